Context: an optimization exercise on an open-source flow, tuned for small area. The choices shown serve that exercise and are no tape-out recipe.
In this exercise RTL edits were held to simulation tests only and were not proved equivalent to the original.
Order is by start time. A run may have started before the one above it ended, and the first run may already hold edits.
Some runs may be left out. An edit can pass the tests and still lose a function that they never use.

==> design.v <==
`timescale 1ns / 1ps
module spi_master_byte
#(
  parameter DIV_INIT = 16'd250   
)
(
  input  wire        clk,
  input  wire        rst,
  input  wire [15:0] clk_div,      
  input  wire        start,        
  input  wire [7:0]  mosi_byte,
  output reg  [7:0]  miso_byte,
  output reg         busy,
  output reg         done,         
  output reg         sck,
  output reg         mosi,
  input  wire        miso
);
  reg [15:0] div_cnt;
  reg [2:0]  bit_cnt;
  reg        sck_en;          
  reg [7:0]  shifter_tx;
  reg [7:0]  shifter_rx;
  always @(posedge clk) begin
    if (rst) begin
      sck        <= 1'b0;    
      mosi       <= 1'b1;    
      busy       <= 1'b0;
      done       <= 1'b0;
      div_cnt    <= 16'd0;
      bit_cnt    <= 3'd0;
      sck_en     <= 1'b0;
      shifter_tx <= 8'hFF;
      shifter_rx <= 8'h00;
      miso_byte  <= 8'h00;
    end else begin
      done <= 1'b0;
      if (start && !busy) begin
        busy       <= 1'b1;
        sck_en     <= 1'b1;
        bit_cnt    <= 3'd7;
        shifter_tx <= mosi_byte;
        shifter_rx <= 8'h00;
        mosi       <= mosi_byte[7];   
        sck        <= 1'b0;           
        div_cnt    <= clk_div;
      end
      if (busy && sck_en) begin
        if (div_cnt == 16'd0) begin
          div_cnt <= clk_div;
          sck     <= ~sck;
          if (~sck) begin
            shifter_rx <= {shifter_rx[6:0], miso};
            if (bit_cnt == 3'd0) begin
            end
          end else begin
            if (bit_cnt != 3'd0) begin
              bit_cnt    <= bit_cnt - 3'd1;
              shifter_tx <= {shifter_tx[6:0], 1'b1};
              mosi       <= shifter_tx[6];  
            end else begin
              busy      <= 1'b0;
              sck_en    <= 1'b0;
              sck       <= 1'b0;   
              mosi      <= 1'b1;
              miso_byte <= shifter_rx;    
              done      <= 1'b1;
            end
          end
        end else begin
          div_cnt <= div_cnt - 16'd1;
        end
      end
    end
  end
endmodule
`timescale 1ns / 1ps
module sd_spi_init
#(
  parameter DUMMY_BYTES   = 10,       
  parameter INIT_DIV      = 16'd250,  
  parameter TMO_LONG      = 24'd255,  
  parameter TMO_SHORT     = 24'd127   
)
(
  input  wire        clk,
  input  wire        rst,
  output wire [15:0] spi_div,
  output reg         spi_start,
  output reg  [7:0]  spi_mosi,
  input  wire        spi_busy,
  input  wire        spi_done,
  input  wire [7:0]  spi_miso,
  output reg         sd_cs_n,
  output reg         ready,
  output reg         is_sdhc,
  output reg         error
);
  assign spi_div = INIT_DIV;
  localparam CMD0  = 8'h40;  
  localparam CMD8  = 8'h48;  
  localparam CMD55 = 8'h77;  
  localparam ACMD41= 8'h69;  
  localparam CMD58 = 8'h7A;  
  localparam CMD16 = 8'h50;  
  reg [23:0] timeout;
  reg [7:0]  byte_cnt;
  reg [7:0]  r1;
  reg [31:0] r_long;
  localparam S_RST         = 0,
             S_DUMMY_CS1   = 1,
             S_DUMMY_SEND  = 2,
             S_CMD0_SEND   = 3,
             S_CMD0_R1     = 4,
             S_CMD8_SEND   = 5,
             S_CMD8_R1     = 6,
             S_CMD8_READ   = 7,
             S_ACMD_LOOP   = 8,
             S_CMD55_SEND  = 9,
             S_CMD55_R1    = 10,
             S_ACMD41_SEND = 11,
             S_ACMD41_R1   = 12,
             S_CMD58_SEND  = 13,
             S_CMD58_R1    = 14,
             S_CMD58_READ  = 15,
             S_CMD16_SEND  = 16,
             S_CMD16_R1    = 17,
             S_DONE        = 18,
             S_ERR         = 19;
  reg [4:0] state, next;
  task send_byte;
  begin
    if (!spi_busy && !spi_done) begin
      spi_start <= 1'b1;
    end
  end
  endtask
  always @(posedge clk) begin
    if (rst) begin
      state     <= S_RST;
      sd_cs_n   <= 1'b1;
      spi_start <= 1'b0;
      spi_mosi  <= 8'hFF;
      ready     <= 1'b0;
      is_sdhc   <= 1'b0;
      error     <= 1'b0;
      timeout   <= 24'd0;
      byte_cnt  <= 8'd0;
      r1        <= 8'hFF;
      r_long    <= 32'h0;
    end else begin
      spi_start <= 1'b0;  
      case (state)
        S_RST: begin
          sd_cs_n  <= 1'b1;
          ready    <= 1'b0;
          is_sdhc  <= 1'b0;
          error    <= 1'b0;
          timeout  <= 24'd0;
          byte_cnt <= 8'd0;
          state    <= S_DUMMY_CS1;
        end
        S_DUMMY_CS1: begin
          sd_cs_n  <= 1'b1;
          if (byte_cnt < DUMMY_BYTES) begin
            spi_mosi <= 8'hFF;
            send_byte();
            if (spi_done) byte_cnt <= byte_cnt + 8'd1;
          end else begin
            byte_cnt <= 8'd0;
            state    <= S_CMD0_SEND;
          end
        end
        S_CMD0_SEND: begin
          sd_cs_n  <= 1'b0;
          if (!spi_busy && !spi_done) begin
            case (byte_cnt)
              8'd0: begin spi_mosi<=CMD0;  send_byte(); byte_cnt<=1; end
              8'd1: begin spi_mosi<=8'h00; send_byte(); byte_cnt<=2; end
              8'd2: begin spi_mosi<=8'h00; send_byte(); byte_cnt<=3; end
              8'd3: begin spi_mosi<=8'h00; send_byte(); byte_cnt<=4; end
              8'd4: begin spi_mosi<=8'h00; send_byte(); byte_cnt<=5; end
              8'd5: begin spi_mosi<=8'h95; send_byte(); byte_cnt<=6; end
              default: begin byte_cnt<=0; state<=S_CMD0_R1; timeout<=TMO_LONG; end
            endcase
          end
        end
        S_CMD0_R1: begin
          if (timeout==0) begin error<=1'b1; state<=S_ERR; end
          else begin
            if (!spi_busy && !spi_done) begin spi_mosi<=8'hFF; send_byte(); timeout<=timeout-1; end
            if (spi_done) begin
              r1 <= spi_miso;
              if (spi_miso==8'h01) begin state<=S_CMD8_SEND; end
              else if (spi_miso!=8'hFF) begin error<=1'b1; state<=S_ERR; end
            end
          end
        end
        S_CMD8_SEND: begin
          if (!spi_busy && !spi_done) begin
            case (byte_cnt)
              8'd0: begin spi_mosi<=CMD8;          send_byte(); byte_cnt<=1; end
              8'd1: begin spi_mosi<=8'h00;         send_byte(); byte_cnt<=2; end
              8'd2: begin spi_mosi<=8'h00;         send_byte(); byte_cnt<=3; end
              8'd3: begin spi_mosi<=8'h01;         send_byte(); byte_cnt<=4; end
              8'd4: begin spi_mosi<=8'hAA;         send_byte(); byte_cnt<=5; end
              8'd5: begin spi_mosi<=8'h87;         send_byte(); byte_cnt<=6; end
              default: begin byte_cnt<=0; state<=S_CMD8_R1; timeout<=TMO_LONG; end
            endcase
          end
        end
        S_CMD8_R1: begin
          if (timeout==0) begin error<=1'b1; state<=S_ERR; end
          else begin
            if (!spi_busy && !spi_done) begin spi_mosi<=8'hFF; send_byte(); timeout<=timeout-1; end
            if (spi_done) begin
              r1 <= spi_miso;
              if (spi_miso==8'h01 || spi_miso==8'h05) begin  
                byte_cnt<=0; state<=S_CMD8_READ;
              end else if (spi_miso!=8'hFF) begin error<=1'b1; state<=S_ERR; end
            end
          end
        end
        S_CMD8_READ: begin
          if (byte_cnt<4) begin
            if (!spi_busy && !spi_done) begin spi_mosi<=8'hFF; send_byte(); end
            if (spi_done) begin
              r_long <= {r_long[23:0], spi_miso};
              byte_cnt <= byte_cnt + 1;
            end
          end else begin
            byte_cnt <= 0;
            state    <= S_ACMD_LOOP;
          end
        end
        S_ACMD_LOOP: begin
          state <= S_CMD55_SEND;
        end
        S_CMD55_SEND: begin
          if (!spi_busy && !spi_done) begin
            case (byte_cnt)
              8'd0: begin spi_mosi<=CMD55; send_byte(); byte_cnt<=1; end
              8'd1: begin spi_mosi<=8'h00; send_byte(); byte_cnt<=2; end
              8'd2: begin spi_mosi<=8'h00; send_byte(); byte_cnt<=3; end
              8'd3: begin spi_mosi<=8'h00; send_byte(); byte_cnt<=4; end
              8'd4: begin spi_mosi<=8'h00; send_byte(); byte_cnt<=5; end
              8'd5: begin spi_mosi<=8'h65; send_byte(); byte_cnt<=6; end  
              default: begin byte_cnt<=0; state<=S_CMD55_R1; timeout<=TMO_SHORT; end
            endcase
          end
        end
        S_CMD55_R1: begin
          if (timeout==0) begin error<=1'b1; state<=S_ERR; end
          else begin
            if (!spi_busy && !spi_done) begin spi_mosi<=8'hFF; send_byte(); timeout<=timeout-1; end
            if (spi_done) begin
              r1 <= spi_miso;
              if (spi_miso!=8'hFF) begin state<=S_ACMD41_SEND; byte_cnt<=0; end
            end
          end
        end
        S_ACMD41_SEND: begin
          if (!spi_busy && !spi_done) begin
            case (byte_cnt)
              8'd0: begin spi_mosi<=ACMD41; send_byte(); byte_cnt<=1; end
              8'd1: begin spi_mosi<=8'h40;  send_byte(); byte_cnt<=2; end
              8'd2: begin spi_mosi<=8'h00;  send_byte(); byte_cnt<=3; end
              8'd3: begin spi_mosi<=8'h00;  send_byte(); byte_cnt<=4; end
              8'd4: begin spi_mosi<=8'h00;  send_byte(); byte_cnt<=5; end
              8'd5: begin spi_mosi<=8'h77;  send_byte(); byte_cnt<=6; end  
              default: begin byte_cnt<=0; state<=S_ACMD41_R1; timeout<=TMO_LONG; end
            endcase
          end
        end
        S_ACMD41_R1: begin
          if (timeout==0) begin error<=1'b1; state<=S_ERR; end
          else begin
            if (!spi_busy && !spi_done) begin spi_mosi<=8'hFF; send_byte(); timeout<=timeout-1; end
            if (spi_done) begin
              r1 <= spi_miso;
              if (spi_miso==8'h00) begin state<=S_CMD58_SEND; byte_cnt<=0; end
              else if (spi_miso!=8'hFF) begin state<=S_ACMD_LOOP; end  
            end
          end
        end
        S_CMD58_SEND: begin
          if (!spi_busy && !spi_done) begin
            case (byte_cnt)
              8'd0: begin spi_mosi<=CMD58; send_byte(); byte_cnt<=1; end
              8'd1: begin spi_mosi<=8'h00; send_byte(); byte_cnt<=2; end
              8'd2: begin spi_mosi<=8'h00; send_byte(); byte_cnt<=3; end
              8'd3: begin spi_mosi<=8'h00; send_byte(); byte_cnt<=4; end
              8'd4: begin spi_mosi<=8'h00; send_byte(); byte_cnt<=5; end
              8'd5: begin spi_mosi<=8'hFD; send_byte(); byte_cnt<=6; end  
              default: begin byte_cnt<=0; state<=S_CMD58_R1; timeout<=TMO_SHORT; end
            endcase
          end
        end
        S_CMD58_R1: begin
          if (timeout==0) begin error<=1'b1; state<=S_ERR; end
          else begin
            if (!spi_busy && !spi_done) begin spi_mosi<=8'hFF; send_byte(); timeout<=timeout-1; end
            if (spi_done) begin
              r1 <= spi_miso;
              if (spi_miso==8'h00) begin byte_cnt<=0; r_long<=32'h0; state<=S_CMD58_READ; end
              else if (spi_miso!=8'hFF) begin error<=1'b1; state<=S_ERR; end
            end
          end
        end
        S_CMD58_READ: begin
          if (byte_cnt<4) begin
            if (!spi_busy && !spi_done) begin spi_mosi<=8'hFF; send_byte(); end
            if (spi_done) begin
              r_long <= {r_long[23:0], spi_miso};
              byte_cnt <= byte_cnt + 1;
            end
          end else begin
            is_sdhc <= r_long[30];
            if (!r_long[30]) state <= S_CMD16_SEND;  
            else             state <= S_DONE;
            byte_cnt <= 0;
          end
        end
        S_CMD16_SEND: begin
          if (!spi_busy && !spi_done) begin
            case (byte_cnt)
              8'd0: begin spi_mosi<=CMD16; send_byte(); byte_cnt<=1; end
              8'd1: begin spi_mosi<=8'h00; send_byte(); byte_cnt<=2; end
              8'd2: begin spi_mosi<=8'h00; send_byte(); byte_cnt<=3; end
              8'd3: begin spi_mosi<=8'h02; send_byte(); byte_cnt<=4; end
              8'd4: begin spi_mosi<=8'h00; send_byte(); byte_cnt<=5; end
              8'd5: begin spi_mosi<=8'h15; send_byte(); byte_cnt<=6; end  
              default: begin byte_cnt<=0; state<=S_CMD16_R1; timeout<=TMO_SHORT; end
            endcase
          end
        end
        S_CMD16_R1: begin
          if (timeout==0) begin error<=1'b1; state<=S_ERR; end
          else begin
            if (!spi_busy && !spi_done) begin spi_mosi<=8'hFF; send_byte(); timeout<=timeout-1; end
            if (spi_done) begin
              if (spi_miso==8'h00) state<=S_DONE;
              else if (spi_miso!=8'hFF) begin error<=1'b1; state<=S_ERR; end
            end
          end
        end
        S_DONE: begin
          sd_cs_n <= 1'b1;  
          ready   <= 1'b1;
        end
        S_ERR: begin
          sd_cs_n <= 1'b1;
          ready   <= 1'b0;
        end
        default: state <= S_ERR;
      endcase
    end
  end
endmodule
`timescale 1ns / 1ps
module sd_block_reader
#(
  parameter DATA_DIV    = 16'd4,      
  parameter WAIT_BYTES  = 24'd800000  
)
(
  input  wire        clk,
  input  wire        rst,
  output wire [15:0] spi_div,
  output reg         spi_start,
  output reg  [7:0]  spi_mosi,
  input  wire        spi_busy,
  input  wire        spi_done,
  input  wire [7:0]  spi_miso,
  output reg         sd_cs_n,
  input  wire        start,        
  input  wire        multi,        
  input  wire [31:0] lba_start,
  input  wire [31:0] blocks,       
  input  wire        stop_multi,   
  output reg         data_valid,
  output reg  [7:0]  data_byte,
  output reg         block_done,   
  output reg         all_done,     
  output reg         error
);
  assign spi_div = DATA_DIV;
  localparam CMD17 = 8'h51;
  localparam CMD18 = 8'h52;
  localparam CMD12 = 8'h4C;
  reg [23:0] waitcnt;
  reg [8:0]  bcnt;         
  reg [31:0] cur_lba;
  reg [31:0] blocks_left;
  reg [7:0]  r1;
  reg [7:0]  token;
  localparam R_IDLE       = 0,
             R_CMD_SEND   = 1,
             R_CMD_R1     = 2,
             R_WAIT_TOK   = 3,
             R_STREAM     = 4,
             R_DROP_CRC   = 5,
             R_BLK_DONE   = 6,
             R_NEXT_BLK   = 7,
             R_SEND_STOP  = 8,
             R_STOP_R1    = 9,
             R_DONE       = 10,
             R_ERR        = 11;
  reg [3:0] state;
  reg [2:0] ph;  
  task start_byte;
  begin
    if (!spi_busy && !spi_done) spi_start <= 1'b1;
  end
  endtask
  always @(posedge clk) begin
    if (rst) begin
      sd_cs_n     <= 1'b1;
      spi_start   <= 1'b0;
      spi_mosi    <= 8'hFF;
      data_valid  <= 1'b0;
      data_byte   <= 8'h00;
      block_done  <= 1'b0;
      all_done    <= 1'b0;
      error       <= 1'b0;
      state       <= R_IDLE;
      waitcnt     <= 24'd0;
      bcnt        <= 9'd0;
      cur_lba     <= 32'd0;
      blocks_left <= 32'd0;
      r1          <= 8'hFF;
      token       <= 8'hFF;
      ph          <= 3'd0;
    end else begin
      spi_start  <= 1'b0;
      data_valid <= 1'b0;
      block_done <= 1'b0;
      all_done   <= 1'b0;
      case (state)
        R_IDLE: begin
          sd_cs_n     <= 1'b1;
          if (start) begin
            sd_cs_n     <= 1'b0;
            cur_lba     <= lba_start;
            blocks_left <= blocks;
            ph          <= 3'd0;
            state       <= R_CMD_SEND;
            error       <= 1'b0;
          end
        end
        R_CMD_SEND: begin
          if (!spi_busy && !spi_done) begin
            case (ph)
              3'd0: begin spi_mosi <= multi ? CMD18 : CMD17; start_byte(); ph<=3'd1; end
              3'd1: begin spi_mosi <= cur_lba[31:24];         start_byte(); ph<=3'd2; end
              3'd2: begin spi_mosi <= cur_lba[23:16];         start_byte(); ph<=3'd3; end
              3'd3: begin spi_mosi <= cur_lba[15:8];          start_byte(); ph<=3'd4; end
              3'd4: begin spi_mosi <= cur_lba[7:0];           start_byte(); ph<=3'd5; end
              3'd5: begin spi_mosi <= 8'hFF;                  start_byte(); ph<=3'd6; end  
              default: begin ph<=3'd0; waitcnt<=WAIT_BYTES; state<=R_CMD_R1; end
            endcase
          end
        end
        R_CMD_R1: begin
          if (waitcnt==0) begin error<=1'b1; state<=R_ERR; end
          else if (!spi_busy && !spi_done) begin spi_mosi<=8'hFF; start_byte(); waitcnt<=waitcnt-1; end
          if (spi_done) begin
            r1 <= spi_miso;
            if (spi_miso==8'h00) begin bcnt<=9'd0; state<=R_WAIT_TOK; waitcnt<=WAIT_BYTES; end
            else if (spi_miso!=8'hFF) begin error<=1'b1; state<=R_ERR; end
          end
        end
        R_WAIT_TOK: begin
          if (waitcnt==0) begin error<=1'b1; state<=R_ERR; end
          else if (!spi_busy && !spi_done) begin spi_mosi<=8'hFF; start_byte(); waitcnt<=waitcnt-1; end
          if (spi_done) begin
            token <= spi_miso;
            if (spi_miso==8'hFE) begin state<=R_STREAM; bcnt<=9'd0; end
          end
        end
        R_STREAM: begin
          if (!spi_busy && !spi_done) begin spi_mosi<=8'hFF; start_byte(); end
          if (spi_done) begin
            data_byte  <= spi_miso;
            data_valid <= 1'b1;
            bcnt       <= bcnt + 1;
            if (bcnt == 9'd511) state<=R_DROP_CRC;
          end
        end
        R_DROP_CRC: begin
          if (!spi_busy && !spi_done) begin spi_mosi<=8'hFF; start_byte(); end
          if (spi_done) begin
            if (ph==0) begin ph<=1; end
            else begin ph<=0; state<=R_BLK_DONE; end
          end
        end
        R_BLK_DONE: begin
          block_done <= 1'b1;
          if (!multi) begin
            sd_cs_n  <= 1'b1;  
            all_done <= 1'b1;
            state    <= R_DONE;
          end else begin
            if (stop_multi || (blocks_left==32'd1)) begin
              state <= R_SEND_STOP;
              ph    <= 0;
            end else begin
              cur_lba     <= cur_lba + 32'd1;
              if (blocks_left!=0) blocks_left <= blocks_left - 32'd1;
              state <= R_NEXT_BLK;
            end
          end
        end
        R_NEXT_BLK: begin
          waitcnt <= WAIT_BYTES;
          state   <= R_WAIT_TOK;
        end
        R_SEND_STOP: begin
          if (!spi_busy && !spi_done) begin
            case (ph)
              3'd0: begin spi_mosi<=CMD12; start_byte(); ph<=1; end
              3'd1: begin spi_mosi<=8'h00; start_byte(); ph<=2; end
              3'd2: begin spi_mosi<=8'h00; start_byte(); ph<=3; end
              3'd3: begin spi_mosi<=8'h00; start_byte(); ph<=4; end
              3'd4: begin spi_mosi<=8'h00; start_byte(); ph<=5; end
              3'd5: begin spi_mosi<=8'hFD; start_byte(); ph<=6; end
              default: begin ph<=0; waitcnt<=WAIT_BYTES; state<=R_STOP_R1; end
            endcase
          end
        end
        R_STOP_R1: begin
          if (waitcnt==0) begin error<=1'b1; state<=R_ERR; end
          else if (!spi_busy && !spi_done) begin spi_mosi<=8'hFF; start_byte(); waitcnt<=waitcnt-1; end
          if (spi_done) begin
            if (spi_miso!=8'hFF) begin
              sd_cs_n  <= 1'b1;
              all_done <= 1'b1;
              state    <= R_DONE;
            end
          end
        end
        R_DONE: begin
        end
        R_ERR: begin
          sd_cs_n <= 1'b1;
        end
        default: state <= R_ERR;
      endcase
    end
  end
endmodule
`timescale 1ns / 1ps
module sd_frame_reader_top
#(
  parameter SYSCLK_HZ      = 100_000_000,
  parameter INIT_DIV       = 16'd250,   
  parameter DATA_DIV       = 16'd2,     
  parameter LBA_START      = 32'd2048,  
  parameter BLOCKS_TO_READ = 32'd600    
)
(
  input  wire        clk,
  input  wire        rst,
  output wire        sd_sck,
  output wire        sd_mosi,
  input  wire        sd_miso,
  output wire        sd_cs_n,
  output reg  [31:0] waddr,
  output reg  [7:0]  wdata,
  output reg         we,
  output reg         frame_done,
  output wire        init_ready,
  output wire        init_is_sdhc,
  output wire        any_error
);
  wire [15:0] spi_div_sel;
  wire        spi_start;
  wire [7:0]  spi_mosi_b;
  wire        spi_busy;
  wire        spi_done;
  wire [7:0]  spi_miso_b;
  wire        sck_net, mosi_net;
  wire        cs_from_init, cs_from_rd;
  wire [15:0] div_from_init, div_from_rd;
  wire        start_from_init, start_from_rd;
  wire [7:0]  mosi_from_init,  mosi_from_rd;
reg         use_init;
wire        spi_start_sel;
wire [7:0]  spi_mosi_sel;
wire        spi_busy_own = spi_busy | spi_start_sel;
assign spi_div_sel  = use_init ? div_from_init   : div_from_rd;
assign spi_start_sel= use_init ? start_from_init : start_from_rd;
assign spi_mosi_sel = use_init ? mosi_from_init  : mosi_from_rd;
assign sd_cs_n      = use_init ? cs_from_init    : cs_from_rd;
spi_master_byte spi0 (
  .clk       (clk),
  .rst       (rst),
  .clk_div   (spi_div_sel),    
  .start     (spi_start_sel),  
  .mosi_byte (spi_mosi_sel),   
  .miso_byte (spi_miso_b),
  .busy      (spi_busy),
  .done      (spi_done),
  .sck       (sck_net),
  .mosi      (mosi_net),
  .miso      (sd_miso)
);
assign sd_sck  = sck_net;
assign sd_mosi = mosi_net;
  wire init_ready_w;
  wire init_is_sdhc_w;
  wire init_err;
  sd_spi_init #(
    .DUMMY_BYTES (10),
    .INIT_DIV    (INIT_DIV)
  ) init0 (
    .clk        (clk),
    .rst        (rst),
    .spi_div    (div_from_init),
    .spi_start  (start_from_init),
    .spi_mosi   (mosi_from_init),
    .spi_busy   (spi_busy_own),
    .spi_done   (spi_done),
    .spi_miso   (spi_miso_b),
    .sd_cs_n    (cs_from_init),
    .ready      (init_ready_w),
    .is_sdhc    (init_is_sdhc_w),
    .error      (init_err)
  );
  assign init_ready   = init_ready_w;
  assign init_is_sdhc = init_is_sdhc_w;
  reg         rd_start;
  reg         rd_multi;
  reg  [31:0] rd_lba;
  reg  [31:0] rd_blocks;
  reg         rd_stop;
  wire [15:0] div_from_rd_w;
  assign div_from_rd = div_from_rd_w;
  wire rd_data_valid;
  wire [7:0] rd_data_byte;
  wire rd_block_done, rd_all_done, rd_err;
  sd_block_reader #(
    .DATA_DIV   (DATA_DIV),
    .WAIT_BYTES (24'd20_000)  
  ) reader0 (
    .clk        (clk),
    .rst        (rst),
    .spi_div    (div_from_rd_w),
    .spi_start  (start_from_rd),
    .spi_mosi   (mosi_from_rd),
    .spi_busy   (spi_busy_own),
    .spi_done   (spi_done),
    .spi_miso   (spi_miso_b),
    .sd_cs_n    (cs_from_rd),
    .start      (rd_start),
    .multi      (rd_multi),
    .lba_start  (rd_lba),
    .blocks     (rd_blocks),
    .stop_multi (rd_stop),
    .data_valid (rd_data_valid),
    .data_byte  (rd_data_byte),
    .block_done (rd_block_done),
    .all_done   (rd_all_done),
    .error      (rd_err)
  );
  localparam T_INIT    = 0,
             T_WAIT    = 1,
             T_READ    = 2,
             T_FINISH  = 3;
  reg [1:0] tstate;
  assign any_error = init_err | rd_err;
  always @(posedge clk) begin
    if (rst) begin
      use_init    <= 1'b1;
      waddr       <= 32'd0;
      wdata       <= 8'd0;
      we          <= 1'b0;
      frame_done  <= 1'b0;
      rd_start    <= 1'b0;
      rd_multi    <= 1'b0;
      rd_lba      <= 32'd0;
      rd_blocks   <= 32'd0;
      rd_stop     <= 1'b0;
      tstate      <= T_INIT;
    end else begin
      we         <= 1'b0;
      frame_done <= 1'b0;
      rd_start   <= 1'b0;
      rd_stop    <= 1'b0;
      case (tstate)
        T_INIT: begin
          use_init <= 1'b1;
          if (init_ready_w) begin
            tstate <= T_WAIT;
          end
        end
        T_WAIT: begin
          use_init <= 1'b0;
          if (init_is_sdhc_w)
            rd_lba <= LBA_START;
          else
            rd_lba <= LBA_START << 9;
          rd_blocks <= BLOCKS_TO_READ;
          rd_multi  <= 1'b1;  
          rd_start  <= 1'b1;
          tstate    <= T_READ;
        end
        T_READ: begin
          if (rd_data_valid) begin
            wdata <= rd_data_byte;
            we    <= 1'b1;
            waddr <= waddr + 32'd1;
          end
          if (rd_block_done && (rd_blocks==32'd1)) begin
            rd_stop   <= 1'b1;    
          end
          if (rd_block_done && rd_blocks!=0) begin
            rd_blocks <= rd_blocks - 32'd1;
          end
          if (rd_all_done) begin
            frame_done <= 1'b1;
            tstate     <= T_FINISH;
          end
        end
        T_FINISH: begin
        end
        default: tstate <= T_INIT;
      endcase
    end
  end
endmodule
==> run.sh <==
#!/bin/bash
# synth_recipe.tcl (not shown) runs the flow's synth.tcl, then flattens the netlist and writes it again
# the make line also repeats each setting of config.mk as NAME=value (left out here)
make -C /OpenROAD-flow-scripts/flow DESIGN_CONFIG=/design/flow/config.mk WORK_HOME=/design/flow/orfs CLKGATE_MAP_FILE= SYNTH_SCRIPT=/design/flow/synth_recipe.tcl finish
==> config.mk <==
export PLATFORM = sky130hd
export DESIGN_NAME = sd_frame_reader_top
export DESIGN_NICKNAME = sd_frame_reader_top
export VERILOG_FILES = /design/flow/design.v
export SDC_FILE = /design/flow/constraint.sdc
export NUM_CORES = 4
export LEC_CHECK = 0
export CAP_MARGIN = 20
export CORE_MARGIN = 2
export CORE_UTILIZATION = 40
export SLEW_MARGIN = 20
==> constraint.sdc <==
create_clock -name core_clock -period 10.0 [get_ports {clk}]
set_input_delay 2.0000 -clock core_clock [delete_from_list [all_inputs] [get_ports {clk}]]
set_output_delay 2.0000 -clock core_clock [all_outputs]
set_load 0.01 [all_outputs]
==> results of run 1 <==
==> metrics by stage <==
stage / std cells / cell area, sq um / hold WS (ns) / worst slack [ns] / util
floorplan: 2243 / 17500 / 0.432 / 6.78 / -
global placement: 2753 / 18400 / 0.443 / 6.05 / 0.426
detailed placement: 2753 / 18400 / 0.450 / 6.02 / 0.426
CTS: 2819 / 19700 / 0.460 / 5.67 / 0.455
global route: 2819 / 19700 / 0.476 / 5.62 / 0.456
finish: 2819 / 19700 / 0.456 / 5.71 / 0.456
==> registers in the layout (all words and copies together), names as in the netlist, 3 cells and up <==
signal               flops
rd_blocks               32
reader0.blocks_left     32
reader0.cur_lba         32
waddr                   32
init0.timeout           24
reader0.waitcnt         24
spi0.div_cnt            16
reader0.bcnt             9
init0.byte_cnt           8
init0.spi_mosi           8
reader0.data_byte        8
reader0.spi_mosi         8
spi0.miso_byte           8
spi0.shifter_rx          8
wdata                    8
spi0.shifter_tx          7
init0.state              5
init0.r_long             4
reader0.state            4
reader0.ph               3
spi0.bit_cnt             3
==> area by class of cell <==
| type | count | area [sq um] |
|---|---|---|
| clock buffer | 49 | 1010 |
| fill | 4372 | 23500 |
| inverter | 56 | 210 |
| multi-input combinational | 1730 | 10600 |
| sequential | 309 | 6190 |
| tap | 585 | 732 |
| timing repair buffer | 73 | 674 |
| clock inverter | 17 | 245 |
==> layout by cell type, fill, tap and decap left out, drive strengths merged, types with 41 or more instances in the layout <==
cell	count
a21oi	221
clkbuf	49
clkdlybuf4s50	49
dfxtp	309
inv	55
mux2i	43
nand2	198
nand3	80
nand4	41
nor2	233
nor3	75
o21ai	115
o31ai	52
or3	52
or4	58
==> worst max-delay path by stage <==
| stage | startpoint | endpoint | slack (ns) | cells after the start |
|---|---|---|---|---|
| final | use_init$_SDFFE_PP1P_ | sd_cs_n | 5.71 | 2 |
| after global routing | use_init$_SDFFE_PP1P_ | sd_cs_n | 5.62 | 2 |
| after floorplan | use_init$_SDFFE_PP1P_ | sd_cs_n | 6.78 | 3 |
| after CTS | use_init$_SDFFE_PP1P_ | sd_cs_n | 5.67 | 2 |
| after global placement | rst | reader0.waitcnt[1]$_SDFFE_PP0P_ | 6.05 | 5 |
| after detailed placement | rst | reader0.waitcnt[1]$_SDFFE_PP0P_ | 6.02 | 5 |
==> cell families after synthesis <==
family,count (synthesis),share of synthesized area
flops,309,0.352
mux,54,0.0318
xor+xnor,44,0.0220
simple gates,939,0.280
buf+inv,204,0.0459
compound gates,669,0.251
fa+ha+maj,24,0.0171
==> routing by layer <==
layer | global-route usage | routed length, um
met2 | 0.354 | 23100
met4 | 0.0812 | 1500
met5 | 0 | 0
met1 | 0.303 | 23500
met3 | 0.0343 | 2610
==> synth_stat cells (15+ instances only) <==
master                     count
sky130_fd_sc_hd__nand3_1      80
sky130_fd_sc_hd__a21o_1       17
sky130_fd_sc_hd__and3_1       24
sky130_fd_sc_hd__a21oi_1     221
sky130_fd_sc_hd__o21ai_0     110
sky130_fd_sc_hd__nor4_1       33
sky130_fd_sc_hd__nand2_1     198
sky130_fd_sc_hd__a31oi_1      31
sky130_fd_sc_hd__dfxtp_1     309
sky130_fd_sc_hd__or4_1        57
sky130_fd_sc_hd__nand3b_1     15
sky130_fd_sc_hd__mux2i_1      43
sky130_fd_sc_hd__o211ai_1     16
sky130_fd_sc_hd__inv_1        51
sky130_fd_sc_hd__or2_2        17
sky130_fd_sc_hd__nand4_1      41
sky130_fd_sc_hd__a311oi_1     20
sky130_fd_sc_hd__xnor2_1      16
sky130_fd_sc_hd__a211oi_1     36
sky130_fd_sc_hd__ha_1         24
sky130_fd_sc_hd__or3_1        51
sky130_fd_sc_hd__nor2_1      233
sky130_fd_sc_hd__o31ai_1      52
sky130_fd_sc_hd__clkbuf_1    124
sky130_fd_sc_hd__nor3_1       73
sky130_fd_sc_hd__nor2b_1      17
sky130_fd_sc_hd__xor2_1       28
sky130_fd_sc_hd__nand2b_1     30
sky130_fd_sc_hd__o22ai_1      15
==> worst min-delay path, stage by stage, from the launching register on <==
cell	delay (ns)
sky130_fd_sc_hd__dfxtp_1	0.31
sky130_fd_sc_hd__nand2_1	0.05
sky130_fd_sc_hd__a21oi_1	0.05
==> flow_summary.html, run 1 <==
<table>
<tr><th>Metric</th><th>Value</th></tr>
<tr><th colspan="2">Logic synthesis</th></tr>
<tr><td>Post-Syn Area per Cell</td><td>7.82 sq um</td></tr>
<tr><td>Number of warnings issued by yosys</td><td>4</td></tr>
<tr><td>EDFF count, synth</td><td>0</td></tr>
<tr><td>Number of distinct library cell variants in the gate-level netlist after synthesis</td><td>99</td></tr>
<tr><td>Synth area leaders</td><td>sky130_fd_sc_hd__dfxtp_1 (35%), sky130_fd_sc_hd__a21oi_1 (6.3%), sky130_fd_sc_hd__nor2_1 (5.0%)</td></tr>
<tr><td>Netlist area before placement</td><td>0.0175 sq mm</td></tr>
<tr><td>Share of Yosys cell area claimed by the top area cell type</td><td>0.352</td></tr>
<tr><td>Post-synthesis cell type with the largest combined area</td><td>sky130_fd_sc_hd__dfxtp_1</td></tr>
<tr><td>Proportion of synthesized chip area in sequential cells</td><td>0.352</td></tr>
<tr><td>Cells after Synth</td><td>2243</td></tr>
<tr><td>Synthesized flop and latch total</td><td>309</td></tr>
<tr><td>Most used DFF post-synth</td><td>sky130_fd_sc_hd__dfxtp_1</td></tr>
<tr><td>Post-synthesis async set-or-reset flop share</td><td>0</td></tr>
<tr><th colspan="2">Route</th></tr>
<tr><td>Routed wirelength normalized by instance count</td><td>18.0 um</td></tr>
<tr><td>Ratio of routed vias to standard cells</td><td>6.03</td></tr>
<tr><td>Post-route antenna net violation count</td><td>0</td></tr>
<tr><td>Number of design-rule violations left by the first detailed-router iteration</td><td>1361</td></tr>
<tr><td>Length of the first detailed-routing pass in iterations</td><td>6</td></tr>
<tr><td>Wire length after detailed routing</td><td>50800 um</td></tr>
<tr><td>Number of remaining DRC errors</td><td>0</td></tr>
<tr><td>Detailed-route via count</td><td>16993</td></tr>
<tr><th colspan="2">Floorplan</th></tr>
<tr><td>Die height</td><td>roughly 210 um</td></tr>
<tr><td>Number of I/O pins</td><td>51</td></tr>
<tr><td>Effective utilization at floorplan</td><td>0.407</td></tr>
<tr><td>Core Box Area</td><td>about 0.043 sq mm</td></tr>
<tr><td>Row Count</td><td>76</td></tr>
<tr><td>Die span in x</td><td>roughly 210 um</td></tr>
<tr><td>Die ar.</td><td>0.0456 sq mm</td></tr>
<tr><th colspan="2">Worst setup path</th></tr>
<tr><td>Buffer and inverter count on the worst path</td><td>1</td></tr>
<tr><td>Start of the worst register-to-register path</td><td>reader0.state[2]$_SDFFE_PP0P_</td></tr>
<tr><td>Category of the worst setup path launch point</td><td>register</td></tr>
<tr><td>Peak per-stage delay on the critical path</td><td>between 0.8 and 0.9 ns</td></tr>
<tr><td>Slowest cell on crit path</td><td>sky130_fd_sc_hd__dfxtp_1</td></tr>
<tr><td>CP top delay family</td><td>flip-flops</td></tr>
<tr><td>Minimum setup slack among reg-to-reg paths</td><td>around 6.1 ns</td></tr>
<tr><td>Critical path data required time</td><td>approximately 8.0 ns</td></tr>
<tr><td>Terminus of the critical flop-to-flop path</td><td>reader0.blocks_left[12]$_SDFFE_PP0P_</td></tr>
<tr><td>Critical path cell sequence</td><td>mux2_2 -&gt; clkdlybuf4s50_1</td></tr>
<tr><td>Category of the critical setup timing path</td><td>reg2out</td></tr>
<tr><td>Kind of end point of the critical path</td><td>output pin</td></tr>
<tr><td>Arrival time of data at the critical path endpoint</td><td>around 2.3 ns</td></tr>
<tr><td>Worst Reg-to-Reg Cells</td><td>7</td></tr>
<tr><td>Largest driver fanout on the critical path</td><td>13</td></tr>
<tr><th colspan="2">Layout</th></tr>
<tr><td>Share of post-route cells with drive strength above 1</td><td>0.0676</td></tr>
<tr><td>Nets@finish</td><td>2234</td></tr>
<tr><td>Area Growth Syn to Fin</td><td>12.1%</td></tr>
<tr><td>Count of antenna diodes in the layout</td><td>0</td></tr>
<tr><th colspan="2">CTS</th></tr>
<tr><td>Post-CTS sizing</td><td>0</td></tr>
<tr><td>Hold bufs inserted after CTS</td><td>0</td></tr>
<tr><td>Number of clock sinks</td><td>309</td></tr>
<tr><td>Clk pin slew, worst setup/hold paths</td><td>0.06 ns</td></tr>
<tr><td>H-tree lvl count</td><td>2</td></tr>
<tr><td>Deepest clock path buffer count</td><td>3</td></tr>
<tr><td>Clock latency on the worst-skew pair</td><td>0.56 ns</td></tr>
<tr><td>Post-CTS setup repair buffer count</td><td>0</td></tr>
<tr><td>Total CTS buffers</td><td>37</td></tr>
<tr><td>Clock tree root driver cell</td><td>sky130_fd_sc_hd__clkbuf_16</td></tr>
<tr><td>Clock tree from TritonCTS</td><td>built</td></tr>
<tr><th colspan="2">Global route</th></tr>
<tr><td>Gr usage total</td><td>0.222</td></tr>
<tr><td>Overflow left after global routing</td><td>0</td></tr>
<tr><td>Number of global-route vias before repair</td><td>15820</td></tr>
<tr><td>Maximum number of pins on one net before global-route repair</td><td>slightly below 100</td></tr>
<tr><td>Wire length of the first global-routing pass</td><td>83400 um</td></tr>
<tr><td>Number of antenna violations at the first check in global routing</td><td>0</td></tr>
<tr><th colspan="2">Placement</th></tr>
<tr><td>Final RePlAce weighted congestion</td><td>0.916</td></tr>
<tr><td>Number of port buffers</td><td>50</td></tr>
<tr><td>Detailed Place HPWL</td><td>34500 um</td></tr>
<tr><th colspan="2">Hold path</th></tr>
<tr><td>Hold Path Stages</td><td>2</td></tr>
<tr><td>Start point of the worst min-delay path</td><td>reader0.data_byte[3]$_SDFFE_PP0P_</td></tr>
<tr><td>Hold crit path type</td><td>reg2reg</td></tr>
<tr><td>Hold EP</td><td>wdata[3]$_SDFFE_PP0P_</td></tr>
<tr><th colspan="2">Timing</th></tr>
<tr><td>Total Negative Setup Slacks</td><td>0 ns</td></tr>
<tr><td>Setup repair after global routing missed its margin</td><td>false</td></tr>
<tr><td>Final number of setup-violating endpoints</td><td>0</td></tr>
<tr><td>Worst slew margin relative to its limit</td><td>0.290</td></tr>
<tr><td>Fraction of the cycle the final worst path needs</td><td>0.429</td></tr>
<tr><td>Minimum clock period after layout</td><td>4.29 ns</td></tr>
<tr><td>Final count of hold timing violations</td><td>0</td></tr>
<tr><td>Slew at the pin closest to its max-slew limit</td><td>1.06 ns</td></tr>
<tr><td>Maximum frequency from static timing analysis</td><td>0.233 GHz</td></tr>
<tr><td>Number of max-slew violations in the final report</td><td>0</td></tr>
<tr><td>Post-Route Skew</td><td>~0.010 ns</td></tr>
<tr><th colspan="2">Outcome</th></tr>
<tr><td>Run status</td><td>finished clean</td></tr>
<tr><th colspan="2">Job</th></tr>
<tr><td>Max Cap Viol</td><td>0</td></tr>
</table>
Power of run 1 is not shown: the default activity estimate is doubtful for this run.
==> run 2: changes to the inputs <==
==> design.v (replaced) <==
`timescale 1ns / 1ps
module sd_frame_reader_top
#(
  parameter SYSCLK_HZ      = 100_000_000,
  parameter INIT_DIV       = 16'd250,
  parameter DATA_DIV       = 16'd2,
  parameter LBA_START      = 32'd2048,
  parameter BLOCKS_TO_READ = 32'd600
)
(
  input  wire        clk,
  input  wire        rst,
  output wire        sd_sck,
  output wire        sd_mosi,
  input  wire        sd_miso,
  output wire        sd_cs_n,
  output wire [31:0] waddr,
  output reg  [7:0]  wdata,
  output reg         we,
  output reg         frame_done,
  output wire        init_ready,
  output wire        init_is_sdhc,
  output wire        any_error
);
  localparam S_RST      = 5'd0,
             S_DUMMY    = 5'd1,
             S_CMD0_S   = 5'd2,
             S_CMD0_R   = 5'd3,
             S_CMD8_S   = 5'd4,
             S_CMD8_R   = 5'd5,
             S_CMD8_RD  = 5'd6,
             S_LOOP     = 5'd7,
             S_CMD55_S  = 5'd8,
             S_CMD55_R  = 5'd9,
             S_ACMD41_S = 5'd10,
             S_ACMD41_R = 5'd11,
             S_CMD58_S  = 5'd12,
             S_CMD58_R  = 5'd13,
             S_CMD58_RD = 5'd14,
             S_CMD16_S  = 5'd15,
             S_CMD16_R  = 5'd16,
             S_DONE     = 5'd17,
             S_RCMD_S   = 5'd18,
             S_RCMD_R   = 5'd19,
             S_WTOK     = 5'd20,
             S_STREAM   = 5'd21,
             S_DROP     = 5'd22,
             S_BLK      = 5'd23,
             S_NEXT     = 5'd24,
             S_STOP_S   = 5'd25,
             S_STOP_R   = 5'd26,
             S_FIN1     = 5'd27,
             S_FIN      = 5'd28,
             S_ERR      = 5'd29;
  reg [4:0]  state;
  reg [14:0] cnt;       
  reg        start, busy, done, sck;
  reg [2:0]  bitc;
  reg [7:0]  divc;
  reg [7:0]  rx;
  reg        cs_n, ready, sdhc, ccs, dv;
  reg [18:0] addr;
  wire idle = !busy && !start && !done;
  reg [7:0] tx;
  always @* begin
    tx = 8'hFF;
    case (state)
      S_CMD0_S:   case (cnt[2:0]) 3'd1: tx = 8'h40; 3'd6: tx = 8'h95; default: tx = 8'h00; endcase
      S_CMD8_S:   case (cnt[2:0]) 3'd1: tx = 8'h48; 3'd4: tx = 8'h01; 3'd5: tx = 8'hAA; 3'd6: tx = 8'h87; default: tx = 8'h00; endcase
      S_CMD55_S:  case (cnt[2:0]) 3'd1: tx = 8'h77; 3'd6: tx = 8'h65; default: tx = 8'h00; endcase
      S_ACMD41_S: case (cnt[2:0]) 3'd1: tx = 8'h69; 3'd2: tx = 8'h40; 3'd6: tx = 8'h77; default: tx = 8'h00; endcase
      S_CMD58_S:  case (cnt[2:0]) 3'd1: tx = 8'h7A; 3'd6: tx = 8'hFD; default: tx = 8'h00; endcase
      S_CMD16_S:  case (cnt[2:0]) 3'd1: tx = 8'h50; 3'd4: tx = 8'h02; 3'd6: tx = 8'h15; default: tx = 8'h00; endcase
      S_RCMD_S:   case (cnt[2:0]) 3'd1: tx = 8'h52; 3'd3: tx = sdhc ? 8'h00 : 8'h10; 3'd4: tx = sdhc ? 8'h08 : 8'h00; 3'd6: tx = 8'hFF; default: tx = 8'h00; endcase
      S_STOP_S:   case (cnt[2:0]) 3'd1: tx = 8'h4C; 3'd6: tx = 8'hFD; default: tx = 8'h00; endcase
      default:    tx = 8'hFF;
    endcase
  end
  assign sd_sck       = sck;
  assign sd_mosi      = busy ? tx[bitc] : 1'b1;
  assign sd_cs_n      = cs_n;
  assign waddr        = {13'd0, addr};
  assign init_ready   = ready;
  assign init_is_sdhc = sdhc;
  assign any_error    = (state == S_ERR);
  always @(posedge clk) begin
    if (rst) begin
      busy <= 1'b0;
      done <= 1'b0;
      sck  <= 1'b0;
      bitc <= 3'd0;
      divc <= 8'd0;
      rx   <= 8'd0;
    end else begin
      done <= 1'b0;
      if (start) begin
        busy <= 1'b1;
        bitc <= 3'd7;
        divc <= ready ? DATA_DIV[7:0] : INIT_DIV[7:0];
      end
      if (busy) begin
        if (divc == 8'd0) begin
          divc <= ready ? DATA_DIV[7:0] : INIT_DIV[7:0];
          sck  <= ~sck;
          if (!sck) rx <= {rx[6:0], sd_miso};
          else if (bitc != 3'd0) bitc <= bitc - 3'd1;
          else begin busy <= 1'b0; done <= 1'b1; end
        end else begin
          divc <= divc - 8'd1;
        end
      end
    end
  end
  reg [4:0] nstate;
  reg       issue, inc;
  always @* begin
    nstate = state;
    issue  = 1'b0;
    inc    = 1'b0;
    case (state)
      S_RST: nstate = S_DUMMY;
      S_DUMMY: begin
        if (!(cnt[3] & cnt[1])) begin issue = idle; inc = done; end
        else nstate = S_CMD0_S;
      end
      S_CMD0_S, S_CMD8_S, S_CMD55_S, S_ACMD41_S, S_CMD58_S, S_CMD16_S,
      S_RCMD_S, S_STOP_S: begin
        if (idle) begin
          if (!(cnt[2] & cnt[1])) begin issue = 1'b1; inc = 1'b1; end
          else case (state)
            S_CMD0_S:   nstate = S_CMD0_R;
            S_CMD8_S:   nstate = S_CMD8_R;
            S_CMD55_S:  nstate = S_CMD55_R;
            S_ACMD41_S: nstate = S_ACMD41_R;
            S_CMD58_S:  nstate = S_CMD58_R;
            S_CMD16_S:  nstate = S_CMD16_R;
            S_RCMD_S:   nstate = S_RCMD_R;
            default:    nstate = S_STOP_R;
          endcase
        end
      end
      S_CMD0_R, S_CMD8_R, S_ACMD41_R: begin
        if (&cnt[7:0]) nstate = S_ERR;
        else begin
          issue = idle; inc = idle;
          if (done) begin
            case (state)
              S_CMD0_R:
                if (rx == 8'h01) nstate = S_CMD8_S;
                else if (rx != 8'hFF) nstate = S_ERR;
              S_CMD8_R:
                if (rx == 8'h01 || rx == 8'h05) nstate = S_CMD8_RD;
                else if (rx != 8'hFF) nstate = S_ERR;
              default:
                if (rx == 8'h00) nstate = S_CMD58_S;
                else if (rx != 8'hFF) nstate = S_LOOP;
            endcase
          end
        end
      end
      S_CMD55_R, S_CMD58_R, S_CMD16_R: begin
        if (&cnt[6:0]) nstate = S_ERR;
        else begin
          issue = idle; inc = idle;
          if (done) begin
            case (state)
              S_CMD55_R:
                if (rx != 8'hFF) nstate = S_ACMD41_S;
              S_CMD58_R:
                if (rx == 8'h00) nstate = S_CMD58_RD;
                else if (rx != 8'hFF) nstate = S_ERR;
              default:
                if (rx == 8'h00) nstate = S_DONE;
                else if (rx != 8'hFF) nstate = S_ERR;
            endcase
          end
        end
      end
      S_CMD8_RD, S_CMD58_RD: begin
        if (!cnt[2]) begin issue = idle; inc = done; end
        else if (state == S_CMD8_RD) nstate = S_LOOP;
        else nstate = ccs ? S_DONE : S_CMD16_S;
      end
      S_LOOP: nstate = S_CMD55_S;
      S_DONE: begin
        inc = 1'b1;
        if (cnt[1] & cnt[0]) nstate = S_RCMD_S;
      end
      S_RCMD_R, S_WTOK, S_STOP_R: begin
        if (cnt[14] & cnt[11] & cnt[10] & cnt[9] & cnt[5]) nstate = S_ERR;
        else begin
          issue = idle; inc = idle;
        end
        if (done) begin
          case (state)
            S_RCMD_R:
              if (rx == 8'h00) nstate = S_WTOK;
              else if (rx != 8'hFF) nstate = S_ERR;
            S_WTOK:
              if (rx == 8'hFE) nstate = S_STREAM;
            default:
              if (rx != 8'hFF) nstate = S_FIN1;
          endcase
        end
      end
      S_STREAM: begin
        issue = idle;
        if (done && (&addr[8:0])) nstate = S_DROP;
      end
      S_DROP: begin
        issue = idle; inc = done;
        if (done && cnt[0]) nstate = S_BLK;
      end
      S_BLK:  nstate = (addr[18] & addr[15] & addr[13] & addr[12]) ? S_STOP_S : S_NEXT;
      S_NEXT: nstate = S_WTOK;
      S_STOP_S: ;
      S_FIN1: nstate = S_FIN;
      S_FIN:  ;
      default: nstate = S_ERR;
    endcase
  end
  always @(posedge clk) begin
    if (rst) begin
      state      <= S_RST;
      cnt        <= 15'd0;
      start      <= 1'b0;
      cs_n       <= 1'b1;
      ready      <= 1'b0;
      sdhc       <= 1'b0;
      ccs        <= 1'b0;
      dv         <= 1'b0;
      we         <= 1'b0;
      wdata      <= 8'd0;
      addr       <= 19'd0;
      frame_done <= 1'b0;
    end else begin
      state <= nstate;
      start <= issue;
      if (nstate != state) cnt <= 15'd0;
      else if (inc)        cnt <= cnt + 15'd1;
      case (state)
        S_CMD0_S: cs_n <= 1'b0;
        S_DONE:   cs_n <= cnt[1] & cnt[0] ? 1'b0 : 1'b1;
        S_ERR:    cs_n <= 1'b1;
        default: ;
      endcase
      if (nstate == S_FIN1) cs_n <= 1'b1;
      if (state == S_DONE) ready <= 1'b1;
      if (state == S_CMD58_RD && done && cnt[2:0] == 3'd0) ccs <= rx[6];
      if (state == S_CMD58_RD && cnt[2]) sdhc <= ccs;
      dv <= (state == S_STREAM) && done;
      we <= dv;
      if (dv) begin
        wdata <= rx;
        addr  <= addr + 19'd1;
      end
      frame_done <= (state == S_FIN1);
    end
  end
endmodule
--- a/config.mk
+++ b/config.mk
@@ -7,2 +7,3 @@
 export LEC_CHECK = 0
+export ABC_AREA = 1
 export CAP_MARGIN = 20
==> run 2 against run 1 <==
Against the previous run:
- sequential share of layout area is 6.1 points lower
- setup slack worse by 0.94 ns
- synthesized area is 70% lower
- clock skew is 0.0020 ns lower
- die area is 69% lower
- highest routed layer unchanged
- final cell count is 63% lower
- global-route usage is 0.30 points lower
- core utilization is 0.68 points higher
- cell area is 69% lower
- synthesized cell count is 63% lower
- maximum frequency is 18% lower
==> flow_summary.html, run 2 <==
<table>
<tr><th>Metric</th><th>Value</th></tr>
<tr><th colspan="2">Outcome</th></tr>
<tr><td>Run status</td><td>finished clean</td></tr>
<tr><th colspan="2">Floorplan</th></tr>
<tr><td>Die ar.</td><td>0.0143 sq mm (-69%)</td></tr>
<tr><td>Effective utilization at floorplan</td><td>0.407 (about the same)</td></tr>
<tr><td>Number of I/O pins</td><td>51 (unchanged)</td></tr>
<tr><td>Core Box Area</td><td>0.0131 sq mm (-70%)</td></tr>
<tr><td>Die height</td><td>120 um (-44%)</td></tr>
<tr><td>Die span in x</td><td>120 um (-44%)</td></tr>
<tr><td>Row Count</td><td>42 (-45%)</td></tr>
<tr><th colspan="2">Timing</th></tr>
<tr><td>Worst path setup slack after routing</td><td>4.77 ns (-0.939 ns)</td></tr>
<tr><td>Number of max-slew violations in the final report</td><td>0 (unchanged)</td></tr>
<tr><td>Total Negative Setup Slacks</td><td>0 ns (unchanged)</td></tr>
<tr><td>Setup repair after global routing missed its margin</td><td>false</td></tr>
<tr><td>Final count of hold timing violations</td><td>0 (unchanged)</td></tr>
<tr><td>Maximum frequency from static timing analysis</td><td>0.191 GHz (-18%)</td></tr>
<tr><td>Fraction of the cycle the final worst path needs</td><td>0.523 (+0.0939)</td></tr>
<tr><td>Worst slew margin relative to its limit</td><td>0.387 (+0.0967)</td></tr>
<tr><td>Post-Route Skew</td><td>0.00833 ns (-0.00196 ns)</td></tr>
<tr><td>Slew at the pin closest to its max-slew limit</td><td>0.918 ns (-0.142 ns)</td></tr>
<tr><td>Final number of setup-violating endpoints</td><td>0 (unchanged)</td></tr>
<tr><td>Minimum clock period after layout</td><td>5.23 ns (+0.939 ns)</td></tr>
<tr><th colspan="2">Route</th></tr>
<tr><td>Wire length after detailed routing</td><td>15100 um (-70%)</td></tr>
<tr><td>Ratio of routed vias to standard cells</td><td>5.20 (-14%)</td></tr>
<tr><td>Post-route antenna net violation count</td><td>0 (unchanged)</td></tr>
<tr><td>Detailed-route via count</td><td>5458 (-68%)</td></tr>
<tr><td>Number of remaining DRC errors</td><td>0 (unchanged)</td></tr>
<tr><td>Number of design-rule violations left by the first detailed-router iteration</td><td>345 (-75%)</td></tr>
<tr><td>Length of the first detailed-routing pass in iterations</td><td>5 (-1)</td></tr>
<tr><td>Routed wirelength normalized by instance count</td><td>14.4 um (-20%)</td></tr>
<tr><th colspan="2">Job</th></tr>
<tr><td>Max Cap Viol</td><td>0 (unchanged)</td></tr>
<tr><th colspan="2">Layout</th></tr>
<tr><td>Count of antenna diodes in the layout</td><td>0 (unchanged)</td></tr>
<tr><td>Share of post-route cells with drive strength above 1</td><td>0.0825 (+0.0149)</td></tr>
<tr><td>Leading cell types in the layout, fill and taps excluded</td><td>sky130_fd_sc_hd__nand2_1 (171), sky130_fd_sc_hd__nor2_1 (113), sky130_fd_sc_hd__inv_1 (87)</td></tr>
<tr><td>Area Growth Syn to Fin</td><td>13.8%</td></tr>
<tr><td>Nets@finish</td><td>881 (-61%)</td></tr>
<tr><td>Max reg flops</td><td>19</td></tr>
<tr><td>Register with the most flip-flops</td><td>addr</td></tr>
<tr><td>Leading cell type in the layout, fill and taps excluded</td><td>sky130_fd_sc_hd__nand2_1</td></tr>
<tr><td>Largest registers</td><td>addr (19), cnt (15)</td></tr>
<tr><th colspan="2">CTS</th></tr>
<tr><td>Clock tree from TritonCTS</td><td>built</td></tr>
<tr><td>Hold bufs inserted after CTS</td><td>0 (unchanged)</td></tr>
<tr><td>Deepest clock path buffer count</td><td>2 (-1)</td></tr>
<tr><td>Clock tree root driver cell</td><td>sky130_fd_sc_hd__clkbuf_16</td></tr>
<tr><td>H-tree lvl count</td><td>3 (+1)</td></tr>
<tr><td>Total CTS buffers</td><td>9 (-76%)</td></tr>
<tr><td>Number of clock sinks</td><td>77 (-75%)</td></tr>
<tr><td>Clk pin slew, worst setup/hold paths</td><td>0.06 ns (about the same)</td></tr>
<tr><td>Post-CTS setup repair buffer count</td><td>0 (unchanged)</td></tr>
<tr><td>Post-CTS sizing</td><td>0 (unchanged)</td></tr>
<tr><td>Clock latency on the worst-skew pair</td><td>0.35 ns (-0.21 ns)</td></tr>
<tr><th colspan="2">Worst setup path</th></tr>
<tr><td>Category of the worst setup path launch point</td><td>register</td></tr>
<tr><td>Critical path data required time</td><td>8.00 ns (about the same)</td></tr>
<tr><td>Buffer and inverter count on the worst path</td><td>3 (+2)</td></tr>
<tr><td>Peak per-stage delay on the critical path</td><td>0.61 ns (-0.20 ns)</td></tr>
<tr><td>Most numerous cell on the critical path</td><td>sky130_fd_sc_hd__nand2_1</td></tr>
<tr><td>Kind of end point of the critical path</td><td>output pin</td></tr>
<tr><td>Arrival time of data at the critical path endpoint</td><td>3.23 ns (+0.94 ns)</td></tr>
<tr><td>Slowest cell on crit path</td><td>sky130_fd_sc_hd__dfxtp_1</td></tr>
<tr><td>Critical path cell sequence</td><td>inv_2 -&gt; nor2_4 -&gt; nand2_1 -&gt; nor2_1 -&gt; inv_1 -&gt; o21ai_0 -&gt; nor2_1 -&gt; nand3_1 -&gt; o2bb2ai_1 -&gt; and2_0 -&gt; o21ai_0 -&gt; nand2_1 -&gt; nand2_1 -&gt; clkdlybuf4s50_1</td></tr>
<tr><td>CP top delay family</td><td>simple AND/OR/NAND/NOR gates</td></tr>
<tr><td>Largest driver fanout on the critical path</td><td>9 (-4)</td></tr>
<tr><td>Category of the critical setup timing path</td><td>reg2out</td></tr>
<tr><th colspan="2">Logic synthesis</th></tr>
<tr><td>Proportion of synthesized chip area in sequential cells</td><td>0.289 (-0.0639)</td></tr>
<tr><td>Most frequent cells after synthesis</td><td>sky130_fd_sc_hd__nand2_1 (171), sky130_fd_sc_hd__nor2_1 (113), sky130_fd_sc_hd__inv_1 (87), sky130_fd_sc_hd__dfxtp_1 (77), sky130_fd_sc_hd__nand3_1 (75)</td></tr>
<tr><td>Number of distinct library cell variants in the gate-level netlist after synthesis</td><td>46 (-54%)</td></tr>
<tr><td>Post-Syn Area per Cell</td><td>6.36 sq um (-19%)</td></tr>
<tr><td>Cell with the most instances after synthesis</td><td>sky130_fd_sc_hd__nand2_1</td></tr>
<tr><td>Synth area leaders</td><td>sky130_fd_sc_hd__dfxtp_1 (29%), sky130_fd_sc_hd__nand2_1 (12%), sky130_fd_sc_hd__nor2_1 (7.9%)</td></tr>
<tr><td>Number of warnings issued by yosys</td><td>1 (-3)</td></tr>
<tr><td>Post-synthesis async set-or-reset flop share</td><td>0 (unchanged)</td></tr>
<tr><td>Post-synthesis cell type with the largest combined area</td><td>sky130_fd_sc_hd__dfxtp_1</td></tr>
<tr><td>Synthesized flop and latch total</td><td>77 (-75%)</td></tr>
<tr><td>Share of Yosys cell area claimed by the top area cell type</td><td>0.289 (-0.0639)</td></tr>
<tr><td>EDFF count, synth</td><td>0 (unchanged)</td></tr>
<tr><td>Netlist area before placement</td><td>0.00534 sq mm (-70%)</td></tr>
<tr><td>Most used DFF post-synth</td><td>sky130_fd_sc_hd__dfxtp_1</td></tr>
<tr><td>Cells after Synth</td><td>840 (-63%)</td></tr>
<tr><th colspan="2">Hold path</th></tr>
<tr><td>Hold crit path type</td><td>reg2reg</td></tr>
<tr><th colspan="2">Global route</th></tr>
<tr><td>Number of antenna violations at the first check in global routing</td><td>0 (unchanged)</td></tr>
<tr><td>Wire length of the first global-routing pass</td><td>25100 um (-70%)</td></tr>
<tr><td>Overflow left after global routing</td><td>0 (unchanged)</td></tr>
<tr><td>Number of global-route vias before repair</td><td>5111 (-68%)</td></tr>
<tr><td>Gr usage total</td><td>0.219 (-0.00296)</td></tr>
<tr><td>Maximum number of pins on one net before global-route repair</td><td>34 (-65%)</td></tr>
<tr><th colspan="2">Placement</th></tr>
<tr><td>Final RePlAce weighted congestion</td><td>0.948 (+3.6%)</td></tr>
<tr><td>Number of port buffers</td><td>37 (-26%)</td></tr>
<tr><td>Detailed Place HPWL</td><td>11300 um (-67%)</td></tr>
<tr><td>Placement Setup Slack</td><td>5.15 ns (-0.870 ns)</td></tr>
</table>
==> run 2: kinds of logic after synthesis <==
group           Yosys count  synth area share
simple gates            453             0.388
compound gates          145             0.149
buf+inv                 130             0.110
flops                    77             0.289
xor+xnor                 17            0.0279
fa+ha+maj                10            0.0234
mux                       7            0.0131
other cells               1          0.000702
==> run 2: worst min-delay path, cell delays in order, from the launching register on <==
cell	delay (ns)
sky130_fd_sc_hd__dfxtp_1	0.31
sky130_fd_sc_hd__inv_1	0.07
sky130_fd_sc_hd__a221oi_1	0.07
==> run 2: through the flow <==
step / hold WS, ns / instances / cell area [sq um] / utilization
after floorplan: 0.463 / 852 / 5390 / -
after global placement: 0.487 / 1033 / 5770 / 0.439
after detailed placement: 0.492 / 1033 / 5770 / 0.439
after CTS: 0.501 / 1049 / 6080 / 0.462
after global routing: 0.527 / 1049 / 6080 / 0.462
final: 0.498 / 1049 / 6080 / 0.462
==> run 2: cell type report <==
class | instances | area [sq um]
clock buffers | 11 | 233
clock inverters | 5 | 75.1
fillers | 1398 | 7060
inverters | 95 | 357
multi-input cells | 645 | 3260
flip-flops and latches | 77 | 1540
well taps | 176 | 220
repair buffers | 40 | 393
==> run 2: path summary, 6_finish.rpt <==
path / from / end / slack, ns / cells past startpoint
worst min-delay path: divc[1]$_SDFFE_PP0N_ / divc[1]$_SDFFE_PP0N_ / 0.50 / 2
worst max-delay path: state[1]$_SDFF_PP0_ / sd_mosi / 4.77 / 14
worst max register to register: state[3]$_SDFF_PP0_ / cnt[1]$_SDFFE_PP0P_ / 7.03 / 16
worst min register to register: divc[1]$_SDFFE_PP0N_ / divc[1]$_SDFFE_PP0N_ / 0.50 / 2
==> run 2: per-layer routing <==
layer	GRT usage	vias up	wire [um]	share of wire
li1	-	2800	-	-
met5	0	-	0	0
met3	0.0442	43	807	0.053
met4	0.106	0	622	0.041
met2	0.354	199	6760	0.45
met1	0.278	2416	6930	0.46
Power of run 2 is not shown: the default activity estimate is doubtful for this run.
==> run 3: changes to the inputs <==
==> design.v (replaced) <==
`timescale 1ns / 1ps
module sd_frame_reader_top
(
  input  wire        clk,
  input  wire        rst,
  output wire        sd_sck,
  output wire        sd_mosi,
  input  wire        sd_miso,
  output wire        sd_cs_n,
  output wire [31:0] waddr,
  output reg  [7:0]  wdata,
  output wire        we,
  output wire        frame_done,
  output wire        init_ready,
  output wire        init_is_sdhc,
  output wire        any_error
);
  localparam [4:0]
    S_RST      = 5'd0,
    S_DUMMY    = 5'd1,
    S_CMD0_S   = 5'd2,
    S_CMD0_R   = 5'd3,
    S_CMD8_S   = 5'd4,
    S_CMD8_R   = 5'd5,
    S_CMD8_RD  = 5'd6,
    S_LOOP     = 5'd7,
    S_CMD55_S  = 5'd8,
    S_CMD55_R  = 5'd9,
    S_ACMD41_S = 5'd10,
    S_ACMD41_R = 5'd11,
    S_CMD58_S  = 5'd12,
    S_CMD58_R  = 5'd13,
    S_CMD58_RD = 5'd14,
    S_CMD16_S  = 5'd15,
    S_CMD16_R  = 5'd16,
    S_DONE     = 5'd17,
    S_RCMD_S   = 5'd18,
    S_RCMD_R   = 5'd19,
    S_WTOK     = 5'd20,
    S_STRF     = 5'd21,
    S_STREAM   = 5'd22,
    S_DROP     = 5'd23,
    S_BLK      = 5'd24,
    S_NEXT     = 5'd25,
    S_STOP_S   = 5'd26,
    S_STOP_R   = 5'd27,
    S_FIN1     = 5'd28,
    S_FIN2     = 5'd29,
    S_FIN      = 5'd30,
    S_ERR      = 5'd31;
  reg [4:0]  state;
  reg [16:0] R;
  wire [3:0] idx = R[11:8];
  reg        start, busy, done, sck;
  reg [2:0]  bitc;
  reg [7:0]  rx;
  reg        cs_n, ready, sdhc, ccs;
  reg [18:0] addr;
  wire idle = !busy && !start && !done;
  wire st_send = (state == S_CMD0_S) | (state == S_CMD8_S) | (state == S_CMD55_S) |
                 (state == S_ACMD41_S) | (state == S_CMD58_S) | (state == S_CMD16_S) |
                 (state == S_RCMD_S) | (state == S_STOP_S);
  wire st_long  = (state == S_CMD0_R) | (state == S_CMD8_R) | (state == S_ACMD41_R);
  wire st_short = (state == S_CMD55_R) | (state == S_CMD58_R) | (state == S_CMD16_R);
  wire st_wait  = (state == S_RCMD_R) | (state == S_WTOK) | (state == S_STOP_R);
  wire st_poll  = st_long | st_short | st_wait;
  wire st_read  = (state == S_CMD8_RD) | (state == S_CMD58_RD);
  wire lim = st_long  ? &R[15:8] :
             st_short ? &R[14:8] :
             (R[16] & R[13] & R[12] & R[11] & R[7]);    
  wire rx_ff = &rx;
  wire rx_00 = ~|rx;
  wire rx_01 = (rx == 8'h01);
  wire dv = idle  && ((state == S_STREAM) || (state == S_DROP && idx[0] == 1'b0));
  assign we = start && ((state == S_STREAM) || (state == S_DROP && idx[0] == 1'b0));
  reg [7:0] tx;
  always @* begin
    case (state)
      S_CMD0_S:   case (idx[2:0]) 3'd1: tx = 8'h40; 3'd6: tx = 8'h95; default: tx = 8'h00; endcase
      S_CMD8_S:   case (idx[2:0]) 3'd1: tx = 8'h48; 3'd4: tx = 8'h01; 3'd5: tx = 8'hAA; 3'd6: tx = 8'h87; default: tx = 8'h00; endcase
      S_CMD55_S:  case (idx[2:0]) 3'd1: tx = 8'h77; 3'd6: tx = 8'h65; default: tx = 8'h00; endcase
      S_ACMD41_S: case (idx[2:0]) 3'd1: tx = 8'h69; 3'd2: tx = 8'h40; 3'd6: tx = 8'h77; default: tx = 8'h00; endcase
      S_CMD58_S:  case (idx[2:0]) 3'd1: tx = 8'h7A; 3'd6: tx = 8'hFD; default: tx = 8'h00; endcase
      S_CMD16_S:  case (idx[2:0]) 3'd1: tx = 8'h50; 3'd4: tx = 8'h02; 3'd6: tx = 8'h15; default: tx = 8'h00; endcase
      S_RCMD_S:   case (idx[2:0]) 3'd1: tx = 8'h52; 3'd3: tx = sdhc ? 8'h00 : 8'h10; 3'd4: tx = sdhc ? 8'h08 : 8'h00; 3'd6: tx = 8'hFF; default: tx = 8'h00; endcase
      S_STOP_S:   case (idx[2:0]) 3'd1: tx = 8'h4C; 3'd6: tx = 8'hFD; default: tx = 8'h00; endcase
      default:    tx = 8'hFF;
    endcase
  end
  assign sd_sck       = sck;
  assign sd_mosi      = busy ? tx[bitc] : 1'b1;
  assign sd_cs_n      = cs_n;
  assign waddr        = {13'd0, addr};
  assign init_ready   = ready;
  assign init_is_sdhc = sdhc;
  assign any_error    = (state == S_ERR);
  assign frame_done   = (state == S_FIN2);
  wire tc = ready ? R[1] : (&R[7:3] & R[1]);
  always @(posedge clk) begin
    if (start) bitc <= 3'd7;
    else if (busy && tc && sck) bitc <= bitc - 3'd1;
    if (busy && tc && !sck) rx <= {rx[6:0], sd_miso};
    if (state == S_CMD58_RD && done && idx[2:0] == 3'd0) ccs <= rx[6];
  end
  always @(posedge clk) begin
    if (rst) begin
      busy <= 1'b0;
      done <= 1'b0;
      sck  <= 1'b0;
    end else begin
      done <= 1'b0;
      if (start) busy <= 1'b1;
      if (busy && tc) begin
        sck <= ~sck;
        if (sck && bitc == 3'd0) begin busy <= 1'b0; done <= 1'b1; end
      end
    end
  end
  reg [4:0] nstate;
  reg       issue, iinc, iclr, pclr, gox;
  always @* begin
    nstate = state;
    gox    = 1'b0;
    issue  = 1'b0;
    iinc   = 1'b0;
    iclr   = 1'b0;
    pclr   = 1'b0;
    if (st_send) begin
      if (idle) begin
        if (!(idx[2] & idx[1])) begin issue = 1'b1; iinc = 1'b1; end
        else begin
          iclr = 1'b1;
          case (state)
            S_CMD0_S:   begin gox = 1'b1; nstate = S_CMD0_R; end
            S_CMD8_S:   begin gox = 1'b1; nstate = S_CMD8_R; end
            S_CMD55_S:  begin gox = 1'b1; nstate = S_CMD55_R; end
            S_ACMD41_S: begin gox = 1'b1; nstate = S_ACMD41_R; end
            S_CMD58_S:  begin gox = 1'b1; nstate = S_CMD58_R; end
            S_CMD16_S:  begin gox = 1'b1; nstate = S_CMD16_R; end
            S_RCMD_S:   begin gox = 1'b1; nstate = S_RCMD_R; end
            default:    begin gox = 1'b1; nstate = S_STOP_R; end
          endcase
        end
      end
    end
    if (st_long | st_short) begin
      if (lim) begin gox = 1'b1; nstate = S_ERR; end
      else begin
        issue = idle;
        if (done) begin
          case (state)
            S_CMD0_R:
              if (rx_01) begin gox = 1'b1; nstate = S_CMD8_S; end
              else if (!rx_ff) begin gox = 1'b1; nstate = S_ERR; end
            S_CMD8_R:
              if (rx_01 || rx == 8'h05) begin gox = 1'b1; nstate = S_CMD8_RD; end
              else if (!rx_ff) begin gox = 1'b1; nstate = S_ERR; end
            S_ACMD41_R:
              if (rx_00) begin gox = 1'b1; nstate = S_CMD58_S; end
              else if (!rx_ff) begin gox = 1'b1; nstate = S_LOOP; end
            S_CMD55_R:
              if (!rx_ff) begin gox = 1'b1; nstate = S_ACMD41_S; end
            S_CMD58_R:
              if (rx_00) begin gox = 1'b1; nstate = S_CMD58_RD; end
              else if (!rx_ff) begin gox = 1'b1; nstate = S_ERR; end
            default:
              if (rx_00) begin gox = 1'b1; nstate = S_DONE; end
              else if (!rx_ff) begin gox = 1'b1; nstate = S_ERR; end
          endcase
        end
      end
    end
    if (st_wait) begin
      if (lim) begin gox = 1'b1; nstate = S_ERR; end
      else issue = idle;
      if (done) begin
        case (state)
          S_RCMD_R:
            if (rx_00) begin begin gox = 1'b1; nstate = S_WTOK; end pclr = 1'b1; end
            else if (!rx_ff) begin gox = 1'b1; nstate = S_ERR; end
          S_WTOK:
            if (rx == 8'hFE) begin gox = 1'b1; nstate = S_STRF; end
          default:
            if (!rx_ff) begin gox = 1'b1; nstate = S_FIN1; end
        endcase
      end
    end
    if (st_read) begin
      if (!idx[2]) begin issue = idle; iinc = done; end
      else begin
        iclr = 1'b1;
        if (state == S_CMD8_RD) begin gox = 1'b1; nstate = S_LOOP; end
        else begin gox = 1'b1; nstate = ccs ? S_DONE : S_CMD16_S; end
      end
    end
    case (state)
      S_RST: begin gox = 1'b1; nstate = S_DUMMY; end
      S_DUMMY: begin
        if (!(idx[3] & idx[1])) begin issue = idle; iinc = done; end
        else begin iclr = 1'b1; begin gox = 1'b1; nstate = S_CMD0_S; end end
      end
      S_LOOP: begin gox = 1'b1; nstate = S_CMD55_S; end
      S_DONE: begin
        iinc = 1'b1;
        if (idx[1] & idx[0]) begin iclr = 1'b1; begin gox = 1'b1; nstate = S_RCMD_S; end end
      end
      S_STRF: begin
        issue = idle;
        if (done) begin gox = 1'b1; nstate = S_STREAM; end
      end
      S_STREAM: begin
        issue = idle;
        if (done && (&addr[8:0])) begin gox = 1'b1; nstate = S_DROP; end
      end
      S_DROP: begin
        issue = idle; iinc = done;
        if (done && idx[0]) begin iclr = 1'b1; begin gox = 1'b1; nstate = S_BLK; end end
      end
      S_BLK:  begin gox = 1'b1; nstate = (addr[18] & addr[15] & addr[13] & addr[12]) ? S_STOP_S : S_NEXT; end
      S_NEXT: begin gox = 1'b1; nstate = S_WTOK; end
      S_FIN1: begin gox = 1'b1; nstate = S_FIN2; end
      S_FIN2: begin gox = 1'b1; nstate = S_FIN; end
      default: ;
    endcase
  end
  wire        go    = gox | pclr;
  wire        pstep = issue & st_poll;
  wire        c0    = busy & !tc;
  wire        c2    = ready & pstep;
  wire        c8    = (!ready & pstep) | iinc;
  wire [1:0]  s0    = R[1:0] + {1'b0, c0};
  wire        k2    = (c0 & R[1] & R[0]) | c2;
  wire [5:0]  s2    = R[7:2] + {5'd0, k2};
  wire        k8    = (k2 & (&R[7:2])) | c8;
  wire [8:0]  s8    = R[16:8] + {8'd0, k8};
  wire        dclr  = start | (busy & tc);
  always @(posedge clk) begin
    if (rst || go) R <= 17'd0;
    else if (dclr) R <= {s8, ready ? s2 : 6'd0, 2'd0};
    else R <= {s8, s2, s0};
  end
  always @(posedge clk) begin
    if (rst) begin
      state      <= S_RST;
      start      <= 1'b0;
      cs_n       <= 1'b1;
      ready      <= 1'b0;
      sdhc       <= 1'b0;
      wdata      <= 8'd0;
      addr       <= 19'd0;
    end else begin
      state <= nstate;
      start <= issue;
      if (state == S_CMD0_S) cs_n <= 1'b0;
      if (state == S_DONE) cs_n <= idx[1] & idx[0] ? 1'b0 : 1'b1;
      if (state == S_ERR || nstate == S_FIN1) cs_n <= 1'b1;
      if (state == S_DONE) ready <= 1'b1;
      if (state == S_CMD58_RD && idx[2]) sdhc <= ccs;
      if (dv) begin
        wdata <= rx;
        addr  <= addr + 19'd1;
      end
    end
  end
endmodule
==> run 3 against run 2 <==
Against the previous run:
- via count shrank 11%
- die area shrank 13%
- flip-flop and latch count shrank 9
- synthesized area shrank 14%
- hold slack lost 0.0071 ns
- critical path depth shrank 2
- maximum frequency grew 3.8%
==> flow_summary.html, run 3 <==
<table>
<tr><th>Metric</th><th>Value</th></tr>
<tr><th colspan="2">Outcome</th></tr>
<tr><td>Run status</td><td>finished clean</td></tr>
<tr><th colspan="2">Global route</th></tr>
<tr><td>Number of antenna violations at the first check in global routing</td><td>0 (unchanged)</td></tr>
<tr><td>Maximum number of pins on one net before global-route repair</td><td>24 (-29%)</td></tr>
<tr><td>Number of global-route vias before repair</td><td>4590 (-10%)</td></tr>
<tr><td>Gr usage total</td><td>0.225 (+0.00641)</td></tr>
<tr><td>Overflow left after global routing</td><td>0 (unchanged)</td></tr>
<tr><td>Wire length of the first global-routing pass</td><td>22600 um (-10%)</td></tr>
<tr><th colspan="2">Layout</th></tr>
<tr><td>Multi-input gate area</td><td>0.00264 sq mm (-19%)</td></tr>
<tr><td>Register with the most flip-flops</td><td>addr</td></tr>
<tr><td>Area Growth Syn to Fin</td><td>15.4%</td></tr>
<tr><td>Share of post-route cells with drive strength above 1</td><td>0.0474 (-0.0351)</td></tr>
<tr><td>Count of antenna diodes in the layout</td><td>0 (unchanged)</td></tr>
<tr><td>Reg area</td><td>0.00145 sq mm (-5.8%)</td></tr>
<tr><td>Count of fill cells added during filler insertion</td><td>1220 (-13%)</td></tr>
<tr><td>Largest registers</td><td>addr (19), R (17)</td></tr>
<tr><td>Max reg flops</td><td>19 (unchanged)</td></tr>
<tr><td>Leading cell types in the layout, fill and taps excluded</td><td>sky130_fd_sc_hd__nand2_1 (169), sky130_fd_sc_hd__nor2_1 (128), sky130_fd_sc_hd__inv_1 (102)</td></tr>
<tr><td>Leading cell type in the layout, fill and taps excluded</td><td>sky130_fd_sc_hd__nand2_1</td></tr>
<tr><td>Nets@finish</td><td>788 (-11%)</td></tr>
<tr><th colspan="2">Floorplan</th></tr>
<tr><td>Die span in x</td><td>111 um (-6.8%)</td></tr>
<tr><td>Row Count</td><td>39 (-7.1%)</td></tr>
<tr><td>Effective utilization at floorplan</td><td>0.408 (+0.00147)</td></tr>
<tr><td>Core Box Area</td><td>0.0113 sq mm (-14%)</td></tr>
<tr><td>Number of I/O pins</td><td>51 (unchanged)</td></tr>
<tr><td>Die ar.</td><td>0.0124 sq mm (-13%)</td></tr>
<tr><td>Die height</td><td>111 um (-6.8%)</td></tr>
<tr><th colspan="2">Logic synthesis</th></tr>
<tr><td>Share of Yosys cell area claimed by the top area cell type</td><td>0.256 (-0.0329)</td></tr>
<tr><td>Netlist area before placement</td><td>0.00462 sq mm (-14%)</td></tr>
<tr><td>Number of distinct library cell variants in the gate-level netlist after synthesis</td><td>46 (unchanged)</td></tr>
<tr><td>Post-synthesis cell type with the largest combined area</td><td>sky130_fd_sc_hd__dfxtp_1</td></tr>
<tr><td>Cells after Synth</td><td>742 (-12%)</td></tr>
<tr><td>Most frequent cells after synthesis</td><td>sky130_fd_sc_hd__nand2_1 (169), sky130_fd_sc_hd__nor2_1 (128), sky130_fd_sc_hd__inv_1 (102), sky130_fd_sc_hd__dfxtp_1 (59), sky130_fd_sc_hd__nand3_1 (50)</td></tr>
<tr><td>Synth area leaders</td><td>sky130_fd_sc_hd__dfxtp_1 (26%), sky130_fd_sc_hd__nand2_1 (14%), sky130_fd_sc_hd__nor2_1 (10%)</td></tr>
<tr><td>EDFF count, synth</td><td>9 (+9)</td></tr>
<tr><td>Post-Syn Area per Cell</td><td>6.23 sq um (-2.1%)</td></tr>
<tr><td>Cell with the most instances after synthesis</td><td>sky130_fd_sc_hd__nand2_1</td></tr>
<tr><td>Post-synthesis async set-or-reset flop share</td><td>0 (unchanged)</td></tr>
<tr><td>Most used DFF post-synth</td><td>sky130_fd_sc_hd__dfxtp_1</td></tr>
<tr><td>Synthesized flop and latch total</td><td>68 (-12%)</td></tr>
<tr><td>Proportion of synthesized chip area in sequential cells</td><td>0.314 (+0.0256)</td></tr>
<tr><td>Number of warnings issued by yosys</td><td>1 (unchanged)</td></tr>
<tr><th colspan="2">Timing</th></tr>
<tr><td>Worst slew margin relative to its limit</td><td>0.475 (+0.0879)</td></tr>
<tr><td>Maximum frequency from static timing analysis</td><td>0.198 GHz (+3.8%)</td></tr>
<tr><td>Setup repair after global routing missed its margin</td><td>false</td></tr>
<tr><td>Number of max-slew violations in the final report</td><td>0 (unchanged)</td></tr>
<tr><td>Total Negative Setup Slacks</td><td>0 ns (unchanged)</td></tr>
<tr><td>Minimum clock period after layout</td><td>5.04 ns (-0.190 ns)</td></tr>
<tr><td>Post-Route Skew</td><td>0.00668 ns (-0.00164 ns)</td></tr>
<tr><td>Slew at the pin closest to its max-slew limit</td><td>0.784 ns (-0.134 ns)</td></tr>
<tr><td>Final number of setup-violating endpoints</td><td>0 (unchanged)</td></tr>
<tr><td>Final count of hold timing violations</td><td>0 (unchanged)</td></tr>
<tr><td>Fraction of the cycle the final worst path needs</td><td>0.504 (-0.0190)</td></tr>
<tr><th colspan="2">Route</th></tr>
<tr><td>Wire length after detailed routing</td><td>13800 um (-8.7%)</td></tr>
<tr><td>Number of remaining DRC errors</td><td>0 (unchanged)</td></tr>
<tr><td>Length of the first detailed-routing pass in iterations</td><td>5 (unchanged)</td></tr>
<tr><td>Post-route antenna net violation count</td><td>0 (unchanged)</td></tr>
<tr><td>Ratio of routed vias to standard cells</td><td>5.23 (+0.53%)</td></tr>
<tr><td>Detailed-route via count</td><td>4833 (-11%)</td></tr>
<tr><td>Number of design-rule violations left by the first detailed-router iteration</td><td>465 (+35%)</td></tr>
<tr><td>Routed wirelength normalized by instance count</td><td>14.9 um (+3.6%)</td></tr>
<tr><th colspan="2">Worst setup path</th></tr>
<tr><td>Category of the worst setup path launch point</td><td>register</td></tr>
<tr><td>Start of the worst register-to-register path</td><td>state[4]$_SDFF_PP0_</td></tr>
<tr><td>Arrival time of data at the critical path endpoint</td><td>3.04 ns (-0.19 ns)</td></tr>
<tr><td>Most numerous cell on the critical path</td><td>sky130_fd_sc_hd__nor2_1</td></tr>
<tr><td>Category of the critical setup timing path</td><td>reg2out</td></tr>
<tr><td>Largest driver fanout on the critical path</td><td>8 (-1)</td></tr>
<tr><td>Kind of end point of the critical path</td><td>output pin</td></tr>
<tr><td>Slowest cell on crit path</td><td>sky130_fd_sc_hd__clkdlybuf4s50_1</td></tr>
<tr><td>Peak per-stage delay on the critical path</td><td>0.52 ns (-0.09 ns)</td></tr>
<tr><td>Minimum setup slack among reg-to-reg paths</td><td>6.41 ns (-0.62 ns)</td></tr>
<tr><td>Critical path cell sequence</td><td>nor2_1 -&gt; nand2_1 -&gt; nor2_1 -&gt; inv_1 -&gt; nor2_1 -&gt; nor2_1 -&gt; nand2_1 -&gt; nor2_1 -&gt; o311ai_0 -&gt; o21ai_0 -&gt; nand2_1 -&gt; clkdlybuf4s50_1</td></tr>
<tr><td>Critical path data required time</td><td>8.00 ns (about the same)</td></tr>
<tr><td>Crit path launch</td><td>state[3]$_SDFF_PP0_</td></tr>
<tr><th colspan="2">CTS</th></tr>
<tr><td>Clock tree root driver cell</td><td>sky130_fd_sc_hd__clkbuf_16</td></tr>
<tr><td>Deepest clock path buffer count</td><td>2 (unchanged)</td></tr>
<tr><td>H-tree lvl count</td><td>3 (unchanged)</td></tr>
<tr><td>Post-CTS setup repair buffer count</td><td>0 (unchanged)</td></tr>
<tr><td>Clock tree from TritonCTS</td><td>built</td></tr>
<tr><td>Clock latency on the worst-skew pair</td><td>0.34 ns (about the same)</td></tr>
<tr><td>Hold bufs inserted after CTS</td><td>0 (unchanged)</td></tr>
<tr><td>Clk pin slew, worst setup/hold paths</td><td>0.06 ns (about the same)</td></tr>
<tr><td>Number of clock sinks</td><td>68 (-12%)</td></tr>
<tr><td>Total CTS buffers</td><td>9 (unchanged)</td></tr>
<tr><td>Post-CTS sizing</td><td>0 (unchanged)</td></tr>
<tr><th colspan="2">Placement</th></tr>
<tr><td>Final RePlAce weighted congestion</td><td>0.945 (-0.31%)</td></tr>
<tr><td>Number of port buffers</td><td>37 (unchanged)</td></tr>
<tr><td>Detailed Place HPWL</td><td>10900 um (-3.2%)</td></tr>
<tr><th colspan="2">Hold path</th></tr>
<tr><td>Hold crit path type</td><td>reg2reg</td></tr>
<tr><td>Start point of the worst min-delay path</td><td>cs_n$_SDFFE_PP1P_</td></tr>
<tr><th colspan="2">Job</th></tr>
<tr><td>Max Cap Viol</td><td>0 (unchanged)</td></tr>
</table>
[run 3: cell count changes after synthesis, sizes merged, moves of 9 or more]
cell / before / now
inv: 95 / 108
dfxtp: 77 / 59
nand2: 182 / 171
edfxtp: 0 / 9
o21ai: 56 / 42
a21oi: 63 / 45
nand3: 80 / 53
[run 3: path summary, 6_finish.rpt]
path	end	depth (start not counted)
setup / recovery	sd_mosi	12
hold / removal	cs_n$_SDFFE_PP1P_	2
setup reg to reg	R[16]$_SDFF_PP0_	18
hold reg to reg	cs_n$_SDFFE_PP1P_	2
[run 3: worst max-delay path: cells and delay by family (launching register included)]
kind	cells	cell delay, ns
flops	1	0.38
simple gates	8	1.26
compound gates	2	0.44
buf+inv	2	0.62
[run 3: area by class of cell]
cell class,instances,area share
Multi-Input combinational cell,551,0.496
Sequential cell,68,0.272
Inverter,109,0.0767
Timing Repair Buffer,37,0.0695
Clock buffer,13,0.0488
Tap cell,143,0.0336
Clock inverter,3,0.00375
[run 3: per-stage QoR]
| stage | worst slack, ns | instances | cell area (sq um) | utilization | hold slack (ns) |
|---|---|---|---|---|---|
| finish | 4.96 | 924 | 5330 | 0.471 | 0.491 |
| global placement | 5.32 | 908 | 5050 | 0.446 | 0.469 |
| detailed placement | 5.37 | 908 | 5050 | 0.446 | 0.469 |
| global route | 4.68 | 924 | 5330 | 0.471 | 0.526 |
| CTS | 4.99 | 924 | 5330 | 0.471 | 0.494 |
| floorplan | 6.05 | 754 | 4660 | - | 0.457 |
[run 3: cells by family after synthesis]
group           share of synthesized area
simple gates                        0.379
buf+inv                             0.124
compound gates                      0.145
flops                               0.314
fa+ha+maj                          0.0244
xor+xnor                           0.0133
other cells                      0.000812
[run 3: routing by layer]
metal | GRT usage | share of wire
met3 | 0.0452 | 0.062
met5 | 0 | 0
met4 | 0.0963 | 0.030
met2 | 0.346 | 0.43
met1 | 0.309 | 0.48
Power of run 3 is not shown: the default activity estimate is doubtful for this run.
==> run 4: changes to the inputs <==
==> flow/run.sh (new file) <==
#!/bin/bash
# Own layout flow: the standard synthesis, then an area re-mapping of the
# combinational logic (registers untouched), then the standard layout.
set -euo pipefail
W=$(pwd)
R=$W/orfs/results/$FLOW_PLATFORM/sd_frame_reader_top/base
YOSYS=$FLOW_HOME/../tools/install/yosys/bin/yosys
[[ -x $YOSYS ]] || YOSYS=yosys

bash standard.sh synth > $W/log_synth.txt 2>&1
cp $R/1_2_yosys.v $W/std_synth.v

export REMAP_LIB=$FLOW_HOME/platforms/$FLOW_PLATFORM/lib/sky130_fd_sc_hd__tt_025C_1v80.lib
export REMAP_TOP=$FLOW_TOP
export REMAP_IN=$W/std_synth.v
export REMAP_OUT=$W/remap.v
export REMAP_ABC_TIME=60
export REMAP_DONT_USE="$(cat $W/flow/dont_use.txt)"
$YOSYS -c $W/flow/remap.tcl > $W/log_remap.txt 2>&1

cp $W/remap.v $R/1_2_yosys.v
rm -f $R/1_synth.odb $R/1_synth.sdc
bash standard.sh > $W/log_layout.txt 2>&1
==> flow/dont_use.txt (new file) <==
sky130_fd_sc_hd__probe_p_8 sky130_fd_sc_hd__probec_p_8 sky130_fd_sc_hd__lpflow_bleeder_1 sky130_fd_sc_hd__lpflow_clkbufkapwr_1 sky130_fd_sc_hd__lpflow_clkbufkapwr_16 sky130_fd_sc_hd__lpflow_clkbufkapwr_2 sky130_fd_sc_hd__lpflow_clkbufkapwr_4 sky130_fd_sc_hd__lpflow_clkbufkapwr_8 sky130_fd_sc_hd__lpflow_clkinvkapwr_1 sky130_fd_sc_hd__lpflow_clkinvkapwr_16 sky130_fd_sc_hd__lpflow_clkinvkapwr_2 sky130_fd_sc_hd__lpflow_clkinvkapwr_4 sky130_fd_sc_hd__lpflow_clkinvkapwr_8 sky130_fd_sc_hd__lpflow_decapkapwr_12 sky130_fd_sc_hd__lpflow_decapkapwr_3 sky130_fd_sc_hd__lpflow_decapkapwr_4 sky130_fd_sc_hd__lpflow_decapkapwr_6 sky130_fd_sc_hd__lpflow_decapkapwr_8 sky130_fd_sc_hd__lpflow_inputiso0n_1 sky130_fd_sc_hd__lpflow_inputiso0p_1 sky130_fd_sc_hd__lpflow_inputiso1n_1 sky130_fd_sc_hd__lpflow_inputiso1p_1 sky130_fd_sc_hd__lpflow_inputisolatch_1 sky130_fd_sc_hd__lpflow_isobufsrc_1 sky130_fd_sc_hd__lpflow_isobufsrc_16 sky130_fd_sc_hd__lpflow_isobufsrc_2 sky130_fd_sc_hd__lpflow_isobufsrc_4 sky130_fd_sc_hd__lpflow_isobufsrc_8 sky130_fd_sc_hd__lpflow_isobufsrckapwr_16 sky130_fd_sc_hd__lpflow_lsbuf_lh_hl_isowell_tap_1 sky130_fd_sc_hd__lpflow_lsbuf_lh_hl_isowell_tap_2 sky130_fd_sc_hd__lpflow_lsbuf_lh_hl_isowell_tap_4 sky130_fd_sc_hd__lpflow_lsbuf_lh_isowell_4 sky130_fd_sc_hd__lpflow_lsbuf_lh_isowell_tap_1 sky130_fd_sc_hd__lpflow_lsbuf_lh_isowell_tap_2 sky130_fd_sc_hd__lpflow_lsbuf_lh_isowell_tap_4
==> flow/remap.tcl (new file) <==
# Area re-mapping of the standard synthesis netlist's combinational logic.
# Every register instance keeps its name and cell type; only the logic
# between registers and ports is re-synthesised (ABC, area oriented).
yosys -import
set lib      $::env(REMAP_LIB)
set top      $::env(REMAP_TOP)
set abc_time $::env(REMAP_ABC_TIME)
set du {}
foreach c $::env(REMAP_DONT_USE) { lappend du -dont_use $c }

read_liberty -ignore_miss_func $lib
read_verilog $::env(REMAP_IN)
hierarchy -top $top
# sequential cells stay instances
setattr -mod -set keep_hierarchy 1 sky130_fd_sc_hd__*df* sky130_fd_sc_hd__*dl*
flatten
opt_clean -purge
select -module $top
tee -o $::env(REMAP_OUT).pre_stat.txt stat
abc -liberty $lib {*}$du -script "+strash;&get,-n;&deepsyn,-T,$abc_time;&put;dch,-f;amap;topo"
opt_clean -purge
splitnets
opt_clean -purge
hilomap -singleton -hicell sky130_fd_sc_hd__conb_1 HI -locell sky130_fd_sc_hd__conb_1 LO
insbuf -buf sky130_fd_sc_hd__buf_4 A X
opt_clean -purge
select -clear
select $top
write_verilog -noattr -nohex -nodec -selected $::env(REMAP_OUT)
==> standard.sh (new file) <==
#!/bin/bash
# synth_recipe.tcl (not shown) runs the flow's synth.tcl, then flattens the netlist and writes it again
# the make line also repeats each setting of config.mk as NAME=value (left out here)
make -C /OpenROAD-flow-scripts/flow DESIGN_CONFIG=/design/flow/config.mk WORK_HOME=/design/flow/orfs CLKGATE_MAP_FILE= SYNTH_SCRIPT=/design/flow/synth_recipe.tcl "${@:-finish}"
removed: run.sh
==> run 4 against run 3 <==
Against the previous run:
- register-to-register slack lost 1.2 ns
- first-iteration DRC count fell by 33%
- final cell count decreased by 35%
- maximum frequency down 12%
- die area down 23%
- critical path depth unchanged
- non-clock buffer count increased by 1
- core utilization shrank 0.85 points
- clock skew grew 0.0023 ns
==> flow_summary.html, run 4 <==
<table>
<tr><th>Metric</th><th>Value</th></tr>
<tr><th colspan="2">Floorplan</th></tr>
<tr><td>Core Box Area</td><td>0.00859 sq mm (-24%)</td></tr>
<tr><td>Effective utilization at floorplan</td><td>0.408 (about the same)</td></tr>
<tr><td>Die span in x</td><td>97.6 um (-12%)</td></tr>
<tr><td>Number of I/O pins</td><td>51 (unchanged)</td></tr>
<tr><td>Die height</td><td>97.6 um (-12%)</td></tr>
<tr><td>Die ar.</td><td>0.00953 sq mm (-23%)</td></tr>
<tr><td>Row Count</td><td>34 (-13%)</td></tr>
<tr><th colspan="2">Global route</th></tr>
<tr><td>Number of global-route vias before repair</td><td>3074 (-33%)</td></tr>
<tr><td>Wire length of the first global-routing pass</td><td>15200 um (-32%)</td></tr>
<tr><td>Maximum number of pins on one net before global-route repair</td><td>34 (+42%)</td></tr>
<tr><td>Number of antenna violations at the first check in global routing</td><td>0 (unchanged)</td></tr>
<tr><td>Overflow left after global routing</td><td>0 (unchanged)</td></tr>
<tr><td>Gr usage total</td><td>0.198 (-0.0271)</td></tr>
<tr><th colspan="2">Worst setup path</th></tr>
<tr><td>Kind of end point of the critical path</td><td>output pin</td></tr>
<tr><td>CP top delay family</td><td>compound AO/OA/AOI/OAI gates</td></tr>
<tr><td>Minimum setup slack among reg-to-reg paths</td><td>5.20 ns (-1.21 ns)</td></tr>
<tr><td>Worst Reg-to-Reg Cells</td><td>21 (+3)</td></tr>
<tr><td>Terminus of the critical flop-to-flop path</td><td>addr[18]$_SDFFE_PP0P_</td></tr>
<tr><td>Slowest cell on crit path</td><td>sky130_fd_sc_hd__dfxtp_1</td></tr>
<tr><td>Category of the worst setup path launch point</td><td>register</td></tr>
<tr><td>Critical path data required time</td><td>8.00 ns (about the same)</td></tr>
<tr><td>Critical path cell sequence</td><td>clkinv_1 -&gt; nand2_1 -&gt; nor3_1 -&gt; a221o_1 -&gt; o21ai_0 -&gt; nor2_1 -&gt; a221oi_1 -&gt; a31oi_1 -&gt; o21ai_0 -&gt; a31oi_1 -&gt; or3_1 -&gt; clkdlybuf4s50_1</td></tr>
<tr><td>Category of the critical setup timing path</td><td>reg2out</td></tr>
<tr><td>Start of the worst register-to-register path</td><td>state[2]$_SDFF_PP0_</td></tr>
<tr><td>Buffer and inverter count on the worst path</td><td>2 (unchanged)</td></tr>
<tr><td>Arrival time of data at the critical path endpoint</td><td>3.71 ns (+0.67 ns)</td></tr>
<tr><td>Peak per-stage delay on the critical path</td><td>0.60 ns (+0.08 ns)</td></tr>
<tr><td>Largest driver fanout on the critical path</td><td>12 (+4)</td></tr>
<tr><th colspan="2">Timing</th></tr>
<tr><td>Post-Route Skew</td><td>0.00900 ns (+0.00232 ns)</td></tr>
<tr><td>Number of max-slew violations in the final report</td><td>0 (unchanged)</td></tr>
<tr><td>Slew at the pin closest to its max-slew limit</td><td>0.816 ns (+0.0314 ns)</td></tr>
<tr><td>Setup repair after global routing missed its margin</td><td>false</td></tr>
<tr><td>Fraction of the cycle the final worst path needs</td><td>0.571 (+0.0673)</td></tr>
<tr><td>Tightest hold margin</td><td>0.452 ns (-0.0393 ns)</td></tr>
<tr><td>Worst path setup slack after routing</td><td>4.29 ns (-0.673 ns)</td></tr>
<tr><td>Worst slew margin relative to its limit</td><td>0.448 (-0.0266)</td></tr>
<tr><td>Final number of setup-violating endpoints</td><td>0 (unchanged)</td></tr>
<tr><td>Final count of hold timing violations</td><td>0 (unchanged)</td></tr>
<tr><td>Minimum clock period after layout</td><td>5.71 ns (+0.673 ns)</td></tr>
<tr><td>Maximum frequency from static timing analysis</td><td>0.175 GHz (-12%)</td></tr>
<tr><td>Total Negative Setup Slacks</td><td>0 ns (unchanged)</td></tr>
<tr><th colspan="2">Layout</th></tr>
<tr><td>Count of antenna diodes in the layout</td><td>0 (unchanged)</td></tr>
<tr><td>Largest registers</td><td>addr (19), R (17)</td></tr>
<tr><td>Finished Core Util</td><td>0.463 (-0.00846)</td></tr>
<tr><td>Share of post-route cells with drive strength above 1</td><td>0.0304 (-0.0169)</td></tr>
<tr><td>Register with the most flip-flops</td><td>addr</td></tr>
<tr><td>Nets@finish</td><td>491 (-38%)</td></tr>
<tr><td>Leading cell type in the layout, fill and taps excluded</td><td>sky130_fd_sc_hd__nor2_1</td></tr>
<tr><td>Area Growth Syn to Fin</td><td>13.4%</td></tr>
<tr><td>Leading cell types in the layout, fill and taps excluded</td><td>sky130_fd_sc_hd__nor2_1 (94), sky130_fd_sc_hd__dfxtp_1 (59), sky130_fd_sc_hd__nor3_1 (54)</td></tr>
<tr><td>Max reg flops</td><td>19 (unchanged)</td></tr>
<tr><td>Count of fill cells added during filler insertion</td><td>893 (-27%)</td></tr>
<tr><th colspan="2">Logic synthesis</th></tr>
<tr><td>Cells after Synth</td><td>467 (-37%)</td></tr>
<tr><td>Netlist area before placement</td><td>0.00350 sq mm (-24%)</td></tr>
<tr><td>Number of warnings issued by yosys</td><td>1 (unchanged)</td></tr>
<tr><td>Post-Syn Area per Cell</td><td>7.50 sq um (+21%)</td></tr>
<tr><th colspan="2">Placement</th></tr>
<tr><td>Placement Setup Slack</td><td>4.82 ns (-0.557 ns)</td></tr>
<tr><td>Final RePlAce weighted congestion</td><td>0.983 (+4.0%)</td></tr>
<tr><td>Detailed Place HPWL</td><td>6840 um (-37%)</td></tr>
<tr><td>Number of port buffers</td><td>37 (unchanged)</td></tr>
<tr><th colspan="2">Hold path</th></tr>
<tr><td>Hold crit path type</td><td>reg2reg</td></tr>
<tr><td>Hold Path Stages</td><td>2 (unchanged)</td></tr>
<tr><td>Start point of the worst min-delay path</td><td>wdata[4]$_SDFFE_PP0P_</td></tr>
<tr><td>Hold EP</td><td>wdata[4]$_SDFFE_PP0P_</td></tr>
<tr><th colspan="2">CTS</th></tr>
<tr><td>Hold bufs inserted after CTS</td><td>0 (unchanged)</td></tr>
<tr><td>Deepest clock path buffer count</td><td>2 (unchanged)</td></tr>
<tr><td>Post-CTS sizing</td><td>0 (unchanged)</td></tr>
<tr><td>Clock tree from TritonCTS</td><td>built</td></tr>
<tr><td>H-tree lvl count</td><td>3 (unchanged)</td></tr>
<tr><td>Clk pin slew, worst setup/hold paths</td><td>0.07 ns (about the same)</td></tr>
<tr><td>Number of clock sinks</td><td>68 (unchanged)</td></tr>
<tr><td>Clock tree root driver cell</td><td>sky130_fd_sc_hd__clkbuf_8</td></tr>
<tr><td>Post-CTS setup repair buffer count</td><td>0 (unchanged)</td></tr>
<tr><td>Clock latency on the worst-skew pair</td><td>0.35 ns (about the same)</td></tr>
<tr><td>Total CTS buffers</td><td>9 (unchanged)</td></tr>
<tr><th colspan="2">Route</th></tr>
<tr><td>Post-route antenna net violation count</td><td>0 (unchanged)</td></tr>
<tr><td>Met1 WL</td><td>4160 um (-37%)</td></tr>
<tr><td>Wire length on met3</td><td>692 um (-19%)</td></tr>
<tr><td>Number of remaining DRC errors</td><td>0 (unchanged)</td></tr>
<tr><td>Detailed-route via count</td><td>3304 (-32%)</td></tr>
<tr><td>Length of the first detailed-routing pass in iterations</td><td>6 (+1)</td></tr>
<tr><td>Number of design-rule violations left by the first detailed-router iteration</td><td>310 (-33%)</td></tr>
<tr><td>Routed wirelength normalized by instance count</td><td>15.3 um (+2.3%)</td></tr>
<tr><td>Ratio of routed vias to standard cells</td><td>5.50 (+5.1%)</td></tr>
<tr><td>Wire length after detailed routing</td><td>9180 um (-33%)</td></tr>
<tr><td>Top sig layer</td><td>met4</td></tr>
<tr><td>Met2 wirelength from detailed routing</td><td>4030 um (-33%)</td></tr>
<tr><th colspan="2">Job</th></tr>
<tr><td>Max Cap Viol</td><td>0 (unchanged)</td></tr>
<tr><th colspan="2">Outcome</th></tr>
<tr><td>Run status</td><td>finished clean</td></tr>
</table>
## run 4: worst max path at each step
stage,start,end,slack [ns],cells past startpoint
floorplan,state[3]$_SDFF_PP0_,sd_mosi,5.68,11
global placement,state[3]$_SDFF_PP0_,sd_mosi,4.96,12
detailed placement,state[3]$_SDFF_PP0_,sd_mosi,4.82,12
CTS,state[3]$_SDFF_PP0_,sd_mosi,4.36,12
global route,state[3]$_SDFF_PP0_,sd_mosi,4.06,12
finish,state[3]$_SDFF_PP0_,sd_mosi,4.29,12
## run 4: per-layer routing
metal,track usage,vias to the layer above
met3,0.0518,26
met4,0.0951,0
met1,0.261,1502
met2,0.302,157
li1,-,1619
met5,0,-
## run 4: area by class of cell
| class | instances | area, sq um | area share |
|---|---|---|---|
| Clock buffer | 13 | 170 | 0.0428 |
| Clock inverter | 3 | 42.5 | 0.0107 |
| Inverter | 52 | 195 | 0.0491 |
| Multi-Input combinational cell | 319 | 1600 | 0.403 |
| Sequential cell | 68 | 1450 | 0.365 |
| Tap cell | 108 | 135 | 0.0340 |
| Timing Repair Buffer | 38 | 378 | 0.0951 |
## run 4: metrics by stage
step                      cell area [sq um]  cells
after floorplan                        3550    479
after global placement                 3760    585
after detailed placement               3760    585
after CTS                              3980    601
after global routing                   3980    601
final                                  3980    601
## run 4: tightest hold or removal path, cell delays in order (launching register included)
cell and delay, ns:
sky130_fd_sc_hd__dfxtp_1 0.32, sky130_fd_sc_hd__nand2_1 0.04, sky130_fd_sc_hd__o21ai_0 0.05
Power of run 4 is not shown: the default activity estimate is doubtful for this run.
==> run 5: changes to the inputs <==
==> design.v (replaced) <==
`timescale 1ns / 1ps
module sd_frame_reader_top
(
  input  wire        clk,
  input  wire        rst,
  output wire        sd_sck,
  output wire        sd_mosi,
  input  wire        sd_miso,
  output wire        sd_cs_n,
  output wire [31:0] waddr,
  output reg  [7:0]  wdata,
  output wire        we,
  output wire        frame_done,
  output wire        init_ready,
  output wire        init_is_sdhc,
  output wire        any_error
);
  localparam [4:0]
    S_RST      = 5'd0,
    S_DUMMY    = 5'd1,
    S_CMD0_S   = 5'd2,
    S_CMD0_R   = 5'd3,
    S_CMD8_S   = 5'd4,
    S_CMD8_R   = 5'd5,
    S_CMD8_RD  = 5'd6,
    S_LOOP     = 5'd7,
    S_CMD55_S  = 5'd8,
    S_CMD55_R  = 5'd9,
    S_ACMD41_S = 5'd10,
    S_ACMD41_R = 5'd11,
    S_CMD58_S  = 5'd12,
    S_CMD58_R  = 5'd13,
    S_CMD58_RD = 5'd14,
    S_CMD16_S  = 5'd15,
    S_CMD16_R  = 5'd16,
    S_ERR_I    = 5'd17,
    S_DONE     = 5'd18,
    S_RCMD_S   = 5'd19,
    S_RCMD_R   = 5'd20,
    S_WTOK     = 5'd21,
    S_STRF     = 5'd22,
    S_STREAM   = 5'd23,
    S_DROP     = 5'd24,
    S_BLK      = 5'd25,
    S_NEXT     = 5'd26,
    S_STOP_S   = 5'd27,
    S_STOP_R   = 5'd28,
    S_FIN      = 5'd29,
    S_ERR_R    = 5'd30;
  reg [4:0]  state;
  reg [16:0] R;
  wire [3:0] idx = R[11:8];
  reg [1:0]  ph;
  reg        sck;
  reg [2:0]  bitc;
  reg [7:0]  rx;
  reg        sdhc;
  reg [18:0] addr;
  wire idle  = (ph == 2'd0);
  wire start = (ph == 2'd1);
  wire busy  = (ph == 2'd2);
  wire done  = (ph == 2'd3);
  wire rd    = (state > S_DONE);           
  wire st_send  = (state == S_CMD0_S) | (state == S_CMD8_S) | (state == S_CMD55_S) |
                  (state == S_ACMD41_S) | (state == S_CMD58_S) | (state == S_CMD16_S) |
                  (state == S_RCMD_S) | (state == S_STOP_S);
  wire st_long  = (state == S_CMD0_R) | (state == S_CMD8_R) | (state == S_ACMD41_R);
  wire st_short = (state == S_CMD55_R) | (state == S_CMD58_R) | (state == S_CMD16_R);
  wire st_wait  = (state == S_RCMD_R) | (state == S_WTOK) | (state == S_STOP_R);
  wire st_poll  = st_long | st_short | st_wait;
  wire st_read  = (state == S_CMD8_RD) | (state == S_CMD58_RD);
  wire st_err   = (state == S_ERR_I) | (state == S_ERR_R);
  wire lim = st_long  ? &R[15:8] :
             st_short ? &R[14:8] :
             (R[16] & R[13] & R[12] & R[11] & R[7]);    
  wire rx_ff = &rx;
  wire rx_00 = ~|rx;
  wire rx_01 = (rx == 8'h01);
  wire wr_st = (state == S_STREAM) || (state == S_DROP && idx[0] == 1'b0);
  wire dv = idle && wr_st;
  assign we = start && wr_st;
  reg [7:0] tx;
  always @* begin
    case (state)
      S_CMD0_S:   case (idx[2:0]) 3'd1: tx = 8'h40; 3'd6: tx = 8'h95; default: tx = 8'h00; endcase
      S_CMD8_S:   case (idx[2:0]) 3'd1: tx = 8'h48; 3'd4: tx = 8'h01; 3'd5: tx = 8'hAA; 3'd6: tx = 8'h87; default: tx = 8'h00; endcase
      S_CMD55_S:  case (idx[2:0]) 3'd1: tx = 8'h77; 3'd6: tx = 8'h65; default: tx = 8'h00; endcase
      S_ACMD41_S: case (idx[2:0]) 3'd1: tx = 8'h69; 3'd2: tx = 8'h40; 3'd6: tx = 8'h77; default: tx = 8'h00; endcase
      S_CMD58_S:  case (idx[2:0]) 3'd1: tx = 8'h7A; 3'd6: tx = 8'hFD; default: tx = 8'h00; endcase
      S_CMD16_S:  case (idx[2:0]) 3'd1: tx = 8'h50; 3'd4: tx = 8'h02; 3'd6: tx = 8'h15; default: tx = 8'h00; endcase
      S_RCMD_S:   case (idx[2:0]) 3'd1: tx = 8'h52; 3'd3: tx = sdhc ? 8'h00 : 8'h10; 3'd4: tx = sdhc ? 8'h08 : 8'h00; 3'd6: tx = 8'hFF; default: tx = 8'h00; endcase
      S_STOP_S:   case (idx[2:0]) 3'd1: tx = 8'h4C; 3'd6: tx = 8'hFD; default: tx = 8'h00; endcase
      default:    tx = 8'hFF;
    endcase
  end
  assign sd_sck       = sck;
  assign sd_mosi      = busy ? tx[bitc] : 1'b1;
  assign sd_cs_n      = (state == S_RST) | (state == S_DUMMY) |
                        ((state == S_CMD0_S) & (idx[2:0] == 3'd0)) |
                        ((state == S_DONE) & (idx[1:0] != 2'd0)) |
                        (state == S_FIN) | (st_err & idx[0]);
  assign waddr        = {13'd0, addr};
  assign init_ready   = rd | ((state == S_DONE) & (idx[1:0] != 2'd0));
  assign init_is_sdhc = sdhc;
  assign any_error    = st_err;
  assign frame_done   = (state == S_FIN) & (idx[1:0] == 2'd1);
  wire tc  = rd ? R[1] : (&R[7:3] & R[1]);
  wire fin = busy && tc && sck && bitc == 3'd0;
  always @(posedge clk) begin
    if (start) bitc <= 3'd7;
    else if (busy && tc && sck) bitc <= bitc - 3'd1;
    if (busy && tc && !sck) rx <= {rx[6:0], sd_miso};
  end
  reg [4:0] nstate;
  reg       issue, iinc, go;
  always @* begin
    nstate = state;
    go     = 1'b0;
    issue  = 1'b0;
    iinc   = 1'b0;
    if (st_send) begin
      if (idle) begin
        if (!(idx[2] & idx[1])) begin issue = 1'b1; iinc = 1'b1; end
        else begin
          go = 1'b1;
          case (state)
            S_CMD0_S:   nstate = S_CMD0_R;
            S_CMD8_S:   nstate = S_CMD8_R;
            S_CMD55_S:  nstate = S_CMD55_R;
            S_ACMD41_S: nstate = S_ACMD41_R;
            S_CMD58_S:  nstate = S_CMD58_R;
            S_CMD16_S:  nstate = S_CMD16_R;
            S_RCMD_S:   nstate = S_RCMD_R;
            default:    nstate = S_STOP_R;
          endcase
        end
      end
    end
    if (st_long | st_short) begin
      if (lim) begin go = 1'b1; nstate = S_ERR_I; end
      else begin
        issue = idle;
        if (done) begin
          case (state)
            S_CMD0_R:
              if (rx_01) begin go = 1'b1; nstate = S_CMD8_S; end
              else if (!rx_ff) begin go = 1'b1; nstate = S_ERR_I; end
            S_CMD8_R:
              if (rx_01 || rx == 8'h05) begin go = 1'b1; nstate = S_CMD8_RD; end
              else if (!rx_ff) begin go = 1'b1; nstate = S_ERR_I; end
            S_ACMD41_R:
              if (rx_00) begin go = 1'b1; nstate = S_CMD58_S; end
              else if (!rx_ff) begin go = 1'b1; nstate = S_LOOP; end
            S_CMD55_R:
              if (!rx_ff) begin go = 1'b1; nstate = S_ACMD41_S; end
            S_CMD58_R:
              if (rx_00) begin go = 1'b1; nstate = S_CMD58_RD; end
              else if (!rx_ff) begin go = 1'b1; nstate = S_ERR_I; end
            default:
              if (rx_00) begin go = 1'b1; nstate = S_DONE; end
              else if (!rx_ff) begin go = 1'b1; nstate = S_ERR_I; end
          endcase
        end
      end
    end
    if (st_wait) begin
      if (lim) begin go = 1'b1; nstate = S_ERR_R; end
      else issue = idle;
      if (done) begin
        case (state)
          S_RCMD_R:
            if (rx_00) begin go = 1'b1; nstate = S_WTOK; end
            else if (!rx_ff) begin go = 1'b1; nstate = S_ERR_R; end
          S_WTOK:
            if (rx == 8'hFE) begin go = 1'b1; nstate = S_STRF; end
          default:
            if (!rx_ff) begin go = 1'b1; nstate = S_FIN; end
        endcase
      end
    end
    if (st_read) begin
      if (!idx[2]) begin issue = idle; iinc = done; end
      else begin
        go = 1'b1;
        if (state == S_CMD8_RD) nstate = S_LOOP;
        else nstate = R[12] ? S_DONE : S_CMD16_S;
      end
    end
    if (st_err) iinc = !idx[0];
    case (state)
      S_RST: begin go = 1'b1; nstate = S_DUMMY; end
      S_DUMMY: begin
        if (!(idx[3] & idx[1])) begin issue = idle; iinc = done; end
        else begin go = 1'b1; nstate = S_CMD0_S; end
      end
      S_LOOP: begin go = 1'b1; nstate = S_CMD55_S; end
      S_DONE: begin
        iinc = 1'b1;
        if (idx[1] & idx[0]) begin go = 1'b1; nstate = S_RCMD_S; end
      end
      S_STRF: begin
        issue = idle;
        if (done) begin go = 1'b1; nstate = S_STREAM; end
      end
      S_STREAM: begin
        issue = idle;
        if (done && (&addr[8:0])) begin go = 1'b1; nstate = S_DROP; end
      end
      S_DROP: begin
        issue = idle; iinc = done;
        if (done && idx[0]) begin go = 1'b1; nstate = S_BLK; end
      end
      S_BLK:  begin go = 1'b1; nstate = (addr[18] & addr[15] & addr[13] & addr[12]) ? S_STOP_S : S_NEXT; end
      S_NEXT: begin go = 1'b1; nstate = S_WTOK; end
      S_FIN:  iinc = !idx[1];
      default: ;
    endcase
  end
  wire        pstep = issue & st_poll;
  wire        c0    = busy & !tc;
  wire        c2    = rd & pstep;
  wire        c8    = (!rd & pstep) | iinc;
  wire [1:0]  s0    = R[1:0] + {1'b0, c0};
  wire        k2    = (c0 & R[1] & R[0]) | c2;
  wire [5:0]  s2    = R[7:2] + {5'd0, k2};
  wire        k8    = (k2 & (&R[7:2])) | c8;
  wire [8:0]  s8    = R[16:8] + {8'd0, k8};
  wire        dclr  = start | (busy & tc);
  wire        ccs_ld = (state == S_CMD58_RD) & done & (idx[2:0] == 3'd0);
  always @(posedge clk) begin
    if (go) R <= 17'd0;
    else begin
      if (dclr) R <= {s8, rd ? s2 : 6'd0, 2'd0};
      else      R <= {s8, s2, s0};
      if (ccs_ld) R[12] <= rx[6];
    end
  end
  always @(posedge clk) begin
    if (rst) begin
      state <= S_RST;
      ph    <= 2'd0;
      sck   <= 1'b0;
      sdhc  <= 1'b0;
      wdata <= 8'd0;
      addr  <= 19'd0;
    end else begin
      state <= nstate;
      case (ph)
        2'd0:    ph <= issue ? 2'd1 : 2'd0;
        2'd1:    ph <= 2'd2;
        2'd2:    ph <= fin ? 2'd3 : 2'd2;
        default: ph <= 2'd0;
      endcase
      if (busy && tc) sck <= ~sck;
      if (state == S_CMD58_RD && idx[2]) sdhc <= R[12];
      if (dv) begin
        wdata <= rx;
        addr  <= addr + 19'd1;
      end
    end
  end
endmodule
--- a/flow/run.sh
+++ b/flow/run.sh
@@ -8,2 +8,5 @@
 [[ -x $YOSYS ]] || YOSYS=yosys
+
+export BUFFER_PORTS_ARGS="-buffer_cell sky130_fd_sc_hd__buf_1"
+export CTS_ARGS="-sink_clustering_enable -repair_clock_nets -dont_use_dummy_load -buf_list sky130_fd_sc_hd__clkbuf_8"
 
--- a/config.mk
+++ b/config.mk
@@ -10,3 +10,4 @@
 export CORE_MARGIN = 2
-export CORE_UTILIZATION = 40
+export CORE_UTILIZATION = 60
+export PLACE_DENSITY = 0.7
 export SLEW_MARGIN = 20
==> run 5 against run 4 <==
Against the previous run:
- synthesized area is 1.1% lower
- global-route usage is 10 points higher
- flip-flop and latch count is 4 lower
- wire length is 0.13% higher
- maximum frequency is 17% higher
- highest routed layer unchanged
- critical path depth is 4 lower
- first-iteration DRC count is 29% higher
==> flow_summary.html, run 5 <==
<table>
<tr><th>Metric</th><th>Value</th></tr>
<tr><th colspan="2">Global route</th></tr>
<tr><td>Gr usage total</td><td>0.298 (+0.100)</td></tr>
<tr><td>Number of global-route vias before repair</td><td>2970 (-3.4%)</td></tr>
<tr><td>Number of antenna violations at the first check in global routing</td><td>0 (unchanged)</td></tr>
<tr><td>Wire length of the first global-routing pass</td><td>14500 um (-4.7%)</td></tr>
<tr><td>Maximum number of pins on one net before global-route repair</td><td>29 (-15%)</td></tr>
<tr><td>Overflow left after global routing</td><td>0 (unchanged)</td></tr>
<tr><th colspan="2">Job</th></tr>
<tr><td>Max Cap Viol</td><td>0 (unchanged)</td></tr>
<tr><th colspan="2">CTS</th></tr>
<tr><td>H-tree lvl count</td><td>3 (unchanged)</td></tr>
<tr><td>Clk pin slew, worst setup/hold paths</td><td>0.05 ns (-0.02 ns)</td></tr>
<tr><td>Hold bufs inserted after CTS</td><td>0 (unchanged)</td></tr>
<tr><td>Post-CTS setup repair buffer count</td><td>0 (unchanged)</td></tr>
<tr><td>Number of clock sinks</td><td>64 (-5.9%)</td></tr>
<tr><td>Total CTS buffers</td><td>9 (unchanged)</td></tr>
<tr><td>Deepest clock path buffer count</td><td>2 (unchanged)</td></tr>
<tr><td>Clock tree from TritonCTS</td><td>built</td></tr>
<tr><td>Post-CTS sizing</td><td>0 (unchanged)</td></tr>
<tr><td>Clock tree root driver cell</td><td>sky130_fd_sc_hd__clkbuf_8</td></tr>
<tr><td>Clock latency on the worst-skew pair</td><td>0.34 ns (about the same)</td></tr>
<tr><th colspan="2">Layout</th></tr>
<tr><td>Count of antenna diodes in the layout</td><td>0 (unchanged)</td></tr>
<tr><td>Share of post-route cells with drive strength above 1</td><td>0.0229 (-0.00756)</td></tr>
<tr><td>Leading cell type in the layout, fill and taps excluded</td><td>sky130_fd_sc_hd__nor2_1</td></tr>
<tr><td>Reg area</td><td>0.00136 sq mm (-6.2%)</td></tr>
<tr><td>Multi-input gate area</td><td>0.00166 sq mm (+3.7%)</td></tr>
<tr><td>Leading cell types in the layout, fill and taps excluded</td><td>sky130_fd_sc_hd__nor2_1 (103), sky130_fd_sc_hd__dfxtp_1 (56), sky130_fd_sc_hd__clkinv_1 (50)</td></tr>
<tr><td>Register with the most flip-flops</td><td>addr</td></tr>
<tr><td>Count of fill cells added during filler insertion</td><td>520 (-42%)</td></tr>
<tr><td>Area Growth Syn to Fin</td><td>3.25%</td></tr>
<tr><td>Largest registers</td><td>addr (19), R (17)</td></tr>
<tr><td>Nets@finish</td><td>486 (-1.0%)</td></tr>
<tr><td>Max reg flops</td><td>19 (unchanged)</td></tr>
<tr><th colspan="2">Timing</th></tr>
<tr><td>Final number of setup-violating endpoints</td><td>0 (unchanged)</td></tr>
<tr><td>Number of max-slew violations in the final report</td><td>0 (unchanged)</td></tr>
<tr><td>Tightest hold margin</td><td>0.464 ns (+0.0128 ns)</td></tr>
<tr><td>Worst slew margin relative to its limit</td><td>0.447 (-0.00106)</td></tr>
<tr><td>Total Negative Setup Slacks</td><td>0 ns (unchanged)</td></tr>
<tr><td>Fraction of the cycle the final worst path needs</td><td>0.488 (-0.0831)</td></tr>
<tr><td>Final count of hold timing violations</td><td>0 (unchanged)</td></tr>
<tr><td>Slew at the pin closest to its max-slew limit</td><td>0.826 ns (+0.0100 ns)</td></tr>
<tr><td>Minimum clock period after layout</td><td>4.88 ns (-0.831 ns)</td></tr>
<tr><td>Post-Route Skew</td><td>0.0138 ns (+0.00483 ns)</td></tr>
<tr><td>Setup repair after global routing missed its margin</td><td>false</td></tr>
<tr><td>Maximum frequency from static timing analysis</td><td>0.205 GHz (+17%)</td></tr>
<tr><th colspan="2">Outcome</th></tr>
<tr><td>Run status</td><td>finished clean</td></tr>
<tr><th colspan="2">Route</th></tr>
<tr><td>Routed wirelength normalized by instance count</td><td>16.6 um (+8.8%)</td></tr>
<tr><td>Met1 WL</td><td>3970 um (-4.5%)</td></tr>
<tr><td>Wire length on met3</td><td>733 um (+5.9%)</td></tr>
<tr><td>Detailed-route via count</td><td>3370 (+2.0%)</td></tr>
<tr><td>Met2 wirelength from detailed routing</td><td>4120 um (+2.3%)</td></tr>
<tr><td>Ratio of routed vias to standard cells</td><td>6.09 (+11%)</td></tr>
<tr><td>Number of remaining DRC errors</td><td>0 (unchanged)</td></tr>
<tr><td>Number of design-rule violations left by the first detailed-router iteration</td><td>401 (+29%)</td></tr>
<tr><td>Wire length after detailed routing</td><td>9190 um (+0.13%)</td></tr>
<tr><td>Top sig layer</td><td>met4</td></tr>
<tr><td>Post-route antenna net violation count</td><td>0 (unchanged)</td></tr>
<tr><td>Length of the first detailed-routing pass in iterations</td><td>10 (+4)</td></tr>
<tr><th colspan="2">Worst setup path</th></tr>
<tr><td>Category of the worst setup path launch point</td><td>register</td></tr>
<tr><td>Arrival time of data at the critical path endpoint</td><td>2.88 ns (-0.83 ns)</td></tr>
<tr><td>Critical path cell sequence</td><td>clkinv_1 -&gt; o21ai_0 -&gt; a21oi_1 -&gt; a2111oi_0 -&gt; o22ai_1 -&gt; nand3b_1 -&gt; nand4b_1 -&gt; buf_1</td></tr>
<tr><td>Worst Reg-to-Reg Cells</td><td>15 (-29%)</td></tr>
<tr><td>Category of the critical setup timing path</td><td>reg2out</td></tr>
<tr><td>Worst setup path end</td><td>sd_mosi</td></tr>
<tr><td>Largest driver fanout on the critical path</td><td>14 (+2)</td></tr>
<tr><td>Crit path launch</td><td>state[2]$_SDFF_PP0_</td></tr>
<tr><td>Peak per-stage delay on the critical path</td><td>0.61 ns (about the same)</td></tr>
<tr><td>Start of the worst register-to-register path</td><td>state[2]$_SDFF_PP0_</td></tr>
<tr><td>Critical path data required time</td><td>8.00 ns (about the same)</td></tr>
<tr><td>Minimum setup slack among reg-to-reg paths</td><td>5.70 ns (+0.50 ns)</td></tr>
<tr><td>Terminus of the critical flop-to-flop path</td><td>addr[18]$_SDFFE_PP0P_</td></tr>
<tr><td>Slowest cell on crit path</td><td>sky130_fd_sc_hd__a2111oi_0</td></tr>
<tr><td>Kind of end point of the critical path</td><td>output pin</td></tr>
<tr><th colspan="2">Floorplan</th></tr>
<tr><td>Die ar.</td><td>0.00640 sq mm (-33%)</td></tr>
<tr><td>Row Count</td><td>27 (-21%)</td></tr>
<tr><td>Die height</td><td>80 um (-18%)</td></tr>
<tr><td>Number of I/O pins</td><td>51 (unchanged)</td></tr>
<tr><td>Die span in x</td><td>80 um (-18%)</td></tr>
<tr><td>Core Box Area</td><td>0.00554 sq mm (-36%)</td></tr>
<tr><td>Effective utilization at floorplan</td><td>0.626 (+0.218)</td></tr>
<tr><th colspan="2">Placement</th></tr>
<tr><td>Detailed Place HPWL</td><td>6880 um (+0.60%)</td></tr>
<tr><td>Final RePlAce weighted congestion</td><td>1.00 (+2.1%)</td></tr>
<tr><td>Number of port buffers</td><td>37 (unchanged)</td></tr>
<tr><th colspan="2">Logic synthesis</th></tr>
<tr><td>Cells after Synth</td><td>461 (-1.3%)</td></tr>
<tr><td>Number of warnings issued by yosys</td><td>1 (unchanged)</td></tr>
<tr><td>Netlist area before placement</td><td>0.00347 sq mm (-1.1%)</td></tr>
<tr><td>Post-Syn Area per Cell</td><td>7.52 sq um (+0.18%)</td></tr>
<tr><th colspan="2">Hold path</th></tr>
<tr><td>Hold crit path type</td><td>reg2reg</td></tr>
</table>
-- run 5: area by class of cell --
type / count / share of cell area
clock buffers: 9 / 0.0346
well taps: 72 / 0.0252
multi-input cells: 319 / 0.464
flip-flops and latches: 64 / 0.380
repair buffers: 39 / 0.0430
inverters: 50 / 0.0524
-- run 5: how the worst min path moves through the flow --
stage	end	startpoint	slack, ns	cells after the start
finish	R[6]$_SDFF_PP0_	R[6]$_SDFF_PP0_	0.46	2
global route	R[3]$_SDFF_PP0_	R[3]$_SDFF_PP0_	0.49	2
CTS	R[6]$_SDFF_PP0_	R[6]$_SDFF_PP0_	0.47	2
detailed placement	R[6]$_SDFF_PP0_	R[6]$_SDFF_PP0_	0.46	2
global placement	R[6]$_SDFF_PP0_	R[6]$_SDFF_PP0_	0.46	2
floorplan	R[16]$_SDFF_PP0_	R[16]$_SDFF_PP0_	0.44	2
-- run 5: through the flow --
stage          std cells  cell area [sq um]   util  setup WS (ns)
2_1_floorplan        473               3510      -           6.24
3_3_place_gp         544               3450  0.624           5.66
3_5_place_dp         544               3450  0.624           5.65
4_1_cts              553               3580  0.646           5.28
5_1_grt              553               3580  0.646           4.99
6_report             553               3580  0.646           5.12
-- run 5: worst max-delay path: cells and delay by family, from the launching register on --
| family | cells | cell delay [ns] |
|---|---|---|
| AOI/OAI and AO/OA | 4 | 1.25 |
| DFF | 1 | 0.49 |
| buffers and inverters | 2 | 0.59 |
| and+or+nand+nor | 2 | 0.22 |
-- run 5: metal layers --
metal | track usage | vias to the layer above
li1 | - | 1622
met1 | 0.394 | 1505
met2 | 0.469 | 195
met3 | 0.0464 | 48
met4 | 0.154 | 0
met5 | 0 | -
Power of run 5 is not shown: the default activity estimate is doubtful for this run.
==> run 6: changes to the inputs <==
--- a/flow/run.sh
+++ b/flow/run.sh
@@ -10,3 +10,2 @@
 export BUFFER_PORTS_ARGS="-buffer_cell sky130_fd_sc_hd__buf_1"
-export CTS_ARGS="-sink_clustering_enable -repair_clock_nets -dont_use_dummy_load -buf_list sky130_fd_sc_hd__clkbuf_8"
 
--- a/config.mk
+++ b/config.mk
@@ -10,4 +10,3 @@
 export CORE_MARGIN = 2
-export CORE_UTILIZATION = 60
-export PLACE_DENSITY = 0.7
+export CORE_UTILIZATION = 40
 export SLEW_MARGIN = 20
==> run 6 against run 5 <==
Against the previous run:
- via count decreased by 1.6%
- wire length rose by 3.2%
- synthesized cell count is the same
- clock-buffer cell count is the same
- clock skew grew 0.0020 ns
==> flow_summary.html, run 6 <==
<table>
<tr><th>Metric</th><th>Value</th></tr>
<tr><th colspan="2">CTS</th></tr>
<tr><td>Clock tree from TritonCTS</td><td>built</td></tr>
<tr><td>Clock tree root driver cell</td><td>sky130_fd_sc_hd__clkbuf_8</td></tr>
<tr><td>Clock latency on the worst-skew pair</td><td>0.35 ns (about the same)</td></tr>
<tr><td>H-tree lvl count</td><td>3 (unchanged)</td></tr>
<tr><td>Total CTS buffers</td><td>9 (unchanged)</td></tr>
<tr><td>Post-CTS setup repair buffer count</td><td>0 (unchanged)</td></tr>
<tr><td>Hold bufs inserted after CTS</td><td>0 (unchanged)</td></tr>
<tr><td>Clk pin slew, worst setup/hold paths</td><td>0.09 ns (+0.04 ns)</td></tr>
<tr><td>Post-CTS sizing</td><td>0 (unchanged)</td></tr>
<tr><td>Number of clock sinks</td><td>64 (unchanged)</td></tr>
<tr><td>Deepest clock path buffer count</td><td>2 (unchanged)</td></tr>
<tr><th colspan="2">Timing</th></tr>
<tr><td>Number of max-slew violations in the final report</td><td>0 (unchanged)</td></tr>
<tr><td>Final number of setup-violating endpoints</td><td>0 (unchanged)</td></tr>
<tr><td>Setup repair after global routing missed its margin</td><td>false</td></tr>
<tr><td>Worst slew margin relative to its limit</td><td>0.425 (-0.0220)</td></tr>
<tr><td>Final count of hold timing violations</td><td>0 (unchanged)</td></tr>
<tr><td>Post-Route Skew</td><td>0.0158 ns (+0.00200 ns)</td></tr>
<tr><td>Slew at the pin closest to its max-slew limit</td><td>0.859 ns (+0.0329 ns)</td></tr>
<tr><td>Maximum frequency from static timing analysis</td><td>0.207 GHz (+0.93%)</td></tr>
<tr><td>Fraction of the cycle the final worst path needs</td><td>0.484 (-0.00450)</td></tr>
<tr><td>Minimum clock period after layout</td><td>4.84 ns (-0.0450 ns)</td></tr>
<tr><td>Worst path setup slack after routing</td><td>5.16 ns (+0.0450 ns)</td></tr>
<tr><td>Total Negative Setup Slacks</td><td>0 ns (unchanged)</td></tr>
<tr><th colspan="2">Route</th></tr>
<tr><td>Met1 WL</td><td>4330 um (+8.9%)</td></tr>
<tr><td>Post-route antenna net violation count</td><td>0 (unchanged)</td></tr>
<tr><td>Length of the first detailed-routing pass in iterations</td><td>5 (-5)</td></tr>
<tr><td>Met2 wirelength from detailed routing</td><td>4390 um (+6.4%)</td></tr>
<tr><td>Number of remaining DRC errors</td><td>0 (unchanged)</td></tr>
<tr><td>Routed wirelength normalized by instance count</td><td>16.0 um (-3.8%)</td></tr>
<tr><td>Wire length on met3</td><td>599 um (-18%)</td></tr>
<tr><td>Number of design-rule violations left by the first detailed-router iteration</td><td>211 (-47%)</td></tr>
<tr><td>Ratio of routed vias to standard cells</td><td>5.59 (-8.2%)</td></tr>
<tr><td>Top sig layer</td><td>met4</td></tr>
<tr><td>Wire length after detailed routing</td><td>9490 um (+3.2%)</td></tr>
<tr><td>Detailed-route via count</td><td>3316 (-1.6%)</td></tr>
<tr><th colspan="2">Job</th></tr>
<tr><td>Max Cap Viol</td><td>0 (unchanged)</td></tr>
<tr><th colspan="2">Floorplan</th></tr>
<tr><td>Die height</td><td>97.1 um (+21%)</td></tr>
<tr><td>Core Box Area</td><td>0.00830 sq mm (+50%)</td></tr>
<tr><td>Die ar.</td><td>0.00943 sq mm (+47%)</td></tr>
<tr><td>Number of I/O pins</td><td>51 (unchanged)</td></tr>
<tr><td>Effective utilization at floorplan</td><td>0.418 (-0.208)</td></tr>
<tr><td>Die span in x</td><td>97.1 um (+21%)</td></tr>
<tr><td>Row Count</td><td>33 (+22%)</td></tr>
<tr><th colspan="2">Global route</th></tr>
<tr><td>Gr usage total</td><td>0.199 (-0.0988)</td></tr>
<tr><td>Maximum number of pins on one net before global-route repair</td><td>29 (unchanged)</td></tr>
<tr><td>Overflow left after global routing</td><td>0 (unchanged)</td></tr>
<tr><td>Wire length of the first global-routing pass</td><td>15100 um (+4.1%)</td></tr>
<tr><td>Number of antenna violations at the first check in global routing</td><td>0 (unchanged)</td></tr>
<tr><td>Number of global-route vias before repair</td><td>2961 (-0.30%)</td></tr>
<tr><th colspan="2">Placement</th></tr>
<tr><td>Detailed Place HPWL</td><td>7190 um (+4.5%)</td></tr>
<tr><td>Number of port buffers</td><td>37 (unchanged)</td></tr>
<tr><td>Placement Setup Slack</td><td>5.62 ns (-0.0328 ns)</td></tr>
<tr><td>Final RePlAce weighted congestion</td><td>0.925 (-7.9%)</td></tr>
<tr><th colspan="2">Worst setup path</th></tr>
<tr><td>Worst Reg-to-Reg Cells</td><td>15 (unchanged)</td></tr>
<tr><td>Worst setup path end</td><td>sd_mosi</td></tr>
<tr><td>Crit path launch</td><td>state[2]$_SDFF_PP0_</td></tr>
<tr><td>Minimum setup slack among reg-to-reg paths</td><td>5.70 ns (about the same)</td></tr>
<tr><td>Category of the worst setup path launch point</td><td>register</td></tr>
<tr><td>Kind of end point of the critical path</td><td>output pin</td></tr>
<tr><td>Arrival time of data at the critical path endpoint</td><td>2.84 ns (-0.04 ns)</td></tr>
<tr><td>Largest driver fanout on the critical path</td><td>14 (unchanged)</td></tr>
<tr><td>Critical path data required time</td><td>8.00 ns (about the same)</td></tr>
<tr><td>Terminus of the critical flop-to-flop path</td><td>addr[18]$_SDFFE_PP0P_</td></tr>
<tr><td>Start of the worst register-to-register path</td><td>state[2]$_SDFF_PP0_</td></tr>
<tr><td>Category of the critical setup timing path</td><td>reg2out</td></tr>
<tr><th colspan="2">Layout</th></tr>
<tr><td>Leading cell types in the layout, fill and taps excluded</td><td>sky130_fd_sc_hd__nor2_1 (103), sky130_fd_sc_hd__dfxtp_1 (56), sky130_fd_sc_hd__clkinv_1 (50)</td></tr>
<tr><td>Largest registers</td><td>addr (19), R (17)</td></tr>
<tr><td>Max reg flops</td><td>19 (unchanged)</td></tr>
<tr><td>Leading cell type in the layout, fill and taps excluded</td><td>sky130_fd_sc_hd__nor2_1</td></tr>
<tr><td>Area Growth Syn to Fin</td><td>6.07%</td></tr>
<tr><td>Register with the most flip-flops</td><td>addr</td></tr>
<tr><td>Nets@finish</td><td>486 (unchanged)</td></tr>
<tr><td>Share of post-route cells with drive strength above 1</td><td>0.0369 (+0.0140)</td></tr>
<tr><td>Count of antenna diodes in the layout</td><td>0 (unchanged)</td></tr>
<tr><th colspan="2">Outcome</th></tr>
<tr><td>Run status</td><td>finished clean</td></tr>
<tr><th colspan="2">Hold path</th></tr>
<tr><td>Hold crit path type</td><td>reg2reg</td></tr>
<tr><th colspan="2">Logic synthesis</th></tr>
<tr><td>Post-Syn Area per Cell</td><td>7.52 sq um (unchanged)</td></tr>
<tr><td>Cells after Synth</td><td>461 (unchanged)</td></tr>
<tr><td>Number of warnings issued by yosys</td><td>1 (unchanged)</td></tr>
<tr><td>Netlist area before placement</td><td>0.00347 sq mm (unchanged)</td></tr>
</table>
==> run 6: metrics by stage <==
step           hold WS (ns)  std cells  area [sq um]   util
5_1_grt               0.494        593          3680  0.443
3_5_place_dp          0.463        577          3500  0.421
3_3_place_gp          0.460        577          3500  0.421
2_1_floorplan         0.441        473          3510      -
6_report              0.473        593          3680  0.443
4_1_cts               0.476        593          3680  0.443
==> run 6: worst min path at each step <==
stage                          start                to  depth (start not counted)
floorplan           R[16]$_SDFF_PP0_  R[16]$_SDFF_PP0_                          2
global placement     R[3]$_SDFF_PP0_   R[3]$_SDFF_PP0_                          2
detailed placement  R[15]$_SDFF_PP0_  R[15]$_SDFF_PP0_                          2
CTS                 R[15]$_SDFF_PP0_  R[15]$_SDFF_PP0_                          2
global route         R[6]$_SDFF_PP0_   R[6]$_SDFF_PP0_                          2
finish               R[3]$_SDFF_PP0_   R[3]$_SDFF_PP0_                          2
==> run 6: critical path: stages (launching register included) <==
cell and delay (ns):
sky130_fd_sc_hd__dfxtp_1 0.51, sky130_fd_sc_hd__clkinv_1 0.44, sky130_fd_sc_hd__nor2_1 0.33, sky130_fd_sc_hd__clkinv_1 0.18, sky130_fd_sc_hd__o21ai_0 0.19, sky130_fd_sc_hd__nor2_1 0.09, sky130_fd_sc_hd__a221oi_1 0.39, sky130_fd_sc_hd__nand4b_1 0.18
sky130_fd_sc_hd__buf_1 0.17
==> run 6: cell type report <==
cell class / count / area, sq um
clock buffers: 9 / 124
clock inverters: 7 / 56.3
fillers: 859 / 4620
inverters: 50 / 188
multi-input cells: 319 / 1660
flip-flops and latches: 64 / 1360
well taps: 105 / 131
repair buffers: 39 / 154
==> run 6: metal layers <==
layer / vias up / GRT usage
met3: 17 / 0.0410
met1: 1556 / 0.273
met2: 110 / 0.317
li1: 1633 / -
met4: 0 / 0.0618
met5: - / 0
Power of run 6 is not shown: the default activity estimate is doubtful for this run.
==> run 7: changes to the inputs <==
--- a/flow/run.sh
+++ b/flow/run.sh
@@ -10,2 +10,3 @@
 export BUFFER_PORTS_ARGS="-buffer_cell sky130_fd_sc_hd__buf_1"
+export CTS_ARGS="-sink_clustering_enable -repair_clock_nets -dont_use_dummy_load -buf_list sky130_fd_sc_hd__clkbuf_16 -sink_clustering_size 64 -sink_clustering_max_diameter 300"
 
--- a/config.mk
+++ b/config.mk
@@ -10,3 +10,4 @@
 export CORE_MARGIN = 2
-export CORE_UTILIZATION = 40
+export CORE_UTILIZATION = 60
+export PLACE_DENSITY = 0.7
 export SLEW_MARGIN = 20
==> run 7 against run 6 <==
Against the previous run:
- first-iteration DRC count is 120% higher
- synthesized area stayed put
- global-route usage is 10 points higher
- maximum frequency is 0.45% lower
- via count is 1.1% higher
- register-to-register slack worse by 0.04 ns
- highest routed layer unchanged
- non-clock buffer count stayed put
- cell area is 0.10% higher
==> flow_summary.html, run 7 <==
<table>
<tr><th>Metric</th><th>Value</th></tr>
<tr><th colspan="2">Worst setup path</th></tr>
<tr><td>Largest driver fanout on the critical path</td><td>10 (-4)</td></tr>
<tr><td>Kind of end point of the critical path</td><td>output pin</td></tr>
<tr><td>Category of the worst setup path launch point</td><td>register</td></tr>
<tr><td>Critical path data required time</td><td>8.00 ns (about the same)</td></tr>
<tr><td>Category of the critical setup timing path</td><td>reg2out</td></tr>
<tr><td>Arrival time of data at the critical path endpoint</td><td>2.86 ns (+0.02 ns)</td></tr>
<tr><th colspan="2">Route</th></tr>
<tr><td>Length of the first detailed-routing pass in iterations</td><td>7 (+2)</td></tr>
<tr><td>Number of design-rule violations left by the first detailed-router iteration</td><td>468 (+120%)</td></tr>
<tr><td>Post-route antenna net violation count</td><td>0 (unchanged)</td></tr>
<tr><td>Number of remaining DRC errors</td><td>0 (unchanged)</td></tr>
<tr><td>Ratio of routed vias to standard cells</td><td>6.06 (+8.4%)</td></tr>
<tr><td>Wire length after detailed routing</td><td>9240 um (-2.6%)</td></tr>
<tr><td>Detailed-route via count</td><td>3351 (+1.1%)</td></tr>
<tr><td>Routed wirelength normalized by instance count</td><td>16.7 um (+4.5%)</td></tr>
<tr><th colspan="2">Floorplan</th></tr>
<tr><td>Effective utilization at floorplan</td><td>0.626 (+0.208)</td></tr>
<tr><td>Die height</td><td>80 um (-18%)</td></tr>
<tr><td>Row Count</td><td>27 (-18%)</td></tr>
<tr><td>Die span in x</td><td>80 um (-18%)</td></tr>
<tr><td>Number of I/O pins</td><td>51 (unchanged)</td></tr>
<tr><td>Die ar.</td><td>0.00640 sq mm (-32%)</td></tr>
<tr><td>Core Box Area</td><td>0.00554 sq mm (-33%)</td></tr>
<tr><th colspan="2">Timing</th></tr>
<tr><td>Tightest hold margin</td><td>0.463 ns (-0.0103 ns)</td></tr>
<tr><td>Number of max-slew violations in the final report</td><td>0 (unchanged)</td></tr>
<tr><td>Worst path setup slack after routing</td><td>5.14 ns (-0.0217 ns)</td></tr>
<tr><td>Maximum frequency from static timing analysis</td><td>0.206 GHz (-0.45%)</td></tr>
<tr><td>Final count of hold timing violations</td><td>0 (unchanged)</td></tr>
<tr><td>Final number of setup-violating endpoints</td><td>0 (unchanged)</td></tr>
<tr><td>Post-Route Skew</td><td>0.0106 ns (-0.00521 ns)</td></tr>
<tr><td>Minimum clock period after layout</td><td>4.86 ns (+0.0217 ns)</td></tr>
<tr><td>Total Negative Setup Slacks</td><td>0 ns (unchanged)</td></tr>
<tr><td>Fraction of the cycle the final worst path needs</td><td>0.486 (+0.00217)</td></tr>
<tr><td>Worst slew margin relative to its limit</td><td>0.449 (+0.0237)</td></tr>
<tr><td>Setup repair after global routing missed its margin</td><td>false</td></tr>
<tr><td>Slew at the pin closest to its max-slew limit</td><td>0.823 ns (-0.0354 ns)</td></tr>
<tr><th colspan="2">CTS</th></tr>
<tr><td>Deepest clock path buffer count</td><td>2 (unchanged)</td></tr>
<tr><td>Number of clock sinks</td><td>64 (unchanged)</td></tr>
<tr><td>Clock tree root driver cell</td><td>sky130_fd_sc_hd__clkbuf_16</td></tr>
<tr><td>Clock tree from TritonCTS</td><td>built</td></tr>
<tr><td>H-tree lvl count</td><td>3 (unchanged)</td></tr>
<tr><td>Post-CTS setup repair buffer count</td><td>0 (unchanged)</td></tr>
<tr><td>Hold bufs inserted after CTS</td><td>0 (unchanged)</td></tr>
<tr><td>Clk pin slew, worst setup/hold paths</td><td>0.04 ns (-0.05 ns)</td></tr>
<tr><td>Clock latency on the worst-skew pair</td><td>0.32 ns (-0.03 ns)</td></tr>
<tr><td>Post-CTS sizing</td><td>0 (unchanged)</td></tr>
<tr><td>Total CTS buffers</td><td>9 (unchanged)</td></tr>
<tr><th colspan="2">Global route</th></tr>
<tr><td>Maximum number of pins on one net before global-route repair</td><td>29 (unchanged)</td></tr>
<tr><td>Number of global-route vias before repair</td><td>2982 (+0.71%)</td></tr>
<tr><td>Number of antenna violations at the first check in global routing</td><td>0 (unchanged)</td></tr>
<tr><td>Wire length of the first global-routing pass</td><td>14600 um (-3.5%)</td></tr>
<tr><td>Overflow left after global routing</td><td>0 (unchanged)</td></tr>
<tr><td>Gr usage total</td><td>0.299 (+0.100)</td></tr>
<tr><th colspan="2">Layout</th></tr>
<tr><td>Area Growth Syn to Fin</td><td>6.17%</td></tr>
<tr><td>Leading cell type in the layout, fill and taps excluded</td><td>sky130_fd_sc_hd__nor2_1</td></tr>
<tr><td>Number of standard cells in the final layout excluding fillers</td><td>553 (-6.7%)</td></tr>
<tr><td>Count of fill cells added during filler insertion</td><td>501 (-42%)</td></tr>
<tr><td>Nets@finish</td><td>486 (unchanged)</td></tr>
<tr><td>Leading cell types in the layout, fill and taps excluded</td><td>sky130_fd_sc_hd__nor2_1 (103), sky130_fd_sc_hd__dfxtp_1 (56), sky130_fd_sc_hd__clkinv_1 (50)</td></tr>
<tr><td>Multi-input gate area</td><td>0.00166 sq mm (unchanged)</td></tr>
<tr><td>Largest registers</td><td>addr (19), R (17)</td></tr>
<tr><td>Reg area</td><td>0.00136 sq mm (unchanged)</td></tr>
<tr><td>Share of post-route cells with drive strength above 1</td><td>0.0229 (-0.0140)</td></tr>
<tr><td>Count of antenna diodes in the layout</td><td>0 (unchanged)</td></tr>
<tr><td>Max reg flops</td><td>19 (unchanged)</td></tr>
<tr><td>Register with the most flip-flops</td><td>addr</td></tr>
<tr><th colspan="2">Placement</th></tr>
<tr><td>Placement Setup Slack</td><td>5.65 ns (+0.0328 ns)</td></tr>
<tr><td>Number of port buffers</td><td>37 (unchanged)</td></tr>
<tr><td>Final RePlAce weighted congestion</td><td>1.00 (+8.6%)</td></tr>
<tr><td>Detailed Place HPWL</td><td>6880 um (-4.3%)</td></tr>
<tr><td>Number of cells after detailed placement</td><td>544 (-5.7%)</td></tr>
<tr><th colspan="2">Hold path</th></tr>
<tr><td>Hold crit path type</td><td>reg2reg</td></tr>
<tr><th colspan="2">Outcome</th></tr>
<tr><td>Run status</td><td>finished clean</td></tr>
<tr><th colspan="2">Job</th></tr>
<tr><td>Max Cap Viol</td><td>0 (unchanged)</td></tr>
<tr><th colspan="2">Logic synthesis</th></tr>
<tr><td>Post-Syn Area per Cell</td><td>7.52 sq um (unchanged)</td></tr>
<tr><td>Number of warnings issued by yosys</td><td>1 (unchanged)</td></tr>
<tr><td>Cells after Synth</td><td>461 (unchanged)</td></tr>
<tr><td>Netlist area before placement</td><td>0.00347 sq mm (unchanged)</td></tr>
</table>
[run 7: stage by stage]
stage	cell area, sq um	utilization
5_1_grt	3680	0.664
4_1_cts	3680	0.664
6_report	3680	0.664
3_3_place_gp	3450	0.624
2_1_floorplan	3510	-
3_5_place_dp	3450	0.624
[run 7: path summary, 6_finish.rpt]
check,from,endpoint,slack [ns],cells past startpoint
max,state[3]$_SDFF_PP0_,sd_mosi,5.14,8
min,R[6]$_SDFF_PP0_,R[6]$_SDFF_PP0_,0.46,2
max reg2reg,state[2]$_SDFF_PP0_,addr[18]$_SDFFE_PP0P_,5.66,15
min reg2reg,R[6]$_SDFF_PP0_,R[6]$_SDFF_PP0_,0.46,2
[run 7: worst max-delay path: stages (launching register included)]
cell and delay, ns:
sky130_fd_sc_hd__dfxtp_1 0.53, sky130_fd_sc_hd__clkinv_1 0.30, sky130_fd_sc_hd__nor2_1 0.37, sky130_fd_sc_hd__a21oi_1 0.17
sky130_fd_sc_hd__a2111oi_0 0.62, sky130_fd_sc_hd__o22ai_1 0.16, sky130_fd_sc_hd__nand3b_1 0.11, sky130_fd_sc_hd__nand4b_1 0.11
sky130_fd_sc_hd__buf_1 0.16
[run 7: layout make-up]
cell class                 count  share of cell area
sequential                    64               0.370
inverter                      50              0.0510
timing repair buffer          39              0.0418
tap                           72              0.0245
clock buffer                   9              0.0612
multi-input combinational    319               0.452
[run 7: per-layer routing]
layer / track usage / vias up / routed length [um]
met5: 0 / - / 0
met4: 0.154 / 0 / 403
li1: - / 1619 / -
met3: 0.0475 / 50 / 754
met2: 0.473 / 193 / 4130
met1: 0.394 / 1489 / 3960
Power of run 7 is not shown: the default activity estimate is doubtful for this run.
==> run 8: changes to the inputs <==
--- a/flow/run.sh
+++ b/flow/run.sh
@@ -10,3 +10,3 @@
 export BUFFER_PORTS_ARGS="-buffer_cell sky130_fd_sc_hd__buf_1"
-export CTS_ARGS="-sink_clustering_enable -repair_clock_nets -dont_use_dummy_load -buf_list sky130_fd_sc_hd__clkbuf_16 -sink_clustering_size 64 -sink_clustering_max_diameter 300"
+export CTS_ARGS="-sink_clustering_enable -repair_clock_nets -dont_use_dummy_load -buf_list sky130_fd_sc_hd__clkbuf_8 -sink_clustering_size 32 -sink_clustering_max_diameter 300"
 
==> run 8 against run 7 <==
Against the previous run:
- global-route usage is 0.12 points lower
- final cell count is the same
- hold slack better by 0.0012 ns
- clock-buffer cell count did not move
- flip-flop and latch count unchanged
- sequential share of layout area increased by 1.0 points
- cell area is 2.8% lower
- critical path depth unchanged
- critical path type unchanged
- largest cell class unchanged
==> flow_summary.html, run 8 <==
<table>
<tr><th>Metric</th><th>Value</th></tr>
<tr><th colspan="2">Floorplan</th></tr>
<tr><td>Die height</td><td>80 um (unchanged)</td></tr>
<tr><td>Effective utilization at floorplan</td><td>0.626 (unchanged)</td></tr>
<tr><td>Die span in x</td><td>80 um (unchanged)</td></tr>
<tr><td>Core Box Area</td><td>0.00554 sq mm (unchanged)</td></tr>
<tr><td>Number of I/O pins</td><td>51 (unchanged)</td></tr>
<tr><td>Row Count</td><td>27 (unchanged)</td></tr>
<tr><td>Die ar.</td><td>0.00640 sq mm (unchanged)</td></tr>
<tr><th colspan="2">Route</th></tr>
<tr><td>Routed wirelength normalized by instance count</td><td>16.6 um (-0.53%)</td></tr>
<tr><td>Wire length on met3</td><td>733 um (-2.8%)</td></tr>
<tr><td>Ratio of routed vias to standard cells</td><td>6.09 (+0.57%)</td></tr>
<tr><td>Number of remaining DRC errors</td><td>0 (unchanged)</td></tr>
<tr><td>Number of design-rule violations left by the first detailed-router iteration</td><td>401 (-14%)</td></tr>
<tr><td>Wire length after detailed routing</td><td>9190 um (-0.53%)</td></tr>
<tr><td>Length of the first detailed-routing pass in iterations</td><td>10 (+3)</td></tr>
<tr><td>Detailed-route via count</td><td>3370 (+0.57%)</td></tr>
<tr><td>Top sig layer</td><td>met4</td></tr>
<tr><td>Met1 WL</td><td>3970 um (+0.40%)</td></tr>
<tr><td>Post-route antenna net violation count</td><td>0 (unchanged)</td></tr>
<tr><td>Met2 wirelength from detailed routing</td><td>4120 um (about the same)</td></tr>
<tr><th colspan="2">Global route</th></tr>
<tr><td>Gr usage total</td><td>0.298 (-0.00119)</td></tr>
<tr><td>Number of global-route vias before repair</td><td>2970 (-0.40%)</td></tr>
<tr><td>Wire length of the first global-routing pass</td><td>14500 um (-0.47%)</td></tr>
<tr><td>Number of antenna violations at the first check in global routing</td><td>0 (unchanged)</td></tr>
<tr><td>Overflow left after global routing</td><td>0 (unchanged)</td></tr>
<tr><td>Maximum number of pins on one net before global-route repair</td><td>29 (unchanged)</td></tr>
<tr><th colspan="2">CTS</th></tr>
<tr><td>Post-CTS sizing</td><td>0 (unchanged)</td></tr>
<tr><td>Clock tree root driver cell</td><td>sky130_fd_sc_hd__clkbuf_8</td></tr>
<tr><td>Hold bufs inserted after CTS</td><td>0 (unchanged)</td></tr>
<tr><td>Total CTS buffers</td><td>9 (unchanged)</td></tr>
<tr><td>Number of clock sinks</td><td>64 (unchanged)</td></tr>
<tr><td>Deepest clock path buffer count</td><td>2 (unchanged)</td></tr>
<tr><td>H-tree lvl count</td><td>3 (unchanged)</td></tr>
<tr><td>Clock latency on the worst-skew pair</td><td>0.34 ns (+0.02 ns)</td></tr>
<tr><td>Clock tree from TritonCTS</td><td>built</td></tr>
<tr><td>Clk pin slew, worst setup/hold paths</td><td>0.05 ns (about the same)</td></tr>
<tr><td>Post-CTS setup repair buffer count</td><td>0 (unchanged)</td></tr>
<tr><th colspan="2">Outcome</th></tr>
<tr><td>Run status</td><td>finished clean</td></tr>
<tr><th colspan="2">Timing</th></tr>
<tr><td>Final number of setup-violating endpoints</td><td>0 (unchanged)</td></tr>
<tr><td>Worst slew margin relative to its limit</td><td>0.447 (-0.00169)</td></tr>
<tr><td>Fraction of the cycle the final worst path needs</td><td>0.488 (+0.00232)</td></tr>
<tr><td>Tightest hold margin</td><td>0.464 ns (+0.00122 ns)</td></tr>
<tr><td>Maximum frequency from static timing analysis</td><td>0.205 GHz (-0.48%)</td></tr>
<tr><td>Setup repair after global routing missed its margin</td><td>false</td></tr>
<tr><td>Slew at the pin closest to its max-slew limit</td><td>0.826 ns (+0.00253 ns)</td></tr>
<tr><td>Minimum clock period after layout</td><td>4.88 ns (+0.0232 ns)</td></tr>
<tr><td>Post-Route Skew</td><td>0.0138 ns (+0.00321 ns)</td></tr>
<tr><td>Total Negative Setup Slacks</td><td>0 ns (unchanged)</td></tr>
<tr><td>Final count of hold timing violations</td><td>0 (unchanged)</td></tr>
<tr><td>Number of max-slew violations in the final report</td><td>0 (unchanged)</td></tr>
<tr><th colspan="2">Layout</th></tr>
<tr><td>Leading cell types in the layout, fill and taps excluded</td><td>sky130_fd_sc_hd__nor2_1 (103), sky130_fd_sc_hd__dfxtp_1 (56), sky130_fd_sc_hd__clkinv_1 (50)</td></tr>
<tr><td>Post-route cell area</td><td>0.00358 sq mm (-2.8%)</td></tr>
<tr><td>Leading cell type in the layout, fill and taps excluded</td><td>sky130_fd_sc_hd__nor2_1</td></tr>
<tr><td>Nets@finish</td><td>486 (unchanged)</td></tr>
<tr><td>Number of standard cells in the final layout excluding fillers</td><td>553 (unchanged)</td></tr>
<tr><td>Share of post-route cells with drive strength above 1</td><td>0.0229 (unchanged)</td></tr>
<tr><td>Area Growth Syn to Fin</td><td>3.25%</td></tr>
<tr><td>Register with the most flip-flops</td><td>addr</td></tr>
<tr><td>Count of fill cells added during filler insertion</td><td>520 (+3.8%)</td></tr>
<tr><td>Count of antenna diodes in the layout</td><td>0 (unchanged)</td></tr>
<tr><td>Largest registers</td><td>addr (19), R (17)</td></tr>
<tr><td>Max reg flops</td><td>19 (unchanged)</td></tr>
<tr><th colspan="2">Placement</th></tr>
<tr><td>Number of port buffers</td><td>37 (unchanged)</td></tr>
<tr><td>Placed standard-cell area</td><td>0.00345 sq mm (unchanged)</td></tr>
<tr><td>Number of cells after detailed placement</td><td>544 (unchanged)</td></tr>
<tr><td>Detailed Place HPWL</td><td>6880 um (unchanged)</td></tr>
<tr><td>Final RePlAce weighted congestion</td><td>1.00 (unchanged)</td></tr>
<tr><th colspan="2">Worst setup path</th></tr>
<tr><td>Largest driver fanout on the critical path</td><td>14 (+4)</td></tr>
<tr><td>Critical path data required time</td><td>8.00 ns (about the same)</td></tr>
<tr><td>Kind of end point of the critical path</td><td>output pin</td></tr>
<tr><td>Category of the worst setup path launch point</td><td>register</td></tr>
<tr><td>Category of the critical setup timing path</td><td>reg2out</td></tr>
<tr><td>Arrival time of data at the critical path endpoint</td><td>2.88 ns (+0.02 ns)</td></tr>
<tr><th colspan="2">Logic synthesis</th></tr>
<tr><td>Number of warnings issued by yosys</td><td>1 (unchanged)</td></tr>
<tr><td>Netlist area before placement</td><td>0.00347 sq mm (unchanged)</td></tr>
<tr><td>Post-Syn Area per Cell</td><td>7.52 sq um (unchanged)</td></tr>
<tr><td>Cells after Synth</td><td>461 (unchanged)</td></tr>
<tr><th colspan="2">Job</th></tr>
<tr><td>Max Cap Viol</td><td>0 (unchanged)</td></tr>
<tr><th colspan="2">Hold path</th></tr>
<tr><td>Hold crit path type</td><td>reg2reg</td></tr>
</table>
[run 8: cell types whose count changed in the layout (fill, tap and decap cells not counted)]
cell | before | now
sky130_fd_sc_hd__clkbuf_16 | 9 | 0
sky130_fd_sc_hd__clkbuf_8 | 0 | 9
[run 8: cell type report]
type / count / area (sq um) / area share
Sequential cell: 64 / 1360 / 0.380
Multi-Input combinational cell: 319 / 1660 / 0.464
Tap cell: 72 / 90.1 / 0.0252
Timing Repair Buffer: 39 / 154 / 0.0430
Clock buffer: 9 / 124 / 0.0346
Inverter: 50 / 188 / 0.0524
[run 8: final timing paths]
path | start | endpoint | slack [ns] | depth (start not counted)
max | state[2]$_SDFF_PP0_ | sd_mosi | 5.12 | 8
min | R[6]$_SDFF_PP0_ | R[6]$_SDFF_PP0_ | 0.46 | 2
max reg2reg | state[2]$_SDFF_PP0_ | addr[18]$_SDFFE_PP0P_ | 5.70 | 15
min reg2reg | R[6]$_SDFF_PP0_ | R[6]$_SDFF_PP0_ | 0.46 | 2
[run 8: metrics by stage]
step	setup WS [ns]	utilization
finish	5.12	0.646
global route	4.99	0.646
global placement	5.66	0.624
detailed placement	5.65	0.624
floorplan	6.24	-
CTS	5.28	0.646
[run 8: per-layer routing]
| metal | vias up | GRT usage |
|---|---|---|
| li1 | 1622 | - |
| met1 | 1505 | 0.394 |
| met2 | 195 | 0.469 |
| met3 | 48 | 0.0464 |
| met4 | 0 | 0.154 |
| met5 | - | 0 |
[run 8: critical path, stage by stage, from the launching register on]
cell	delay (ns)
sky130_fd_sc_hd__dfxtp_1	0.49
sky130_fd_sc_hd__clkinv_1	0.43
sky130_fd_sc_hd__o21ai_0	0.37
sky130_fd_sc_hd__a21oi_1	0.11
sky130_fd_sc_hd__a2111oi_0	0.61
sky130_fd_sc_hd__o22ai_1	0.16
sky130_fd_sc_hd__nand3b_1	0.11
sky130_fd_sc_hd__nand4b_1	0.11
sky130_fd_sc_hd__buf_1	0.16
Power of run 8 is not shown: the default activity estimate is doubtful for this run.
==> run 9: changes to the inputs <==
--- a/flow/run.sh
+++ b/flow/run.sh
@@ -10,3 +10,3 @@
 export BUFFER_PORTS_ARGS="-buffer_cell sky130_fd_sc_hd__buf_1"
-export CTS_ARGS="-sink_clustering_enable -repair_clock_nets -dont_use_dummy_load -buf_list sky130_fd_sc_hd__clkbuf_8 -sink_clustering_size 32 -sink_clustering_max_diameter 300"
+export CTS_ARGS="-sink_clustering_enable -repair_clock_nets -dont_use_dummy_load -buf_list sky130_fd_sc_hd__clkbuf_4"
 
==> run 9 against run 8 <==
Against the previous run:
- register-to-register slack worse by 0.03 ns
- cell area fell by 1.6%
- wire length is 0.99% lower
- core utilization decreased by 1.0 points
- die area is the same
- non-clock buffer count unchanged
- flip-flop and latch count unchanged
- hold slack better by 0.0038 ns
- first-iteration DRC count fell by 8.2%
- critical path depth unchanged
- setup slack got worse by 0.0044 ns
==> flow_summary.html, run 9 <==
<table>
<tr><th>Metric</th><th>Value</th></tr>
<tr><th colspan="2">Layout</th></tr>
<tr><td>Register with the most flip-flops</td><td>addr</td></tr>
<tr><td>Leading cell types in the layout, fill and taps excluded</td><td>sky130_fd_sc_hd__nor2_1 (103), sky130_fd_sc_hd__dfxtp_1 (56), sky130_fd_sc_hd__clkinv_1 (50)</td></tr>
<tr><td>Share of post-route cells with drive strength above 1</td><td>0.0229 (unchanged)</td></tr>
<tr><td>Largest registers</td><td>addr (19), R (17)</td></tr>
<tr><td>Count of antenna diodes in the layout</td><td>0 (unchanged)</td></tr>
<tr><td>Leading cell type in the layout, fill and taps excluded</td><td>sky130_fd_sc_hd__nor2_1</td></tr>
<tr><td>Area Growth Syn to Fin</td><td>1.62%</td></tr>
<tr><td>Nets@finish</td><td>486 (unchanged)</td></tr>
<tr><td>Max reg flops</td><td>19 (unchanged)</td></tr>
<tr><th colspan="2">CTS</th></tr>
<tr><td>Hold bufs inserted after CTS</td><td>0 (unchanged)</td></tr>
<tr><td>Number of clock sinks</td><td>64 (unchanged)</td></tr>
<tr><td>Clk pin slew, worst setup/hold paths</td><td>0.09 ns (+0.04 ns)</td></tr>
<tr><td>Clock tree from TritonCTS</td><td>built</td></tr>
<tr><td>Total CTS buffers</td><td>9 (unchanged)</td></tr>
<tr><td>Clock tree root driver cell</td><td>sky130_fd_sc_hd__clkbuf_4</td></tr>
<tr><td>Clock latency on the worst-skew pair</td><td>0.41 ns (+0.07 ns)</td></tr>
<tr><td>Post-CTS sizing</td><td>0 (unchanged)</td></tr>
<tr><td>Deepest clock path buffer count</td><td>2 (unchanged)</td></tr>
<tr><td>Post-CTS setup repair buffer count</td><td>0 (unchanged)</td></tr>
<tr><td>H-tree lvl count</td><td>3 (unchanged)</td></tr>
<tr><th colspan="2">Global route</th></tr>
<tr><td>Overflow left after global routing</td><td>0 (unchanged)</td></tr>
<tr><td>Most crowded layer after global routing</td><td>met2</td></tr>
<tr><td>Wire length of the first global-routing pass</td><td>14500 um (-0.14%)</td></tr>
<tr><td>Gr usage total</td><td>0.298 (about the same)</td></tr>
<tr><td>Maximum number of pins on one net before global-route repair</td><td>29 (unchanged)</td></tr>
<tr><td>Number of global-route vias before repair</td><td>2962 (-0.27%)</td></tr>
<tr><td>Number of antenna violations at the first check in global routing</td><td>0 (unchanged)</td></tr>
<tr><td>GR Util met1</td><td>0.394 (unchanged)</td></tr>
<tr><td>M2 GR Usage</td><td>0.472 (+0.00250)</td></tr>
<tr><td>GRT met3 Usage</td><td>0.0452 (-0.00113)</td></tr>
<tr><th colspan="2">Worst setup path</th></tr>
<tr><td>Critical path data required time</td><td>8.00 ns (about the same)</td></tr>
<tr><td>Category of the worst setup path launch point</td><td>register</td></tr>
<tr><td>Category of the critical setup timing path</td><td>reg2out</td></tr>
<tr><td>Kind of end point of the critical path</td><td>output pin</td></tr>
<tr><td>Largest driver fanout on the critical path</td><td>10 (-4)</td></tr>
<tr><td>Arrival time of data at the critical path endpoint</td><td>2.89 ns (about the same)</td></tr>
<tr><th colspan="2">Logic synthesis</th></tr>
<tr><td>Post-Syn Area per Cell</td><td>7.52 sq um (unchanged)</td></tr>
<tr><td>Cells after Synth</td><td>461 (unchanged)</td></tr>
<tr><td>Netlist area before placement</td><td>0.00347 sq mm (unchanged)</td></tr>
<tr><td>Number of warnings issued by yosys</td><td>1 (unchanged)</td></tr>
<tr><th colspan="2">Placement</th></tr>
<tr><td>Final RePlAce weighted congestion</td><td>1.00 (unchanged)</td></tr>
<tr><td>Number of port buffers</td><td>37 (unchanged)</td></tr>
<tr><td>Detailed Place HPWL</td><td>6880 um (unchanged)</td></tr>
<tr><th colspan="2">Route</th></tr>
<tr><td>Number of remaining DRC errors</td><td>0 (unchanged)</td></tr>
<tr><td>Ratio of routed vias to standard cells</td><td>6.05 (-0.65%)</td></tr>
<tr><td>Number of design-rule violations left by the first detailed-router iteration</td><td>368 (-8.2%)</td></tr>
<tr><td>Wire length after detailed routing</td><td>9100 um (-0.99%)</td></tr>
<tr><td>Post-route antenna net violation count</td><td>0 (unchanged)</td></tr>
<tr><td>Detailed-route via count</td><td>3348 (-0.65%)</td></tr>
<tr><td>Length of the first detailed-routing pass in iterations</td><td>6 (-4)</td></tr>
<tr><td>Routed wirelength normalized by instance count</td><td>16.5 um (-0.99%)</td></tr>
<tr><th colspan="2">Floorplan</th></tr>
<tr><td>Die span in x</td><td>80 um (unchanged)</td></tr>
<tr><td>Core Box Area</td><td>0.00554 sq mm (unchanged)</td></tr>
<tr><td>Effective utilization at floorplan</td><td>0.626 (unchanged)</td></tr>
<tr><td>Die ar.</td><td>0.00640 sq mm (unchanged)</td></tr>
<tr><td>Row Count</td><td>27 (unchanged)</td></tr>
<tr><td>Die height</td><td>80 um (unchanged)</td></tr>
<tr><td>Number of I/O pins</td><td>51 (unchanged)</td></tr>
<tr><th colspan="2">Timing</th></tr>
<tr><td>Maximum frequency from static timing analysis</td><td>0.205 GHz (about the same)</td></tr>
<tr><td>Final number of setup-violating endpoints</td><td>0 (unchanged)</td></tr>
<tr><td>Minimum clock period after layout</td><td>4.89 ns (+0.00445 ns)</td></tr>
<tr><td>Total Negative Setup Slacks</td><td>0 ns (unchanged)</td></tr>
<tr><td>Fraction of the cycle the final worst path needs</td><td>0.489 (about the same)</td></tr>
<tr><td>Worst slew margin relative to its limit</td><td>0.466 (+0.0182)</td></tr>
<tr><td>Number of max-slew violations in the final report</td><td>0 (unchanged)</td></tr>
<tr><td>Setup repair after global routing missed its margin</td><td>false</td></tr>
<tr><td>Slew at the pin closest to its max-slew limit</td><td>0.799 ns (-0.0273 ns)</td></tr>
<tr><td>Final count of hold timing violations</td><td>0 (unchanged)</td></tr>
<tr><td>Post-Route Skew</td><td>0.0188 ns (+0.00500 ns)</td></tr>
<tr><th colspan="2">Hold path</th></tr>
<tr><td>Hold crit path type</td><td>reg2reg</td></tr>
<tr><th colspan="2">Outcome</th></tr>
<tr><td>Run status</td><td>finished clean</td></tr>
<tr><th colspan="2">Job</th></tr>
<tr><td>Max Cap Viol</td><td>0 (unchanged)</td></tr>
</table>
## run 9: layout make-up
cell class / instances / area [sq um]
sequential: 64 / 1360
multi-input combinational: 319 / 1660
inverter: 50 / 188
tap: 72 / 90.1
fill: 522 / 2020
timing repair buffer: 39 / 154
clock buffer: 9 / 67.6
## run 9: per-stage QoR
step,hold slack [ns],worst slack (ns),cells,area (sq um),util
global placement,0.461,5.66,544,3450,0.624
global route,0.495,4.92,553,3520,0.636
floorplan,0.441,6.24,473,3510,-
detailed placement,0.459,5.65,544,3450,0.624
finish,0.468,5.11,553,3520,0.636
CTS,0.471,5.20,553,3520,0.636
## run 9: final timing paths
path	start	endpoint	slack [ns]	cells after the start
worst max-delay path	state[3]$_SDFF_PP0_	sd_mosi	5.11	8
worst max register to register	state[2]$_SDFF_PP0_	addr[18]$_SDFFE_PP0P_	5.67	15
worst min-delay path	R[6]$_SDFF_PP0_	R[6]$_SDFF_PP0_	0.47	2
worst min register to register	R[6]$_SDFF_PP0_	R[6]$_SDFF_PP0_	0.47	2
## run 9: per-layer routing
layer	up-vias	routed length, um
met3	47	737
met5	-	0
li1	1618	-
met2	181	4080
met1	1502	3910
met4	0	382
## run 9: critical path, stage by stage, from the launching register on
cell and delay [ns]:
sky130_fd_sc_hd__dfxtp_1 0.55, sky130_fd_sc_hd__clkinv_1 0.31, sky130_fd_sc_hd__nor2_1 0.37, sky130_fd_sc_hd__a21oi_1 0.16, sky130_fd_sc_hd__a2111oi_0 0.56, sky130_fd_sc_hd__o22ai_1 0.15, sky130_fd_sc_hd__nand3b_1 0.11, sky130_fd_sc_hd__nand4b_1 0.12
sky130_fd_sc_hd__buf_1 0.17
Power of run 9 is not shown: the default activity estimate is doubtful for this run.
==> run 10: changes to the inputs <==
--- a/flow/run.sh
+++ b/flow/run.sh
@@ -11,2 +11,3 @@
 export CTS_ARGS="-sink_clustering_enable -repair_clock_nets -dont_use_dummy_load -buf_list sky130_fd_sc_hd__clkbuf_4"
+export SKIP_REPAIR_TIE_FANOUT=1
 
@@ -19,3 +20,3 @@
 export REMAP_OUT=$W/remap.v
-export REMAP_ABC_TIME=60
+export REMAP_ABC_TIME=90
 export REMAP_DONT_USE="$(cat $W/flow/dont_use.txt)"
--- a/flow/remap.tcl
+++ b/flow/remap.tcl
@@ -19,3 +19,3 @@
 tee -o $::env(REMAP_OUT).pre_stat.txt stat
-abc -liberty $lib {*}$du -script "+strash;&get,-n;&deepsyn,-T,$abc_time;&put;dch,-f;amap;topo"
+abc -liberty $lib {*}$du -script "+strash;&get,-n;&deepsyn,-T,$abc_time;&dch,-f;&nf,-R,1000,-p;&put;topo"
 opt_clean -purge
==> run 10 against run 9 <==
Against the previous run:
- synthesized area shrank 1.4%
- critical path depth is 1 higher
- sequential share of layout area rose by 1.1 points
- global-route usage decreased by 1.3 points
- flip-flop and latch count unchanged
- first-iteration DRC count grew 16%
==> flow_summary.html, run 10 <==
<table>
<tr><th>Metric</th><th>Value</th></tr>
<tr><th colspan="2">CTS</th></tr>
<tr><td>Post-CTS setup repair buffer count</td><td>0 (unchanged)</td></tr>
<tr><td>Number of clock sinks</td><td>64 (unchanged)</td></tr>
<tr><td>Clk pin slew, worst setup/hold paths</td><td>0.09 ns (about the same)</td></tr>
<tr><td>H-tree lvl count</td><td>3 (unchanged)</td></tr>
<tr><td>Clock tree from TritonCTS</td><td>built</td></tr>
<tr><td>Total CTS buffers</td><td>9 (unchanged)</td></tr>
<tr><td>Post-CTS sizing</td><td>0 (unchanged)</td></tr>
<tr><td>Hold bufs inserted after CTS</td><td>0 (unchanged)</td></tr>
<tr><td>Clock latency on the worst-skew pair</td><td>0.42 ns (about the same)</td></tr>
<tr><td>Deepest clock path buffer count</td><td>2 (unchanged)</td></tr>
<tr><td>Clock tree root driver cell</td><td>sky130_fd_sc_hd__clkbuf_4</td></tr>
<tr><th colspan="2">Job</th></tr>
<tr><td>Max Cap Viol</td><td>0 (unchanged)</td></tr>
<tr><th colspan="2">Logic synthesis</th></tr>
<tr><td>Number of warnings issued by yosys</td><td>1 (unchanged)</td></tr>
<tr><td>Netlist area before placement</td><td>0.00342 sq mm (-1.4%)</td></tr>
<tr><td>Cells after Synth</td><td>419 (-9.1%)</td></tr>
<tr><td>Post-Syn Area per Cell</td><td>8.16 sq um (+8.5%)</td></tr>
<tr><th colspan="2">Floorplan</th></tr>
<tr><td>Effective utilization at floorplan</td><td>0.621 (-0.00502)</td></tr>
<tr><td>Die span in x</td><td>79.5 um (-0.67%)</td></tr>
<tr><td>Number of I/O pins</td><td>51 (unchanged)</td></tr>
<tr><td>Core Box Area</td><td>0.00551 sq mm (-0.61%)</td></tr>
<tr><td>Row Count</td><td>27 (unchanged)</td></tr>
<tr><td>Die height</td><td>79.5 um (-0.67%)</td></tr>
<tr><td>Die ar.</td><td>0.00631 sq mm (-1.3%)</td></tr>
<tr><th colspan="2">Global route</th></tr>
<tr><td>Maximum number of pins on one net before global-route repair</td><td>31 (+6.9%)</td></tr>
<tr><td>Wire length of the first global-routing pass</td><td>14100 um (-2.7%)</td></tr>
<tr><td>Number of antenna violations at the first check in global routing</td><td>0 (unchanged)</td></tr>
<tr><td>Number of global-route vias before repair</td><td>2958 (-0.14%)</td></tr>
<tr><td>GR Util met1</td><td>0.375 (-0.0190)</td></tr>
<tr><td>Overflow left after global routing</td><td>0 (unchanged)</td></tr>
<tr><td>Gr usage total</td><td>0.285 (-0.0133)</td></tr>
<tr><td>M2 GR Usage</td><td>0.443 (-0.0288)</td></tr>
<tr><td>GRT met3 Usage</td><td>0.0826 (+0.0373)</td></tr>
<tr><td>Most crowded layer after global routing</td><td>met2</td></tr>
<tr><th colspan="2">Worst setup path</th></tr>
<tr><td>Start of the worst register-to-register path</td><td>state[3]$_SDFF_PP0_</td></tr>
<tr><td>Peak per-stage delay on the critical path</td><td>0.77 ns (+0.21 ns)</td></tr>
<tr><td>Category of the worst setup path launch point</td><td>register</td></tr>
<tr><td>Most numerous cell on the critical path</td><td>sky130_fd_sc_hd__a21oi_1</td></tr>
<tr><td>CP top delay family</td><td>simple AND/OR/NAND/NOR gates</td></tr>
<tr><td>Kind of end point of the critical path</td><td>output pin</td></tr>
<tr><td>Largest driver fanout on the critical path</td><td>19 (+9)</td></tr>
<tr><td>Category of the critical setup timing path</td><td>reg2out</td></tr>
<tr><td>Slowest cell on crit path</td><td>sky130_fd_sc_hd__dfxtp_1</td></tr>
<tr><td>Arrival time of data at the critical path endpoint</td><td>2.87 ns (-0.02 ns)</td></tr>
<tr><td>Worst Reg-to-Reg Cells</td><td>13 (-2)</td></tr>
<tr><td>Minimum setup slack among reg-to-reg paths</td><td>5.67 ns (about the same)</td></tr>
<tr><td>Critical path cell sequence</td><td>clkinv_1 -&gt; nand2_1 -&gt; nor4b_1 -&gt; nor4_1 -&gt; a21oi_1 -&gt; a21oi_1 -&gt; or3_1 -&gt; nand4_1 -&gt; buf_1</td></tr>
<tr><td>Buffer and inverter count on the worst path</td><td>2 (unchanged)</td></tr>
<tr><td>Terminus of the critical flop-to-flop path</td><td>R[16]$_SDFF_PP0_</td></tr>
<tr><td>Critical path data required time</td><td>8.00 ns (about the same)</td></tr>
<tr><th colspan="2">Hold path</th></tr>
<tr><td>Hold Path Stages</td><td>1 (-1)</td></tr>
<tr><td>Hold crit path type</td><td>reg2reg</td></tr>
<tr><td>Hold EP</td><td>wdata[0]$_SDFFE_PP0P_</td></tr>
<tr><td>Start point of the worst min-delay path</td><td>wdata[0]$_SDFFE_PP0P_</td></tr>
<tr><th colspan="2">Timing</th></tr>
<tr><td>Final count of hold timing violations</td><td>0 (unchanged)</td></tr>
<tr><td>Final number of setup-violating endpoints</td><td>0 (unchanged)</td></tr>
<tr><td>Maximum frequency from static timing analysis</td><td>0.205 GHz (+0.34%)</td></tr>
<tr><td>Worst path setup slack after routing</td><td>5.13 ns (+0.0164 ns)</td></tr>
<tr><td>Worst slew margin relative to its limit</td><td>0.320 (-0.145)</td></tr>
<tr><td>Post-Route Skew</td><td>0.0266 ns (+0.00780 ns)</td></tr>
<tr><td>Number of max-slew violations in the final report</td><td>0 (unchanged)</td></tr>
<tr><td>Fraction of the cycle the final worst path needs</td><td>0.487 (-0.00164)</td></tr>
<tr><td>Minimum clock period after layout</td><td>4.87 ns (-0.0164 ns)</td></tr>
<tr><td>Setup repair after global routing missed its margin</td><td>false</td></tr>
<tr><td>Slew at the pin closest to its max-slew limit</td><td>0.994 ns (+0.195 ns)</td></tr>
<tr><td>Total Negative Setup Slacks</td><td>0 ns (unchanged)</td></tr>
<tr><th colspan="2">Layout</th></tr>
<tr><td>Max reg flops</td><td>19 (unchanged)</td></tr>
<tr><td>Leading cell type in the layout, fill and taps excluded</td><td>sky130_fd_sc_hd__dfxtp_1</td></tr>
<tr><td>Nets@finish</td><td>431 (-11%)</td></tr>
<tr><td>Register with the most flip-flops</td><td>addr</td></tr>
<tr><td>Largest registers</td><td>addr (19), R (17)</td></tr>
<tr><td>Area Growth Syn to Fin</td><td>0.293%</td></tr>
<tr><td>Count of antenna diodes in the layout</td><td>0 (unchanged)</td></tr>
<tr><td>Leading cell types in the layout, fill and taps excluded</td><td>sky130_fd_sc_hd__dfxtp_1 (56), sky130_fd_sc_hd__nor2_1 (53), sky130_fd_sc_hd__buf_1 (37)</td></tr>
<tr><td>Finished Core Util</td><td>0.622 (-0.0134)</td></tr>
<tr><td>Count of fill cells added during filler insertion</td><td>505 (-3.3%)</td></tr>
<tr><td>Share of post-route cells with drive strength above 1</td><td>0.0258 (+0.00295)</td></tr>
<tr><th colspan="2">Route</th></tr>
<tr><td>Detailed-route via count</td><td>3265 (-2.5%)</td></tr>
<tr><td>Routed wirelength normalized by instance count</td><td>17.5 um (+6.5%)</td></tr>
<tr><td>Post-route antenna net violation count</td><td>0 (unchanged)</td></tr>
<tr><td>Number of design-rule violations left by the first detailed-router iteration</td><td>426 (+16%)</td></tr>
<tr><td>Ratio of routed vias to standard cells</td><td>6.56 (+8.3%)</td></tr>
<tr><td>Length of the first detailed-routing pass in iterations</td><td>7 (+1)</td></tr>
<tr><td>Wire length after detailed routing</td><td>8730 um (-4.1%)</td></tr>
<tr><td>Number of remaining DRC errors</td><td>0 (unchanged)</td></tr>
<tr><th colspan="2">Outcome</th></tr>
<tr><td>Run status</td><td>finished clean</td></tr>
<tr><th colspan="2">Placement</th></tr>
<tr><td>Number of port buffers</td><td>37 (unchanged)</td></tr>
<tr><td>Placement Setup Slack</td><td>5.70 ns (+0.0498 ns)</td></tr>
<tr><td>Final RePlAce weighted congestion</td><td>0.956 (-4.8%)</td></tr>
<tr><td>Detailed Place HPWL</td><td>6040 um (-12%)</td></tr>
</table>
-- run 10: final cells by class --
type | count | area, sq um | share of cell area
Clock buffer | 9 | 67.6 | 0.0197
Inverter | 4 | 15.0 | 0.00438
Sequential cell | 64 | 1360 | 0.397
Tap cell | 72 | 90.1 | 0.0263
Multi-Input combinational cell | 311 | 1750 | 0.510
Timing Repair Buffer | 38 | 146 | 0.0427
-- run 10: metrics by stage --
step	instance area [sq um]	hold slack, ns	instances
finish	3430	0.478	498
global route	3430	0.503	498
CTS	3430	0.481	498
detailed placement	3360	0.457	489
global placement	3360	0.454	489
floorplan	3420	0.437	419
-- run 10: metal layers --
metal	vias to the layer above	share of wire
li1	1539	-
met1	1491	0.41
met2	195	0.45
met3	40	0.11
met4	0	0.031
met5	-	0
-- run 10: worst max-delay path by stage --
stage / start / to / slack (ns) / cells past startpoint
6_report: state[3]$_SDFF_PP0_ / sd_mosi / 5.13 / 9
2_1_floorplan: R[9]$_SDFF_PP0_ / sd_mosi / 6.19 / 9
4_1_cts: state[2]$_SDFF_PP0_ / sd_mosi / 5.25 / 10
3_5_place_dp: state[3]$_SDFF_PP0_ / sd_mosi / 5.70 / 9
5_1_grt: state[3]$_SDFF_PP0_ / sd_mosi / 4.96 / 9
3_3_place_gp: state[2]$_SDFF_PP0_ / sd_mosi / 5.70 / 10
Power of run 10 is not shown: the default activity estimate is doubtful for this run.
==> run 11: changes to the inputs <==
--- a/design.v
+++ b/design.v
@@ -2,2 +2,9 @@
 module sd_frame_reader_top
+#(
+  parameter SYSCLK_HZ      = 100_000_000,
+  parameter INIT_DIV       = 16'd250,
+  parameter DATA_DIV       = 16'd2,
+  parameter LBA_START      = 32'd2048,
+  parameter BLOCKS_TO_READ = 32'd600
+)
 (
@@ -59,5 +66,5 @@
   wire idle  = (ph == 2'd0);
-  wire start = (ph == 2'd1);
-  wire busy  = (ph == 2'd2);
-  wire done  = (ph == 2'd3);
+  wire start = (ph == 2'd3);
+  wire busy  = (ph == 2'd1);
+  wire done  = (ph == 2'd2);
   wire rd    = (state > S_DONE);           
@@ -248,5 +255,5 @@
       case (ph)
-        2'd0:    ph <= issue ? 2'd1 : 2'd0;
-        2'd1:    ph <= 2'd2;
-        2'd2:    ph <= fin ? 2'd3 : 2'd2;
+        2'd0:    ph <= issue ? 2'd3 : 2'd0;
+        2'd3:    ph <= 2'd1;
+        2'd1:    ph <= fin ? 2'd2 : 2'd1;
         default: ph <= 2'd0;
==> run 11 against run 10 <==
Against the previous run:
- sequential share of layout area is 0.33 points lower
- critical path depth rose by 1
- flip-flop and latch count is the same
- synthesized cell count is 1.2% higher
- via count decreased by 1.9%
- final cell count up 1.2%
- global-route usage decreased by 1.9 points
- first-iteration DRC count fell by 17%
- critical path type unchanged
==> flow_summary.html, run 11 <==
<table>
<tr><th>Metric</th><th>Value</th></tr>
<tr><th colspan="2">Outcome</th></tr>
<tr><td>Run status</td><td>finished clean</td></tr>
<tr><th colspan="2">Layout</th></tr>
<tr><td>Leading cell type in the layout, fill and taps excluded</td><td>sky130_fd_sc_hd__dfxtp_1</td></tr>
<tr><td>Register with the most flip-flops</td><td>addr</td></tr>
<tr><td>Reg area</td><td>0.00136 sq mm (unchanged)</td></tr>
<tr><td>Leading cell types in the layout, fill and taps excluded</td><td>sky130_fd_sc_hd__dfxtp_1 (56), sky130_fd_sc_hd__nor2_1 (45), sky130_fd_sc_hd__buf_1 (37)</td></tr>
<tr><td>Number of standard cells in the final layout excluding fillers</td><td>504 (+1.2%)</td></tr>
<tr><td>Count of antenna diodes in the layout</td><td>0 (unchanged)</td></tr>
<tr><td>Largest registers</td><td>addr (19), R (17)</td></tr>
<tr><td>Multi-input gate area</td><td>0.00177 sq mm (+1.4%)</td></tr>
<tr><td>Nets@finish</td><td>437 (+1.4%)</td></tr>
<tr><td>Share of post-route cells with drive strength above 1</td><td>0.0255 (-0.000359)</td></tr>
<tr><td>Count of fill cells added during filler insertion</td><td>521 (+3.2%)</td></tr>
<tr><td>Max reg flops</td><td>19 (unchanged)</td></tr>
<tr><td>Finished Core Util</td><td>0.624 (+0.00140)</td></tr>
<tr><td>Area Growth Syn to Fin</td><td>0.327% (about the same)</td></tr>
<tr><th colspan="2">Floorplan</th></tr>
<tr><td>Die span in x</td><td>79.8 um (+0.38%)</td></tr>
<tr><td>Die height</td><td>79.8 um (+0.38%)</td></tr>
<tr><td>Number of I/O pins</td><td>51 (unchanged)</td></tr>
<tr><td>Row Count</td><td>27 (unchanged)</td></tr>
<tr><td>Die ar.</td><td>0.00636 sq mm (+0.77%)</td></tr>
<tr><td>Core Box Area</td><td>0.00554 sq mm (+0.61%)</td></tr>
<tr><td>Effective utilization at floorplan</td><td>0.622 (+0.00118)</td></tr>
<tr><th colspan="2">Timing</th></tr>
<tr><td>Worst slew margin relative to its limit</td><td>0.461 (+0.141)</td></tr>
<tr><td>Setup repair after global routing missed its margin</td><td>false</td></tr>
<tr><td>Maximum frequency from static timing analysis</td><td>0.196 GHz (-4.5%)</td></tr>
<tr><td>Post-Route Skew</td><td>0.0294 ns (+0.00272 ns)</td></tr>
<tr><td>Fraction of the cycle the final worst path needs</td><td>0.510 (+0.0229)</td></tr>
<tr><td>Slew at the pin closest to its max-slew limit</td><td>0.798 ns (-0.196 ns)</td></tr>
<tr><td>Number of max-slew violations in the final report</td><td>0 (unchanged)</td></tr>
<tr><td>Total Negative Setup Slacks</td><td>0 ns (unchanged)</td></tr>
<tr><td>Final number of setup-violating endpoints</td><td>0 (unchanged)</td></tr>
<tr><td>Final count of hold timing violations</td><td>0 (unchanged)</td></tr>
<tr><td>Minimum clock period after layout</td><td>5.10 ns (+0.229 ns)</td></tr>
<tr><th colspan="2">CTS</th></tr>
<tr><td>Post-CTS setup repair buffer count</td><td>0 (unchanged)</td></tr>
<tr><td>Deepest clock path buffer count</td><td>2 (unchanged)</td></tr>
<tr><td>Clock latency on the worst-skew pair</td><td>0.41 ns (about the same)</td></tr>
<tr><td>Number of clock sinks</td><td>64 (unchanged)</td></tr>
<tr><td>Clk pin slew, worst setup/hold paths</td><td>0.08 ns (about the same)</td></tr>
<tr><td>Hold bufs inserted after CTS</td><td>0 (unchanged)</td></tr>
<tr><td>Clock tree root driver cell</td><td>sky130_fd_sc_hd__clkbuf_4</td></tr>
<tr><td>Clock tree from TritonCTS</td><td>built</td></tr>
<tr><td>Post-CTS sizing</td><td>0 (unchanged)</td></tr>
<tr><td>H-tree lvl count</td><td>3 (unchanged)</td></tr>
<tr><td>Total CTS buffers</td><td>9 (unchanged)</td></tr>
<tr><th colspan="2">Route</th></tr>
<tr><td>Number of remaining DRC errors</td><td>0 (unchanged)</td></tr>
<tr><td>Length of the first detailed-routing pass in iterations</td><td>6 (-1)</td></tr>
<tr><td>Detailed-route via count</td><td>3202 (-1.9%)</td></tr>
<tr><td>Number of design-rule violations left by the first detailed-router iteration</td><td>353 (-17%)</td></tr>
<tr><td>Ratio of routed vias to standard cells</td><td>6.35 (-3.1%)</td></tr>
<tr><td>Post-route antenna net violation count</td><td>0 (unchanged)</td></tr>
<tr><td>Routed wirelength normalized by instance count</td><td>16.4 um (-6.7%)</td></tr>
<tr><td>Wire length after detailed routing</td><td>8240 um (-5.6%)</td></tr>
<tr><th colspan="2">Worst setup path</th></tr>
<tr><td>Largest driver fanout on the critical path</td><td>16 (-3)</td></tr>
<tr><td>Arrival time of data at the critical path endpoint</td><td>3.10 ns (+0.23 ns)</td></tr>
<tr><td>Category of the worst setup path launch point</td><td>register</td></tr>
<tr><td>Minimum setup slack among reg-to-reg paths</td><td>5.60 ns (-0.07 ns)</td></tr>
<tr><td>Critical path data required time</td><td>8.00 ns (about the same)</td></tr>
<tr><td>Kind of end point of the critical path</td><td>output pin</td></tr>
<tr><td>Terminus of the critical flop-to-flop path</td><td>addr[18]$_SDFFE_PP0P_</td></tr>
<tr><td>Category of the critical setup timing path</td><td>reg2out</td></tr>
<tr><td>Start of the worst register-to-register path</td><td>state[3]$_SDFF_PP0_</td></tr>
<tr><td>Worst Reg-to-Reg Cells</td><td>14 (+1)</td></tr>
<tr><th colspan="2">Placement</th></tr>
<tr><td>Number of port buffers</td><td>37 (unchanged)</td></tr>
<tr><td>Number of cells after detailed placement</td><td>495 (+1.2%)</td></tr>
<tr><td>Detailed Place HPWL</td><td>5990 um (-0.80%)</td></tr>
<tr><td>Final RePlAce weighted congestion</td><td>0.955 (about the same)</td></tr>
<tr><th colspan="2">Global route</th></tr>
<tr><td>Gr usage total</td><td>0.266 (-0.0191)</td></tr>
<tr><td>Wire length of the first global-routing pass</td><td>13100 um (-7.2%)</td></tr>
<tr><td>Maximum number of pins on one net before global-route repair</td><td>31 (unchanged)</td></tr>
<tr><td>Number of global-route vias before repair</td><td>2779 (-6.1%)</td></tr>
<tr><td>Number of antenna violations at the first check in global routing</td><td>0 (unchanged)</td></tr>
<tr><td>Overflow left after global routing</td><td>0 (unchanged)</td></tr>
<tr><th colspan="2">Logic synthesis</th></tr>
<tr><td>Cells after Synth</td><td>424 (+1.2%)</td></tr>
<tr><td>Number of warnings issued by yosys</td><td>1 (unchanged)</td></tr>
<tr><td>Netlist area before placement</td><td>0.00344 sq mm (+0.81%)</td></tr>
<tr><td>Post-Syn Area per Cell</td><td>8.12 sq um (-0.38%)</td></tr>
<tr><th colspan="2">Hold path</th></tr>
<tr><td>Hold crit path type</td><td>reg2reg</td></tr>
<tr><td>Hold Path Stages</td><td>1 (unchanged)</td></tr>
<tr><td>Start point of the worst min-delay path</td><td>R[6]$_SDFF_PP0_</td></tr>
<tr><td>Hold EP</td><td>R[6]$_SDFF_PP0_</td></tr>
<tr><th colspan="2">Job</th></tr>
<tr><td>Max Cap Viol</td><td>0 (unchanged)</td></tr>
</table>
run 11: metal layers:
metal  part of all wire  track usage  wire [um]
met1               0.45        0.351       3680
met2               0.45        0.424       3710
met3              0.074       0.0532        614
met4              0.029        0.114        235
met5                  0            0          0
run 11: worst max-delay path: stages (launching register included):
cell	delay (ns)
sky130_fd_sc_hd__dfxtp_1	0.67
sky130_fd_sc_hd__clkinv_1	0.46
sky130_fd_sc_hd__nand2_1	0.25
sky130_fd_sc_hd__nor2_1	0.11
sky130_fd_sc_hd__and4_1	0.24
sky130_fd_sc_hd__a221oi_1	0.31
sky130_fd_sc_hd__a32o_1	0.22
sky130_fd_sc_hd__a31oi_1	0.07
sky130_fd_sc_hd__o21ai_0	0.09
sky130_fd_sc_hd__nand4_1	0.11
sky130_fd_sc_hd__buf_1	0.17
run 11: how the worst max path moves through the flow:
stage | start | end | slack, ns
3_5_place_dp | state[0]$_SDFF_PP0_ | sd_mosi | 5.44
6_report | state[0]$_SDFF_PP0_ | sd_mosi | 4.90
5_1_grt | state[0]$_SDFF_PP0_ | sd_mosi | 4.70
2_1_floorplan | state[0]$_SDFF_PP0_ | sd_mosi | 5.96
3_3_place_gp | state[0]$_SDFF_PP0_ | sd_mosi | 5.47
4_1_cts | state[0]$_SDFF_PP0_ | sd_mosi | 5.00
run 11: layout make-up:
class / count / share of cell area
Multi-Input combinational cell: 317 / 0.513
Sequential cell: 64 / 0.394
Timing Repair Buffer: 39 / 0.0445
Tap cell: 72 / 0.0261
Clock buffer: 9 / 0.0196
Inverter: 3 / 0.00326
run 11: through the flow:
stage          instance area (sq um)  hold slack [ns]  worst slack (ns)
6_report                        3460            0.471              4.90
5_1_grt                         3460            0.491              4.70
4_1_cts                         3460            0.475              5.00
3_5_place_dp                    3390            0.453              5.44
3_3_place_gp                    3390            0.451              5.47
2_1_floorplan                   3440            0.429              5.96
Power of run 11 is not shown: the default activity estimate is doubtful for this run.
==> run 12: changes to the inputs <==
--- a/flow/run.sh
+++ b/flow/run.sh
@@ -20,3 +20,3 @@
 export REMAP_OUT=$W/remap.v
-export REMAP_ABC_TIME=90
+export REMAP_ABC_TIME=900
 export REMAP_DONT_USE="$(cat $W/flow/dont_use.txt)"
--- a/flow/remap.tcl
+++ b/flow/remap.tcl
@@ -19,3 +19,3 @@
 tee -o $::env(REMAP_OUT).pre_stat.txt stat
-abc -liberty $lib {*}$du -script "+strash;&get,-n;&deepsyn,-T,$abc_time;&dch,-f;&nf,-R,1000,-p;&put;topo"
+abc -liberty $lib {*}$du -script "+strash;&get,-n;&deepsyn,-J,300,-T,$abc_time;&dch,-f;&nf,-R,1000,-p;&put;topo"
 opt_clean -purge
==> run 12 against run 11 <==
Against the previous run:
- first-iteration DRC count down 12%
- clock skew up 0.0078 ns
- cell area down 1.3%
- critical path type unchanged
- clock-buffer cell count unchanged
- flip-flop and latch count unchanged
- largest cell class unchanged
- synthesized area down 1.1%
- wire length down 1.3%
- core utilization down 0.41 points
- global-route usage up 1.0 points
==> flow_summary.html, run 12 <==
<table>
<tr><th>Metric</th><th>Value</th></tr>
<tr><th colspan="2">Outcome</th></tr>
<tr><td>Run status</td><td>finished clean</td></tr>
<tr><th colspan="2">Global route</th></tr>
<tr><td>Gr usage total</td><td>0.276 (+0.0102)</td></tr>
<tr><td>Overflow left after global routing</td><td>0 (unchanged)</td></tr>
<tr><td>Number of antenna violations at the first check in global routing</td><td>0 (unchanged)</td></tr>
<tr><td>Maximum number of pins on one net before global-route repair</td><td>30 (-3.2%)</td></tr>
<tr><td>Wire length of the first global-routing pass</td><td>13600 um (+3.5%)</td></tr>
<tr><td>Number of global-route vias before repair</td><td>2859 (+2.9%)</td></tr>
<tr><th colspan="2">Worst setup path</th></tr>
<tr><td>Critical path data required time</td><td>8.00 ns (about the same)</td></tr>
<tr><td>Start of the worst register-to-register path</td><td>state[3]$_SDFF_PP0_</td></tr>
<tr><td>Worst Reg-to-Reg Cells</td><td>15 (+1)</td></tr>
<tr><td>Minimum setup slack among reg-to-reg paths</td><td>5.49 ns (-0.11 ns)</td></tr>
<tr><td>Crit path launch</td><td>state[0]$_SDFF_PP0_</td></tr>
<tr><td>Terminus of the critical flop-to-flop path</td><td>addr[18]$_SDFFE_PP0P_</td></tr>
<tr><td>Kind of end point of the critical path</td><td>output pin</td></tr>
<tr><td>Arrival time of data at the critical path endpoint</td><td>3.05 ns (-0.05 ns)</td></tr>
<tr><td>Category of the critical setup timing path</td><td>reg2out</td></tr>
<tr><td>Category of the worst setup path launch point</td><td>register</td></tr>
<tr><td>Largest driver fanout on the critical path</td><td>20 (+4)</td></tr>
<tr><th colspan="2">Layout</th></tr>
<tr><td>Leading cell types in the layout, fill and taps excluded</td><td>sky130_fd_sc_hd__dfxtp_1 (56), sky130_fd_sc_hd__nor2_1 (45), sky130_fd_sc_hd__a21oi_1 (37), sky130_fd_sc_hd__buf_1 (37), sky130_fd_sc_hd__nand2_1 (34)</td></tr>
<tr><td>Leading cell type in the layout, fill and taps excluded</td><td>sky130_fd_sc_hd__dfxtp_1</td></tr>
<tr><td>Largest registers</td><td>addr (19), R (17)</td></tr>
<tr><td>Share of post-route cells with drive strength above 1</td><td>0.0236 (-0.00182)</td></tr>
<tr><td>Area Growth Syn to Fin</td><td>0.110%</td></tr>
<tr><td>Max reg flops</td><td>19 (unchanged)</td></tr>
<tr><td>Count of antenna diodes in the layout</td><td>0 (unchanged)</td></tr>
<tr><td>Nets@finish</td><td>428 (-2.1%)</td></tr>
<tr><td>Register with the most flip-flops</td><td>addr</td></tr>
<tr><td>Count of fill cells added during filler insertion</td><td>531 (+1.9%)</td></tr>
<tr><th colspan="2">CTS</th></tr>
<tr><td>Hold bufs inserted after CTS</td><td>0 (unchanged)</td></tr>
<tr><td>Clock tree from TritonCTS</td><td>built</td></tr>
<tr><td>Post-CTS sizing</td><td>0 (unchanged)</td></tr>
<tr><td>Total CTS buffers</td><td>9 (unchanged)</td></tr>
<tr><td>Deepest clock path buffer count</td><td>2 (unchanged)</td></tr>
<tr><td>Clock latency on the worst-skew pair</td><td>0.42 ns (about the same)</td></tr>
<tr><td>Clock tree root driver cell</td><td>sky130_fd_sc_hd__clkbuf_4</td></tr>
<tr><td>Number of clock sinks</td><td>64 (unchanged)</td></tr>
<tr><td>H-tree lvl count</td><td>3 (unchanged)</td></tr>
<tr><td>Post-CTS setup repair buffer count</td><td>0 (unchanged)</td></tr>
<tr><td>Clk pin slew, worst setup/hold paths</td><td>0.10 ns (+0.02 ns)</td></tr>
<tr><th colspan="2">Floorplan</th></tr>
<tr><td>Number of I/O pins</td><td>51 (unchanged)</td></tr>
<tr><td>Die ar.</td><td>0.00630 sq mm (-1.0%)</td></tr>
<tr><td>Effective utilization at floorplan</td><td>0.619 (-0.00278)</td></tr>
<tr><td>Core Box Area</td><td>0.00551 sq mm (-0.61%)</td></tr>
<tr><td>Row Count</td><td>27 (unchanged)</td></tr>
<tr><td>Die height</td><td>79.4 um (-0.50%)</td></tr>
<tr><td>Die span in x</td><td>79.4 um (-0.50%)</td></tr>
<tr><th colspan="2">Placement</th></tr>
<tr><td>Number of port buffers</td><td>37 (unchanged)</td></tr>
<tr><td>Final RePlAce weighted congestion</td><td>0.952 (-0.31%)</td></tr>
<tr><td>Detailed Place HPWL</td><td>5830 um (-2.7%)</td></tr>
<tr><th colspan="2">Route</th></tr>
<tr><td>Detailed-route via count</td><td>3114 (-2.7%)</td></tr>
<tr><td>Number of remaining DRC errors</td><td>0 (unchanged)</td></tr>
<tr><td>Number of design-rule violations left by the first detailed-router iteration</td><td>311 (-12%)</td></tr>
<tr><td>Length of the first detailed-routing pass in iterations</td><td>7 (+1)</td></tr>
<tr><td>Routed wirelength normalized by instance count</td><td>16.4 um (+0.50%)</td></tr>
<tr><td>Post-route antenna net violation count</td><td>0 (unchanged)</td></tr>
<tr><td>Wire length after detailed routing</td><td>8140 um (-1.3%)</td></tr>
<tr><td>Ratio of routed vias to standard cells</td><td>6.29 (-0.98%)</td></tr>
<tr><th colspan="2">Logic synthesis</th></tr>
<tr><td>Number of warnings issued by yosys</td><td>1 (unchanged)</td></tr>
<tr><td>Netlist area before placement</td><td>0.00341 sq mm (-1.1%)</td></tr>
<tr><td>Post-Syn Area per Cell</td><td>8.19 sq um (+0.85%)</td></tr>
<tr><td>Cells after Synth</td><td>416 (-1.9%)</td></tr>
<tr><th colspan="2">Hold path</th></tr>
<tr><td>Hold crit path type</td><td>reg2reg</td></tr>
<tr><td>Hold EP</td><td>wdata[7]$_SDFFE_PP0P_</td></tr>
<tr><td>Hold Path Stages</td><td>1 (unchanged)</td></tr>
<tr><td>Start point of the worst min-delay path</td><td>wdata[7]$_SDFFE_PP0P_</td></tr>
<tr><th colspan="2">Timing</th></tr>
<tr><td>Final number of setup-violating endpoints</td><td>0 (unchanged)</td></tr>
<tr><td>Total Negative Setup Slacks</td><td>0 ns (unchanged)</td></tr>
<tr><td>Setup repair after global routing missed its margin</td><td>false</td></tr>
<tr><td>Post-Route Skew</td><td>0.0372 ns (+0.00782 ns)</td></tr>
<tr><td>Worst slew margin relative to its limit</td><td>0.481 (+0.0195)</td></tr>
<tr><td>Slew at the pin closest to its max-slew limit</td><td>0.777 ns (-0.0202 ns)</td></tr>
<tr><td>Final count of hold timing violations</td><td>0 (unchanged)</td></tr>
<tr><td>Number of max-slew violations in the final report</td><td>0 (unchanged)</td></tr>
<tr><td>Fraction of the cycle the final worst path needs</td><td>0.505 (-0.00518)</td></tr>
<tr><td>Minimum clock period after layout</td><td>5.05 ns (-0.0518 ns)</td></tr>
<tr><td>Tightest hold margin</td><td>0.485 ns (+0.0141 ns)</td></tr>
<tr><td>Maximum frequency from static timing analysis</td><td>0.198 GHz (+1.0%)</td></tr>
<tr><th colspan="2">Job</th></tr>
<tr><td>Max Cap Viol</td><td>0 (unchanged)</td></tr>
</table>
-- run 12: changes by cell type in the layout (fill, tap and decap cells not counted), sizes merged, moves of 4 or more --
| cell | delta |
|---|---|
| nor3 | -7 |
| nand3 | -6 |
| nor3b | +5 |
| o31ai | +5 |
| and2 | -4 |
| clkinv | +4 |
-- run 12: routing by layer --
layer  global-route usage  wire [um]  vias to the layer above
li1                     -          -                     1510
met1                0.366       3700                     1445
met2                0.423       3620                      142
met3               0.0973        665                       17
met4               0.0862        144                        0
met5                    0          0                        -
-- run 12: worst max-delay path by stage --
stage / depth (start not counted) / end
CTS: 9 / sd_mosi
floorplan: 8 / sd_mosi
finish: 9 / sd_mosi
detailed placement: 9 / sd_mosi
global route: 9 / sd_mosi
global placement: 9 / sd_mosi
-- run 12: area by class of cell --
type | instances | area (sq um) | share of cell area
clock buffer | 9 | 67.6 | 0.0198
inverter | 7 | 26.3 | 0.00770
multi-input combinational | 305 | 1720 | 0.504
sequential | 64 | 1360 | 0.399
tap | 72 | 90.1 | 0.0264
timing repair buffer | 38 | 146 | 0.0429
-- run 12: worst max-delay path, cell delays in order (launching register included) --
cell                        delay [ns]
sky130_fd_sc_hd__dfxtp_1          0.76
sky130_fd_sc_hd__clkinv_1         0.39
sky130_fd_sc_hd__nand2_1          0.25
sky130_fd_sc_hd__nand2_1          0.12
sky130_fd_sc_hd__a32oi_1          0.28
sky130_fd_sc_hd__o311ai_0         0.17
sky130_fd_sc_hd__a22o_1           0.23
sky130_fd_sc_hd__a21oi_1          0.14
sky130_fd_sc_hd__o2111ai_1        0.12
sky130_fd_sc_hd__buf_1            0.17
-- run 12: metrics by stage --
| stage | utilization | instance area [sq um] | instances | worst slack, ns |
|---|---|---|---|---|
| 2_1_floorplan | - | 3410 | 416 | 6.02 |
| 3_3_place_gp | 0.607 | 3340 | 486 | 5.53 |
| 3_5_place_dp | 0.607 | 3340 | 486 | 5.48 |
| 4_1_cts | 0.620 | 3410 | 495 | 5.02 |
| 5_1_grt | 0.620 | 3410 | 495 | 4.68 |
| 6_report | 0.620 | 3410 | 495 | 4.95 |
Power of run 12 is not shown: the default activity estimate is doubtful for this run.
==> run 13: changes to the inputs <==
--- a/design.v
+++ b/design.v
@@ -27,29 +27,29 @@
     S_DUMMY    = 5'd1,
-    S_CMD0_S   = 5'd2,
-    S_CMD0_R   = 5'd3,
-    S_CMD8_S   = 5'd4,
-    S_CMD8_R   = 5'd5,
-    S_CMD8_RD  = 5'd6,
-    S_LOOP     = 5'd7,
-    S_CMD55_S  = 5'd8,
-    S_CMD55_R  = 5'd9,
+    S_CMD0_S   = 5'd8,
+    S_CMD0_R   = 5'd16,
+    S_CMD8_S   = 5'd9,
+    S_CMD8_R   = 5'd17,
+    S_CMD8_RD  = 5'd2,
+    S_LOOP     = 5'd3,
+    S_CMD55_S  = 5'd11,
+    S_CMD55_R  = 5'd19,
     S_ACMD41_S = 5'd10,
-    S_ACMD41_R = 5'd11,
+    S_ACMD41_R = 5'd18,
     S_CMD58_S  = 5'd12,
-    S_CMD58_R  = 5'd13,
-    S_CMD58_RD = 5'd14,
-    S_CMD16_S  = 5'd15,
-    S_CMD16_R  = 5'd16,
-    S_ERR_I    = 5'd17,
-    S_DONE     = 5'd18,
-    S_RCMD_S   = 5'd19,
-    S_RCMD_R   = 5'd20,
-    S_WTOK     = 5'd21,
-    S_STRF     = 5'd22,
-    S_STREAM   = 5'd23,
-    S_DROP     = 5'd24,
-    S_BLK      = 5'd25,
-    S_NEXT     = 5'd26,
-    S_STOP_S   = 5'd27,
-    S_STOP_R   = 5'd28,
+    S_CMD58_R  = 5'd20,
+    S_CMD58_RD = 5'd4,
+    S_CMD16_S  = 5'd13,
+    S_CMD16_R  = 5'd21,
+    S_ERR_I    = 5'd6,
+    S_DONE     = 5'd5,
+    S_RCMD_S   = 5'd14,
+    S_RCMD_R   = 5'd22,
+    S_WTOK     = 5'd7,
+    S_STRF     = 5'd24,
+    S_STREAM   = 5'd25,
+    S_DROP     = 5'd26,
+    S_BLK      = 5'd27,
+    S_NEXT     = 5'd28,
+    S_STOP_S   = 5'd15,
+    S_STOP_R   = 5'd23,
     S_FIN      = 5'd29,
@@ -69,9 +69,11 @@
   wire done  = (ph == 2'd2);
-  wire rd    = (state > S_DONE);           
-  wire st_send  = (state == S_CMD0_S) | (state == S_CMD8_S) | (state == S_CMD55_S) |
-                  (state == S_ACMD41_S) | (state == S_CMD58_S) | (state == S_CMD16_S) |
-                  (state == S_RCMD_S) | (state == S_STOP_S);
-  wire st_long  = (state == S_CMD0_R) | (state == S_CMD8_R) | (state == S_ACMD41_R);
-  wire st_short = (state == S_CMD55_R) | (state == S_CMD58_R) | (state == S_CMD16_R);
-  wire st_wait  = (state == S_RCMD_R) | (state == S_WTOK) | (state == S_STOP_R);
+  wire rd    = (state == S_RCMD_S) | (state == S_RCMD_R) | (state == S_WTOK) |
+               (state == S_STRF) | (state == S_STREAM) | (state == S_DROP) |
+               (state == S_BLK) | (state == S_NEXT) | (state == S_STOP_S) |
+               (state == S_STOP_R) | (state == S_FIN) | (state == S_ERR_R);
+  wire st_send  = (state[4:3] == 2'b01);
+  wire st_r1    = (state[4:3] == 2'b10);
+  wire st_long  = st_r1 & !state[2] & !(state[1] & state[0]);
+  wire st_short = st_r1 & (state[2] ^ (state[1] & state[0])) & !(state[2] & state[1]);
+  wire st_wait  = (st_r1 & state[2] & state[1]) | (state == S_WTOK);
   wire st_poll  = st_long | st_short | st_wait;
@@ -132,12 +134,3 @@
           go = 1'b1;
-          case (state)
-            S_CMD0_S:   nstate = S_CMD0_R;
-            S_CMD8_S:   nstate = S_CMD8_R;
-            S_CMD55_S:  nstate = S_CMD55_R;
-            S_ACMD41_S: nstate = S_ACMD41_R;
-            S_CMD58_S:  nstate = S_CMD58_R;
-            S_CMD16_S:  nstate = S_CMD16_R;
-            S_RCMD_S:   nstate = S_RCMD_R;
-            default:    nstate = S_STOP_R;
-          endcase
+          nstate = {2'b10, state[2:0]};
         end
--- a/flow/remap.tcl
+++ b/flow/remap.tcl
@@ -19,3 +19,3 @@
 tee -o $::env(REMAP_OUT).pre_stat.txt stat
-abc -liberty $lib {*}$du -script "+strash;&get,-n;&deepsyn,-J,300,-T,$abc_time;&dch,-f;&nf,-R,1000,-p;&put;topo"
+abc -liberty $lib {*}$du -script "+strash;&get,-n;&deepsyn,-J,300,-T,$abc_time;&dch,-f;&nf,-R,1000,-p,-F,10,-A,10,-a;&put;topo"
 opt_clean -purge
==> run 13 against run 12 <==
Against the previous run:
- register-to-register slack worse by 0.51 ns
- core utilization fell by 0.38 points
- critical path depth is 7 higher
- sequential share of layout area is 0.75 points higher
- die area fell by 1.7%
- still clean on timing, DRC and antenna
- final cell count is 1.0% lower
- maximum frequency rose by 0.63%
- clock-buffer cell count unchanged
- first-iteration DRC count rose by 24%
- highest routed layer unchanged
==> flow_summary.html, run 13 <==
<table>
<tr><th>Metric</th><th>Value</th></tr>
<tr><th colspan="2">Outcome</th></tr>
<tr><td>Run status</td><td>finished clean</td></tr>
<tr><th colspan="2">Layout</th></tr>
<tr><td>Area Growth Syn to Fin</td><td>0.112% (about the same)</td></tr>
<tr><td>Count of antenna diodes in the layout</td><td>0 (unchanged)</td></tr>
<tr><td>Leading cell type in the layout, fill and taps excluded</td><td>sky130_fd_sc_hd__dfxtp_1</td></tr>
<tr><td>Nets@finish</td><td>423 (-1.2%)</td></tr>
<tr><td>Largest registers</td><td>addr (19), R (17)</td></tr>
<tr><td>Share of post-route cells with drive strength above 1</td><td>0.0239 (+0.000283)</td></tr>
<tr><td>Count of fill cells added during filler insertion</td><td>524 (-1.3%)</td></tr>
<tr><td>Max reg flops</td><td>19 (unchanged)</td></tr>
<tr><td>Register with the most flip-flops</td><td>addr</td></tr>
<tr><td>Leading cell types in the layout, fill and taps excluded</td><td>sky130_fd_sc_hd__dfxtp_1 (56), sky130_fd_sc_hd__nor2_1 (46), sky130_fd_sc_hd__a21oi_1 (39)</td></tr>
<tr><th colspan="2">Route</th></tr>
<tr><td>Length of the first detailed-routing pass in iterations</td><td>8 (+1)</td></tr>
<tr><td>Number of design-rule violations left by the first detailed-router iteration</td><td>386 (+24%)</td></tr>
<tr><td>Post-route antenna net violation count</td><td>0 (unchanged)</td></tr>
<tr><td>Number of remaining DRC errors</td><td>0 (unchanged)</td></tr>
<tr><td>Wire length after detailed routing</td><td>7730 um (-5.0%)</td></tr>
<tr><td>Ratio of routed vias to standard cells</td><td>6.20 (-1.4%)</td></tr>
<tr><td>Detailed-route via count</td><td>3040 (-2.4%)</td></tr>
<tr><td>Routed wirelength normalized by instance count</td><td>15.8 um (-4.0%)</td></tr>
<tr><th colspan="2">Global route</th></tr>
<tr><td>Gr usage total</td><td>0.259 (-0.0168)</td></tr>
<tr><td>Maximum number of pins on one net before global-route repair</td><td>31 (+3.3%)</td></tr>
<tr><td>Overflow left after global routing</td><td>0 (unchanged)</td></tr>
<tr><td>Wire length of the first global-routing pass</td><td>12700 um (-6.4%)</td></tr>
<tr><td>Number of antenna violations at the first check in global routing</td><td>0 (unchanged)</td></tr>
<tr><td>Number of global-route vias before repair</td><td>2723 (-4.8%)</td></tr>
<tr><th colspan="2">Timing</th></tr>
<tr><td>Post-Route Skew</td><td>0.0336 ns (-0.00357 ns)</td></tr>
<tr><td>Final number of setup-violating endpoints</td><td>0 (unchanged)</td></tr>
<tr><td>Final count of hold timing violations</td><td>0 (unchanged)</td></tr>
<tr><td>Maximum frequency from static timing analysis</td><td>0.199 GHz (+0.63%)</td></tr>
<tr><td>Setup repair after global routing missed its margin</td><td>false</td></tr>
<tr><td>Total Negative Setup Slacks</td><td>0 ns (unchanged)</td></tr>
<tr><td>Fraction of the cycle the final worst path needs</td><td>0.502 (-0.00314)</td></tr>
<tr><td>Number of max-slew violations in the final report</td><td>0 (unchanged)</td></tr>
<tr><td>Minimum clock period after layout</td><td>5.02 ns (-0.0314 ns)</td></tr>
<tr><td>Worst slew margin relative to its limit</td><td>0.395 (-0.0864)</td></tr>
<tr><td>Slew at the pin closest to its max-slew limit</td><td>0.900 ns (+0.122 ns)</td></tr>
<tr><th colspan="2">Worst setup path</th></tr>
<tr><td>Critical path cell sequence</td><td>nand2_1 -&gt; or3_1 -&gt; nor4_1 -&gt; and3_1 -&gt; and2_0 -&gt; and3_1 -&gt; and3_1 -&gt; and3_1 -&gt; and2_0 -&gt; and3_1 -&gt; and2_0 -&gt; and3_1 -&gt; and2_0 -&gt; nand3_1 -&gt; xor2_1 -&gt; nor2_1</td></tr>
<tr><td>Worst Reg-to-Reg Cells</td><td>16 (+1)</td></tr>
<tr><td>Buffer and inverter count on the worst path</td><td>0 (-2)</td></tr>
<tr><td>Critical path depth</td><td>16 (+7)</td></tr>
<tr><td>CP top delay family</td><td>simple AND/OR/NAND/NOR gates</td></tr>
<tr><td>Largest driver fanout on the critical path</td><td>15 (-25%)</td></tr>
<tr><td>Arrival time of data at the critical path endpoint</td><td>5.29 ns (+2.24 ns)</td></tr>
<tr><td>Kind of end point of the critical path</td><td>register</td></tr>
<tr><td>Category of the critical setup timing path</td><td>reg2reg</td></tr>
<tr><td>Critical path data required time</td><td>10.27 ns (+2.27 ns)</td></tr>
<tr><td>Slowest cell on crit path</td><td>sky130_fd_sc_hd__nor4_1</td></tr>
<tr><td>Peak per-stage delay on the critical path</td><td>0.76 ns (about the same)</td></tr>
<tr><td>Most numerous cell on the critical path</td><td>sky130_fd_sc_hd__and3_1</td></tr>
<tr><td>Category of the worst setup path launch point</td><td>register</td></tr>
<tr><th colspan="2">CTS</th></tr>
<tr><td>Post-CTS setup repair buffer count</td><td>0 (unchanged)</td></tr>
<tr><td>Hold bufs inserted after CTS</td><td>0 (unchanged)</td></tr>
<tr><td>Clock tree from TritonCTS</td><td>built</td></tr>
<tr><td>Number of clock sinks</td><td>64 (unchanged)</td></tr>
<tr><td>Total CTS buffers</td><td>9 (unchanged)</td></tr>
<tr><td>Deepest clock path buffer count</td><td>2 (unchanged)</td></tr>
<tr><td>Clock latency on the worst-skew pair</td><td>0.40 ns (-0.02 ns)</td></tr>
<tr><td>Clk pin slew, worst setup/hold paths</td><td>0.09 ns (about the same)</td></tr>
<tr><td>Clock tree root driver cell</td><td>sky130_fd_sc_hd__clkbuf_4</td></tr>
<tr><td>H-tree lvl count</td><td>3 (unchanged)</td></tr>
<tr><td>Post-CTS sizing</td><td>0 (unchanged)</td></tr>
<tr><th colspan="2">Hold path</th></tr>
<tr><td>Hold crit path type</td><td>reg2reg</td></tr>
<tr><td>Hold Path Stages</td><td>1 (unchanged)</td></tr>
<tr><th colspan="2">Logic synthesis</th></tr>
<tr><td>Number of warnings issued by yosys</td><td>1 (unchanged)</td></tr>
<tr><td>Netlist area before placement</td><td>0.00335 sq mm (-1.8%)</td></tr>
<tr><td>Cells after Synth</td><td>411 (-1.2%)</td></tr>
<tr><td>Post-Syn Area per Cell</td><td>8.14 sq um (-0.64%)</td></tr>
<tr><th colspan="2">Floorplan</th></tr>
<tr><td>Die span in x</td><td>78.7 um (-0.88%)</td></tr>
<tr><td>Core Box Area</td><td>0.00544 sq mm (-1.2%)</td></tr>
<tr><td>Die height</td><td>78.7 um (-0.88%)</td></tr>
<tr><td>Row Count</td><td>27 (unchanged)</td></tr>
<tr><td>Effective utilization at floorplan</td><td>0.615 (-0.00381)</td></tr>
<tr><td>Die ar.</td><td>0.00619 sq mm (-1.7%)</td></tr>
<tr><td>Number of I/O pins</td><td>51 (unchanged)</td></tr>
<tr><th colspan="2">Placement</th></tr>
<tr><td>Number of port buffers</td><td>37 (unchanged)</td></tr>
<tr><td>Detailed Place HPWL</td><td>5580 um (-4.2%)</td></tr>
<tr><td>Final RePlAce weighted congestion</td><td>1.03 (+8.4%)</td></tr>
<tr><th colspan="2">Job</th></tr>
<tr><td>Max Cap Viol</td><td>0 (unchanged)</td></tr>
</table>
[run 13: worst reg2reg max path, cell delays in order, from the launching register on]
cell and delay (ns):
sky130_fd_sc_hd__dfxtp_1 0.61, sky130_fd_sc_hd__nand2_1 0.29, sky130_fd_sc_hd__or3_1 0.46, sky130_fd_sc_hd__nor4_1 0.76, sky130_fd_sc_hd__and3_1 0.30, sky130_fd_sc_hd__and2_0 0.25, sky130_fd_sc_hd__and3_1 0.27, sky130_fd_sc_hd__and3_1 0.26
sky130_fd_sc_hd__and3_1 0.22, sky130_fd_sc_hd__and2_0 0.25, sky130_fd_sc_hd__and3_1 0.23, sky130_fd_sc_hd__and2_0 0.24, sky130_fd_sc_hd__and3_1 0.23, sky130_fd_sc_hd__and2_0 0.25, sky130_fd_sc_hd__nand3_1 0.14, sky130_fd_sc_hd__xor2_1 0.14
sky130_fd_sc_hd__nor2_1 0.05
[run 13: stage by stage]
| stage | area, sq um | worst slack [ns] | utilization | std cells | hold slack, ns |
|---|---|---|---|---|---|
| finish | 3350 | 4.98 | 0.616 | 490 | 0.486 |
| CTS | 3350 | 5.05 | 0.616 | 490 | 0.493 |
| detailed placement | 3280 | 5.07 | 0.603 | 481 | 0.468 |
| global route | 3350 | 4.55 | 0.616 | 490 | 0.514 |
| floorplan | 3350 | 5.78 | - | 411 | 0.438 |
| global placement | 3280 | 5.28 | 0.603 | 481 | 0.462 |
[run 13: layout make-up]
class	count	area (sq um)	area share
Timing Repair Buffer	38	146	0.0437
Inverter	6	22.5	0.00672
Multi-Input combinational cell	301	1660	0.496
Sequential cell	64	1360	0.406
Tap cell	72	90.1	0.0269
Clock buffer	9	67.6	0.0202
[run 13: metal layers]
| layer | routed length (um) | vias to the layer above | GRT usage |
|---|---|---|---|
| met1 | 3530 | 1383 | 0.352 |
| li1 | - | 1491 | - |
| met5 | 0 | - | 0 |
| met2 | 3420 | 139 | 0.391 |
| met3 | 593 | 27 | 0.0793 |
| met4 | 184 | 0 | 0.0895 |
[run 13: path summary, 6_finish.rpt]
| path | from | end | slack (ns) |
|---|---|---|---|
| max reg2reg | state[3]$_SDFF_PP0_ | addr[18]$_SDFFE_PP0P_ | 4.98 |
| min | wdata[6]$_SDFFE_PP0P_ | wdata[6]$_SDFFE_PP0P_ | 0.49 |
| min reg2reg | wdata[6]$_SDFFE_PP0P_ | wdata[6]$_SDFFE_PP0P_ | 0.49 |
| max | state[3]$_SDFF_PP0_ | addr[18]$_SDFFE_PP0P_ | 4.98 |
Power of run 13 is not shown: the default activity estimate is doubtful for this run.
==> run 14: changes to the inputs <==
--- a/design.v
+++ b/design.v
@@ -59,5 +59,3 @@
   wire [3:0] idx = R[11:8];
-  reg [1:0]  ph;
-  reg        sck;
-  reg [2:0]  bitc;
+  reg [4:0]  e;
   reg [7:0]  rx;
@@ -65,6 +63,8 @@
   reg [18:0] addr;
-  wire idle  = (ph == 2'd0);
-  wire start = (ph == 2'd3);
-  wire busy  = (ph == 2'd1);
-  wire done  = (ph == 2'd2);
+  wire idle  = (e == 5'd0);
+  wire start = (e == 5'd1);
+  wire done  = (e == 5'd2);
+  wire busy  = e[4];
+  wire sck   = e[4] & e[0];
+  wire [2:0] bitc = ~e[3:1];
   wire rd    = (state == S_RCMD_S) | (state == S_RCMD_R) | (state == S_WTOK) |
@@ -116,6 +116,3 @@
   wire tc  = rd ? R[1] : (&R[7:3] & R[1]);
-  wire fin = busy && tc && sck && bitc == 3'd0;
   always @(posedge clk) begin
-    if (start) bitc <= 3'd7;
-    else if (busy && tc && sck) bitc <= bitc - 3'd1;
     if (busy && tc && !sck) rx <= {rx[6:0], sd_miso};
@@ -240,4 +237,3 @@
       state <= S_RST;
-      ph    <= 2'd0;
-      sck   <= 1'b0;
+      e     <= 5'd0;
       sdhc  <= 1'b0;
@@ -247,9 +243,7 @@
       state <= nstate;
-      case (ph)
-        2'd0:    ph <= issue ? 2'd3 : 2'd0;
-        2'd3:    ph <= 2'd1;
-        2'd1:    ph <= fin ? 2'd2 : 2'd1;
-        default: ph <= 2'd0;
-      endcase
-      if (busy && tc) sck <= ~sck;
+      if (idle) begin
+        if (issue) e <= 5'd1;
+      end else if (start) e <= 5'd16;
+      else if (done) e <= 5'd0;
+      else if (busy && tc) e <= (&e[3:0]) ? 5'd2 : e + 5'd1;
       if (state == S_CMD58_RD && idx[2]) sdhc <= R[12];
==> run 14 against run 13 <==
Against the previous run:
- clock-buffer cell count unchanged
- still clean on timing, DRC and antenna
- highest routed layer unchanged
- non-clock buffer count unchanged
- sequential share of layout area decreased by 0.54 points
- cell area decreased by 0.15%
- register-to-register slack improved by 0.08 ns
- global-route usage increased by 1.1 points
- wire length about the same
- critical endpoint is now sd_mosi
==> flow_summary.html, run 14 <==
<table>
<tr><th>Metric</th><th>Value</th></tr>
<tr><th colspan="2">Timing</th></tr>
<tr><td>Final number of setup-violating endpoints</td><td>0 (unchanged)</td></tr>
<tr><td>Maximum frequency from static timing analysis</td><td>0.201 GHz (+0.95%)</td></tr>
<tr><td>Post-Route Skew</td><td>0.0400 ns (+0.00637 ns)</td></tr>
<tr><td>Final count of hold timing violations</td><td>0 (unchanged)</td></tr>
<tr><td>Tightest hold margin</td><td>0.484 ns (-0.00205 ns)</td></tr>
<tr><td>Slew at the pin closest to its max-slew limit</td><td>0.867 ns (-0.0330 ns)</td></tr>
<tr><td>Minimum clock period after layout</td><td>4.97 ns (-0.0472 ns)</td></tr>
<tr><td>Total Negative Setup Slacks</td><td>0 ns (unchanged)</td></tr>
<tr><td>Number of max-slew violations in the final report</td><td>0 (unchanged)</td></tr>
<tr><td>Fraction of the cycle the final worst path needs</td><td>0.497 (-0.00472)</td></tr>
<tr><td>Worst path setup slack after routing</td><td>5.03 ns (+0.0472 ns)</td></tr>
<tr><td>Setup repair after global routing missed its margin</td><td>false</td></tr>
<tr><td>Worst slew margin relative to its limit</td><td>0.407 (+0.0126)</td></tr>
<tr><th colspan="2">Route</th></tr>
<tr><td>Length of the first detailed-routing pass in iterations</td><td>6 (-2)</td></tr>
<tr><td>Ratio of routed vias to standard cells</td><td>6.10 (-1.7%)</td></tr>
<tr><td>Routed wirelength normalized by instance count</td><td>15.8 um (about the same)</td></tr>
<tr><td>Number of remaining DRC errors</td><td>0 (unchanged)</td></tr>
<tr><td>Post-route antenna net violation count</td><td>0 (unchanged)</td></tr>
<tr><td>Wire length after detailed routing</td><td>7730 um (about the same)</td></tr>
<tr><td>Detailed-route via count</td><td>2987 (-1.7%)</td></tr>
<tr><td>Number of design-rule violations left by the first detailed-router iteration</td><td>248 (-36%)</td></tr>
<tr><th colspan="2">Placement</th></tr>
<tr><td>Number of port buffers</td><td>37 (unchanged)</td></tr>
<tr><td>Final RePlAce weighted congestion</td><td>0.968 (-6.2%)</td></tr>
<tr><td>Detailed Place HPWL</td><td>5630 um (+0.83%)</td></tr>
<tr><td>Placement Setup Slack</td><td>5.11 ns (+0.0394 ns)</td></tr>
<tr><th colspan="2">Worst setup path</th></tr>
<tr><td>Worst Reg-to-Reg Cells</td><td>17 (+1)</td></tr>
<tr><td>Terminus of the critical flop-to-flop path</td><td>addr[18]$_SDFFE_PP0P_</td></tr>
<tr><td>Crit path launch</td><td>state[0]$_SDFF_PP0_</td></tr>
<tr><td>Largest driver fanout on the critical path</td><td>23 (+8)</td></tr>
<tr><td>Minimum setup slack among reg-to-reg paths</td><td>5.06 ns (+0.08 ns)</td></tr>
<tr><td>Category of the critical setup timing path</td><td>reg2out</td></tr>
<tr><td>Start of the worst register-to-register path</td><td>e[4]$_SDFFE_PP0P_</td></tr>
<tr><td>Critical path data required time</td><td>8.00 ns (-2.27 ns)</td></tr>
<tr><td>Arrival time of data at the critical path endpoint</td><td>2.97 ns (-2.32 ns)</td></tr>
<tr><td>Kind of end point of the critical path</td><td>output pin</td></tr>
<tr><td>Category of the worst setup path launch point</td><td>register</td></tr>
<tr><th colspan="2">Layout</th></tr>
<tr><td>Largest registers</td><td>addr (19), R (17)</td></tr>
<tr><td>Share of post-route cells with drive strength above 1</td><td>0.0239 (unchanged)</td></tr>
<tr><td>Count of fill cells added during filler insertion</td><td>518 (-1.1%)</td></tr>
<tr><td>Leading cell types in the layout, fill and taps excluded</td><td>sky130_fd_sc_hd__dfxtp_1 (55), sky130_fd_sc_hd__nor2_1 (45), sky130_fd_sc_hd__a21oi_1 (39)</td></tr>
<tr><td>Area Growth Syn to Fin</td><td>0.112% (about the same)</td></tr>
<tr><td>Max reg flops</td><td>19 (unchanged)</td></tr>
<tr><td>Register with the most flip-flops</td><td>addr</td></tr>
<tr><td>Nets@finish</td><td>423 (unchanged)</td></tr>
<tr><td>Finished Core Util</td><td>0.615 (-0.000920)</td></tr>
<tr><td>Count of antenna diodes in the layout</td><td>0 (unchanged)</td></tr>
<tr><td>Leading cell type in the layout, fill and taps excluded</td><td>sky130_fd_sc_hd__dfxtp_1</td></tr>
<tr><th colspan="2">CTS</th></tr>
<tr><td>Number of clock sinks</td><td>63 (-1.6%)</td></tr>
<tr><td>Post-CTS sizing</td><td>0 (unchanged)</td></tr>
<tr><td>Clock tree root driver cell</td><td>sky130_fd_sc_hd__clkbuf_4</td></tr>
<tr><td>Post-CTS setup repair buffer count</td><td>0 (unchanged)</td></tr>
<tr><td>Clock tree from TritonCTS</td><td>built</td></tr>
<tr><td>Hold bufs inserted after CTS</td><td>0 (unchanged)</td></tr>
<tr><td>H-tree lvl count</td><td>3 (unchanged)</td></tr>
<tr><td>Clock latency on the worst-skew pair</td><td>0.42 ns (+0.02 ns)</td></tr>
<tr><td>Clk pin slew, worst setup/hold paths</td><td>0.09 ns (about the same)</td></tr>
<tr><td>Total CTS buffers</td><td>9 (unchanged)</td></tr>
<tr><td>Deepest clock path buffer count</td><td>2 (unchanged)</td></tr>
<tr><th colspan="2">Floorplan</th></tr>
<tr><td>Core Box Area</td><td>0.00544 sq mm (unchanged)</td></tr>
<tr><td>Effective utilization at floorplan</td><td>0.614 (-0.000920)</td></tr>
<tr><td>Number of I/O pins</td><td>51 (unchanged)</td></tr>
<tr><td>Row Count</td><td>27 (unchanged)</td></tr>
<tr><td>Die ar.</td><td>0.00618 sq mm (-0.15%)</td></tr>
<tr><td>Die height</td><td>78.6 um (about the same)</td></tr>
<tr><td>Die span in x</td><td>78.6 um (about the same)</td></tr>
<tr><th colspan="2">Logic synthesis</th></tr>
<tr><td>Post-Syn Area per Cell</td><td>8.13 sq um (-0.15%)</td></tr>
<tr><td>Cells after Synth</td><td>411 (unchanged)</td></tr>
<tr><td>Number of warnings issued by yosys</td><td>1 (unchanged)</td></tr>
<tr><td>Netlist area before placement</td><td>0.00334 sq mm (-0.15%)</td></tr>
<tr><th colspan="2">Job</th></tr>
<tr><td>Max Cap Viol</td><td>0 (unchanged)</td></tr>
<tr><th colspan="2">Hold path</th></tr>
<tr><td>Hold Path Stages</td><td>2 (+1)</td></tr>
<tr><td>Start point of the worst min-delay path</td><td>R[16]$_SDFF_PP0_</td></tr>
<tr><td>Hold EP</td><td>R[16]$_SDFF_PP0_</td></tr>
<tr><td>Hold crit path type</td><td>reg2reg</td></tr>
<tr><th colspan="2">Global route</th></tr>
<tr><td>Gr usage total</td><td>0.270 (+0.0108)</td></tr>
<tr><td>Overflow left after global routing</td><td>0 (unchanged)</td></tr>
<tr><td>Wire length of the first global-routing pass</td><td>13000 um (+2.2%)</td></tr>
<tr><td>Number of antenna violations at the first check in global routing</td><td>0 (unchanged)</td></tr>
<tr><td>Maximum number of pins on one net before global-route repair</td><td>32 (+3.2%)</td></tr>
<tr><td>Number of global-route vias before repair</td><td>2775 (+1.9%)</td></tr>
<tr><th colspan="2">Outcome</th></tr>
<tr><td>Run status</td><td>finished clean</td></tr>
</table>
run 14: worst max-delay path, cell delays in order, from the launching register on:
cell,delay (ns)
sky130_fd_sc_hd__dfxtp_1,0.84
sky130_fd_sc_hd__nand2_1,0.28
sky130_fd_sc_hd__nand2b_1,0.25
sky130_fd_sc_hd__nand3b_1,0.15
sky130_fd_sc_hd__a41o_1,0.18
sky130_fd_sc_hd__a21oi_1,0.04
sky130_fd_sc_hd__a211oi_1,0.22
sky130_fd_sc_hd__a31oi_1,0.06
sky130_fd_sc_hd__or3b_1,0.39
sky130_fd_sc_hd__buf_1,0.15
run 14: layout make-up:
| class | count | area (sq um) | area share |
|---|---|---|---|
| clock buffers | 9 | 67.6 | 0.0202 |
| inverters | 3 | 11.3 | 0.00337 |
| multi-input cells | 305 | 1690 | 0.505 |
| flip-flops and latches | 63 | 1340 | 0.401 |
| well taps | 72 | 90.1 | 0.0269 |
| repair buffers | 38 | 146 | 0.0438 |
run 14: per-stage QoR:
stage          cell area (sq um)  cells
2_1_floorplan               3340    411
3_3_place_gp                3280    481
3_5_place_dp                3280    481
4_1_cts                     3340    490
5_1_grt                     3340    490
6_report                    3340    490
run 14: metal layers:
layer	global-route usage	vias up	wire, um
met4	0.133	0	241
met2	0.431	91	3570
met1	0.349	1399	3550
li1	-	1476	-
met5	0	-	0
met3	0.0517	21	370
run 14: worst max-delay path by stage:
stage	slack [ns]	endpoint	depth (start not counted)
2_1_floorplan	5.86	addr[18]$_SDFFE_PP0P_	17
3_3_place_gp	5.38	addr[18]$_SDFFE_PP0P_	17
3_5_place_dp	5.11	addr[18]$_SDFFE_PP0P_	17
4_1_cts	5.06	sd_mosi	9
5_1_grt	4.38	addr[18]$_SDFFE_PP0P_	17
6_report	5.03	sd_mosi	9
Power of run 14 is not shown: the default activity estimate is doubtful for this run.

static timing again, ports no longer ideal:
The results above use ideal ports. As a check the final layouts listed here were re-extracted and re-timed, cells and wires unchanged.
Step 1 (the two cells are an assumption about what drives the block):
set clk [get_ports {clk}]
set_driving_cell -lib_cell sky130_fd_sc_hd__clkbuf_16 $clk
set_driving_cell -lib_cell sky130_fd_sc_hd__buf_2 [delete_from_list [all_inputs] $clk]
Step 2 adds t to the input delays and takes it off the output delays; t is the mean of the earliest and latest rising clock arrival at the registers after step 1. Input paths then give back, and output paths get back, about the clock's delay inside the block.
Three values: ideal, step 1, step 2; two values: the first two.
| run | t, ns | setup WS [ns] | slew at the worst register clock pin (ns) | worst slew at a driven data input, ns |
|---|---|---|---|---|
| run 1 | 0.611 | 5.709 / 5.651 / 5.992 | 0.06 / 0.06 | 0.04 |
| run 2 | 0.384 | 4.769 / 4.729 / 5.113 | 0.06 / 0.06 | 0.04 |
| run 3 | 0.367 | 4.959 / 4.924 / 5.291 | 0.06 / 0.06 | 0.03 |
| run 4 | 0.376 | 4.287 / 4.257 / 4.632 | 0.07 / 0.07 | 0.03 |
| run 5 | 0.363 | 5.118 / 5.086 / 5.449 | 0.07 / 0.07 | 0.03 |
| run 6 | 0.379 | 5.163 / 5.128 / 5.507 | 0.09 / 0.09 | 0.03 |
| run 7 | 0.353 | 5.141 / 5.106 / 5.459 | 0.05 / 0.05 | 0.03 |
| run 8 | 0.363 | 5.118 / 5.086 / 5.449 | 0.07 / 0.07 | 0.03 |
| run 9 | 0.426 | 5.113 / 5.083 / 5.510 | 0.10 / 0.10 | 0.03 |
| run 10 | 0.432 | 5.130 / 5.102 / 5.534 | 0.11 / 0.11 | 0.03 |
| run 11 | 0.424 | 4.901 / 4.874 / 5.298 | 0.10 / 0.10 | 0.03 |
| run 12 | 0.425 | 4.953 / 4.924 / 5.350 | 0.11 / 0.11 | 0.03 |
| run 13 | 0.413 | 4.984 / 4.984 / 4.984 | 0.11 / 0.11 | 0.03 |
| run 14 | 0.431 | 5.031 / 5.004 / 5.057 | 0.11 / 0.11 | 0.03 |
After both steps every run listed still meets setup and hold.
